What follows belongs to an exercise in optimizing a design on an open flow for small area; a production flow would make more cautious choices. RTL that was checked went through simulation tests only; none was proved equivalent to the original. Order is by start time. A run may have started before the one above it ended, and the first run may already hold edits. Not every run is shown, and edits may drop behaviour that the tests do not exercise. For run 1, only the layout was checked, not whether the RTL still works.

--- flow/design.v ---
module serial_interface (
    input         clk,
    input         rst_n,
    input  [3:0]  prog_nibble_in,
    input prog_nibble_in_valid,
    output [11:0] frame_addr,
    output [7:0]  frame_cmd,
    output [31:0] frame_wdata,
    output        frame_valid,
    input         frame_ready
);
    reg [3:0]  nibble_counter;
    reg [11:0] addr_reg;
    reg [7:0]  cmd_reg;
    reg [31:0] wdata_reg;
    reg        valid_reg;
    reg [3:0]  addr_nibbles [2:0];
    reg [3:0]  cmd_nibbles  [1:0];
    reg [3:0]  data_nibbles [7:0];
    integer i;
    always @(posedge clk or negedge rst_n) begin
        if (!rst_n) begin
            nibble_counter <= 4'd0;
            valid_reg <= 1'b0;
            for (i = 0; i < 3; i = i + 1) addr_nibbles[i] <= 4'd0;
            for (i = 0; i < 2; i = i + 1) cmd_nibbles[i] <= 4'd0;
            for (i = 0; i < 8; i = i + 1) data_nibbles[i] <= 4'd0;
        end
        else if (frame_ready || !valid_reg) begin
            if (nibble_counter > 4'd12) begin
                nibble_counter <= 4'd0;
                valid_reg <= 1'b1;
                addr_reg <= {addr_nibbles[2], addr_nibbles[1], addr_nibbles[0]};
                cmd_reg <= {cmd_nibbles[1], cmd_nibbles[0]};
                wdata_reg <= {
                    data_nibbles[7], data_nibbles[6], data_nibbles[5], data_nibbles[4],
                    data_nibbles[3], data_nibbles[2], data_nibbles[1], data_nibbles[0]
                };
            end
            else begin
                if (prog_nibble_in_valid) 
                nibble_counter <= nibble_counter + 4'd1;
                valid_reg <= 1'b0;
                case (nibble_counter)
                    4'd0: addr_nibbles[0] <= prog_nibble_in;
                    4'd1: addr_nibbles[1] <= prog_nibble_in;
                    4'd2: addr_nibbles[2] <= prog_nibble_in;
                    4'd3: cmd_nibbles[0] <= prog_nibble_in;
                    4'd4: cmd_nibbles[1] <= prog_nibble_in;
                    4'd5: data_nibbles[0] <= prog_nibble_in;
                    4'd6: data_nibbles[1] <= prog_nibble_in;
                    4'd7: data_nibbles[2] <= prog_nibble_in;
                    4'd8: data_nibbles[3] <= prog_nibble_in;
                    4'd9: data_nibbles[4] <= prog_nibble_in;
                    4'd10: data_nibbles[5] <= prog_nibble_in;
                    4'd11: data_nibbles[6] <= prog_nibble_in;
                    4'd12: data_nibbles[7] <= prog_nibble_in;
                endcase
            end
        end
    end
    assign frame_addr  = addr_reg;
    assign frame_cmd   = cmd_reg;
    assign frame_wdata = wdata_reg;
    assign frame_valid = valid_reg;
endmodule
module cmd_controller (
    input         clk,
    input         rst_n,
    input         frame_valid,
    input  [11:0] frame_addr,
    input  [7:0]  frame_cmd,
    input  [31:0] frame_wdata,
    output        frame_ready,
    output        cmd_start,
    output        cmd_busy,
    output [31:0] cmd_result,
    output        cmd_result_valid,
    output        cmd_error,
    output [1:0]  cmd_error_type,	
    input         serializer_busy,
    output [11:0] mem_addr,
    output [31:0] mem_wdata,
    input  [31:0] mem_rdata,
    output        mem_wen,
    output        mem_cen
);
    parameter [2:0] STATE_IDLE                  = 3'b000;
    parameter [2:0] STATE_DECODE                = 3'b001;
    parameter [2:0] STATE_EXECUTE               = 3'b010;
    parameter [2:0] STATE_MEM_ACCESS            = 3'b011;
    parameter [2:0] STATE_WAIT                  = 3'b100;
    parameter [2:0] STATE_DONE                  = 3'b101; 
    parameter [2:0] STATE_WAIT_SERIALIZER_DONE1 = 3'b110;
    parameter [2:0] STATE_WAIT_SERIALIZER_DONE2 = 3'b111;
    parameter [1:0] ERR_ADDR_OOR      = 2'b00;   
    parameter [1:0] ERR_DIV_ZERO      = 2'b01;   
    parameter [1:0] ERR_CMP_MISMATCH  = 2'b10;   
    parameter [7:0] CMD_FILL0    = 8'h00;   
    parameter [7:0] CMD_FILL1    = 8'h01;   
    parameter [7:0] CMD_WRITE    = 8'h02;   
    parameter [7:0] CMD_READ     = 8'h03;   
    parameter [7:0] CMD_WRITE_INC= 8'h04;   
    parameter [7:0] CMD_READ_SEQ = 8'h05;   
    parameter [7:0] CMD_INC_ACC  = 8'h06;   
    parameter [7:0] CMD_ADD      = 8'h10;   
    parameter [7:0] CMD_SUB      = 8'h11;   
    parameter [7:0] CMD_MUL      = 8'h12;   
    parameter [7:0] CMD_DIV      = 8'h13;   
    parameter [7:0] CMD_INV      = 8'h14;   
    parameter [7:0] CMD_AND      = 8'h15;   
    parameter [7:0] CMD_OR       = 8'h16;   
    parameter [7:0] CMD_XOR      = 8'h17;   
    parameter ADDR_WIDTH         = 12;      
    parameter DATA_WIDTH         = 32;      
    parameter MAX_MEM_ADDR       = 12'hFFF;  
    parameter ADDR_LIMIT_PLUS   = 12'hFFE;  
    parameter ADDR_LIMIT_MULT   = 12'hFFD;  
    reg [2:0]  state, next_state;
    reg [ADDR_WIDTH-1:0] addr_reg;         
    reg [7:0]            cmd_reg;          
    reg [DATA_WIDTH-1:0] wdata_reg;        
    reg [63:0]           result_reg;       
    reg                  result_valid_reg;  
    reg                  error_reg;         
    reg [1:0]            error_type_reg;   
    reg                  busy_reg;          
    reg [ADDR_WIDTH-1:0] counter;          
    reg [DATA_WIDTH-1:0] divident;         
    reg [ADDR_WIDTH-1:0] mem_addr_reg;     
    reg [DATA_WIDTH-1:0] mem_wdata_reg;    
    reg                  mem_wen_reg;      
    reg                  mem_cen_reg;      
    always @(posedge clk or negedge rst_n) begin
        if (!rst_n) begin
            state <= STATE_IDLE;
            addr_reg <= {ADDR_WIDTH{1'b0}};
            cmd_reg <= 8'd0;
            wdata_reg <= {DATA_WIDTH{1'b0}};
            result_reg <= 64'd0;
            result_valid_reg <= 1'b0;
            error_reg <= 1'b0;
            error_type_reg <= 2'd0;
            busy_reg <= 1'b0;
            counter <= {ADDR_WIDTH{1'b0}};
            mem_addr_reg <= {ADDR_WIDTH{1'b0}};
            mem_wdata_reg <= {DATA_WIDTH{1'b0}};
            mem_wen_reg <= 1'b0;
            mem_cen_reg <= 1'b0;
            divident <= {DATA_WIDTH{1'b0}};
        end
        else begin
            state <= next_state;   
            case (state)
                STATE_IDLE: begin
                    if (frame_valid) begin
                        addr_reg <= frame_addr;
                        cmd_reg <= frame_cmd;
                        wdata_reg <= frame_wdata;
                        busy_reg <= 1'b1;                 
                        result_reg <= 64'd0;              
                        result_valid_reg <= 1'b0;         
                        error_reg <= 1'b0;                
                        divident <= {DATA_WIDTH{1'b0}};   
                        counter <= frame_addr;            
                    end
                end
                STATE_DECODE: begin
                    if (addr_reg >= ADDR_LIMIT_PLUS && 
                       (cmd_reg == CMD_ADD || cmd_reg == CMD_SUB)) begin
                        error_reg <= 1'b1;
                        error_type_reg <= ERR_ADDR_OOR;
                    end
                    else if (addr_reg >= ADDR_LIMIT_MULT && 
                            (cmd_reg == CMD_MUL || cmd_reg == CMD_DIV)) begin
                        error_reg <= 1'b1;
                        error_type_reg <= ERR_ADDR_OOR;
                    end
                end
                STATE_EXECUTE: begin
                    case (cmd_reg)
                        CMD_FILL0: begin   
                            mem_addr_reg <= counter;
                            mem_wdata_reg <= {DATA_WIDTH{1'b0}};
                            mem_wen_reg <= 1'b1;
                            mem_cen_reg <= 1'b1;
                            counter <= counter + 1'b1;
                        end
                        CMD_FILL1: begin   
                            mem_addr_reg <= counter;
                            mem_wdata_reg <= {DATA_WIDTH{1'b1}};
                            mem_wen_reg <= 1'b1;
                            mem_cen_reg <= 1'b1;
                            counter <= counter + 1'b1;
                        end
                        CMD_WRITE: begin   
                            mem_addr_reg <= addr_reg;
                            mem_wdata_reg <= wdata_reg;
                            mem_wen_reg <= 1'b1;
                            mem_cen_reg <= 1'b1;
                        end
                        CMD_READ: begin   
                            mem_addr_reg <= addr_reg;
                            mem_wen_reg <= 1'b0;   
                            mem_cen_reg <= 1'b1;
                        end
                        CMD_WRITE_INC: begin   
                            mem_addr_reg <= counter;
                            mem_wdata_reg <= wdata_reg;
                            mem_wen_reg <= 1'b1;
                            mem_cen_reg <= 1'b1;
                            counter <= counter + 1'b1;
                            wdata_reg <= wdata_reg + 1'b1;   
                        end
                        CMD_READ_SEQ: begin   
                            mem_addr_reg <= counter;
                            mem_wen_reg <= 1'b0;   
                            mem_cen_reg <= 1'b1;
                            counter <= counter + 1'b1;
                        end
                        CMD_INC_ACC: begin   
                            mem_addr_reg <= addr_reg;
                            mem_wen_reg <= 1'b0;   
                            mem_cen_reg <= 1'b1;
                        end
                        CMD_ADD, CMD_SUB, CMD_AND, CMD_OR, CMD_XOR: begin
                            mem_addr_reg <= counter;
                            mem_wen_reg <= 1'b0;   
                            if (counter <= addr_reg + 1) begin
                                mem_cen_reg <= 1'b1;
                            end
                            else begin
                                mem_cen_reg <= 1'b0;
                            end
                            counter <= counter + 1'b1;
                        end
                        CMD_MUL, CMD_DIV: begin
                            mem_addr_reg <= counter;
                            mem_wen_reg <= 1'b0;   
                            mem_cen_reg <= 1'b1;
                            counter <= counter + 1'b1;
                        end
                        CMD_INV: begin   
                            mem_addr_reg <= addr_reg;
                            mem_wen_reg <= 1'b0;   
                            mem_cen_reg <= 1'b1;
                        end
                    endcase
                end
                STATE_MEM_ACCESS: begin
                    mem_wen_reg <= 1'b0;
                    mem_cen_reg <= 1'b0;
                    if ((cmd_reg == CMD_ADD || cmd_reg == CMD_SUB || cmd_reg == CMD_MUL || 
                         cmd_reg == CMD_DIV || cmd_reg == CMD_AND || cmd_reg == CMD_OR ||
                         cmd_reg == CMD_XOR) && counter == addr_reg + 2) begin
                        result_reg <= result_reg + mem_rdata;   
                    end
                end
                STATE_WAIT: begin
                    case (cmd_reg)
                        CMD_READ: begin   
                            result_reg <= {32'd0, mem_rdata};
                            result_valid_reg <= 1'b1;
                        end
                        CMD_READ_SEQ: begin   
                            result_reg <= {32'd0, mem_rdata};
                            result_valid_reg <= 1'b1;
                        end
                        CMD_INC_ACC: begin   
                            result_reg <= {32'd0, mem_rdata + 1'b1};
                            result_valid_reg <= 1'b1;
                            mem_wdata_reg <= mem_rdata + 1'b1;
                            mem_addr_reg <= addr_reg;
                            mem_wen_reg <= 1'b1;
                            mem_cen_reg <= 1'b1;
                        end
                        CMD_ADD: begin   
                            if (counter == addr_reg + 2) begin
                                mem_addr_reg <= addr_reg + 2;
                                mem_wdata_reg <= result_reg[31:0] + mem_rdata;
                                mem_wen_reg <= 1'b1;
                                mem_cen_reg <= 1'b1;
                            end
                        end
                        CMD_SUB: begin   
                            if (counter == addr_reg + 2) begin
                                mem_addr_reg <= addr_reg + 2;
                                mem_wdata_reg <= result_reg[31:0] - mem_rdata;
                                mem_wen_reg <= 1'b1;
                                mem_cen_reg <= 1'b1;
                            end
                        end
                        CMD_MUL: begin   
                            if (counter == addr_reg + 2) begin
                                mem_addr_reg <= addr_reg + 2;
                                mem_wdata_reg <= result_reg[31:0] * mem_rdata;
                                result_reg <= result_reg * mem_rdata;   
                                mem_wen_reg <= 1'b1;
                                mem_cen_reg <= 1'b1;
                            end
                            else if (counter == addr_reg + 3) begin
                                mem_addr_reg <= addr_reg + 3;
                                mem_wdata_reg <= result_reg[63:32];
                                mem_wen_reg <= 1'b1;
                                mem_cen_reg <= 1'b1;
                            end
                        end
                        CMD_DIV: begin   
                            if (counter == addr_reg + 2 && !error_reg) begin
                                if (mem_rdata == {DATA_WIDTH{1'b0}}) begin
                                    error_reg <= 1'b1;
                                    error_type_reg <= ERR_DIV_ZERO;
                                end
                                else begin
                                    mem_addr_reg <= addr_reg + 2;
                                    mem_wdata_reg <= result_reg[31:0] / mem_rdata;
                                    divident <= result_reg[31:0] % mem_rdata;   
                                    mem_wen_reg <= 1'b1;
                                    mem_cen_reg <= 1'b1;
                                end
                            end
                            else if (counter == addr_reg + 3 && !error_reg) begin
                                mem_addr_reg <= addr_reg + 3;
                                mem_wdata_reg <= divident;
                                mem_wen_reg <= 1'b1;
                                mem_cen_reg <= 1'b1;
                            end
                        end
                        CMD_INV: begin   
                            result_reg <= {32'd0, ~mem_rdata};
                            result_valid_reg <= 1'b1;
                            mem_wdata_reg <= ~mem_rdata;
                            mem_addr_reg <= addr_reg;
                            mem_wen_reg <= 1'b1;
                            mem_cen_reg <= 1'b1;
                        end
                        CMD_AND: begin   
                            if (counter == addr_reg + 2) begin
                                mem_addr_reg <= addr_reg + 2;
                                mem_wdata_reg <= result_reg[31:0] & mem_rdata;
                                mem_wen_reg <= 1'b1;
                                mem_cen_reg <= 1'b1;
                            end
                        end
                        CMD_OR: begin   
                            if (counter == addr_reg + 2) begin
                                mem_addr_reg <= addr_reg + 2;
                                mem_wdata_reg <= result_reg[31:0] | mem_rdata;
                                mem_wen_reg <= 1'b1;
                                mem_cen_reg <= 1'b1;
                            end
                        end
                        CMD_XOR: begin   
                            if (counter == addr_reg + 2) begin
                                mem_addr_reg <= addr_reg + 2;
                                mem_wdata_reg <= result_reg[31:0] ^ mem_rdata;
                                mem_wen_reg <= 1'b1;
                                mem_cen_reg <= 1'b1;
                            end
                        end
                    endcase
                end
                STATE_WAIT_SERIALIZER_DONE1: begin
                    result_valid_reg <= 1'b0;   
                end
                STATE_WAIT_SERIALIZER_DONE2: begin
                end
                STATE_DONE: begin
                    result_valid_reg <= 1'b0;   
                    busy_reg <= 1'b0;           
                    mem_wen_reg <= 1'b0;        
                    mem_cen_reg <= 1'b0;        
                end
            endcase
        end
    end
    always @(*) begin
        next_state = state;   
        case (state)
            STATE_IDLE: 
                if (frame_valid) 
                    next_state = STATE_DECODE;
            STATE_DECODE: 
                next_state = STATE_EXECUTE;
            STATE_EXECUTE: 
                if ((cmd_reg == CMD_FILL0 || cmd_reg == CMD_FILL1) && 
                    counter < MAX_MEM_ADDR) 
                    next_state = STATE_EXECUTE;
                else if (cmd_reg == CMD_WRITE_INC && counter < MAX_MEM_ADDR)
                    next_state = STATE_EXECUTE;
                else if ((cmd_reg == CMD_ADD || cmd_reg == CMD_SUB || cmd_reg == CMD_MUL || 
                         cmd_reg == CMD_DIV || cmd_reg == CMD_AND || cmd_reg == CMD_OR || 
                         cmd_reg == CMD_XOR) && counter < addr_reg + 1)
                    next_state = STATE_EXECUTE;
                else
                    next_state = STATE_MEM_ACCESS;
            STATE_MEM_ACCESS: 
                next_state = STATE_WAIT;
            STATE_WAIT: 
                if (cmd_reg == CMD_READ_SEQ && counter <= MAX_MEM_ADDR && counter != 0)
                    next_state = STATE_WAIT_SERIALIZER_DONE1;
                else if ((cmd_reg == CMD_ADD || cmd_reg == CMD_SUB || cmd_reg == CMD_MUL || 
                         cmd_reg == CMD_DIV || cmd_reg == CMD_AND || cmd_reg == CMD_OR || 
                         cmd_reg == CMD_XOR) && counter == addr_reg + 2)
                    next_state = STATE_EXECUTE;
                else if (cmd_reg == CMD_MUL && counter == addr_reg + 3)
                    next_state = STATE_EXECUTE;
                else if (cmd_reg == CMD_DIV && counter == addr_reg + 3 && !error_reg)
                    next_state = STATE_EXECUTE;
                else
                    next_state = STATE_DONE;
            STATE_WAIT_SERIALIZER_DONE1:
                next_state = STATE_WAIT_SERIALIZER_DONE2;
            STATE_WAIT_SERIALIZER_DONE2:
                if (!serializer_busy)
                    next_state = STATE_EXECUTE;
            STATE_DONE: 
                next_state = STATE_IDLE;
            default:
                next_state = STATE_IDLE;
        endcase
    end
    assign frame_ready = (state == STATE_IDLE);       
    assign cmd_start = (state == STATE_DECODE);       
    assign cmd_busy = busy_reg;                       
    assign cmd_result = result_reg[31:0];             
    assign cmd_result_valid = result_valid_reg;       
    assign cmd_error = error_reg;                     
    assign cmd_error_type = error_type_reg;           
    assign mem_addr = mem_addr_reg;
    assign mem_wdata = mem_wdata_reg;
    assign mem_wen = mem_wen_reg;
    assign mem_cen = mem_cen_reg;
endmodule
module output_serializer (
    input         clk,
    input         rst_n,
    input  [31:0] data_in,
    input         data_valid,
    input         cmd_busy,
    output [3:0]  serial_out,
    output        serial_valid,
    output        serializer_busy
);
    reg [2:0]  nibble_counter;
    reg [31:0] data_reg;
    reg        valid_reg;
    reg        busy_reg;
    always @(posedge clk or negedge rst_n) begin
        if (!rst_n) begin
            nibble_counter <= 3'd0;
            data_reg <= 32'd0;
            valid_reg <= 1'b0;
            busy_reg <= 1'b0;
        end
        else begin
            if (data_valid && !busy_reg) begin
                data_reg <= data_in;
                nibble_counter <= 3'd0;
                valid_reg <= 1'b1;
                busy_reg <= 1'b1;
            end
  	    else if (busy_reg ) begin
                if (nibble_counter == 3'd7) begin
                    nibble_counter <= 3'd0;
                    valid_reg <= 1'b0;
                    busy_reg <= 1'b0;
                end
                else begin
                    nibble_counter <= nibble_counter + 3'd1;
                    valid_reg <= 1'b1;
                end
                data_reg <= {4'd0, data_reg[31:4]};
            end
            else begin
                valid_reg <= 1'b0;
            end
        end
    end
    assign serial_out = data_reg[3:0];
    assign serial_valid = valid_reg;
    assign serializer_busy = busy_reg;
endmodule
module done_generator (
    input         clk,
    input         rst_n,
    input         cmd_start,
    input         cmd_busy,
    input         cmd_error,
    input  [1:0]  cmd_error_type,
    output        prog_done
);
    reg done_reg;
    reg [1:0] pulse_counter;
    reg error_pulse;
    always @(posedge clk or negedge rst_n) begin
        if (!rst_n) begin
            done_reg <= 1'b0;
            pulse_counter <= 2'd0;
            error_pulse <= 1'b0;
        end
        else begin
            if (cmd_busy && !cmd_start) begin
                if (cmd_error) begin
                    error_pulse <= 1'b1;
                    pulse_counter <= 2'd2;
                    done_reg <= 1'b1;
                end
                else begin
                    pulse_counter <= 2'd1;
                end
            end
            else if (pulse_counter > 0) begin
                pulse_counter <= pulse_counter - 2'd1;
                if (pulse_counter == 2'd1) begin
                    done_reg <= 1'b1;
                    error_pulse <= 1'b0;
                end
            end
            else begin
                done_reg <= 1'b0;
            end
        end
    end
    assign prog_done = done_reg;
endmodule
`timescale 1ns/1ps
module cpu_top (
    input         clk,
    input         rst_n,
    input  [3:0]  prog_nibble_in,
    input prog_nibble_in_valid,
    output [3:0]  prog_nibble_out,
    output        prog_out_valid,
    output        prog_done,
    output [11:0] mem_addr,
    output [31:0] mem_wdata,
    input  [31:0] mem_rdata,
    output        mem_wen,
    output        mem_cen
);
    wire [11:0] frame_addr;
    wire [7:0]  frame_cmd;
    wire [31:0] frame_wdata;
    wire        frame_valid;
    wire        frame_ready;
    wire        cmd_start;
    wire        cmd_busy;
    wire [31:0] cmd_result;
    wire        cmd_result_valid;
    wire        cmd_error;
    wire [1:0]  cmd_error_type;
    wire        serializer_busy;
    serial_interface u_serial_if (
        .clk            (clk),
        .rst_n          (rst_n),
        .prog_nibble_in (prog_nibble_in),
        .prog_nibble_in_valid (prog_nibble_in_valid),
        .frame_addr     (frame_addr),
        .frame_cmd      (frame_cmd),
        .frame_wdata    (frame_wdata),
        .frame_valid    (frame_valid),
        .frame_ready    (frame_ready)
    );
    cmd_controller u_cmd_ctrl (
        .clk                (clk),
        .rst_n              (rst_n),
        .frame_valid        (frame_valid),
        .frame_addr         (frame_addr),
        .frame_cmd          (frame_cmd),
        .frame_wdata        (frame_wdata),
        .frame_ready        (frame_ready),
        .cmd_start          (cmd_start),
        .cmd_busy           (cmd_busy),
        .cmd_result         (cmd_result),
        .cmd_result_valid   (cmd_result_valid),
        .cmd_error          (cmd_error),
        .cmd_error_type     (cmd_error_type),
	.serializer_busy    (serializer_busy),
        .mem_addr           (mem_addr),
        .mem_wdata          (mem_wdata),
        .mem_rdata          (mem_rdata),
        .mem_wen            (mem_wen),
        .mem_cen            (mem_cen)
    );
    output_serializer u_out_serializer (
        .clk                (clk),
        .rst_n              (rst_n),
        .data_in            (cmd_result),
        .data_valid         (cmd_result_valid),
        .cmd_busy           (cmd_busy),
        .serial_out         (prog_nibble_out),
        .serial_valid       (prog_out_valid),
        .serializer_busy    (serializer_busy)
    );
    done_generator u_done_gen (
        .clk            (clk),
        .rst_n          (rst_n),
        .cmd_start      (cmd_start),
        .cmd_busy       (cmd_busy),
        .cmd_error      (cmd_error),
        .cmd_error_type (cmd_error_type),
        .prog_done      (prog_done)
    );
endmodule
--- flow/run.sh ---
#!/bin/bash
# synth_recipe.tcl (not shown) runs the flow's synth.tcl, then flattens the netlist and writes it again
# the make line also repeats each setting of config.mk as NAME=value (left out here)
make -C /OpenROAD-flow-scripts/flow DESIGN_CONFIG=/design/flow/config.mk WORK_HOME=/design/flow/orfs CLKGATE_MAP_FILE= SYNTH_SCRIPT=/design/flow/synth_recipe.tcl finish
--- flow/config.mk ---
export PLATFORM = sky130hd
export DESIGN_NAME = cpu_top
export DESIGN_NICKNAME = cpu_top
export VERILOG_FILES = /design/flow/design.v
export SDC_FILE = /design/flow/constraint.sdc
export NUM_CORES = 4
export LEC_CHECK = 0
export CAP_MARGIN = 20
export CORE_MARGIN = 2
export CORE_UTILIZATION = 40
export SLEW_MARGIN = 20
--- flow/constraint.sdc ---
create_clock -name core_clock -period 250.0 [get_ports {clk}]
set_input_delay 50.0000 -clock core_clock [delete_from_list [all_inputs] [get_ports {clk}]]
set_output_delay 50.0000 -clock core_clock [all_outputs]
set_load 0.01 [all_outputs]
==> impl_metrics.toml, run 1 <==
[yosys]
synth_edf_count = 52
synthesis.area_um2 = 100000
ys_types = 97
async_flop_share_pct = 85.6
seq_area_frac_synth_pct = 9.24
synth.ff_latch_count = 360
yosys.area.top_type = "fa_1"
synth_ff_type = "dfrtp_1"
netlist.area_leader.share_pct = 27.4
synth_area_leaders = "fa_1, ha_1, nand2_1, dfrtp_1, inv_1"
synth_warnings = 7
syn_avg_cell_area_um2 = 7.79
synthCells = 12900
syn-num-nets = 15100

[layout]
fin_util_pct = 42.8
fillCellCount = 25600
largest_register_ffs = 64
regArea_um2 = 9310
multi_input_area_um2 = 82200
nNetsFinal = 14800
area_growth_pct = 6.17
drive_gt1_share_pct = 5.61

[clock_network]
clkTransAtPathRegs_ns = 0.06
cts_setup_buffers = 0
cts-htree-levels = 2
cts_tree = "done"
cts.sinks = 360
postCtsHoldBufs = 0
post_cts_resized = 0
clk-insertion-delay-late_ns = 0.69
cts-root-buf = "clkbuf_16"
cts_inserted_buffers = 45
clk_path_buf_depth = 3

[route]
antenna_left = 0
routed-wl-met2_um = 194000
wl_met3_um = 52500
avgViaCountPerCell = 6.12
top_layer = "met5"
drt_iter0_drc = 12100
avgRoutedWirePerCell_um = 28.8
wl_met1_um = 182000
wirelength_um = 460000
dr.pass1.iters = 10
remaining_drc_errors = 0
num_vias = 97700

[sta]
holdWs_ns = 0.420
rsz0062_at_grt = "false"
skew_ns = 0.0452
min_period_ns = 135.19
slew_violations = 0
slew-limit-headroom_pct = 12.2
tightest_slew_ns = 1.30
hold_violations = 0
setup_viol = 0
fmax_mhz = 7.40
tns_ns = 0
min_period_over_period_pct = 54.1

[critical_path]
start_kind = "input port"
ff2ff_path_depth = 281
r2r_slack_ns = 165.92
crit_type = "input port to flip-flop"
r2r_end = "u_cmd_ctrl.divident[27]$_DFFE_PN0P_"
critPathArrivalTime_ns = 135.74
cp.required_ns = 250.55
cp_max_fo = 35
cp_slowest_cell = "a31oi_2"
endpoint_kind = "flip-flop"
cpMostUsedCell = "ha_1"
worst_path_largest_cell_delay_ns = 0.95
worstReg2RegStart = "u_cmd_ctrl.result_reg[31]$_DFFE_PN0P_"

[grt]
antenna_found_initial = 43
grt_pass1_vias = 94900
overflow = 0
grt_use_total_pct = 35.4
grt_max_degree = 126
grt_pass1_wl_um = 666000

[placement]
globalplace.congestion = 1.08
dp_hpwl_um = 352000
portBuffers = 90

[floorplan]
die_h_um = 505
core-area_um2 = 249000
io_pins = 91
initial_core_util_pct = 40.3
die_x_um = 505
rows = 183
die_area_um2 = 255000

[job]
maxCapViolCount = 0

[outcome]
status = "complete, no violations"

[worst_hold_path]
whs_path_depth = 0
hold_path.startpoint = "u_serial_if.data_nibbles[3][0]$_DFFE_PN0P_"
hold_class = "flip-flop to flip-flop"
hold_path_end = "u_serial_if.wdata_reg[12]$_DFFE_PP_"
==> final cells by class <==
class	instances	share of cell area, %
multi-input cells	10100	77.2
inverters	1702	6.00
clock inverters	25	0.267
clock buffers	59	1.17
well taps	3330	3.91
repair buffers	355	2.65
flip-flops and latches	360	8.74
diodes	25	0.0587
==> stage by stage <==
step	cells	instance area, um2	setup slack [ns]
global route	15900	106000	109.83
CTS	15900	106000	117.12
detailed placement	15900	105000	116.72
floorplan	12900	100000	130.65
global placement	15900	105000	117.82
finish	16000	106000	114.81
==> Yosys cell counts, types with 60 or more instances <==
master and count:
a211oi_1 107, a21o_1 216, a21oi_1 837, a221oi_1 60, a31oi_1 116, and2_1 139, and3_1 77, buf_1 134
clkbuf_1 554, dfrtp_1 308, fa_1 1371, ha_1 812, inv_1 1673, mux2_2 115, mux2i_1 86, nand2_1 2141
nand2b_1 79, nand3_1 234, nand4_1 62, nor2_1 911, nor2b_1 86, nor3_1 221, o211ai_1 96, o21a_1 123
o21ai_0 643, o21bai_1 65, o22ai_1 78, or2_2 66, or3_1 69, xnor2_1 426, xor2_1 203
==> worst max-delay path, delay by kind of cell <==
kind,cells,cell delay [ns]
buf+inv,23,5.35
compound gates,138,43.15
fa+ha+maj,31,10.17
mux,3,1.34
simple gates,92,25.46
==> cell families (layout without fill, tap and decap cells) <==
kind of cell / Yosys count / in the layout / synth area share [%]
XOR/XNOR: 629 / 629 / 5.49
AND/OR/NAND/NOR: 4248 / 4248 / 18.5
multiplexers: 203 / 203 / 2.19
other: 0 / 25 / 0
adder cells (fa/ha/maj): 2183 / 2183 / 37.5
AO/OA/AOI/OAI: 2846 / 2846 / 18.1
buffers and inverters: 2400 / 2141 / 9.00
flip-flops: 360 / 360 / 9.24
==> routing by layer <==
layer / GRT usage (%) / vias up
met1: 46.8 / 48500
li1: - / 42100
met4: 20.1 / 20
met3: 8.57 / 1321
met5: 0.0751 / -
met2: 52.7 / 5800
==> worst max path at each step <==
stage,slack (ns),start,cells past startpoint,end
2_1_floorplan,130.65,mem_rdata[29],318,u_cmd_ctrl.divident[31]$_DFFE_PN0P_
4_1_cts,117.12,mem_rdata[28],287,u_cmd_ctrl.divident[27]$_DFFE_PN0P_
5_1_grt,109.83,mem_rdata[28],286,u_cmd_ctrl.divident[27]$_DFFE_PN0P_
3_3_place_gp,117.82,mem_rdata[28],286,u_cmd_ctrl.divident[27]$_DFFE_PN0P_
3_5_place_dp,116.72,mem_rdata[28],286,u_cmd_ctrl.divident[7]$_DFFE_PN0P_
6_report,114.81,mem_rdata[28],287,u_cmd_ctrl.divident[27]$_DFFE_PN0P_
==> cells in the final DEF, fill, tap and decap left out, types with 65 or more instances in the layout <==
cell      synthesis  layout
nand2_1        2141    2135
nor2_1          911     909
fa_1           1371    1371
or2_2            66      66
o21ai_0         643     642
ha_1            812     812
a21oi_1         837     834
a21o_1          216     216
and3_1           77      76
nor2b_1          86      86
a211oi_1        107     107
mux2_2          115     115
nor3_1          221     213
or3_1            69      69
mux2i_1          86      86
and2_1          139     138
dfrtp_1         308     276
o21a_1          123     122
nand3_1         234     234
buf_4             4     273
xor2_1          203     203
inv_1          1673    1665
a31oi_1         116     114
nand2b_1         79      79
o21bai_1         65      65
o211ai_1         96      96
xnor2_1         426     423
o22ai_1          78      78
Power of run 1 is left out: the tool's default activity adds up to more than one toggle a clock period on the data nets, which glitch-free logic cannot reach.
==> inputs of run 2 (changes only) <==
==> flow/design.v (replaced) <==
module serial_interface (
    input         clk,
    input         rst_n,
    input  [3:0]  prog_nibble_in,
    input prog_nibble_in_valid,
    output [11:0] frame_addr,
    output [7:0]  frame_cmd,
    output [31:0] frame_wdata,
    output        frame_valid,
    input         frame_ready
);
    reg [3:0]  nibble_counter;
    reg        valid_reg;
    reg [51:0] frame_sr;
    always @(posedge clk or negedge rst_n) begin
        if (!rst_n) begin
            nibble_counter <= 4'd0;
            valid_reg <= 1'b0;
        end
        else if (frame_ready || !valid_reg) begin
            if (nibble_counter > 4'd12) begin
                nibble_counter <= 4'd0;
                valid_reg <= 1'b1;
            end
            else begin
                if (prog_nibble_in_valid)
                    nibble_counter <= nibble_counter + 4'd1;
                valid_reg <= 1'b0;
            end
        end
    end
    always @(posedge clk) begin
        if ((frame_ready || !valid_reg) && nibble_counter <= 4'd12 && prog_nibble_in_valid)
            frame_sr <= {prog_nibble_in, frame_sr[51:4]};
    end
    assign frame_addr  = frame_sr[11:0];
    assign frame_cmd   = frame_sr[19:12];
    assign frame_wdata = frame_sr[51:20];
    assign frame_valid = valid_reg;
endmodule
module cmd_controller (
    input         clk,
    input         rst_n,
    input         frame_valid,
    input  [11:0] frame_addr,
    input  [7:0]  frame_cmd,
    input  [31:0] frame_wdata,
    output        frame_ready,
    output        cmd_start,
    output        cmd_busy,
    output [31:0] cmd_result,
    output        cmd_result_valid,
    output        cmd_error,
    output [1:0]  cmd_error_type,
    input         serializer_busy,
    output [11:0] mem_addr,
    output [31:0] mem_wdata,
    input  [31:0] mem_rdata,
    output        mem_wen,
    output        mem_cen
);
    localparam [2:0] S_IDLE = 3'd0, S_DEC = 3'd1, S_EXE = 3'd2, S_MEM = 3'd3,
                     S_WAIT = 3'd4, S_DONE = 3'd5, S_SER1 = 3'd6, S_SER2 = 3'd7;
    localparam [3:0] C_FILL0 = 4'd0, C_FILL1 = 4'd1, C_WRITE = 4'd2, C_READ = 4'd3,
                     C_WINC = 4'd4, C_RSEQ = 4'd5, C_INC = 4'd6, C_NOP = 4'd7,
                     C_ADD = 4'd8, C_SUB = 4'd9, C_MUL = 4'd10, C_DIV = 4'd11,
                     C_INV = 4'd12, C_AND = 4'd13, C_OR = 4'd14, C_XOR = 4'd15;
    reg [2:0]  state;
    reg [3:0]  cmd;
    reg        error_reg;
    reg [11:0] aq;           
    reg        pend;         
    reg [2:0]  k;            
    reg        wrapped;      
    reg        mem_wen_reg;
    reg        mem_cen_reg;
    reg [31:0] W;
    reg [47:0] P;
    wire [3:0] fcode = (frame_cmd[7:5] == 3'b000 && !frame_cmd[3]) ?
                       {frame_cmd[4], frame_cmd[2:0]} : C_NOP;
    wire is_fill   = (cmd[3:1] == 3'b000);
    wire is_arith  = cmd[3] && (cmd != C_INV);
    wire is_logic  = cmd[3] && !cmd[1] ? 1'b0 : 1'b0;
    wire is_mul    = (cmd == C_MUL);
    wire is_div    = (cmd == C_DIV);
    wire is_muldiv = (cmd[3:1] == 3'b101);
    wire [11:0] cnt;
    wire        cnt_co;
    rca #(12) u_cnt (.a(aq), .b(12'd0), .ci(pend), .s(cnt), .co(cnt_co));
    wire cnt_max = &cnt;
    wire le_a  = wrapped || (k == 3'd0);
    wire eq1   = !wrapped && (k == 3'd1);
    wire eq2   = !wrapped && (k == 3'd2);
    wire eq3   = !wrapped && (k == 3'd3);
    wire st_idle = (state == S_IDLE);
    wire st_exe  = (state == S_EXE);
    wire st_mem  = (state == S_MEM);
    wire st_wait = (state == S_WAIT);
    wire st_done = (state == S_DONE);
    wire [31:0] d = mem_rdata;
    wire [32:0] dor;          
    assign dor[32] = 1'b0;
    genvar gi;
    generate
        for (gi = 31; gi >= 0; gi = gi - 1) begin : g_dor
            assign dor[gi] = dor[gi+1] | d[gi];
        end
    endgenerate
    wire rdata_zero = !dor[0];
    wire [31:0] q;
    wire [22:0] r22;
    wire [31:0] r31;
    generate
        for (gi = 0; gi < 32; gi = gi + 1) begin : g_div
            localparam integer NB = gi + 1;
            wire [NB-1:0] t;
            wire [NB-1:0] s;
            wire [NB-1:0] r;
            wire          co;
            if (gi == 0) begin : g_t0
                assign t = W[31];
            end else if (gi == 23) begin : g_t23
                assign t = {P[22:0], W[31-gi]};
            end else begin : g_tn
                assign t = {g_div[gi-1].r[gi-1:0], W[31-gi]};
            end
            rca #(NB) u_sub (.a(t), .b(~d[NB-1:0]), .ci(1'b1), .s(s), .co(co));
            assign q[31-gi] = co && !dor[NB];
            assign r = q[31-gi] ? s : t;
        end
    endgenerate
    assign r22 = g_div[22].r;
    assign r31 = g_div[31].r;
    wire [15:0] mb = st_wait ? mem_rdata[15:0] : mem_rdata[31:16];
    wire [31:0] pin = st_wait ? 32'd0 : P[47:16];
    wire [31:0] mrow [0:16];
    wire [15:0] mlo;
    assign mrow[0] = pin;
    generate
        for (gi = 0; gi < 16; gi = gi + 1) begin : g_mul
            wire [31:0] s;
            wire        co;
            rca #(32) u_add (.a(mrow[gi]), .b(W & {32{mb[gi]}}), .ci(1'b0), .s(s), .co(co));
            assign mlo[gi] = s[0];
            assign mrow[gi+1] = {co, s[31:1]};
        end
    endgenerate
    wire [31:0] md_low  = is_mul ? {mlo, P[15:0]} : {P[47:25], q[8:0]};
    wire [31:0] md_high = is_mul ? mrow[16] : r31;
    wire        a_sub = (cmd == C_SUB);
    wire [31:0] ax = (cmd == C_INC) ? 32'd0 : W;
    wire [31:0] ay = {32{st_wait}} & (mem_rdata ^ {32{a_sub}});
    wire        aci = a_sub || (cmd == C_INC) || (cmd == C_WINC);
    wire [31:0] asum;
    wire        aco;
    rca #(32) u_alu (.a(ax), .b(ay), .ci(aci), .s(asum), .co(aco));
    reg [2:0] next_state;
    always @(*) begin
        next_state = state;
        case (state)
            S_IDLE: if (frame_valid) next_state = S_DEC;
            S_DEC:  next_state = S_EXE;
            S_EXE:
                if (is_fill && !cnt_max)
                    next_state = S_EXE;
                else if (cmd == C_WINC && !cnt_max)
                    next_state = S_EXE;
                else if (is_arith && le_a)
                    next_state = S_EXE;
                else
                    next_state = S_MEM;
            S_MEM:  next_state = S_WAIT;
            S_WAIT:
                if (cmd == C_RSEQ && cnt != 12'd0)
                    next_state = S_SER1;
                else if (is_arith && eq2)
                    next_state = S_EXE;
                else if (is_mul && eq3)
                    next_state = S_EXE;
                else if (is_div && eq3 && !error_reg)
                    next_state = S_EXE;
                else
                    next_state = S_DONE;
            S_SER1: next_state = S_SER2;
            S_SER2: if (!serializer_busy) next_state = S_EXE;
            S_DONE: next_state = S_IDLE;
            default: next_state = S_IDLE;
        endcase
    end
    wire exe_inc = is_fill || cmd == C_WINC || cmd == C_RSEQ || is_arith;
    wire wait_wr = (cmd == C_INC) || (cmd == C_INV) ||
                   (is_arith && !is_div && eq2) || (is_mul && eq3) ||
                   (is_div && !error_reg && ((eq2 && !rdata_zero) || eq3));
    always @(posedge clk or negedge rst_n) begin
        if (!rst_n) begin
            state <= S_IDLE;
            cmd <= 4'd0;
            error_reg <= 1'b0;
            aq <= 12'd0;
            pend <= 1'b0;
            k <= 3'd0;
            wrapped <= 1'b0;
            mem_wen_reg <= 1'b0;
            mem_cen_reg <= 1'b0;
        end
        else begin
            state <= next_state;
            case (state)
                S_IDLE: if (frame_valid) begin
                    cmd <= fcode;
                    aq <= frame_addr;
                    pend <= 1'b0;
                    k <= 3'd0;
                    wrapped <= 1'b0;
                    error_reg <= (frame_addr >= 12'hFFE && fcode[3:1] == 3'b100) ||
                                 (frame_addr >= 12'hFFD && fcode[3:1] == 3'b101);
                end
                S_EXE: begin
                    if (exe_inc) begin
                        aq <= cnt;
                        pend <= 1'b1;
                        k <= k + 3'd1;
                        if (cnt_max) wrapped <= 1'b1;
                    end
                    if (cmd != C_NOP) begin
                        mem_wen_reg <= (cmd[3:1] == 3'b000) || cmd == C_WRITE || cmd == C_WINC;
                        mem_cen_reg <= !(is_arith && !is_muldiv) || le_a || eq1;
                    end
                end
                S_MEM: begin
                    mem_wen_reg <= 1'b0;
                    mem_cen_reg <= 1'b0;
                end
                S_WAIT: begin
                    if (cmd == C_DIV && eq2 && !error_reg && rdata_zero)
                        error_reg <= 1'b1;
                    if (wait_wr) begin
                        aq <= cnt;
                        pend <= 1'b0;
                        mem_wen_reg <= 1'b1;
                        mem_cen_reg <= 1'b1;
                    end
                end
                S_DONE: begin
                    mem_wen_reg <= 1'b0;
                    mem_cen_reg <= 1'b0;
                end
                default: ;
            endcase
        end
    end
    always @(posedge clk) begin
        case (state)
            S_IDLE: if (frame_valid) W <= frame_wdata;
            S_EXE: begin
                if (is_fill)
                    W <= {32{cmd[0]}};
                else if (cmd == C_WINC && mem_cen_reg)
                    W <= asum;
                else if (is_muldiv && eq2)
                    W <= md_high;
            end
            S_MEM: if (is_arith && eq2) W <= mem_rdata;
            S_WAIT: begin
                case (cmd)
                    C_READ, C_RSEQ: W <= mem_rdata;
                    C_INC, C_ADD, C_SUB: W <= asum;
                    C_INV: W <= ~mem_rdata;
                    C_AND: W <= W & mem_rdata;
                    C_OR:  W <= W | mem_rdata;
                    C_XOR: W <= W ^ mem_rdata;
                    default: ;
                endcase
                if (is_mul) P <= {mrow[16], mlo};
                else        P <= {q[31:9], 2'b00, r22};
            end
            default: ;
        endcase
    end
    assign frame_ready = st_idle;
    assign cmd_start = (state == S_DEC);
    assign cmd_busy = !st_idle;
    assign cmd_result = W;
    assign cmd_result_valid = (state == S_SER1) ||
        (st_done && (cmd == C_READ || cmd == C_RSEQ || cmd == C_INC || cmd == C_INV));
    assign cmd_error = error_reg;
    assign cmd_error_type = 2'b00;
    assign mem_addr = aq;
    assign mem_wdata = (st_exe && is_muldiv && eq2) ? md_low : W;
    assign mem_wen = mem_wen_reg;
    assign mem_cen = mem_cen_reg;
endmodule
module output_serializer (
    input         clk,
    input         rst_n,
    input  [31:0] data_in,
    input         data_valid,
    input         cmd_busy,
    output [3:0]  serial_out,
    output        serial_valid,
    output        serializer_busy
);
    reg [2:0]  nibble_counter;
    reg [31:0] data_reg;
    reg        busy_reg;
    always @(posedge clk or negedge rst_n) begin
        if (!rst_n) begin
            nibble_counter <= 3'd0;
            busy_reg <= 1'b0;
        end
        else begin
            if (data_valid && !busy_reg) begin
                nibble_counter <= 3'd0;
                busy_reg <= 1'b1;
            end
            else if (busy_reg) begin
                nibble_counter <= nibble_counter + 3'd1;
                if (nibble_counter == 3'd7)
                    busy_reg <= 1'b0;
            end
        end
    end
    always @(posedge clk) begin
        if (data_valid && !busy_reg)
            data_reg <= data_in;
        else
            data_reg <= {data_reg[31:28], data_reg[31:4]};
    end
    assign serial_out = data_reg[3:0];
    assign serial_valid = busy_reg;
    assign serializer_busy = busy_reg;
endmodule
module done_generator (
    input         clk,
    input         rst_n,
    input         cmd_start,
    input         cmd_busy,
    input         cmd_error,
    input  [1:0]  cmd_error_type,
    output        prog_done
);
    reg done_reg;
    reg [1:0] pulse_counter;
    reg error_pulse;
    always @(posedge clk or negedge rst_n) begin
        if (!rst_n) begin
            done_reg <= 1'b0;
            pulse_counter <= 2'd0;
            error_pulse <= 1'b0;
        end
        else begin
            if (cmd_busy && !cmd_start) begin
                if (cmd_error) begin
                    error_pulse <= 1'b1;
                    pulse_counter <= 2'd2;
                    done_reg <= 1'b1;
                end
                else begin
                    pulse_counter <= 2'd1;
                end
            end
            else if (pulse_counter > 0) begin
                pulse_counter <= pulse_counter - 2'd1;
                if (pulse_counter == 2'd1) begin
                    done_reg <= 1'b1;
                    error_pulse <= 1'b0;
                end
            end
            else begin
                done_reg <= 1'b0;
            end
        end
    end
    assign prog_done = done_reg;
endmodule
module rca #(parameter N = 32) (
    input  [N-1:0] a,
    input  [N-1:0] b,
    input          ci,
    output [N-1:0] s,
    output         co
);
    wire [N:0] c;
    assign c[0] = ci;
    genvar k;
    generate
        for (k = 0; k < N; k = k + 1) begin : g_fa
            assign s[k] = a[k] ^ b[k] ^ c[k];
            assign c[k+1] = (a[k] & b[k]) | (c[k] & (a[k] ^ b[k]));
        end
    endgenerate
    assign co = c[N];
endmodule
`timescale 1ns/1ps
module cpu_top (
    input         clk,
    input         rst_n,
    input  [3:0]  prog_nibble_in,
    input prog_nibble_in_valid,
    output [3:0]  prog_nibble_out,
    output        prog_out_valid,
    output        prog_done,
    output [11:0] mem_addr,
    output [31:0] mem_wdata,
    input  [31:0] mem_rdata,
    output        mem_wen,
    output        mem_cen
);
    wire [11:0] frame_addr;
    wire [7:0]  frame_cmd;
    wire [31:0] frame_wdata;
    wire        frame_valid;
    wire        frame_ready;
    wire        cmd_start;
    wire        cmd_busy;
    wire [31:0] cmd_result;
    wire        cmd_result_valid;
    wire        cmd_error;
    wire [1:0]  cmd_error_type;
    wire        serializer_busy;
    serial_interface u_serial_if (
        .clk            (clk),
        .rst_n          (rst_n),
        .prog_nibble_in (prog_nibble_in),
        .prog_nibble_in_valid (prog_nibble_in_valid),
        .frame_addr     (frame_addr),
        .frame_cmd      (frame_cmd),
        .frame_wdata    (frame_wdata),
        .frame_valid    (frame_valid),
        .frame_ready    (frame_ready)
    );
    cmd_controller u_cmd_ctrl (
        .clk                (clk),
        .rst_n              (rst_n),
        .frame_valid        (frame_valid),
        .frame_addr         (frame_addr),
        .frame_cmd          (frame_cmd),
        .frame_wdata        (frame_wdata),
        .frame_ready        (frame_ready),
        .cmd_start          (cmd_start),
        .cmd_busy           (cmd_busy),
        .cmd_result         (cmd_result),
        .cmd_result_valid   (cmd_result_valid),
        .cmd_error          (cmd_error),
        .cmd_error_type     (cmd_error_type),
	.serializer_busy    (serializer_busy),
        .mem_addr           (mem_addr),
        .mem_wdata          (mem_wdata),
        .mem_rdata          (mem_rdata),
        .mem_wen            (mem_wen),
        .mem_cen            (mem_cen)
    );
    output_serializer u_out_serializer (
        .clk                (clk),
        .rst_n              (rst_n),
        .data_in            (cmd_result),
        .data_valid         (cmd_result_valid),
        .cmd_busy           (cmd_busy),
        .serial_out         (prog_nibble_out),
        .serial_valid       (prog_out_valid),
        .serializer_busy    (serializer_busy)
    );
    done_generator u_done_gen (
        .clk            (clk),
        .rst_n          (rst_n),
        .cmd_start      (cmd_start),
        .cmd_busy       (cmd_busy),
        .cmd_error      (cmd_error),
        .cmd_error_type (cmd_error_type),
        .prog_done      (prog_done)
    );
endmodule
--- a/flow/config.mk
+++ b/flow/config.mk
@@ -5,6 +5,7 @@
 export SDC_FILE = /design/flow/constraint.sdc
 export NUM_CORES = 4
 export LEC_CHECK = 0
+export ABC_AREA = 1
 export CAP_MARGIN = 20
 export CORE_MARGIN = 2
 export CORE_UTILIZATION = 40
==> impl_metrics.toml, run 2 <==
[outcome]
status = "complete, no violations"

[sta]
tightest_slew_ns = 1.20
hold_violations = 0
skew_ns = 0.0192
rsz0062_at_grt = "false"
slew_violations = 0
min_period_over_period_pct = 82.0
min_period_ns = 205.07
slew-limit-headroom_pct = 18.9
fmax_mhz = 4.88
setup_viol = 0
tns_ns = 0

[clock_network]
clk-insertion-delay-late_ns = 0.61
cts_inserted_buffers = 29
clkTransAtPathRegs_ns = 0.07
post_cts_resized = 0
clk_path_buf_depth = 3
cts_setup_buffers = 0
cts.sinks = 203
postCtsHoldBufs = 0
cts-htree-levels = 1
cts_tree = "done"
cts-root-buf = "clkbuf_16"

[critical_path]
endpoint_kind = "primary output"
timing.critical_path.buf_inv = 24
r2r_slack_ns = 135.03
worst_path_largest_cell_delay_ns = 0.95
cp.required_ns = 200.00
cpMostUsedCell = "fa_1"
critPathArrivalTime_ns = 155.07
worstReg2RegStart = "u_cmd_ctrl.W[31]$_DFFE_PP_"
start_kind = "input port"
cp_slowest_cell = "inv_1"
cp_max_fo = 51
cp-startpoint = "mem_rdata[1]"
path_delay_family = "adder cells"
crit_type = "input port to primary output"

[route]
drt_iter0_drc = 3631
dr.pass1.iters = 8
num_vias = 35400
wirelength_um = 160000
antenna_left = 0
avgRoutedWirePerCell_um = 25.9
remaining_drc_errors = 0
avgViaCountPerCell = 5.75

[grt]
grt_use_total_pct = 29.2
grt_pass1_wl_um = 239000
grt_max_degree = 71
overflow = 0
grt_pass1_vias = 36100
antenna_found_initial = 12

[layout]
layout_commonest_cell = "fa_1"
mostFrequentLayoutCells = "fa_1, nand2_1, nor2_1"
fillCellCount = 10600
drive_gt1_share_pct = 8.48
top_regs = "u_serial_if.frame_sr: 52 flops, u_cmd_ctrl.P: 48 flops"
final_area_um2 = 47100
largest_register_ffs = 52
nNetsFinal = 5904
area_growth_pct = 8.19

[placement]
dp_hpwl_um = 128000
place_area_um2 = 46100
globalplace.congestion = 1.02
portBuffers = 90

[yosys]
ys_types = 64
synthCells = 4704
synth.ff_latch_count = 203
yosys.area.top_type = "fa_1"
synth_warnings = 4
synth_most_common_cell = "fa_1"
synth_edf_count = 136
syn-num-nets = 5900
ys_top_cells_by_count = "fa_1, nand2_1, nor2_1"
synth_area_leaders = "fa_1, edfxtp_1, nand2_1, nor2_1, ha_1"
synth_ff_type = "edfxtp_1"
seq_area_frac_synth_pct = 12.9
async_flop_share_pct = 19.2
netlist.area_leader.share_pct = 47.0
synthesis.area_um2 = 43600
syn_avg_cell_area_um2 = 9.26

[floorplan]
die_area_um2 = 112000
die_x_um = 334
rows = 121
initial_core_util_pct = 40.2
die_h_um = 334
core-area_um2 = 108000
io_pins = 91

[job]
maxCapViolCount = 0

[worst_hold_path]
hold_class = "flip-flop to flip-flop"
hold_path.startpoint = "u_out_serializer.data_reg[7]$_DFF_P_"
-- run 2: changes by cell type after synthesis, sizes merged, moves of 216 or more --
cell,change
clkbuf,-349
dfrtp,-269
xnor2,-423
inv,-1357
o21ai,-385
nor2,-229
fa,-348
nand2,-1116
a21o,-216
a21oi,-692
ha,-678
-- run 2: cells by family after synthesis --
family / Yosys count / share of synthesized area (%)
AOI/OAI and AO/OA: 766 / 11.2
DFF: 203 / 12.9
xor gates and xnor gates: 5 / 0.101
and+or+nand+nor: 1917 / 18.2
muxes: 42 / 1.05
buffers and inverters: 614 / 5.72
adders and majority gates: 1157 / 50.9
-- run 2: metal layers --
metal	wire length (um)	global-route usage [%]	up-vias	share of wire [%]
met4	8370	12.5	10	5.2
met2	69100	43.7	1680	43
met5	226	0	-	0.14
met1	64700	39.2	18100	41
li1	-	-	15300	-
met3	17300	9.05	353	11
-- run 2: metrics by stage --
stage | hold WS, ns | util, % | setup slack, ns | std cells
floorplan | 0.406 | - | 52.90 | 4704
global placement | 0.412 | 42.5 | 46.94 | 6087
detailed placement | 0.415 | 42.5 | 45.64 | 6087
CTS | 0.428 | 43.4 | 45.45 | 6141
global route | 0.446 | 43.4 | 41.23 | 6145
finish | 0.425 | 43.5 | 44.93 | 6156
-- run 2: cell type report --
| type | count | area (um2) | area share [%] |
|---|---|---|---|
| Multi-Input combinational cell | 3887 | 35500 | 75.4 |
| Clock inverter | 20 | 166 | 0.353 |
| Antenna cell | 11 | 27.5 | 0.0584 |
| Sequential cell | 203 | 5620 | 11.9 |
| Tap cell | 1414 | 1770 | 3.75 |
| Clock buffer | 34 | 744 | 1.58 |
| Timing Repair Buffer | 229 | 1930 | 4.09 |
| Inverter | 358 | 1350 | 2.87 |
-- run 2: final timing paths --
path / end / cells past startpoint
max in group asynchronous: u_done_gen.done_reg$_DFFE_PN0P_ / 1
worst max register to register: u_cmd_ctrl.P[0]$_DFFE_PP_ / 360
min in group asynchronous: u_cmd_ctrl.aq[7]$_DFFE_PN0P_ / 1
worst min-delay path: u_out_serializer.data_reg[3]$_DFF_P_ / 2
worst max-delay path: mem_wdata[0] / 288
worst min register to register: u_out_serializer.data_reg[3]$_DFF_P_ / 2
-- run 2: tightest hold or removal path: cells and delay by family, from the launching register on --
kind            cells  cell delay, ns
compound gates      1            0.06
flops               1            0.30
simple gates        1            0.04
Power of run 2 is left out for the same reason.
==> inputs of run 3 (changes only) <==
--- a/flow/design.v
+++ b/flow/design.v
@@ -75,7 +75,7 @@
     reg        mem_wen_reg;
     reg        mem_cen_reg;
     reg [31:0] W;
-    reg [47:0] P;
+    reg [45:0] P;
     wire [3:0] fcode = (frame_cmd[7:5] == 3'b000 && !frame_cmd[3]) ?
                        {frame_cmd[4], frame_cmd[2:0]} : C_NOP;
     wire is_fill   = (cmd[3:1] == 3'b000);
@@ -131,13 +131,14 @@
     endgenerate
     assign r22 = g_div[22].r;
     assign r31 = g_div[31].r;
-    wire [15:0] mb = st_wait ? mem_rdata[15:0] : mem_rdata[31:16];
-    wire [31:0] pin = st_wait ? 32'd0 : P[47:16];
-    wire [31:0] mrow [0:16];
-    wire [15:0] mlo;
+    wire [10:0] mb = st_wait ? mem_rdata[10:0] :
+                     st_exe  ? mem_rdata[21:11] : {1'b0, mem_rdata[31:22]};
+    wire [31:0] pin = st_wait ? 32'd0 : P[31:0];
+    wire [31:0] mrow [0:11];
+    wire [10:0] mlo;
     assign mrow[0] = pin;
     generate
-        for (gi = 0; gi < 16; gi = gi + 1) begin : g_mul
+        for (gi = 0; gi < 11; gi = gi + 1) begin : g_mul
             wire [31:0] s;
             wire        co;
             rca #(32) u_add (.a(mrow[gi]), .b(W & {32{mb[gi]}}), .ci(1'b0), .s(s), .co(co));
@@ -145,8 +146,26 @@
             assign mrow[gi+1] = {co, s[31:1]};
         end
     endgenerate
-    wire [31:0] md_low  = is_mul ? {mlo, P[15:0]} : {P[47:25], q[8:0]};
-    wire [31:0] md_high = is_mul ? mrow[16] : r31;
+    wire [31:0] macc = mrow[11];
+    wire [9:0] trow [0:10];
+    wire [9:0] tlo;
+    assign trow[0] = macc[9:0];
+    generate
+        for (gi = 0; gi < 10; gi = gi + 1) begin : g_tri
+            localparam integer NB = 10 - gi;
+            wire [NB-1:0] s;
+            wire          co;
+            rca #(NB) u_add (.a(trow[gi][NB-1:0]), .b(W[NB-1:0] & {NB{mem_rdata[22+gi]}}),
+                             .ci(1'b0), .s(s), .co(co));
+            assign tlo[gi] = s[0];
+            if (NB > 1) begin : g_n
+                assign trow[gi+1] = {1'b0, s[NB-1:1]};
+            end else begin : g_1
+                assign trow[gi+1] = 10'd0;
+            end
+        end
+    endgenerate
+    wire [31:0] md_low  = is_mul ? {tlo, mlo, P[42:32]} : {P[45:23], q[8:0]};
     wire        a_sub = (cmd == C_SUB);
     wire [31:0] ax = (cmd == C_INC) ? 32'd0 : W;
     wire [31:0] ay = {32{st_wait}} & (mem_rdata ^ {32{a_sub}});
@@ -253,14 +272,18 @@
         case (state)
             S_IDLE: if (frame_valid) W <= frame_wdata;
             S_EXE: begin
+                if (is_mul) P[31:0] <= macc;
                 if (is_fill)
                     W <= {32{cmd[0]}};
                 else if (cmd == C_WINC && mem_cen_reg)
                     W <= asum;
-                else if (is_muldiv && eq2)
-                    W <= md_high;
+                else if (is_div && eq2)
+                    W <= r31;
+            end
+            S_MEM: begin
+                if (is_arith && eq2) W <= mem_rdata;
+                if (is_mul && eq3) W <= {macc[30:0], mlo[10]};
             end
-            S_MEM: if (is_arith && eq2) W <= mem_rdata;
             S_WAIT: begin
                 case (cmd)
                     C_READ, C_RSEQ: W <= mem_rdata;
@@ -271,8 +294,8 @@
                     C_XOR: W <= W ^ mem_rdata;
                     default: ;
                 endcase
-                if (is_mul) P <= {mrow[16], mlo};
-                else        P <= {q[31:9], 2'b00, r22};
+                if (is_mul) P <= {3'b000, mlo, macc};
+                else        P <= {q[31:9], r22};
             end
             default: ;
         endcase
--- a/flow/config.mk
+++ b/flow/config.mk
@@ -8,5 +8,5 @@
 export ABC_AREA = 1
 export CAP_MARGIN = 20
 export CORE_MARGIN = 2
-export CORE_UTILIZATION = 40
+export CORE_UTILIZATION = 60
 export SLEW_MARGIN = 20
==> impl_metrics.toml, run 3 <==
[outcome]
status = "complete, no violations"

[grt]
grt_max_degree = 61
grt_use_total_pct = 43.4
overflow = 0
antenna_found_initial = 5
grt_pass1_wl_um = 225000
grt_pass1_vias = 35100

[sta]
setup_viol = 0
tns_ns = 0
fmax_mhz = 4.88
rsz0062_at_grt = "false"
tightest_slew_ns = 1.22
min_period_over_period_pct = 82.0
skew_ns = 0.0163
hold_violations = 0
slew_violations = 0
slew-limit-headroom_pct = 17.7
min_period_ns = 204.96

[yosys]
syn_avg_cell_area_um2 = 8.93
synth_edf_count = 134
synth_most_common_cell = "nand2_1"
syn-num-nets = 5740
synth_warnings = 4
async_flop_share_pct = 19.4
yosys.area.top_type = "fa_1"
ys_types = 61
seq_area_frac_synth_pct = 13.4
synth.ff_latch_count = 201
netlist.area_leader.share_pct = 43.5
synth_area_leaders = "fa_1, edfxtp_1, nand2_1, nor2_1, ha_1"
synthCells = 4659
ys_top_cells_by_count = "nand2_1, fa_1, nor2_1"
synth_ff_type = "edfxtp_1"
synthesis.area_um2 = 41600

[clock_network]
postCtsHoldBufs = 0
clk-insertion-delay-late_ns = 0.58
cts-root-buf = "clkbuf_16"
cts-htree-levels = 1
cts_inserted_buffers = 24
cts_setup_buffers = 0
clk_path_buf_depth = 3
cts.sinks = 201
cts_tree = "done"
clkTransAtPathRegs_ns = 0.07
post_cts_resized = 0

[floorplan]
io_pins = 91
die_x_um = 267
core-area_um2 = 68600
die_h_um = 267
initial_core_util_pct = 60.6
die_area_um2 = 71400
rows = 96

[critical_path]
critPathArrivalTime_ns = 154.96
cpMostUsedCell = "fa_1"
cp.required_ns = 200.00
start_kind = "input port"
cp-startpoint = "mem_rdata[1]"
ff2ff_path_depth = 358
cp_slowest_cell = "inv_1"
worstReg2RegStart = "u_cmd_ctrl.W[31]$_DFFE_PP_"
worst_path_largest_cell_delay_ns = 1.00
r2r_slack_ns = 134.86
endpoint_kind = "primary output"
critPathCapture = "mem_wdata[0]"
crit_type = "input port to primary output"
r2r_end = "u_cmd_ctrl.P[8]$_DFFE_PP_"
cp_max_fo = 60

[layout]
top_regs = "u_serial_if.frame_sr: 52 flops, u_cmd_ctrl.P: 46 flops"
drive_gt1_share_pct = 9.35
multi_input_area_um2 = 33600
largest_register_ffs = 52
regArea_um2 = 5560
layout_commonest_cell = "nand2_1"
area_growth_pct = 6.65
mostFrequentLayoutCells = "nand2_1, fa_1, nor2_1"
fillCellCount = 5903
nNetsFinal = 5728

[route]
num_vias = 35200
drt_iter0_drc = 4135
remaining_drc_errors = 0
wirelength_um = 150000
antenna_left = 0
avgViaCountPerCell = 6.30
dr.pass1.iters = 6
avgRoutedWirePerCell_um = 26.7

[placement]
portBuffers = 90
dp_hpwl_um = 116000
globalplace.congestion = 1.05

[worst_hold_path]
hold_class = "flip-flop to flip-flop"

[job]
maxCapViolCount = 0
==> run 3: metrics by stage <==
step / utilization, % / cell area (um2) / hold WS (ns) / std cells / setup WS [ns]
CTS: 64.7 / 44400 / 0.424 / 5595 / 45.76
floorplan: - / 41600 / 0.406 / 4659 / 52.80
global route: 64.7 / 44400 / 0.456 / 5595 / 41.76
global placement: 63.5 / 43600 / 0.407 / 5552 / 47.10
finish: 64.7 / 44400 / 0.423 / 5597 / 45.04
detailed placement: 63.5 / 43600 / 0.414 / 5552 / 46.07
==> run 3: worst min path at each step <==
stage	from	end	slack, ns	cells past startpoint
after floorplan	u_out_serializer.data_reg[4]$_DFF_P_	u_out_serializer.data_reg[0]$_DFF_P_	0.41	2
after global placement	u_out_serializer.data_reg[25]$_DFF_P_	u_out_serializer.data_reg[21]$_DFF_P_	0.41	2
after detailed placement	u_out_serializer.data_reg[16]$_DFF_P_	u_out_serializer.data_reg[12]$_DFF_P_	0.41	2
after CTS	u_out_serializer.data_reg[7]$_DFF_P_	u_out_serializer.data_reg[3]$_DFF_P_	0.42	2
after global routing	u_out_serializer.data_reg[9]$_DFF_P_	u_out_serializer.data_reg[5]$_DFF_P_	0.46	2
final	u_out_serializer.data_reg[7]$_DFF_P_	u_out_serializer.data_reg[3]$_DFF_P_	0.42	2
==> run 3: critical path: cells and delay by family <==
kind | cells | cell delay [ns]
simple gates | 10 | 1.28
mux | 1 | 0.36
buf+inv | 24 | 5.92
compound gates | 9 | 1.53
fa+ha+maj | 242 | 95.67
==> run 3: layer usage <==
| layer | global-route usage [%] | share of wire [%] |
|---|---|---|
| met4 | 28.2 | 8.3 |
| met1 | 57.7 | 37 |
| met5 | 0 | 0.033 |
| met3 | 12.6 | 12 |
| met2 | 62.3 | 42 |
==> run 3: area by class of cell <==
cell class	count	area share, %
timing repair buffer	223	4.09
tap	931	2.63
inverter	374	3.19
clock inverter	14	0.313
antenna	2	0.0113
clock buffer	29	1.42
multi-input combinational	3823	75.8
sequential	201	12.5
==> run 3: kinds of logic after synthesis <==
kind of cell	Yosys count	synth area share (%)
DFF	201	13.4
adders and majority gates	1042	47.7
and+or+nand+nor	1974	20.2
buffers and inverters	635	6.03
muxes	50	1.28
xor gates and xnor gates	24	0.505
AOI/OAI and AO/OA	733	10.9
Power of run 3 is left out for the same reason.
==> inputs of run 4 (changes only) <==
--- a/flow/config.mk
+++ b/flow/config.mk
@@ -8,5 +8,5 @@
 export ABC_AREA = 1
 export CAP_MARGIN = 20
 export CORE_MARGIN = 2
-export CORE_UTILIZATION = 60
+export CORE_UTILIZATION = 80
 export SLEW_MARGIN = 20
==> impl_metrics.toml, run 4 <==
[placement]
portBuffers = 90
dp_hpwl_um = 121000
pre_cts_slack_ns = 47.02
globalplace.congestion = 1.07
place_area_um2 = 43200

[critical_path]
cp_max_fo = 61
path_delay_family = "adder cells"
cp.required_ns = 200.00
timing.critical_path.buf_inv = 24
r2r_end = "u_cmd_ctrl.P[8]$_DFFE_PP_"
crit_type = "input port to primary output"
cpMostUsedCell = "fa_1"
ff2ff_path_depth = 359
start_kind = "input port"
critPathArrivalTime_ns = 154.83
worst_path_largest_cell_delay_ns = 0.82
cp_slowest_cell = "inv_1"
r2r_slack_ns = 131.30
worstReg2RegStart = "u_cmd_ctrl.W[31]$_DFFE_PP_"
endpoint_kind = "primary output"

[yosys]
syn_avg_cell_area_um2 = 8.93
synth_top_family_by_area = "adder cells"
synthMuxAreaShare_pct = 1.28
netlist.area_leader.share_pct = 43.5
async_flop_share_pct = 19.4
synth.ff_latch_count = 201
synth_ff_type = "edfxtp_1"
synth_fa_ha_area_share_pct = 47.7
synth_compound_area_share_pct = 10.9
synth_area_leaders = "fa_1, edfxtp_1, nand2_1, nor2_1, ha_1"
synth_warnings = 4
yosys.area_share.simple_pct = 20.2
syn-num-nets = 5740
synth_xor_area_share_pct = 0.505
synthesis.area_um2 = 41600
ys_types = 61
ys_top_cells_by_count = "nand2_1, fa_1, nor2_1"
seq_area_frac_synth_pct = 13.4
synthCells = 4659
synth_edf_count = 134
synth_most_common_cell = "nand2_1"
yosys.area.top_type = "fa_1"

[grt]
grt_use_total_pct = 64.0
antenna_found_initial = 10
grt_pass1_vias = 41700
grt_pass1_wl_um = 248000
grt_max_degree = 62
overflow = 0

[layout]
drive_gt1_share_pct = 9.05
largest_register_ffs = 52
regArea_um2 = 5560
nNetsFinal = 5713
fin_util_pct = 85.6
multi_input_area_um2 = 33600
final_area_um2 = 44000
top_regs = "u_serial_if.frame_sr: 52 flops, u_cmd_ctrl.P: 46 flops"
area_growth_pct = 5.84
fillCellCount = 2569
layout_commonest_cell = "nand2_1"
mostFrequentLayoutCells = "nand2_1, fa_1, nor2_1"

[sta]
tightest_slew_ns = 1.26
fin_ws_ns = 45.18
fmax_mhz = 4.88
rsz0062_at_grt = "false"
skew_ns = 0.0422
min_period_ns = 204.83
setup_viol = 0
slew_violations = 0
min_period_over_period_pct = 81.9
hold_violations = 0
tns_ns = 0
slew-limit-headroom_pct = 15.9

[floorplan]
io_pins = 91
die_h_um = 232
core-area_um2 = 51400
die_area_um2 = 53800
rows = 83
initial_core_util_pct = 80.9
die_x_um = 232

[route]
avgRoutedWirePerCell_um = 31.0
num_vias = 40100
wirelength_um = 165000
dr.pass1.iters = 13
remaining_drc_errors = 0
avgViaCountPerCell = 7.52
drt_iter0_drc = 7304
antenna_left = 0

[outcome]
status = "complete, no violations"

[clock_network]
cts_inserted_buffers = 24
cts-htree-levels = 1
clk_path_buf_depth = 3
cts_tree = "done"
post_cts_resized = 0
cts.sinks = 201
cts_setup_buffers = 0
clk-insertion-delay-late_ns = 0.61
clkTransAtPathRegs_ns = 0.06
cts-root-buf = "clkbuf_16"
postCtsHoldBufs = 0

[worst_hold_path]
hold_path.startpoint = "u_out_serializer.data_reg[19]$_DFF_P_"
hold_path_end = "u_out_serializer.data_reg[15]$_DFF_P_"
whs_path_depth = 2
hold_class = "flip-flop to flip-flop"

[job]
maxCapViolCount = 0
## run 4: worst max-delay path by stage
stage / startpoint / end / depth (start not counted)
2_1_floorplan: mem_rdata[1] / mem_wdata[0] / 287
3_3_place_gp: mem_rdata[1] / mem_wdata[0] / 284
3_5_place_dp: mem_rdata[1] / mem_wdata[0] / 284
4_1_cts: mem_rdata[1] / mem_wdata[0] / 284
5_1_grt: mem_rdata[1] / mem_wdata[0] / 284
6_report: mem_rdata[1] / mem_wdata[0] / 284
## run 4: cells by family (layout without fill, tap and decap cells)
group | after synthesis | count (layout)
AOI/OAI and AO/OA | 733 | 733
and+or+nand+nor | 1974 | 1974
muxes | 50 | 50
DFF | 201 | 201
adders and majority gates | 1042 | 1042
buffers and inverters | 635 | 626
other | 0 | 5
xor gates and xnor gates | 24 | 24
## run 4: layout make-up
cell class / instances / share of cell area [%]
Tap cell: 680 / 1.93
Clock buffer: 33 / 1.53
Sequential cell: 201 / 12.6
Timing Repair Buffer: 208 / 3.92
Inverter: 374 / 3.21
Clock inverter: 11 / 0.347
Multi-Input combinational cell: 3823 / 76.4
Antenna cell: 5 / 0.0284
## run 4: routing by layer
metal  share of wire, %  routed length, um  vias to the layer above  global-route usage [%]
met2                 39              65000                     4634                    85.8
met4                 13              21300                       10                    57.9
li1                   -                  -                    15000                       -
met3                 20              32500                     1835                    37.5
met1                 28              46600                    18700                    71.0
met5              0.079                131                        -                    1.56
## run 4: per-stage QoR
stage / hold WS [ns] / cells
after floorplan: 0.406 / 4659
after global placement: 0.407 / 5284
after detailed placement: 0.418 / 5285
after CTS: 0.430 / 5329
after global routing: 0.458 / 5330
final: 0.430 / 5335
## run 4: tightest hold or removal path, delay by kind of cell (launching register included)
family | cells | cell delay (ns)
simple gates | 1 | 0.04
compound gates | 1 | 0.05
flops | 1 | 0.31
Power of run 4 is left out for the same reason.
==> inputs of run 5 (changes only) <==
--- a/flow/design.v
+++ b/flow/design.v
@@ -75,7 +75,7 @@
     reg        mem_wen_reg;
     reg        mem_cen_reg;
     reg [31:0] W;
-    reg [45:0] P;
+    reg [47:0] P;
     wire [3:0] fcode = (frame_cmd[7:5] == 3'b000 && !frame_cmd[3]) ?
                        {frame_cmd[4], frame_cmd[2:0]} : C_NOP;
     wire is_fill   = (cmd[3:1] == 3'b000);
@@ -107,65 +107,75 @@
         end
     endgenerate
     wire rdata_zero = !dor[0];
-    wire [31:0] q;
-    wire [22:0] r22;
-    wire [31:0] r31;
+    wire        mfirst = st_wait && eq2;
+    wire [7:0]  mb = st_wait ? (eq2 ? mem_rdata[7:0] : P[47:40]) :
+                     st_exe  ? mem_rdata[15:8] : mem_rdata[23:16];
+    wire [31:0] pin = mfirst ? 32'd0 : P[31:0];
+    wire [31:0] mrow [0:8];
+    wire [7:0]  mlo;
+    assign mrow[0] = pin;
+    generate
+        for (gi = 0; gi < 8; gi = gi + 1) begin : g_mul
+            wire [31:0] s;
+            wire        co;
+            rca #(32) u_add (.a(mrow[gi]), .b(W & {32{mb[gi]}}), .ci(1'b0), .s(s), .co(co));
+            assign mlo[gi] = s[0];
+            assign mrow[gi+1] = {co, s[31:1]};
+        end
+    endgenerate
+    wire [31:0] macc = mrow[8];
+    wire [15:0] qn;
+    wire [15:0] ncol = is_mul ? W[15:0] : ~d[15:0];
     generate
-        for (gi = 0; gi < 32; gi = gi + 1) begin : g_div
+        for (gi = 0; gi < 16; gi = gi + 1) begin : g_div
             localparam integer NB = gi + 1;
             wire [NB-1:0] t;
             wire [NB-1:0] s;
             wire [NB-1:0] r;
             wire          co;
+            wire          x = is_mul ? macc[15-gi] : W[31-gi];
+            wire          g = !is_mul || mem_rdata[31-gi];
             if (gi == 0) begin : g_t0
-                assign t = W[31];
-            end else if (gi == 23) begin : g_t23
-                assign t = {P[22:0], W[31-gi]};
+                assign t = x;
             end else begin : g_tn
-                assign t = {g_div[gi-1].r[gi-1:0], W[31-gi]};
+                assign t = {g_div[gi-1].r[gi-1:0], x};
             end
-            rca #(NB) u_sub (.a(t), .b(~d[NB-1:0]), .ci(1'b1), .s(s), .co(co));
-            assign q[31-gi] = co && !dor[NB];
-            assign r = q[31-gi] ? s : t;
+            rca #(NB) u_sub (.a(t), .b(ncol[NB-1:0] & {NB{g}}), .ci(!is_mul), .s(s), .co(co));
+            assign qn[15-gi] = co && !dor[NB];
+            assign r = (qn[15-gi] || is_mul) ? s : t;
         end
     endgenerate
-    assign r22 = g_div[22].r;
-    assign r31 = g_div[31].r;
-    wire [10:0] mb = st_wait ? mem_rdata[10:0] :
-                     st_exe  ? mem_rdata[21:11] : {1'b0, mem_rdata[31:22]};
-    wire [31:0] pin = st_wait ? 32'd0 : P[31:0];
-    wire [31:0] mrow [0:11];
-    wire [10:0] mlo;
-    assign mrow[0] = pin;
+    wire [15:0] r15 = g_div[15].r;
+    wire [31:9] qh;
+    wire [8:0]  qf;
     generate
-        for (gi = 0; gi < 11; gi = gi + 1) begin : g_mul
-            wire [31:0] s;
-            wire        co;
-            rca #(32) u_add (.a(mrow[gi]), .b(W & {32{mb[gi]}}), .ci(1'b0), .s(s), .co(co));
-            assign mlo[gi] = s[0];
-            assign mrow[gi+1] = {co, s[31:1]};
-        end
-    endgenerate
-    wire [31:0] macc = mrow[11];
-    wire [9:0] trow [0:10];
-    wire [9:0] tlo;
-    assign trow[0] = macc[9:0];
-    generate
-        for (gi = 0; gi < 10; gi = gi + 1) begin : g_tri
-            localparam integer NB = 10 - gi;
+        for (gi = 16; gi < 32; gi = gi + 1) begin : g_div2
+            localparam integer NB = gi + 1;
+            wire [NB-1:0] t;
             wire [NB-1:0] s;
+            wire [NB-1:0] r;
             wire          co;
-            rca #(NB) u_add (.a(trow[gi][NB-1:0]), .b(W[NB-1:0] & {NB{mem_rdata[22+gi]}}),
-                             .ci(1'b0), .s(s), .co(co));
-            assign tlo[gi] = s[0];
-            if (NB > 1) begin : g_n
-                assign trow[gi+1] = {1'b0, s[NB-1:1]};
-            end else begin : g_1
-                assign trow[gi+1] = 10'd0;
+            wire          qq;
+            if (gi == 16) begin : g_t16
+                assign t = {r15, W[31-gi]};
+            end else if (gi == 23) begin : g_t23
+                assign t = {P[22:0], W[31-gi]};
+            end else begin : g_tn
+                assign t = {g_div2[gi-1].r[gi-1:0], W[31-gi]};
+            end
+            rca #(NB) u_sub (.a(t), .b(~d[NB-1:0]), .ci(1'b1), .s(s), .co(co));
+            assign qq = co && !dor[NB];
+            assign r = qq ? s : t;
+            if (gi < 23) begin : g_qh
+                assign qh[31-gi] = qq;
+            end else begin : g_ql
+                assign qf[31-gi] = qq;
             end
         end
     endgenerate
-    wire [31:0] md_low  = is_mul ? {tlo, mlo, P[42:32]} : {P[45:23], q[8:0]};
+    wire [22:0] r22 = g_div2[22].r;
+    wire [31:0] r31 = g_div2[31].r;
+    wire [31:0] md_low  = is_mul ? {r15, mlo, P[39:32]} : {P[45:23], qf};
     wire        a_sub = (cmd == C_SUB);
     wire [31:0] ax = (cmd == C_INC) ? 32'd0 : W;
     wire [31:0] ay = {32{st_wait}} & (mem_rdata ^ {32{a_sub}});
@@ -282,7 +292,7 @@
             end
             S_MEM: begin
                 if (is_arith && eq2) W <= mem_rdata;
-                if (is_mul && eq3) W <= {macc[30:0], mlo[10]};
+                if (is_mul) P[31:0] <= macc;
             end
             S_WAIT: begin
                 case (cmd)
@@ -292,10 +302,14 @@
                     C_AND: W <= W & mem_rdata;
                     C_OR:  W <= W | mem_rdata;
                     C_XOR: W <= W ^ mem_rdata;
+                    C_MUL: if (eq3) W <= macc;
                     default: ;
                 endcase
-                if (is_mul) P <= {3'b000, mlo, macc};
-                else        P <= {q[31:9], r22};
+                if (is_mul) begin
+                    P[31:0] <= macc;
+                    if (eq2) P[47:32] <= {mem_rdata[31:24], mlo};
+                end
+                else        P <= {2'b00, qn, qh[15:9], r22};
             end
             default: ;
         endcase
--- a/flow/config.mk
+++ b/flow/config.mk
@@ -8,5 +8,5 @@
 export ABC_AREA = 1
 export CAP_MARGIN = 20
 export CORE_MARGIN = 2
-export CORE_UTILIZATION = 80
+export CORE_UTILIZATION = 60
 export SLEW_MARGIN = 20
==> impl_metrics.toml, run 5 <==
[grt]
grt_max_degree = 66
overflow = 0
grt_pass1_vias = 33400
antenna_found_initial = 12
grt_use_total_pct = 47.1
grt_pass1_wl_um = 227000

[critical_path]
worstReg2RegStart = "u_cmd_ctrl.state[1]$_DFFE_PN0P_"
endpoint_kind = "primary output"
critPathArrivalTime_ns = 151.61
cp.required_ns = 200.00
crit_type = "input port to primary output"
worst_path_largest_cell_delay_ns = 0.77
cp-startpoint = "mem_rdata[0]"
cp_slowest_cell = "inv_1"
critPathCapture = "mem_wdata[0]"
cpMostUsedCell = "fa_1"
ff2ff_path_depth = 425
start_kind = "input port"
r2r_slack_ns = 120.15
r2r_end = "u_cmd_ctrl.P[13]$_DFFE_PP_"
cp_max_fo = 56

[yosys]
synthesis.area_um2 = 39100
synth_area_leaders = "fa_1, nand2_1, edfxtp_1, nor2_1, inv_1"
synth_warnings = 4
async_flop_share_pct = 19.2
netlist.area_leader.share_pct = 40.5
synth.ff_latch_count = 203
synth_ff_type = "edfxtp_1"
seq_area_frac_synth_pct = 14.4
synthCells = 4484
ys_top_cells_by_count = "nand2_1, fa_1, nor2_1"
synth_most_common_cell = "nand2_1"
yosys.area.top_type = "fa_1"
syn-num-nets = 5424
ys_types = 64
synth_edf_count = 136
syn_avg_cell_area_um2 = 8.72

[route]
drt_iter0_drc = 4961
avgViaCountPerCell = 6.43
num_vias = 34700
avgRoutedWirePerCell_um = 28.7
dr.pass1.iters = 10
antenna_left = 0
remaining_drc_errors = 0
wirelength_um = 155000

[floorplan]
die_area_um2 = 67300
die_h_um = 259
core-area_um2 = 64500
rows = 93
initial_core_util_pct = 60.7
die_x_um = 259
io_pins = 91

[layout]
regArea_um2 = 5620
drive_gt1_share_pct = 10.1
nNetsFinal = 5457
layout_commonest_cell = "nand2_1"
largest_register_ffs = 52
fin_util_pct = 64.9
mostFrequentLayoutCells = "nand2_1, fa_1, nor2_1"
fillCellCount = 5626
area_growth_pct = 7.04
top_regs = "u_serial_if.frame_sr: 52 flops, u_cmd_ctrl.P: 48 flops"
multi_input_area_um2 = 30700

[sta]
fmax_mhz = 4.96
skew_ns = 0.0421
slew-limit-headroom_pct = 20.3
slew_violations = 0
tns_ns = 0
hold_violations = 0
fin_ws_ns = 48.39
rsz0062_at_grt = "false"
tightest_slew_ns = 1.17
min_period_over_period_pct = 80.6
min_period_ns = 201.61
setup_viol = 0

[clock_network]
clk-insertion-delay-late_ns = 0.60
cts-root-buf = "clkbuf_16"
cts_tree = "done"
clkTransAtPathRegs_ns = 0.06
cts_setup_buffers = 0
cts_inserted_buffers = 25
post_cts_resized = 0
cts.sinks = 203
clk_path_buf_depth = 3
cts-htree-levels = 1
postCtsHoldBufs = 0

[worst_hold_path]
hold_class = "flip-flop to flip-flop"

[placement]
dp_hpwl_um = 120000
globalplace.congestion = 1.15
pre_cts_slack_ns = 49.51
portBuffers = 90

[outcome]
status = "complete, no violations"

[job]
maxCapViolCount = 0
run 5: cell count changes in the layout (fill, tap and decap cells not counted), sizes merged, moves of 21 or more:
cell / before / now
a21oi: 147 / 112
a31oi: 160 / 120
a32oi: 0 / 21
clkinv: 28 / 52
fa: 904 / 791
ha: 138 / 110
inv: 353 / 426
mux2: 27 / 55
nand2: 1114 / 1182
nand3: 196 / 129
nor2: 564 / 493
o2111ai: 4 / 28
o21ai: 293 / 268
run 5: through the flow:
step	instances	hold WS (ns)	area [um2]
CTS	5391	0.431	41900
finish	5395	0.431	41900
floorplan	4484	0.406	39100
global placement	5345	0.410	41000
detailed placement	5345	0.415	41000
global route	5392	0.444	41900
run 5: kinds of logic (layout without fill, tap and decap cells):
kind of cell	count (synthesis)	count (layout)	synth area share (%)
buf+inv	685	737	7.25
flops	203	203	14.4
other cells	0	4	0
simple gates	1897	1897	20.4
fa+ha+maj	901	901	44.0
xor+xnor	4	4	0.0896
compound gates	712	712	11.6
mux	82	82	2.27
run 5: worst min path at each step:
| stage | end | cells past startpoint | from | slack (ns) |
|---|---|---|---|---|
| floorplan | u_out_serializer.data_reg[0]$_DFF_P_ | 2 | u_out_serializer.data_reg[4]$_DFF_P_ | 0.41 |
| global placement | u_out_serializer.data_reg[19]$_DFF_P_ | 2 | u_out_serializer.data_reg[23]$_DFF_P_ | 0.41 |
| detailed placement | u_out_serializer.data_reg[6]$_DFF_P_ | 2 | u_out_serializer.data_reg[10]$_DFF_P_ | 0.42 |
| CTS | u_out_serializer.data_reg[20]$_DFF_P_ | 2 | u_out_serializer.data_reg[24]$_DFF_P_ | 0.43 |
| global route | u_out_serializer.data_reg[20]$_DFF_P_ | 2 | u_out_serializer.data_reg[24]$_DFF_P_ | 0.44 |
| finish | u_out_serializer.data_reg[23]$_DFF_P_ | 2 | u_out_serializer.data_reg[27]$_DFF_P_ | 0.43 |
run 5: critical path: cells and delay by family:
kind	cells	cell delay [ns]
mux	2	0.70
compound gates	9	2.19
buf+inv	44	7.42
fa+ha+maj	242	90.24
simple gates	10	0.95
run 5: metal layers:
layer / track usage, % / vias up / part of all wire, %
met5: 0.0712 / - / 0.079
met2: 65.6 / 2434 / 41
met4: 27.0 / 18 / 7.8
met3: 19.4 / 598 / 15
li1: - / 14600 / -
met1: 62.0 / 17100 / 36
run 5: cell type report:
cell class	instances	area share, %
multi-input combinational	3596	73.4
sequential	203	13.4
timing repair buffer	225	4.38
inverter	466	4.19
tap	855	2.56
clock buffer	34	1.84
clock inverter	12	0.203
antenna	4	0.0239
Power of run 5 is left out for the same reason.
==> inputs of run 6 (changes only) <==
--- a/flow/design.v
+++ b/flow/design.v
@@ -124,57 +124,83 @@
         end
     endgenerate
     wire [31:0] macc = mrow[8];
-    wire [15:0] qn;
+    localparam integer DK  = 11;
+    localparam integer DEW = 23 - DK;
+    wire        pass2 = !st_wait && !is_mul;
+    wire [22:0] qn;           
+    wire [8:0]  qf;           
     wire [15:0] ncol = is_mul ? W[15:0] : ~d[15:0];
     generate
-        for (gi = 0; gi < 16; gi = gi + 1) begin : g_div
+        for (gi = 0; gi < 23; gi = gi + 1) begin : g_div
             localparam integer NB = gi + 1;
+            localparam integer MJ = gi - DK;                  
+            localparam         MAPPED = (gi >= DK) && (gi < DK + 9);
             wire [NB-1:0] t;
             wire [NB-1:0] s;
             wire [NB-1:0] r;
+            wire [NB-1:0] yb;
             wire          co;
-            wire          x = is_mul ? macc[15-gi] : W[31-gi];
-            wire          g = !is_mul || mem_rdata[31-gi];
+            wire          x;
+            wire          qsel;
+            if (gi < 16) begin : g_m
+                wire g = !is_mul || mem_rdata[31-gi];
+                assign yb = ncol[NB-1:0] & {NB{g}};
+            end else begin : g_d
+                assign yb = ~d[NB-1:0];
+            end
+            if (MAPPED) begin : g_xm
+                if (gi < 16) begin : g_xmm
+                    assign x = is_mul ? macc[15-gi] : (pass2 ? W[8-MJ] : W[31-gi]);
+                end else begin : g_xmd
+                    assign x = pass2 ? W[8-MJ] : W[31-gi];
+                end
+            end else if (gi < 16) begin : g_xn
+                assign x = is_mul ? macc[15-gi] : W[31-gi];
+            end else begin : g_xd
+                assign x = W[31-gi];
+            end
             if (gi == 0) begin : g_t0
                 assign t = x;
+            end else if (gi == DK) begin : g_tk
+                assign t = {(pass2 ? P[DK-1:0] : g_div[gi-1].r[gi-1:0]), x};
             end else begin : g_tn
                 assign t = {g_div[gi-1].r[gi-1:0], x};
             end
-            rca #(NB) u_sub (.a(t), .b(ncol[NB-1:0] & {NB{g}}), .ci(!is_mul), .s(s), .co(co));
-            assign qn[15-gi] = co && !dor[NB];
-            assign r = (qn[15-gi] || is_mul) ? s : t;
-        end
-    endgenerate
-    wire [15:0] r15 = g_div[15].r;
-    wire [31:9] qh;
-    wire [8:0]  qf;
-    generate
-        for (gi = 16; gi < 32; gi = gi + 1) begin : g_div2
-            localparam integer NB = gi + 1;
-            wire [NB-1:0] t;
-            wire [NB-1:0] s;
-            wire [NB-1:0] r;
-            wire          co;
-            wire          qq;
-            if (gi == 16) begin : g_t16
-                assign t = {r15, W[31-gi]};
-            end else if (gi == 23) begin : g_t23
-                assign t = {P[22:0], W[31-gi]};
-            end else begin : g_tn
-                assign t = {g_div2[gi-1].r[gi-1:0], W[31-gi]};
-            end
-            rca #(NB) u_sub (.a(t), .b(~d[NB-1:0]), .ci(1'b1), .s(s), .co(co));
-            assign qq = co && !dor[NB];
-            assign r = qq ? s : t;
-            if (gi < 23) begin : g_qh
-                assign qh[31-gi] = qq;
-            end else begin : g_ql
-                assign qf[31-gi] = qq;
+            if (gi < 16) begin : g_c
+                rca #(NB) u_sub (.a(t), .b(yb), .ci(!is_mul), .s(s), .co(co));
+            end else begin : g_c1
+                rca #(NB) u_sub (.a(t), .b(yb), .ci(1'b1), .s(s), .co(co));
+            end
+            wire q1 = co && !dor[NB];
+            assign qn[22-gi] = q1;
+            if (MAPPED) begin : g_ext
+                wire [DEW-1:0] te;
+                wire [DEW-1:0] se;
+                wire [DEW-1:0] re;
+                wire           coe;
+                if (gi == DK) begin : g_te0
+                    assign te = P[22:DK];
+                end else begin : g_ten
+                    assign te = g_div[gi-1].g_ext.re;
+                end
+                rca #(DEW) u_ext (.a(te), .b(~d[NB+DEW-1:NB]), .ci(co), .s(se), .co(coe));
+                wire q2 = coe && !dor[NB+DEW];
+                assign qf[8-MJ] = q2;
+                assign qsel = pass2 ? q2 : q1;
+                assign re = qsel ? se : te;
+            end else begin : g_noext
+                assign qsel = q1;
+            end
+            if (gi < 16) begin : g_rm
+                assign r = (qsel || is_mul) ? s : t;
+            end else begin : g_rd
+                assign r = qsel ? s : t;
             end
         end
     endgenerate
-    wire [22:0] r22 = g_div2[22].r;
-    wire [31:0] r31 = g_div2[31].r;
+    wire [15:0] r15 = g_div[15].r;
+    wire [22:0] r22 = g_div[22].r;
+    wire [31:0] r31 = {g_div[DK+8].g_ext.re, g_div[DK+8].r};
     wire [31:0] md_low  = is_mul ? {r15, mlo, P[39:32]} : {P[45:23], qf};
     wire        a_sub = (cmd == C_SUB);
     wire [31:0] ax = (cmd == C_INC) ? 32'd0 : W;
@@ -309,7 +335,7 @@
                     P[31:0] <= macc;
                     if (eq2) P[47:32] <= {mem_rdata[31:24], mlo};
                 end
-                else        P <= {2'b00, qn, qh[15:9], r22};
+                else        P <= {qn, r22};
             end
             default: ;
         endcase
==> impl_metrics.toml, run 6 <==
[outcome]
status = "complete, no violations"

[critical_path]
cpMostUsedCell = "fa_1"
cp_max_fo = 48
path_delay_family = "adder cells"
cp.required_ns = 200.00
critPathArrivalTime_ns = 191.67
endpoint_kind = "primary output"
start_kind = "input port"
ff2ff_path_depth = 561
r2r_slack_ns = 80.00
timing.critical_path.buf_inv = 60
cp_slowest_cell = "inv_1"
worst_path_largest_cell_delay_ns = 0.77
worstReg2RegStart = "u_cmd_ctrl.state[1]$_DFFE_PN0P_"
r2r_end = "u_cmd_ctrl.P[19]$_DFFE_PP_"
crit_type = "input port to primary output"

[placement]
globalplace.congestion = 1.11
dp_hpwl_um = 108000
portBuffers = 90

[sta]
slew_violations = 0
skew_ns = 0.0298
min_period_over_period_pct = 96.7
tns_ns = 0
rsz0062_at_grt = "false"
tightest_slew_ns = 1.23
fmax_mhz = 4.14
min_period_ns = 241.67
setup_viol = 0
hold_violations = 0
slew-limit-headroom_pct = 15.9

[clock_network]
post_cts_resized = 0
cts.sinks = 203
postCtsHoldBufs = 0
cts_tree = "done"
cts-root-buf = "clkbuf_16"
clk-insertion-delay-late_ns = 0.58
clkTransAtPathRegs_ns = 0.07
clk_path_buf_depth = 3
cts-htree-levels = 1
cts_inserted_buffers = 23
cts_setup_buffers = 0

[worst_hold_path]
hold_path.startpoint = "u_out_serializer.data_reg[30]$_DFFE_PP_"
hold_path_end = "u_out_serializer.data_reg[26]$_DFF_P_"
whs_path_depth = 2
hold_class = "flip-flop to flip-flop"

[yosys]
synthCells = 4121
syn-num-nets = 4917
syn_avg_cell_area_um2 = 8.37
synth.ff_latch_count = 203
yosys.area.top_type = "fa_1"
synth_most_common_cell = "nand2_1"
synth_edf_count = 136
async_flop_share_pct = 19.2
ys_types = 61
synth_ff_type = "edfxtp_1"
synth_area_leaders = "fa_1, edfxtp_1, nand2_1, nor2_1, o21ai_0"
netlist.area_leader.share_pct = 38.1
synth_warnings = 4
ys_top_cells_by_count = "nand2_1, fa_1, nor2_1"
synthesis.area_um2 = 34500
seq_area_frac_synth_pct = 16.3

[grt]
overflow = 0
antenna_found_initial = 2
grt_pass1_wl_um = 206000
grt_max_degree = 113
grt_use_total_pct = 47.4
grt_pass1_vias = 32400

[route]
avgRoutedWirePerCell_um = 28.2
remaining_drc_errors = 0
dr.pass1.iters = 7
wirelength_um = 138000
num_vias = 32000
avgViaCountPerCell = 6.53
antenna_left = 0
drt_iter0_drc = 4214

[floorplan]
rows = 87
io_pins = 91
die_area_um2 = 59400
die_h_um = 244
core-area_um2 = 56600
die_x_um = 244
initial_core_util_pct = 60.9

[layout]
nNetsFinal = 4917
largest_register_ffs = 52
top_regs = "u_serial_if.frame_sr: 52 flops, u_cmd_ctrl.P: 48 flops"
drive_gt1_share_pct = 7.49
mostFrequentLayoutCells = "nand2_1, fa_1, nor2_1"
area_growth_pct = 7.43
layout_commonest_cell = "nand2_1"

[job]
maxCapViolCount = 0
-- run 6: cell count changes in the layout (fill, tap and decap cells not counted), sizes merged, moves of 35 or more --
cell | before | now
a31oi | 120 | 77
nor2 | 493 | 528
inv | 426 | 372
buf | 150 | 98
fa | 791 | 656
nand2 | 1182 | 1017
mux2 | 55 | 12
-- run 6: cell families (layout without fill, tap and decap cells) --
group                      count (synthesis)  count (layout)  synth area share [%]
muxes                                     29              29                 0.885
and+or+nand+nor                         1814            1814                  21.9
buffers and inverters                    623             640                  7.05
DFF                                      203             203                  16.3
adders and majority gates                757             757                  41.7
AOI/OAI and AO/OA                        690             690                  12.0
other                                      0               2                     0
xor gates and xnor gates                   5               5                 0.127
-- run 6: tightest hold or removal path, cell delays in order, from the launching register on --
cell and delay, ns:
edfxtp_1 0.32, nand2_1 0.04, o21ai_0 0.05
-- run 6: worst max-delay path by stage --
stage,from,endpoint,slack (ns),depth (start not counted)
after global routing,mem_rdata[16],mem_wdata[0],2.93,472
after floorplan,mem_rdata[16],mem_wdata[0],22.92,468
after detailed placement,mem_rdata[16],mem_wdata[0],9.08,472
after global placement,mem_rdata[16],mem_wdata[0],13.52,472
after CTS,mem_rdata[16],mem_wdata[0],9.03,472
final,mem_rdata[16],mem_wdata[0],8.33,472
-- run 6: cell type report --
type / count / area, um2
multi-input combinational: 3295 / 26500
fill: 4818 / 19600
sequential: 203 / 5620
timing repair buffer: 187 / 1650
inverter: 411 / 1550
tap: 756 / 946
clock buffer: 33 / 677
clock inverter: 9 / 70.1
antenna: 2 / 5.00
-- run 6: through the flow --
step | hold WS, ns | utilization (%) | area (um2) | instances | worst slack, ns
2_1_floorplan | 0.406 | - | 34500 | 4121 | 22.92
3_3_place_gp | 0.412 | 64.0 | 36200 | 4850 | 13.52
3_5_place_dp | 0.417 | 64.0 | 36300 | 4851 | 9.08
4_1_cts | 0.432 | 65.4 | 37000 | 4893 | 9.03
5_1_grt | 0.446 | 65.4 | 37000 | 4894 | 2.93
6_report | 0.423 | 65.4 | 37000 | 4896 | 8.33
-- run 6: layer usage --
layer / track usage [%] / wire length [um] / vias up
met1: 57.2 / 46000 / 15700
met3: 20.6 / 21400 / 656
li1: - / - / 13300
met5: 3.84 / 327 / -
met2: 68.6 / 58400 / 2328
met4: 31.1 / 11800 / 8
Power of run 6 is left out for the same reason.
==> inputs of run 7 (changes only) <==
--- a/flow/config.mk
+++ b/flow/config.mk
@@ -9,4 +9,5 @@
 export CAP_MARGIN = 20
 export CORE_MARGIN = 2
 export CORE_UTILIZATION = 60
+export CTS_BUF_LIST = sky130_fd_sc_hd__clkbuf_4 sky130_fd_sc_hd__clkbuf_8
 export SLEW_MARGIN = 20
==> impl_metrics.toml, run 7 <==
[floorplan]
core-area_um2 = 56600
die_h_um = 244
io_pins = 91
die_area_um2 = 59400
die_x_um = 244
rows = 87
initial_core_util_pct = 60.9

[clock_network]
clkTransAtPathRegs_ns = 0.08
postCtsHoldBufs = 0
cts-htree-levels = 2
cts_inserted_buffers = 38
clk-insertion-delay-late_ns = 0.60
cts_setup_buffers = 0
cts.sinks = 203
clk_path_buf_depth = 3
cts_tree = "done"
post_cts_resized = 0
cts-root-buf = "clkbuf_8"

[yosys]
synth_warnings = 4
synth.ff_latch_count = 203
synth_ff_type = "edfxtp_1"
syn-num-nets = 4917
async_flop_share_pct = 19.2
synth_most_common_cell = "nand2_1"
ys_top_cells_by_count = "nand2_1, fa_1, nor2_1"
ys_types = 61
syn_avg_cell_area_um2 = 8.37
seq_area_frac_synth_pct = 16.3
netlist.area_leader.share_pct = 38.1
synthCells = 4121
synth_edf_count = 136
synthesis.area_um2 = 34500
synth_area_leaders = "fa_1, edfxtp_1, nand2_1, nor2_1, o21ai_0"
yosys.area.top_type = "fa_1"

[sta]
slew_violations = 0
fmax_mhz = 4.14
min_period_over_period_pct = 96.7
holdWs_ns = 0.420
skew_ns = 0.0312
tns_ns = 0
setup_viol = 0
hold_violations = 0
tightest_slew_ns = 1.22
min_period_ns = 241.82
slew-limit-headroom_pct = 16.8
rsz0062_at_grt = "false"

[critical_path]
cp_slowest_cell = "inv_1"
crit_type = "input port to primary output"
endpoint_kind = "primary output"
start_kind = "input port"
worst_path_largest_cell_delay_ns = 0.79
cp_max_fo = 48
cp-startpoint = "mem_rdata[16]"
critPathArrivalTime_ns = 191.82
cpMostUsedCell = "fa_1"
worstReg2RegStart = "u_cmd_ctrl.state[1]$_DFFE_PN0P_"
cp.required_ns = 200.00

[layout]
drive_gt1_share_pct = 8.10
mostFrequentLayoutCells = "nand2_1, fa_1, nor2_1"
area_growth_pct = 7.48
top_regs = "u_serial_if.frame_sr: 52 flops, u_cmd_ctrl.P: 48 flops"
nNetsFinal = 4931
largest_register_ffs = 52
fin_util_pct = 65.5
fillCellCount = 4817
layout_commonest_cell = "nand2_1"

[worst_hold_path]
hold_class = "flip-flop to flip-flop"
hold_path.startpoint = "u_out_serializer.data_reg[10]$_DFF_P_"

[route]
remaining_drc_errors = 0
wl_met1_um = 46300
antenna_left = 0
avgRoutedWirePerCell_um = 28.2
top_layer = "met5"
routed-wl-met2_um = 58100
dr.pass1.iters = 7
wirelength_um = 139000
drt_iter0_drc = 4307
num_vias = 32100
avgViaCountPerCell = 6.53
wl_met3_um = 21700

[outcome]
status = "complete, no violations"

[grt]
grt_max_degree = 113
grt_pass1_wl_um = 206000
overflow = 0
grt_pass1_vias = 32500
grt_use_total_pct = 47.6
antenna_found_initial = 3

[placement]
globalplace.congestion = 1.11
portBuffers = 90
dp_hpwl_um = 108000

[job]
maxCapViolCount = 0
==> run 7: worst max-delay path, delay by kind of cell <==
kind | cells | cell delay (ns)
AO/OA/AOI/OAI | 24 | 4.78
adder cells (fa/ha/maj) | 329 | 119.72
buffers and inverters | 60 | 9.29
multiplexers | 1 | 0.15
AND/OR/NAND/NOR | 58 | 7.62
==> run 7: final cells by class <==
cell class	instances	area, um2	area share (%)
multi-input combinational	3295	26500	71.6
antenna	2	5.00	0.0135
clock buffer	51	639	1.72
clock inverter	17	154	0.415
timing repair buffer	186	1630	4.39
tap	756	946	2.55
inverter	411	1550	4.17
sequential	203	5620	15.2
==> run 7: metal layers <==
layer  GRT usage (%)  vias to the layer above
li1                -                    13300
met1            57.4                    15800
met2            68.6                     2356
met3            20.9                      681
met4            31.4                       12
met5            5.23                        -
==> run 7: path summary, 6_finish.rpt <==
check / depth (start not counted) / slack, ns / endpoint
worst max-delay path: 472 / 8.18 / mem_wdata[0]
worst min-delay path: 2 / 0.42 / u_out_serializer.data_reg[6]$_DFF_P_
worst max register to register: 560 / 79.84 / u_cmd_ctrl.P[18]$_DFFE_PP_
worst min register to register: 2 / 0.42 / u_out_serializer.data_reg[6]$_DFF_P_
max in group asynchronous: 1 / 199.88 / u_cmd_ctrl.cmd[0]$_DFFE_PN0P_
min in group asynchronous: 1 / 49.54 / u_cmd_ctrl.aq[4]$_DFFE_PN0P_
==> run 7: kinds of logic after synthesis <==
group,Yosys count,share of synthesized area [%]
multiplexers,29,0.885
XOR/XNOR,5,0.127
flip-flops,203,16.3
buffers and inverters,623,7.05
AND/OR/NAND/NOR,1814,21.9
adder cells (fa/ha/maj),757,41.7
AO/OA/AOI/OAI,690,12.0
==> run 7: stage by stage <==
step	setup slack, ns	instance area (um2)	instances
2_1_floorplan	22.92	34500	4121
3_3_place_gp	13.52	36200	4850
3_5_place_dp	9.08	36300	4851
4_1_cts	9.00	37000	4919
5_1_grt	2.91	37100	4920
6_report	8.18	37100	4921
Power of run 7 is left out for the same reason.
==> inputs of run 8 (changes only) <==
--- a/flow/config.mk
+++ b/flow/config.mk
@@ -9,5 +9,7 @@
 export CAP_MARGIN = 20
 export CORE_MARGIN = 2
 export CORE_UTILIZATION = 60
-export CTS_BUF_LIST = sky130_fd_sc_hd__clkbuf_4 sky130_fd_sc_hd__clkbuf_8
+export CTS_BUF_LIST = sky130_fd_sc_hd__clkbuf_8
+export CTS_CLUSTER_DIAMETER = 50
+export CTS_CLUSTER_SIZE = 10
 export SLEW_MARGIN = 20
==> impl_metrics.toml, run 8 <==
[critical_path]
cp_max_fo = 48
cp_slowest_cell = "inv_1"
endpoint_kind = "primary output"
start_kind = "input port"
cpMostUsedCell = "fa_1"
critPathArrivalTime_ns = 191.61
cp.required_ns = 200.00
worst_path_largest_cell_delay_ns = 0.78
crit_type = "input port to primary output"

[grt]
overflow = 0
antenna_found_initial = 5
grt_max_degree = 113
grt_use_total_pct = 47.3
grt_pass1_vias = 32300
grt_pass1_wl_um = 205000

[clock_network]
cts.sinks = 203
cts_setup_buffers = 0
cts_tree = "done"
post_cts_resized = 0
clk_path_buf_depth = 3
clkTransAtPathRegs_ns = 0.06
cts-htree-levels = 1
clk-insertion-delay-late_ns = 0.70
postCtsHoldBufs = 0
cts_inserted_buffers = 31
cts-root-buf = "clkbuf_8"

[floorplan]
io_pins = 91
die_x_um = 244
core-area_um2 = 56600
rows = 87
die_area_um2 = 59400
die_h_um = 244
initial_core_util_pct = 60.9

[route]
dr.pass1.iters = 8
remaining_drc_errors = 0
avgViaCountPerCell = 6.53
avgRoutedWirePerCell_um = 28.1
num_vias = 32100
antenna_left = 0
wirelength_um = 138000
drt_iter0_drc = 4170

[yosys]
yosys.area.top_type = "fa_1"
syn_avg_cell_area_um2 = 8.37
netlist.area_leader.share_pct = 38.1
synth_most_common_cell = "nand2_1"
seq_area_frac_synth_pct = 16.3
synth_edf_count = 136
async_flop_share_pct = 19.2
synth_warnings = 4
ys_types = 61
synth_ff_type = "edfxtp_1"
synth.ff_latch_count = 203
synth_area_leaders = "fa_1, edfxtp_1, nand2_1, nor2_1, o21ai_0"
ys_top_cells_by_count = "nand2_1, fa_1, nor2_1"
syn-num-nets = 4917
synthesis.area_um2 = 34500
synthCells = 4121

[layout]
area_growth_pct = 7.13
top_regs = "u_serial_if.frame_sr: 52 flops, u_cmd_ctrl.P: 48 flops"
largest_register_ffs = 52
drive_gt1_share_pct = 7.73
layout_commonest_cell = "nand2_1"
nNetsFinal = 4925
mostFrequentLayoutCells = "nand2_1, fa_1, nor2_1"

[sta]
fin_ws_ns = 8.39
hold_violations = 0
min_period_ns = 241.61
slew-limit-headroom_pct = 15.4
tightest_slew_ns = 1.24
rsz0062_at_grt = "false"
min_period_over_period_pct = 96.6
fmax_mhz = 4.14
tns_ns = 0
skew_ns = 0.0422
slew_violations = 0
setup_viol = 0

[placement]
pre_cts_slack_ns = 9.08
globalplace.congestion = 1.11
dp_hpwl_um = 108000
portBuffers = 90

[outcome]
status = "complete, no violations"

[worst_hold_path]
hold_class = "flip-flop to flip-flop"

[job]
maxCapViolCount = 0
## run 8: layer usage
metal / wire, um / track usage, %
met5: 391 / 3.84
met4: 12100 / 31.1
met3: 21400 / 20.8
met2: 58000 / 68.2
met1: 46100 / 57.2
## run 8: final timing paths
check / startpoint / end / slack (ns) / cells after the start
worst max register to register: u_cmd_ctrl.state[1]$_DFFE_PN0P_ / u_cmd_ctrl.P[18]$_DFFE_PP_ / 79.97 / 560
min in group asynchronous: rst_n / u_cmd_ctrl.aq[4]$_DFFE_PN0P_ / 49.44 / 1
worst min-delay path: u_out_serializer.data_reg[20]$_DFF_P_ / u_out_serializer.data_reg[16]$_DFF_P_ / 0.43 / 2
max in group asynchronous: rst_n / u_cmd_ctrl.cmd[2]$_DFFE_PN0P_ / 199.98 / 1
worst min register to register: u_out_serializer.data_reg[20]$_DFF_P_ / u_out_serializer.data_reg[16]$_DFF_P_ / 0.43 / 2
worst max-delay path: mem_rdata[16] / mem_wdata[0] / 8.39 / 472
## run 8: kinds of logic (layout without fill, tap and decap cells)
| logic type | after synthesis | in the layout | synth area share, % |
|---|---|---|---|
| AO/OA/AOI/OAI | 690 | 690 | 12.0 |
| XOR/XNOR | 5 | 5 | 0.127 |
| adder cells (fa/ha/maj) | 757 | 757 | 41.7 |
| buffers and inverters | 623 | 655 | 7.05 |
| flip-flops | 203 | 203 | 16.3 |
| multiplexers | 29 | 29 | 0.885 |
| other | 0 | 5 | 0 |
| AND/OR/NAND/NOR | 1814 | 1814 | 21.9 |
## run 8: stage by stage
| stage | utilization, % | instance area, um2 | hold slack [ns] | cells |
|---|---|---|---|---|
| 2_1_floorplan | - | 34500 | 0.406 | 4121 |
| 3_3_place_gp | 64.0 | 36200 | 0.412 | 4850 |
| 3_5_place_dp | 64.0 | 36300 | 0.417 | 4851 |
| 4_1_cts | 65.2 | 36900 | 0.434 | 4908 |
| 5_1_grt | 65.2 | 36900 | 0.444 | 4909 |
| 6_report | 65.3 | 36900 | 0.432 | 4914 |
## run 8: area by class of cell
type | instances | area (um2)
Inverter | 411 | 1550
Clock buffer | 32 | 440
Timing Repair Buffer | 187 | 1650
Antenna cell | 5 | 12.5
Fill cell | 4841 | 19700
Tap cell | 756 | 946
Multi-Input combinational cell | 3295 | 26500
Sequential cell | 203 | 5620
Clock inverter | 25 | 196
## run 8: worst max-delay path: cells and delay by family
kind,cells,cell delay [ns]
simple gates,58,7.57
buf+inv,60,9.20
compound gates,24,4.75
fa+ha+maj,329,119.74
mux,1,0.15
Power of run 8 is left out for the same reason.
==> inputs of run 9 (changes only) <==
==> flow/flow/run.sh (new file) <==
#!/bin/bash
# Standard layout, with the port buffers made from the smallest buffer cell.
set -o pipefail
export BUFFER_PORTS_ARGS="-buffer_cell sky130_fd_sc_hd__buf_1"
cat standard.sh > standard_copy.log 2>&1
bash standard.sh > standard.log 2>&1
==> flow/standard.sh (new file) <==
#!/bin/bash
# synth_recipe.tcl (not shown) runs the flow's synth.tcl, then flattens the netlist and writes it again
# the make line also repeats each setting of config.mk as NAME=value (left out here)
make -C /OpenROAD-flow-scripts/flow DESIGN_CONFIG=/design/flow/config.mk WORK_HOME=/design/flow/orfs CLKGATE_MAP_FILE= SYNTH_SCRIPT=/design/flow/synth_recipe.tcl "${@:-finish}"
--- a/flow/config.mk
+++ b/flow/config.mk
@@ -9,7 +9,4 @@
 export CAP_MARGIN = 20
 export CORE_MARGIN = 2
 export CORE_UTILIZATION = 60
-export CTS_BUF_LIST = sky130_fd_sc_hd__clkbuf_8
-export CTS_CLUSTER_DIAMETER = 50
-export CTS_CLUSTER_SIZE = 10
 export SLEW_MARGIN = 20
removed: flow/run.sh
==> impl_metrics.toml, run 9 <==
[grt]
grt_max_degree = 65
overflow = 0
grt_util_met1_pct = 59.0
grt_pass1_wl_um = 204000
busiest_layer = "met2"
antenna_found_initial = 9
grtUsageMet3_pct = 16.6
grt_pass1_vias = 32100
grt_use_total_pct = 47.0
grt_util_met2_pct = 68.9

[critical_path]
worstReg2RegStart = "u_cmd_ctrl.state[1]$_DFFE_PN0P_"
r2r_slack_ns = 80.79
cp.required_ns = 200.00
critPathCapture = "mem_wdata[0]"
start_kind = "input port"
critPathArrivalTime_ns = 190.60
ff2ff_path_depth = 558
r2r_end = "u_cmd_ctrl.P[18]$_DFFE_PP_"
endpoint_kind = "primary output"
cp-startpoint = "mem_rdata[16]"
crit_type = "input port to primary output"
worst_path_largest_cell_delay_ns = 0.74
cp_slowest_cell = "inv_1"
cp_max_fo = 48
cpMostUsedCell = "fa_1"

[sta]
tightest_slew_ns = 1.24
min_period_over_period_pct = 96.2
hold_violations = 0
skew_ns = 0.0161
slew-limit-headroom_pct = 16.5
fmax_mhz = 4.16
setup_viol = 0
tns_ns = 0
rsz0062_at_grt = "false"
slew_violations = 0
holdWs_ns = 0.433
fin_ws_ns = 9.40
min_period_ns = 240.60

[placement]
dp_hpwl_um = 108000
globalplace.congestion = 1.09
portBuffers = 90
pre_cts_slack_ns = 9.99

[yosys]
synthMuxAreaShare_pct = 0.885
seq_area_frac_synth_pct = 16.3
syn-num-nets = 4917
ys_top_cells_by_count = "nand2_1, fa_1, nor2_1"
synthesis.area_um2 = 34500
ys_types = 61
synth_edf_count = 136
synthCells = 4121
synth_ff_type = "edfxtp_1"
syn_avg_cell_area_um2 = 8.37
synth_xor_area_share_pct = 0.127
yosys.area_share.simple_pct = 21.9
synth_warnings = 4
synth_most_common_cell = "nand2_1"
synth.ff_latch_count = 203
synth_compound_area_share_pct = 12.0
netlist.area_leader.share_pct = 38.1
synth_area_leaders = "fa_1, edfxtp_1, nand2_1, nor2_1, o21ai_0"
async_flop_share_pct = 19.2
synth_top_family_by_area = "adder cells"
yosys.area.top_type = "fa_1"
synth_fa_ha_area_share_pct = 41.7

[floorplan]
io_pins = 91
die_area_um2 = 59400
die_h_um = 244
die_x_um = 244
rows = 87
initial_core_util_pct = 60.9
core-area_um2 = 56600

[route]
remaining_drc_errors = 0
dr.pass1.iters = 9
antenna_left = 0
avgRoutedWirePerCell_um = 28.1
num_vias = 32300
wirelength_um = 138000
drt_iter0_drc = 4437
avgViaCountPerCell = 6.57

[clock_network]
post_cts_resized = 0
clk-insertion-delay-late_ns = 0.58
cts_setup_buffers = 0
clk_path_buf_depth = 3
clkTransAtPathRegs_ns = 0.06
cts.sinks = 203
cts_inserted_buffers = 25
cts-htree-levels = 1
postCtsHoldBufs = 0
cts_tree = "done"
cts-root-buf = "clkbuf_16"

[layout]
layout_commonest_cell = "nand2_1"
fin_util_pct = 64.6
area_growth_pct = 6.10
top_regs = "u_serial_if.frame_sr: 52 flops, u_cmd_ctrl.P: 48 flops"
multi_input_area_um2 = 26500
largest_register_ffs = 52
fillCellCount = 4867
nNetsFinal = 4921
drive_gt1_share_pct = 7.72
mostFrequentLayoutCells = "nand2_1, fa_1, nor2_1"
regArea_um2 = 5620

[worst_hold_path]
hold_class = "flip-flop to flip-flop"

[outcome]
status = "complete, no violations"

[job]
maxCapViolCount = 0
[run 9: layer usage]
metal  vias up  part of all wire (%)
met4         6                   8.8
met5         -                 0.059
met3       657                    15
met2      2538                    42
met1     15800                    34
li1      13300                     -
[run 9: final cells by class]
class,instances,share of cell area (%)
diodes,10,0.0684
flip-flops and latches,203,15.4
repair buffers,189,2.99
well taps,756,2.59
multi-input cells,3295,72.5
clock buffers,26,1.72
inverters,411,4.22
clock inverters,19,0.544
[run 9: worst max-delay path: cells and delay by family]
kind                     cells  cell delay (ns)
adder cells (fa/ha/maj)    329           119.39
buffers and inverters       60             8.59
AND/OR/NAND/NOR             58             7.53
AO/OA/AOI/OAI               24             4.63
multiplexers                 1             0.14
[run 9: worst min-delay path by stage]
stage | from | end | slack (ns) | cells past startpoint
after global routing | u_out_serializer.data_reg[26]$_DFF_P_ | u_out_serializer.data_reg[22]$_DFF_P_ | 0.45 | 2
after CTS | u_out_serializer.data_reg[26]$_DFF_P_ | u_out_serializer.data_reg[22]$_DFF_P_ | 0.43 | 2
final | u_out_serializer.data_reg[9]$_DFF_P_ | u_out_serializer.data_reg[5]$_DFF_P_ | 0.43 | 2
after global placement | u_out_serializer.data_reg[6]$_DFF_P_ | u_out_serializer.data_reg[2]$_DFF_P_ | 0.41 | 2
after detailed placement | u_out_serializer.data_reg[26]$_DFF_P_ | u_out_serializer.data_reg[22]$_DFF_P_ | 0.42 | 2
after floorplan | u_out_serializer.data_reg[4]$_DFF_P_ | u_out_serializer.data_reg[0]$_DFF_P_ | 0.41 | 2
[run 9: metrics by stage]
step | std cells | instance area [um2]
floorplan | 4121 | 34500
global route | 4899 | 36600
CTS | 4898 | 36500
global placement | 4852 | 35700
detailed placement | 4853 | 35700
finish | 4909 | 36600
[run 9: logic make-up after synthesis]
kind of cell               after synthesis
xor gates and xnor gates                 5
AOI/OAI and AO/OA                      690
buffers and inverters                  623
and+or+nand+nor                       1814
adders and majority gates              757
muxes                                   29
DFF                                    203
Power of run 9 is left out for the same reason.
==> inputs of run 10 (changes only) <==
==> flow/run.sh (new file) <==
#!/bin/bash
# synth_recipe.tcl (not shown) runs the flow's synth.tcl, then flattens the netlist and writes it again
# the make line also repeats each setting of config.mk as NAME=value (left out here)
make -C /OpenROAD-flow-scripts/flow DESIGN_CONFIG=/design/flow/config.mk WORK_HOME=/design/flow/orfs CLKGATE_MAP_FILE= SYNTH_SCRIPT=/design/flow/synth_recipe.tcl finish
--- a/flow/config.mk
+++ b/flow/config.mk
@@ -9,4 +9,7 @@
 export CAP_MARGIN = 20
 export CORE_MARGIN = 2
 export CORE_UTILIZATION = 60
+export CTS_BUF_LIST = sky130_fd_sc_hd__clkbuf_8
+export CTS_CLUSTER_DIAMETER = 60
+export CTS_CLUSTER_SIZE = 16
 export SLEW_MARGIN = 20
removed: flow/flow/run.sh
removed: flow/standard.sh
==> impl_metrics.toml, run 10 <==
[outcome]
status = "complete, no violations"

[yosys]
synth_area_leaders = "fa_1, edfxtp_1, nand2_1, nor2_1, o21ai_0"
async_flop_share_pct = 19.2
seq_area_frac_synth_pct = 16.3
synthCells = 4121
synth_ff_type = "edfxtp_1"
syn_avg_cell_area_um2 = 8.37
netlist.area_leader.share_pct = 38.1
synth_most_common_cell = "nand2_1"
ys_top_cells_by_count = "nand2_1, fa_1, nor2_1"
synth_warnings = 4
synthesis.area_um2 = 34500
yosys.area.top_type = "fa_1"
synth_edf_count = 136
synth.ff_latch_count = 203
syn-num-nets = 4917
ys_types = 61

[layout]
layout_commonest_cell = "nand2_1"
drive_gt1_share_pct = 7.52
final_area_um2 = 36800
mostFrequentLayoutCells = "nand2_1, fa_1, nor2_1"
largest_register_ffs = 52
area_growth_pct = 6.81
top_regs = "u_serial_if.frame_sr: 52 flops, u_cmd_ctrl.P: 48 flops"
nNetsFinal = 4916

[floorplan]
core-area_um2 = 56600
rows = 87
io_pins = 91
die_area_um2 = 59400
initial_core_util_pct = 60.9
die_x_um = 244
die_h_um = 244

[placement]
place_area_um2 = 36300
dp_hpwl_um = 108000
globalplace.congestion = 1.11
portBuffers = 90

[clock_network]
post_cts_resized = 0
cts_setup_buffers = 0
cts_inserted_buffers = 23
clk-insertion-delay-late_ns = 0.66
cts_tree = "done"
clkTransAtPathRegs_ns = 0.10
cts-htree-levels = 1
cts-root-buf = "clkbuf_8"
postCtsHoldBufs = 0
cts.sinks = 203
clk_path_buf_depth = 3

[critical_path]
r2r_slack_ns = 80.07
critPathArrivalTime_ns = 191.56
cpMostUsedCell = "fa_1"
timing.critical_path.buf_inv = 60
cp.required_ns = 200.00
crit_type = "input port to primary output"
path_delay_family = "adder cells"
endpoint_kind = "primary output"
start_kind = "input port"
cp_slowest_cell = "inv_1"
worst_path_largest_cell_delay_ns = 0.76
cp_max_fo = 48

[job]
maxCapViolCount = 0

[sta]
slew-limit-headroom_pct = 14.2
slew_violations = 0
holdWs_ns = 0.439
skew_ns = 0.0298
hold_violations = 0
setup_viol = 0
min_period_over_period_pct = 96.6
rsz0062_at_grt = "false"
fmax_mhz = 4.14
tns_ns = 0
min_period_ns = 241.56
tightest_slew_ns = 1.25

[grt]
grt_use_total_pct = 47.4
grt_pass1_vias = 32300
overflow = 0
grt_max_degree = 113
antenna_found_initial = 8
grt_pass1_wl_um = 205000

[route]
wirelength_um = 138000
avgRoutedWirePerCell_um = 28.2
remaining_drc_errors = 0
avgViaCountPerCell = 6.54
dr.pass1.iters = 9
drt_iter0_drc = 4346
antenna_left = 0
num_vias = 32000

[worst_hold_path]
hold_class = "flip-flop to flip-flop"
## run 10: final timing paths
check | start | endpoint | depth (start not counted)
min in group asynchronous | rst_n | u_cmd_ctrl.aq[8]$_DFFE_PN0P_ | 1
hold / removal | u_out_serializer.data_reg[6]$_DFF_P_ | u_out_serializer.data_reg[2]$_DFF_P_ | 2
setup reg to reg | u_cmd_ctrl.state[1]$_DFFE_PN0P_ | u_cmd_ctrl.P[18]$_DFFE_PP_ | 560
setup / recovery | mem_rdata[16] | mem_wdata[0] | 472
max in group asynchronous | rst_n | u_cmd_ctrl.aq[10]$_DFFE_PN0P_ | 1
hold reg to reg | u_out_serializer.data_reg[6]$_DFF_P_ | u_out_serializer.data_reg[2]$_DFF_P_ | 2
## run 10: final cells by class
cell class / count / area [um2]
multi-input combinational: 3295 / 26500
fill: 4858 / 19800
sequential: 203 / 5620
timing repair buffer: 186 / 1630
inverter: 411 / 1550
tap: 756 / 946
clock buffer: 24 / 330
clock inverter: 18 / 221
antenna: 6 / 15.0
## run 10: logic make-up after synthesis
family	after synthesis	share of synthesized area [%]
AND/OR/NAND/NOR	1814	21.9
buffers and inverters	623	7.05
XOR/XNOR	5	0.127
adder cells (fa/ha/maj)	757	41.7
AO/OA/AOI/OAI	690	12.0
multiplexers	29	0.885
flip-flops	203	16.3
## run 10: tightest hold or removal path, cell delays in order (launching register included)
cell	delay, ns
dfxtp_1	0.32
nand2_1	0.04
o21ai_0	0.05
## run 10: metrics by stage
step	utilization, %	setup WS [ns]	std cells
after global placement	64.0	13.52	4850
after CTS	65.0	9.06	4893
after global routing	65.0	2.96	4893
after detailed placement	64.0	9.08	4851
final	65.1	8.44	4899
after floorplan	-	22.92	4121
## run 10: metal layers
metal / GRT usage [%] / share of wire, % / up-vias / routed length (um)
met1: 57.5 / 33 / 15700 / 46200
met5: 3.84 / 0.25 / - / 339
met2: 68.5 / 42 / 2388 / 58400
met4: 30.7 / 8.5 / 10 / 11700
met3: 20.8 / 15 / 650 / 21400
li1: - / - / 13300 / -
Power of run 10 is left out for the same reason.
==> inputs of run 11 (changes only) <==
==> flow/flow/run.sh (new file) <==
#!/bin/bash
# The standard layout (standard.sh, unchanged), with the port buffers
# that global placement inserts made from the smallest buffer cell.
# standard.sh's full output (make and every ORFS step) goes to standard.log;
# ORFS's per-step logs stay under orfs/logs/.
set -o pipefail
export BUFFER_PORTS_ARGS="-buffer_cell sky130_fd_sc_hd__buf_1"
bash standard.sh > standard.log 2>&1
==> flow/standard.sh (new file) <==
#!/bin/bash
# synth_recipe.tcl (not shown) runs the flow's synth.tcl, then flattens the netlist and writes it again
# the make line also repeats each setting of config.mk as NAME=value (left out here)
make -C /OpenROAD-flow-scripts/flow DESIGN_CONFIG=/design/flow/config.mk WORK_HOME=/design/flow/orfs CLKGATE_MAP_FILE= SYNTH_SCRIPT=/design/flow/synth_recipe.tcl "${@:-finish}"
removed: flow/run.sh
==> impl_metrics.toml, run 11 <==
[outcome]
status = "complete, no violations"

[yosys]
yosys.area.top_type = "fa_1"
synthesis.area_um2 = 34500
ys_types = 61
seq_area_frac_synth_pct = 16.3
async_flop_share_pct = 19.2
synth_edf_count = 136
syn-num-nets = 4917
ys_top_cells_by_count = "nand2_1, fa_1, nor2_1"
synth_ff_type = "edfxtp_1"
synthCells = 4121
synth.ff_latch_count = 203
synth_warnings = 4
synth_area_leaders = "fa_1, edfxtp_1, nand2_1, nor2_1, o21ai_0"
syn_avg_cell_area_um2 = 8.37
synth_most_common_cell = "nand2_1"
netlist.area_leader.share_pct = 38.1

[route]
wirelength_um = 137000
num_vias = 32200
dr.pass1.iters = 8
avgRoutedWirePerCell_um = 27.9
avgViaCountPerCell = 6.57
drt_iter0_drc = 4152
antenna_left = 0
remaining_drc_errors = 0

[critical_path]
critPathArrivalTime_ns = 190.60
endpoint_kind = "primary output"
ff2ff_path_depth = 558
cp_slowest_cell = "inv_1"
cp_max_fo = 48
start_kind = "input port"
worst_path_largest_cell_delay_ns = 0.75
crit_type = "input port to primary output"
cpMostUsedCell = "fa_1"
cp.required_ns = 200.00

[clock_network]
postCtsHoldBufs = 0
cts_setup_buffers = 0
clkTransAtPathRegs_ns = 0.09
post_cts_resized = 0
cts.sinks = 203
clk_path_buf_depth = 3
cts-root-buf = "clkbuf_8"
cts_inserted_buffers = 25
clk-insertion-delay-late_ns = 0.66
cts_tree = "done"
cts-htree-levels = 1

[layout]
final_cells = 4904
mostFrequentLayoutCells = "nand2_1, fa_1, nor2_1"
nNetsFinal = 4921
area_growth_pct = 5.26
fillCellCount = 4901
top_regs = "u_serial_if.frame_sr: 52 flops, u_cmd_ctrl.P: 48 flops"
drive_gt1_share_pct = 7.70
largest_register_ffs = 52
layout_commonest_cell = "nand2_1"

[grt]
grt_pass1_vias = 32100
antenna_found_initial = 7
grt_pass1_wl_um = 203000
overflow = 0
grt_use_total_pct = 46.7
grt_max_degree = 65

[sta]
rsz0062_at_grt = "false"
setup_viol = 0
tightest_slew_ns = 1.21
fmax_mhz = 4.16
tns_ns = 0
hold_violations = 0
min_period_over_period_pct = 96.2
slew_violations = 0
fin_ws_ns = 9.40
slew-limit-headroom_pct = 18.7
skew_ns = 0.0283
min_period_ns = 240.60

[floorplan]
die_x_um = 244
rows = 87
core-area_um2 = 56600
io_pins = 91
die_area_um2 = 59400
initial_core_util_pct = 60.9
die_h_um = 244

[placement]
pre_cts_slack_ns = 9.99
dp_hpwl_um = 108000
globalplace.congestion = 1.09
dp_cells = 4853
portBuffers = 90

[job]
maxCapViolCount = 0

[worst_hold_path]
whs_path_depth = 2
hold_class = "flip-flop to flip-flop"
run 11: area by class of cell:
class                      count  area [um2]  area share [%]
antenna                        4        10.0          0.0276
clock buffer                  25         344           0.948
clock inverter                21         213           0.586
inverter                     411        1550            4.26
multi-input combinational   3295       26500            73.1
sequential                   203        5620            15.5
tap                          756         946            2.61
timing repair buffer         189        1090            3.01
run 11: path summary, 6_finish.rpt:
path                                                      start                              endpoint  slack, ns
hold / removal             u_out_serializer.data_reg[9]$_DFF_P_  u_out_serializer.data_reg[5]$_DFF_P_       0.44
setup / recovery                                  mem_rdata[16]                          mem_wdata[0]       9.40
setup reg to reg                u_cmd_ctrl.state[1]$_DFFE_PN0P_            u_cmd_ctrl.P[18]$_DFFE_PP_      80.79
max in group asynchronous                                 rst_n          u_cmd_ctrl.aq[2]$_DFFE_PN0P_     199.99
hold reg to reg            u_out_serializer.data_reg[9]$_DFF_P_  u_out_serializer.data_reg[5]$_DFF_P_       0.44
min in group asynchronous                                 rst_n          u_cmd_ctrl.aq[7]$_DFFE_PN0P_      49.46
run 11: cells by family (layout without fill, tap and decap cells):
| family | Yosys count | count (layout) | share of synthesized area (%) |
|---|---|---|---|
| adder cells (fa/ha/maj) | 757 | 757 | 41.7 |
| flip-flops | 203 | 203 | 16.3 |
| other | 0 | 4 | 0 |
| XOR/XNOR | 5 | 5 | 0.127 |
| AND/OR/NAND/NOR | 1814 | 1814 | 21.9 |
| buffers and inverters | 623 | 646 | 7.05 |
| AO/OA/AOI/OAI | 690 | 690 | 12.0 |
| multiplexers | 29 | 29 | 0.885 |
run 11: routing by layer:
layer  track usage (%)  vias to the layer above  share of wire, %
li1                  -                    13300                 -
met1              58.5                    15800                34
met2              68.0                     2471                42
met3              16.4                      612                15
met4              32.3                        2               9.0
met5                 0                        -             0.011
run 11: critical path: cells and delay by family:
kind | cells | cell delay [ns]
and+or+nand+nor | 59 | 7.83
buffers and inverters | 61 | 8.70
muxes | 1 | 0.14
AOI/OAI and AO/OA | 23 | 4.41
adders and majority gates | 328 | 119.34
run 11: stage by stage:
step | utilization [%] | cell area [um2] | hold WS (ns)
final | 64.1 | 36300 | 0.440
after global placement | 63.1 | 35700 | 0.414
after floorplan | - | 34500 | 0.406
after detailed placement | 63.1 | 35700 | 0.421
after CTS | 64.1 | 36300 | 0.444
after global routing | 64.1 | 36300 | 0.467
Power of run 11 is left out for the same reason.
==> inputs of run 12 (changes only) <==
==> flow/run.sh (new file) <==
#!/bin/bash
# synth_recipe.tcl (not shown) runs the flow's synth.tcl, then flattens the netlist and writes it again
# the make line also repeats each setting of config.mk as NAME=value (left out here)
make -C /OpenROAD-flow-scripts/flow DESIGN_CONFIG=/design/flow/config.mk WORK_HOME=/design/flow/orfs CLKGATE_MAP_FILE= SYNTH_SCRIPT=/design/flow/synth_recipe.tcl finish
--- a/flow/config.mk
+++ b/flow/config.mk
@@ -6,10 +6,11 @@
 export NUM_CORES = 4
 export LEC_CHECK = 0
 export ABC_AREA = 1
-export CAP_MARGIN = 20
+export CAP_MARGIN = 0
 export CORE_MARGIN = 2
 export CORE_UTILIZATION = 60
 export CTS_BUF_LIST = sky130_fd_sc_hd__clkbuf_8
 export CTS_CLUSTER_DIAMETER = 60
 export CTS_CLUSTER_SIZE = 16
-export SLEW_MARGIN = 20
+export GPL_TIMING_DRIVEN = 0
+export SLEW_MARGIN = 0
removed: flow/flow/run.sh
removed: flow/standard.sh
==> impl_metrics.toml, run 12 <==
[outcome]
status = "failed layout checks"
check.faults = "max-capacitance violations, max-slew violations"

[route]
avgViaCountPerCell = 6.64
avgRoutedWirePerCell_um = 29.8
drt_iter0_drc = 5020
remaining_drc_errors = 0
num_vias = 33400
antenna_left = 0
dr.pass1.iters = 8
wirelength_um = 150000

[sta]
slew-limit-headroom_pct = -8.96
slew_violations = 9
fmax_mhz = 4.07
tightest_slew_ns = 1.63
min_period_over_period_pct = 98.4
setup_viol = 0
rsz0062_at_grt = "false"
holdWs_ns = 0.437
hold_violations = 0
min_period_ns = 245.97
skew_ns = 0.0264
tns_ns = 0

[layout]
drive_gt1_share_pct = 5.91
area_growth_pct = 7.46
largest_register_ffs = 52
mostFrequentLayoutCells = "nand2_1, fa_1, nor2_1"
top_regs = "u_serial_if.frame_sr: 52 flops, u_cmd_ctrl.P: 48 flops"
layout_commonest_cell = "nand2_1"
nNetsFinal = 5041

[grt]
antenna_found_initial = 15
overflow = 0
grt_max_degree = 51
grt_use_total_pct = 51.4
grt_pass1_vias = 32700
grt_pass1_wl_um = 218000

[yosys]
ys_top_cells_by_count = "nand2_1, fa_1, nor2_1"
synth.ff_latch_count = 203
synthCells = 4121
yosys.area.top_type = "fa_1"
synthesis.area_um2 = 34500
syn_avg_cell_area_um2 = 8.37
synth_ff_type = "edfxtp_1"
async_flop_share_pct = 19.2
synth_most_common_cell = "nand2_1"
syn-num-nets = 4917
synth_warnings = 4
netlist.area_leader.share_pct = 38.1
synth_edf_count = 136
synth_area_leaders = "fa_1, edfxtp_1, nand2_1, nor2_1, o21ai_0"
ys_types = 61
seq_area_frac_synth_pct = 16.3

[critical_path]
crit_type = "input port to primary output"
cpMostUsedCell = "fa_1"
path_delay_family = "adder cells"
r2r_slack_ns = 74.94
cp_slowest_cell = "dlymetal6s2s_1"
worst_path_largest_cell_delay_ns = 0.73
critPathArrivalTime_ns = 195.97
start_kind = "input port"
endpoint_kind = "primary output"
timing.critical_path.buf_inv = 59
cp_max_fo = 12
cp.required_ns = 200.00

[job]
maxCapViolCount = 1

[clock_network]
cts-root-buf = "clkbuf_8"
clkTransAtPathRegs_ns = 0.09
cts_inserted_buffers = 23
cts-htree-levels = 1
cts_tree = "done"
clk_path_buf_depth = 3
clk-insertion-delay-late_ns = 0.64
cts.sinks = 203
postCtsHoldBufs = 0

[floorplan]
core-area_um2 = 56600
initial_core_util_pct = 60.9
rows = 87
io_pins = 91
die_area_um2 = 59400
die_h_um = 244
die_x_um = 244

[placement]
dp_hpwl_um = 121000
globalplace.congestion = 1.10
portBuffers = 90

[worst_hold_path]
hold_class = "flip-flop to flip-flop"
-- run 12: layout make-up --
cell class | count | area [um2]
sequential | 203 | 5620
fill | 5014 | 19500
antenna | 15 | 37.5
inverter | 411 | 1550
clock inverter | 19 | 200
buffer | 212 | 886
timing repair buffer | 99 | 1020
multi-input combinational | 3295 | 26500
clock buffer | 23 | 317
tap | 756 | 946
-- run 12: tightest hold or removal path: cells and delay by family (launching register included) --
kind / cells / cell delay [ns]
DFF: 1 / 0.32
AOI/OAI and AO/OA: 1 / 0.05
and+or+nand+nor: 1 / 0.04
-- run 12: logic make-up after synthesis --
group,share of synthesized area [%]
flip-flops,16.3
XOR/XNOR,0.127
multiplexers,0.885
adder cells (fa/ha/maj),41.7
buffers and inverters,7.05
AO/OA/AOI/OAI,12.0
AND/OR/NAND/NOR,21.9
-- run 12: repair_timing --
| item | in CTS | in global routing |
|---|---|---|
| setup endpoints to repair | 0 | 1 |
| buffers inserted | 0 | 2 |
| gates resized for setup | 0 | 8 |
-- run 12: per-stage QoR --
stage                     worst slack (ns)  utilization [%]  instance area (um2)  instances
final                                 4.03             65.5                37100       5033
after global routing                 0.234             65.4                37000       5021
after CTS                             5.51             65.3                37000       5015
after detailed placement              5.87             64.4                36500       4973
after global placement                5.96             64.2                36300       4967
after floorplan                      22.92                -                34500       4121
-- run 12: path summary, 6_finish.rpt --
path                                                            start                                     to  cells past startpoint
worst min register to register  u_out_serializer.data_reg[26]$_DFF_P_  u_out_serializer.data_reg[22]$_DFF_P_                      2
worst max-delay path                                     mem_rdata[0]                           mem_wdata[0]                    470
worst min-delay path            u_out_serializer.data_reg[26]$_DFF_P_  u_out_serializer.data_reg[22]$_DFF_P_                      2
worst max register to register            u_cmd_ctrl.k[0]$_DFFE_PN0P_              u_cmd_ctrl.P[1]$_DFFE_PP_                    556
min in group asynchronous                                       rst_n           u_cmd_ctrl.aq[4]$_DFFE_PN0P_                      1
max in group asynchronous                                       rst_n        u_cmd_ctrl.state[0]$_DFFE_PN0P_                      1
-- run 12: metal layers --
metal | vias to the layer above | part of all wire (%) | global-route usage [%]
li1 | 13600 | - | -
met1 | 16300 | 35 | 65.4
met2 | 2806 | 40 | 72.2
met3 | 716 | 17 | 22.5
met4 | 10 | 8.6 | 31.7
met5 | - | 0.038 | 0.654
Power of run 12 is left out for the same reason.
==> inputs of run 13 (changes only) <==
==> flow/flow/run.sh (new file) <==
#!/bin/bash
# The standard layout (standard.sh, unchanged), with the port buffers
# made from the smallest buffer cell and no dummy loads in the clock tree.
set -o pipefail
export BUFFER_PORTS_ARGS="-buffer_cell sky130_fd_sc_hd__buf_1"
export CTS_ARGS="-sink_clustering_enable -repair_clock_nets -sink_clustering_size 16 -sink_clustering_max_diameter 60 -buf_list sky130_fd_sc_hd__clkbuf_8 -dont_use_dummy_load"
bash standard.sh > standard.log 2>&1
==> flow/standard.sh (new file) <==
#!/bin/bash
# synth_recipe.tcl (not shown) runs the flow's synth.tcl, then flattens the netlist and writes it again
# the make line also repeats each setting of config.mk as NAME=value (left out here)
make -C /OpenROAD-flow-scripts/flow DESIGN_CONFIG=/design/flow/config.mk WORK_HOME=/design/flow/orfs CLKGATE_MAP_FILE= SYNTH_SCRIPT=/design/flow/synth_recipe.tcl "${@:-finish}"
--- a/flow/config.mk
+++ b/flow/config.mk
@@ -6,11 +6,10 @@
 export NUM_CORES = 4
 export LEC_CHECK = 0
 export ABC_AREA = 1
-export CAP_MARGIN = 0
+export CAP_MARGIN = 20
 export CORE_MARGIN = 2
 export CORE_UTILIZATION = 60
 export CTS_BUF_LIST = sky130_fd_sc_hd__clkbuf_8
 export CTS_CLUSTER_DIAMETER = 60
 export CTS_CLUSTER_SIZE = 16
-export GPL_TIMING_DRIVEN = 0
-export SLEW_MARGIN = 0
+export SLEW_MARGIN = 20
removed: flow/run.sh
==> impl_metrics.toml, run 13 <==
[outcome]
status = "complete, no violations"

[clock_network]
cts-root-buf = "clkbuf_8"
cts.sinks = 203
cts_inserted_buffers = 25
postCtsHoldBufs = 0
cts-htree-levels = 1
clk-insertion-delay-late_ns = 0.66
cts_setup_buffers = 0
clk_path_buf_depth = 3
cts_tree = "done"
clkTransAtPathRegs_ns = 0.08
post_cts_resized = 0

[yosys]
synth_ff_type = "edfxtp_1"
synth_edf_count = 136
synthCells = 4121
syn_avg_cell_area_um2 = 8.37
netlist.area_leader.share_pct = 38.1
synthesis.area_um2 = 34500
synth_most_common_cell = "nand2_1"
syn-num-nets = 4917
async_flop_share_pct = 19.2
ys_types = 61
synth_area_leaders = "fa_1, edfxtp_1, nand2_1, nor2_1, o21ai_0"
yosys.area.top_type = "fa_1"
seq_area_frac_synth_pct = 16.3
synth_warnings = 4
ys_top_cells_by_count = "nand2_1, fa_1, nor2_1"
synth.ff_latch_count = 203

[critical_path]
cp_slowest_cell = "inv_1"
cp.required_ns = 200.00
crit_type = "input port to primary output"
endpoint_kind = "primary output"
cpMostUsedCell = "fa_1"
critPathArrivalTime_ns = 190.64
worst_path_largest_cell_delay_ns = 0.73
cp_max_fo = 48
start_kind = "input port"

[sta]
rsz0062_at_grt = "false"
skew_ns = 0.0867
min_period_over_period_pct = 96.3
tns_ns = 0
fin_ws_ns = 9.36
slew-limit-headroom_pct = 25.4
holdWs_ns = 0.440
slew_violations = 0
fmax_mhz = 4.16
min_period_ns = 240.64
tightest_slew_ns = 1.11
setup_viol = 0
hold_violations = 0

[layout]
largest_register_ffs = 52
layout_commonest_cell = "nand2_1"
fin_util_pct = 63.8
nNetsFinal = 4921
regArea_um2 = 5620
top_regs = "u_serial_if.frame_sr: 52 flops, u_cmd_ctrl.P: 48 flops"
area_growth_pct = 4.71
fillCellCount = 4922
drive_gt1_share_pct = 7.35
mostFrequentLayoutCells = "nand2_1, fa_1, nor2_1"
multi_input_area_um2 = 26500

[route]
wirelength_um = 137000
avgViaCountPerCell = 6.58
drt_iter0_drc = 4204
num_vias = 32200
avgRoutedWirePerCell_um = 28.0
remaining_drc_errors = 0
dr.pass1.iters = 19
antenna_left = 0

[worst_hold_path]
hold_class = "flip-flop to flip-flop"

[grt]
grt_use_total_pct = 46.7
antenna_found_initial = 6
grt_max_degree = 65
overflow = 0
grt_pass1_wl_um = 202000
grt_pass1_vias = 32000

[floorplan]
die_x_um = 244
die_h_um = 244
rows = 87
io_pins = 91
initial_core_util_pct = 60.9
die_area_um2 = 59400
core-area_um2 = 56600

[placement]
portBuffers = 90
pre_cts_slack_ns = 9.99
globalplace.congestion = 1.09
dp_hpwl_um = 108000

[job]
maxCapViolCount = 0
[run 13: cell counts after synthesis]
Identical to the previous run, type by type.
[run 13: cell families (layout without fill, tap and decap cells)]
kind of cell	count (synthesis)	after routing	share of synthesized area, %
simple gates	1814	1814	21.9
fa+ha+maj	757	757	41.7
other cells	0	10	0
compound gates	690	690	12.0
flops	203	203	16.3
mux	29	29	0.885
xor+xnor	5	5	0.127
buf+inv	623	625	7.05
[run 13: cell type report]
| type | instances | area share [%] |
|---|---|---|
| multi-input combinational | 3295 | 73.5 |
| sequential | 203 | 15.6 |
| inverter | 411 | 4.28 |
| timing repair buffer | 189 | 3.02 |
| tap | 756 | 2.62 |
| clock buffer | 25 | 0.953 |
| antenna | 10 | 0.0693 |
[run 13: path summary, 6_finish.rpt]
| check | startpoint | endpoint | slack (ns) | cells after the start |
|---|---|---|---|---|
| worst max-delay path | mem_rdata[16] | mem_wdata[0] | 9.36 | 472 |
| worst min-delay path | u_out_serializer.data_reg[26]$_DFF_P_ | u_out_serializer.data_reg[22]$_DFF_P_ | 0.44 | 2 |
| worst max register to register | u_cmd_ctrl.state[1]$_DFFE_PN0P_ | u_cmd_ctrl.P[18]$_DFFE_PP_ | 80.75 | 558 |
| worst min register to register | u_out_serializer.data_reg[26]$_DFF_P_ | u_out_serializer.data_reg[22]$_DFF_P_ | 0.44 | 2 |
| max in group asynchronous | rst_n | u_cmd_ctrl.aq[2]$_DFFE_PN0P_ | 199.96 | 1 |
| min in group asynchronous | rst_n | u_cmd_ctrl.aq[7]$_DFFE_PN0P_ | 49.45 | 1 |
[run 13: through the flow]
step	cell area, um2	instances
after detailed placement	35700	4853
after global placement	35700	4852
after global routing	36100	4880
final	36100	4889
after CTS	36100	4878
after floorplan	34500	4121
[run 13: layer usage]
metal  wire length, um  vias up  GRT usage [%]
li1                  -    13300              -
met1             46200    15700           58.2
met2             57700     2466           68.0
met3             20800      670           16.8
met4             12400        2           32.2
met5                10        -              0
[run 13: critical path, delay by kind of cell]
family | cells | cell delay (ns)
buffers and inverters | 60 | 8.56
AOI/OAI and AO/OA | 24 | 4.59
muxes | 1 | 0.14
and+or+nand+nor | 58 | 7.55
adders and majority gates | 329 | 119.54
Power of run 13 is left out for the same reason.
==> inputs of run 14 (changes only) <==
--- a/flow/design.v
+++ b/flow/design.v
@@ -201,7 +201,7 @@
     wire [15:0] r15 = g_div[15].r;
     wire [22:0] r22 = g_div[22].r;
     wire [31:0] r31 = {g_div[DK+8].g_ext.re, g_div[DK+8].r};
-    wire [31:0] md_low  = is_mul ? {r15, mlo, P[39:32]} : {P[45:23], qf};
+    wire [31:0] md_low  = is_mul ? {r15, mlo, P[39:32]} : {W[31:9], qf};
     wire        a_sub = (cmd == C_SUB);
     wire [31:0] ax = (cmd == C_INC) ? 32'd0 : W;
     wire [31:0] ay = {32{st_wait}} & (mem_rdata ^ {32{a_sub}});
@@ -209,6 +209,9 @@
     wire [31:0] asum;
     wire        aco;
     rca #(32) u_alu (.a(ax), .b(ay), .ci(aci), .s(asum), .co(aco));
+    wire        l_and = (cmd == C_AND) || (cmd == C_OR);
+    wire        l_xor = (cmd == C_XOR) || (cmd == C_OR);
+    wire [31:0] lres = ((W & mem_rdata) & {32{l_and}}) | ((W ^ mem_rdata) & {32{l_xor}});
     reg [2:0] next_state;
     always @(*) begin
         next_state = state;
@@ -325,9 +328,7 @@
                     C_READ, C_RSEQ: W <= mem_rdata;
                     C_INC, C_ADD, C_SUB: W <= asum;
                     C_INV: W <= ~mem_rdata;
-                    C_AND: W <= W & mem_rdata;
-                    C_OR:  W <= W | mem_rdata;
-                    C_XOR: W <= W ^ mem_rdata;
+                    C_AND, C_OR, C_XOR: W <= lres;
                     C_MUL: if (eq3) W <= macc;
                     default: ;
                 endcase
@@ -335,7 +336,8 @@
                     P[31:0] <= macc;
                     if (eq2) P[47:32] <= {mem_rdata[31:24], mlo};
                 end
-                else        P <= {qn, r22};
+                else        P[22:0] <= r22;
+                if (is_div && eq2) W[31:9] <= qn;
             end
             default: ;
         endcase
==> impl_metrics.toml, run 14 <==
[yosys]
synth_area_leaders = "fa_1, edfxtp_1, nand2_1, nor2_1, inv_1"
synth.ff_latch_count = 203
synth_warnings = 4
synth_ff_type = "edfxtp_1"
ys_top_cells_by_count = "nand2_1, fa_1, nor2_1"
syn_avg_cell_area_um2 = 8.49
synthesis.area_um2 = 33900
synth_most_common_cell = "nand2_1"
async_flop_share_pct = 19.2
ys_types = 70
synthCells = 3992
yosys.area.top_type = "fa_1"
netlist.area_leader.share_pct = 38.7
syn-num-nets = 4756
synth_edf_count = 136
seq_area_frac_synth_pct = 16.6

[route]
antenna_left = 0
wirelength_um = 128000
avgViaCountPerCell = 6.38
dr.pass1.iters = 7
num_vias = 30500
drt_iter0_drc = 3590
remaining_drc_errors = 0
avgRoutedWirePerCell_um = 26.7

[critical_path]
cpMostUsedCell = "fa_1"
endpoint_kind = "primary output"
critPathArrivalTime_ns = 188.85
crit_type = "input port to primary output"
start_kind = "input port"
worst_path_largest_cell_delay_ns = 0.73
cp_max_fo = 59
cp_slowest_cell = "inv_1"
cp.required_ns = 200.00

[floorplan]
die_area_um2 = 58400
rows = 87
io_pins = 91
die_x_um = 242
core-area_um2 = 56200
die_h_um = 242
initial_core_util_pct = 60.3

[clock_network]
clk-insertion-delay-late_ns = 0.66
cts_tree = "done"
cts-root-buf = "clkbuf_8"
clkTransAtPathRegs_ns = 0.10
cts_setup_buffers = 0
postCtsHoldBufs = 0
post_cts_resized = 0
cts.sinks = 203
cts_inserted_buffers = 25
cts-htree-levels = 1
clk_path_buf_depth = 3

[sta]
skew_ns = 0.112
slew_violations = 0
setup_viol = 0
min_period_ns = 238.85
tns_ns = 0
holdWs_ns = 0.402
slew-limit-headroom_pct = 20.1
hold_violations = 0
fmax_mhz = 4.19
tightest_slew_ns = 1.20
rsz0062_at_grt = "false"
min_period_over_period_pct = 95.5

[layout]
drive_gt1_share_pct = 8.97
nNetsFinal = 4790
layout_commonest_cell = "nand2_1"
area_growth_pct = 5.06
final_cells = 4785
fin_util_pct = 63.4
largest_register_ffs = 52
top_regs = "u_serial_if.frame_sr: 52 flops, u_cmd_ctrl.P: 48 flops"
mostFrequentLayoutCells = "nand2_1, fa_1, nor2_1"

[grt]
grt_pass1_wl_um = 193000
grt_pass1_vias = 31100
antenna_found_initial = 13
overflow = 0
grt_max_degree = 62
grt_use_total_pct = 44.6

[placement]
dp_hpwl_um = 102000
portBuffers = 90
dp_cells = 4755
globalplace.congestion = 1.07

[job]
maxCapViolCount = 0

[worst_hold_path]
hold_class = "flip-flop to flip-flop"

[outcome]
status = "complete, no violations"
==> run 14: cell count changes after synthesis, sizes merged, moves of 20 or more <==
cell    delta
a21oi     -20
clkbuf    -21
ha        -32
inv       +28
nand3     -25
o21ai     -45
==> run 14: cell type report <==
type | count | area (um2)
tap | 756 | 946
clock buffer | 25 | 344
multi-input combinational | 3173 | 25900
timing repair buffer | 197 | 1140
sequential | 203 | 5620
fill | 4935 | 20600
inverter | 426 | 1600
antenna | 5 | 12.5
==> run 14: metal layers <==
layer | up-vias | share of wire, % | GRT usage (%) | wire (um)
li1 | 12900 | - | - | -
met1 | 15200 | 35 | 55.7 | 44700
met2 | 1905 | 44 | 67.0 | 56000
met3 | 565 | 12 | 13.3 | 15700
met4 | 14 | 8.9 | 30.5 | 11300
met5 | - | 0.090 | 0 | 115
==> run 14: metrics by stage <==
step / setup WS, ns / instance area [um2]
3_3_place_gp: 14.97 / 35200
4_1_cts: 11.95 / 35600
5_1_grt: 5.66 / 35600
2_1_floorplan: 26.31 / 33900
6_report: 11.15 / 35600
3_5_place_dp: 12.03 / 35300
==> run 14: worst paths after layout <==
check                                                        end                                     from  slack [ns]  cells past startpoint
min in group asynchronous    u_out_serializer.busy_reg$_DFF_PN0_                                    rst_n       49.45                      1
hold / removal             u_out_serializer.data_reg[27]$_DFF_P_  u_out_serializer.data_reg[31]$_DFFE_PP_        0.40                      2
setup reg to reg                       u_cmd_ctrl.W[9]$_DFFE_PP_          u_cmd_ctrl.state[1]$_DFFE_PN0P_       82.22                    574
hold reg to reg            u_out_serializer.data_reg[27]$_DFF_P_  u_out_serializer.data_reg[31]$_DFFE_PP_        0.40                      2
setup / recovery                                    mem_wdata[0]                             mem_rdata[8]       11.15                    486
max in group asynchronous        u_cmd_ctrl.state[2]$_DFFE_PN0P_                                    rst_n      199.96                      1
==> run 14: cell families after synthesis <==
kind of cell             Yosys count  share of synthesized area (%)
XOR/XNOR                           4                          0.103
AO/OA/AOI/OAI                    655                           12.0
buffers and inverters            616                           7.09
flip-flops                       203                           16.6
adder cells (fa/ha/maj)          725                           41.3
multiplexers                      34                           1.06
AND/OR/NAND/NOR                 1755                           21.9
==> run 14: worst max-delay path, delay by kind of cell <==
| family | cells | cell delay (ns) |
|---|---|---|
| adder cells (fa/ha/maj) | 325 | 114.50 |
| AND/OR/NAND/NOR | 74 | 12.31 |
| buffers and inverters | 71 | 8.78 |
| AO/OA/AOI/OAI | 13 | 2.08 |
| multiplexers | 3 | 0.90 |
Power of run 14 is left out for the same reason.
==> inputs of run 15 (changes only) <==
--- a/flow/design.v
+++ b/flow/design.v
@@ -203,8 +203,8 @@
     wire [31:0] r31 = {g_div[DK+8].g_ext.re, g_div[DK+8].r};
     wire [31:0] md_low  = is_mul ? {r15, mlo, P[39:32]} : {W[31:9], qf};
     wire        a_sub = (cmd == C_SUB);
-    wire [31:0] ax = (cmd == C_INC) ? 32'd0 : W;
-    wire [31:0] ay = {32{st_wait}} & (mem_rdata ^ {32{a_sub}});
+    wire [31:0] ax = (cmd == C_INC || cmd == C_INV || cmd == C_READ || cmd == C_RSEQ) ? 32'd0 : W;
+    wire [31:0] ay = {32{st_wait}} & (mem_rdata ^ {32{a_sub || cmd == C_INV}});
     wire        aci = a_sub || (cmd == C_INC) || (cmd == C_WINC);
     wire [31:0] asum;
     wire        aco;
@@ -325,9 +325,7 @@
             end
             S_WAIT: begin
                 case (cmd)
-                    C_READ, C_RSEQ: W <= mem_rdata;
-                    C_INC, C_ADD, C_SUB: W <= asum;
-                    C_INV: W <= ~mem_rdata;
+                    C_READ, C_RSEQ, C_INC, C_INV, C_ADD, C_SUB: W <= asum;
                     C_AND, C_OR, C_XOR: W <= lres;
                     C_MUL: if (eq3) W <= macc;
                     default: ;
==> impl_metrics.toml, run 15 <==
[outcome]
status = "complete, no violations"

[yosys]
synth_ff_type = "edfxtp_1"
netlist.area_leader.share_pct = 39.1
syn_avg_cell_area_um2 = 8.60
async_flop_share_pct = 19.2
synth_warnings = 4
ys_top_cells_by_count = "nand2_1, fa_1, nor2_1"
synthCells = 3905
synthesis.area_um2 = 33600
seq_area_frac_synth_pct = 16.7
synth_most_common_cell = "nand2_1"
synth_area_leaders = "fa_1, edfxtp_1, nand2_1, nor2_1, inv_1"
synth.ff_latch_count = 203
synth_edf_count = 136
ys_types = 64
syn-num-nets = 4669
yosys.area.top_type = "fa_1"

[critical_path]
cpMostUsedCell = "fa_1"
cp.required_ns = 200.00
r2r_slack_ns = 84.02
cp_slowest_cell = "clkinv_1"
start_kind = "input port"
worst_path_largest_cell_delay_ns = 0.69
cp_max_fo = 33
crit_type = "input port to primary output"
endpoint_kind = "primary output"
critPathArrivalTime_ns = 187.75

[clock_network]
cts.sinks = 203
cts-htree-levels = 1
cts-root-buf = "clkbuf_8"
cts_tree = "done"
clk_path_buf_depth = 3
postCtsHoldBufs = 0
clk-insertion-delay-late_ns = 0.67
post_cts_resized = 0
cts_inserted_buffers = 25
clkTransAtPathRegs_ns = 0.10
cts_setup_buffers = 0

[sta]
rsz0062_at_grt = "false"
min_period_over_period_pct = 95.1
min_period_ns = 237.75
slew-limit-headroom_pct = 17.5
setup_viol = 0
skew_ns = 0.141
fmax_mhz = 4.21
slew_violations = 0
tightest_slew_ns = 1.23
hold_violations = 0
tns_ns = 0

[job]
maxCapViolCount = 0

[route]
remaining_drc_errors = 0
avgRoutedWirePerCell_um = 26.6
wirelength_um = 125000
antenna_left = 0
dr.pass1.iters = 8
drt_iter0_drc = 3586
avgViaCountPerCell = 6.36
num_vias = 29800

[layout]
mostFrequentLayoutCells = "nand2_1, fa_1, nor2_1"
top_regs = "u_serial_if.frame_sr: 52 flops, u_cmd_ctrl.P: 48 flops"
area_growth_pct = 5.03
final_area_um2 = 35300
nNetsFinal = 4701
layout_commonest_cell = "nand2_1"
largest_register_ffs = 52
drive_gt1_share_pct = 8.97

[floorplan]
die_area_um2 = 57900
die_h_um = 241
die_x_um = 241
rows = 86
initial_core_util_pct = 60.8
io_pins = 91
core-area_um2 = 55200

[placement]
dp_hpwl_um = 101000
place_area_um2 = 34900
portBuffers = 90
globalplace.congestion = 1.09

[worst_hold_path]
hold_class = "flip-flop to flip-flop"

[grt]
grt_use_total_pct = 44.6
grt_max_degree = 59
grt_pass1_wl_um = 187000
overflow = 0
antenna_found_initial = 6
grt_pass1_vias = 30400
## run 15: cell types whose count changed in the layout (fill, tap and decap cells not counted), moves of 16 or more
cell and change:
o211ai_1 +17, o22ai_1 -16, nand2_1 -30, o21ai_0 -18, a22oi_1 -23, a221oi_1 +24
## run 15: logic make-up after synthesis
kind of cell               count (synthesis)  synth area share, %
buffers and inverters                    606                 7.04
AOI/OAI and AO/OA                        626                 11.7
adders and majority gates                725                 41.7
muxes                                     43                 1.34
DFF                                      203                 16.7
and+or+nand+nor                         1697                 21.3
xor gates and xnor gates                   5                0.130
## run 15: final timing paths
path	startpoint	endpoint	cells past startpoint
max	mem_rdata[16]	mem_wdata[0]	481
min	u_out_serializer.data_reg[17]$_DFF_P_	u_out_serializer.data_reg[13]$_DFF_P_	2
max reg2reg	u_cmd_ctrl.state[1]$_DFFE_PN0P_	u_cmd_ctrl.P[1]$_DFFE_PP_	569
min reg2reg	u_out_serializer.data_reg[17]$_DFF_P_	u_out_serializer.data_reg[13]$_DFF_P_	2
max in group asynchronous	rst_n	u_cmd_ctrl.state[2]$_DFFE_PN0P_	1
min in group asynchronous	rst_n	u_cmd_ctrl.aq[0]$_DFFE_PN0P_	1
## run 15: worst max-delay path, delay by kind of cell
kind | cells | cell delay (ns)
AO/OA/AOI/OAI | 17 | 3.27
AND/OR/NAND/NOR | 65 | 8.55
multiplexers | 4 | 1.24
buffers and inverters | 66 | 7.99
adder cells (fa/ha/maj) | 329 | 116.47
## run 15: final cells by class
type	instances	area, um2
diodes	3	7.51
clock buffers	25	344
fillers	4834	19900
inverters	417	1570
multi-input cells	3096	25700
flip-flops and latches	203	5620
well taps	748	936
repair buffers	194	1120
## run 15: per-layer routing
metal / up-vias / track usage, % / part of all wire, %
met1: 14800 / 55.6 / 35
met3: 489 / 14.9 / 13
li1: 12600 / - / -
met5: - / 0 / 0.035
met4: 6 / 27.9 / 8.0
met2: 1869 / 67.5 / 44
## run 15: metrics by stage
step / hold WS (ns) / util, % / setup slack, ns / std cells
CTS: 0.420 / 63.8 / 12.71 / 4682
global route: 0.448 / 63.9 / 6.87 / 4683
global placement: 0.414 / 63.2 / 16.45 / 4657
detailed placement: 0.418 / 63.2 / 12.81 / 4657
floorplan: 0.406 / - / 25.88 / 3905
finish: 0.425 / 63.9 / 12.25 / 4686
Power of run 15 is left out for the same reason.

-- afterwards: timing with drivers on the ports --
No port has a modelled driver above. Below, the same layouts with a new extraction and two added sets of constraints. Step 1, drivers: a clkbuf_16 drives clk and a buf_2 each remaining input, both assumed. Step 2 times the ports against the registers' clock, not the clock port: input delays grow and output delays shrink by t, the midpoint of the rising clock arrivals with the driver on. a / b / c = no drivers / after step 1 / after step 2; a / b = the first two.
run | t, ns | setup WS [ns] | worst setup path after step 2 | clock arrival spread, ns | slew at the worst register clock pin (ns)
run 1 | 0.738 | 114.809 / 114.856 / 114.118 | input to register | 0.045 / 0.046 | 0.08 / 0.08
run 2 | 0.671 | 44.933 / 44.913 / 44.913 | input to output | 0.021 / 0.021 | 0.07 / 0.07
run 3 | 0.628 | 45.043 / 45.010 / 45.010 | input to output | 0.016 / 0.016 | 0.07 / 0.07
run 4 | 0.637 | 45.175 / 45.131 / 45.131 | input to output | 0.044 / 0.043 | 0.07 / 0.07
run 5 | 0.645 | 48.388 / 48.363 / 48.363 | input to output | 0.043 / 0.043 | 0.07 / 0.07
run 6 | 0.634 | 8.332 / 8.306 / 8.306 | input to output | 0.030 / 0.030 | 0.07 / 0.07
run 7 | 0.647 | 8.182 / 8.157 / 8.157 | input to output | 0.032 / 0.032 | 0.08 / 0.08
run 8 | 0.733 | 8.392 / 8.367 / 8.367 | input to output | 0.042 / 0.042 | 0.09 / 0.09
run 9 | 0.634 | 9.396 / 9.367 / 9.367 | input to output | 0.016 / 0.016 | 0.07 / 0.07
run 10 | 0.711 | 8.441 / 8.416 / 8.416 | input to output | 0.030 / 0.030 | 0.11 / 0.11
run 11 | 0.701 | 9.404 / 9.375 / 9.375 | input to output | 0.028 / 0.028 | 0.11 / 0.11
run 12 | 0.686 | 4.029 / 4.000 / 4.000 | input to output | 0.026 / 0.027 | 0.10 / 0.10
run 13 | 0.671 | 9.358 / 9.329 / 9.329 | input to output | 0.088 / 0.087 | 0.10 / 0.10
run 14 | 0.659 | 11.152 / 11.129 / 11.129 | input to output | 0.118 / 0.118 | 0.11 / 0.11
run 15 | 0.663 | 12.246 / 12.219 / 12.219 | input to output | 0.141 / 0.141 | 0.11 / 0.11
The setup slack of run 1, which loses most, moves by +0.047 ns with the drivers and by -0.691 ns with both steps.
